From an optimization exercise on the open Yosys and OpenROAD flow, aimed at small area, a short achievable clock period and few clock cycles; shortcuts taken in it are not production practice. RTL that was checked went through simulation tests only; none was proved equivalent to the original. Runs are listed by start time; runs that overlapped did not see each other's results, and the first one shown may already differ from the original design. Not every run is shown, and edits may drop behaviour that the tests do not exercise. Function not checked in runs 2, 14 and 16: the RTL went through the layout flow alone. Power and IR drop assume default switching activity.

==> design.v <==
module dct_top(data_in, clk, rst, dct_en, approx_en, data_out, dct_done);
parameter SIZE = 8, APPROX_BITS_ST1 = 6, APPROX_BITS_ST2 = 8, SIZE_MULT = SIZE+6, SIZE_OUT = SIZE+2, SIZE_FINAL = SIZE+4;
input [8*SIZE-1:0] data_in;
input clk, rst, dct_en;
input [1:0] approx_en;
output [64*(SIZE_FINAL-1)-1:0] data_out;
output dct_done;
	reg  [3:0] phase;      
	reg  [3:0] nrows;      
	reg  [2:0] row;        
	reg  [1:0] apx;
	wire       pulse = dct_en & ~nrows[3];
	always @(posedge clk) begin
		apx <= approx_en;
		if (rst) begin
			phase <= 4'd0;
			nrows <= 4'd0;
			row   <= 3'd0;
		end else begin
			if (pulse) begin
				phase <= 4'd1;
				row   <= nrows[2:0];
				nrows <= nrows + 4'd1;
			end else if (phase != 4'd0 && phase != 4'd8)
				phase <= phase + 4'd1;
			else
				phase <= 4'd0;
		end
	end
	reg [63:0] xa;
	reg        va;
	reg [2:0]  ta, ra;
	always @(posedge clk) begin
		xa <= data_in;
		va <= ~rst & (phase != 4'd0);
		ta <= phase[2:0] - 3'd1;
		ra <= row;
	end
	wire [9:0] y1;
	dctn_pass1 p1 (.x(xa), .j(ta), .apx(apx[0]), .y(y1));
	reg [9:0] yb;
	reg       vb;
	reg [2:0] tb, rb;
	reg       done_r;
	always @(posedge clk) begin
		yb <= y1;
		vb <= ~rst & va;
		tb <= ta;
		rb <= ra;
		done_r <= ~rst & va & (ta == 3'd7) & (ra == 3'd7);
	end
	assign dct_done = done_r;
	wire [8*18-1:0] add2;
	dctn_pass2 p2 (.y(yb), .r(rb), .apx(apx[1]), .addend(add2));
	genvar gi, gp;
	generate
		for (gi = 0; gi < 8; gi = gi + 1) begin : g_ring
			reg  [8*18-1:0] rg;
			wire [17:0] base = (rb == 3'd0) ? 18'd0 : rg[7*18 +: 18];
			wire [17:0] nxt  = base + add2[18*gi +: 18];
			always @(posedge clk) begin
				if (vb) rg <= {rg[0 +: 7*18], nxt};
			end
			for (gp = 0; gp < 8; gp = gp + 1) begin : g_out
				assign data_out[11*(8*gi+gp) +: 11] = rg[18*(7-gp) + 7 +: 11];
			end
		end
	endgenerate
endmodule
module dctn_coef(input [2:0] j, input [2:0] k, output reg [2:0] c, output reg s);
	always @* begin
		c = 3'd0; s = 1'b0;
		case (j)
			3'd0: begin c = 3'd0; s = 1'b0; end
			3'd1: begin case (k) 3'd0,3'd7: c = 3'd1; 3'd1,3'd6: c = 3'd3; 3'd2,3'd5: c = 3'd4; default: c = 3'd6; endcase
			            s = (k >= 3'd4); end
			3'd2: begin case (k) 3'd0,3'd3,3'd4,3'd7: c = 3'd2; default: c = 3'd5; endcase
			            s = (k >= 3'd2) & (k <= 3'd5); end
			3'd3: begin case (k) 3'd0,3'd7: c = 3'd3; 3'd1,3'd6: c = 3'd6; 3'd2,3'd5: c = 3'd1; default: c = 3'd4; endcase
			            s = (k == 3'd1) | (k == 3'd2) | (k == 3'd3) | (k == 3'd7); end
			3'd4: begin c = 3'd0; s = (k == 3'd1) | (k == 3'd2) | (k == 3'd5) | (k == 3'd6); end
			3'd5: begin case (k) 3'd0,3'd7: c = 3'd4; 3'd1,3'd6: c = 3'd1; 3'd2,3'd5: c = 3'd6; default: c = 3'd3; endcase
			            s = (k == 3'd1) | (k == 3'd4) | (k == 3'd5) | (k == 3'd7); end
			3'd6: begin case (k) 3'd0,3'd3,3'd4,3'd7: c = 3'd5; default: c = 3'd2; endcase
			            s = (k == 3'd1) | (k == 3'd3) | (k == 3'd4) | (k == 3'd6); end
			default: begin case (k) 3'd0,3'd7: c = 3'd6; 3'd1,3'd6: c = 3'd4; 3'd2,3'd5: c = 3'd3; default: c = 3'd1; endcase
			            s = k[0]; end
		endcase
	end
endmodule
module dctn_mult #(parameter W = 8, A = 6, OW = 20)(
	input  [W-1:0] x,
	input  [2:0]   c,
	input          apx,
	output signed [OW-1:0] m);
	wire signed [OW-1:0] X = {{(OW-W){x[W-1]}}, x};
	wire signed [OW-1:0] H = apx ? ~((1 << A) - 1) : {OW{1'b1}};   
	reg  signed [OW-1:0] a, b, e, f, ci;
	always @* begin
		a = 0; b = 0; e = 0; f = 0; ci = 0;
		case (c)
			3'd0: begin a = X & H; b = X <<< 2; e = (X <<< 3) & H; f = (X <<< 5) & H;
			            ci = apx ? ((x[A-1] + x[A-2] + x[A-3]) << A) : 0; end
			3'd1: begin a = X <<< 6; end
			3'd2: begin a = (X <<< 6) & H; b = ~(X <<< 2); ci = apx ? (((X <<< 6) >> (A-1)) & 1) << A : 1; end
			3'd3: begin a = (X <<< 6) & H; b = ~(X <<< 3); ci = apx ? (((X <<< 6) >> (A-1)) & 1) << A : 1; end
			3'd4: begin a = (X <<< 2) & H; b = X <<< 5; ci = apx ? (((X <<< 2) >> (A-1)) & 1) << A : 0; end
			3'd5: begin a = (X <<< 3) & H; b = X <<< 4; ci = apx ? (((X <<< 3) >> (A-1)) & 1) << A : 0; end
			default: begin a = (X <<< 2) & H; b = X <<< 3; ci = apx ? (((X <<< 2) >> (A-1)) & 1) << A : 0; end
		endcase
	end
	assign m = a + b + e + f + ci;
endmodule
module dctn_pass1(input [63:0] x, input [2:0] j, input apx, output [9:0] y);
	wire signed [18:0] t [0:7];
	genvar k;
	generate
		for (k = 0; k < 8; k = k + 1) begin : g_k
			wire [2:0] c; wire s;
			dctn_coef cf (.j(j), .k(k[2:0]), .c(c), .s(s));
			wire signed [18:0] m;
			dctn_mult #(.W(8), .A(6), .OW(19)) mu (.x(x[8*k +: 8]), .c(c), .apx(apx), .m(m));
			wire signed [18:0] op = s ? ~m : m;
			wire [5:0] L = op[5:0];
			wire [2:0] lk = (k == 0) ? (L[1] + L[2] + L[3] + L[4] + L[5]) :
			                (k == 3 || k == 4 || k == 6) ? {2'b0, L[5]} : 3'd0;
			assign t[k] = apx ? ((op & ~19'sd63) + ({16'd0, lk} << 6)) : (op + s);
		end
	endgenerate
	wire signed [18:0] sum = t[0] + t[1] + t[2] + t[3] + t[4] + t[5] + t[6] + t[7];
	assign y = sum[16:7];
endmodule
module dctn_pass2(input [9:0] y, input [2:0] r, input apx, output [8*18-1:0] addend);
	genvar i;
	generate
		for (i = 0; i < 8; i = i + 1) begin : g_i
			wire [2:0] c; wire s;
			dctn_coef cf (.j(i[2:0]), .k(r), .c(c), .s(s));
			wire signed [19:0] m;
			dctn_mult #(.W(10), .A(8), .OW(20)) mu (.x(y), .c(c), .apx(apx), .m(m));
			wire signed [19:0] op = s ? ~m : m;
			wire [7:0] L = op[7:0];
			wire [2:0] lk = (r == 3'd0) ? (L[3] + L[4] + L[5] + L[6] + L[7]) :
			                (r == 3'd3 || r == 3'd4 || r == 3'd6) ? {2'b0, L[7]} : 3'd0;
			wire b7 = (r == 3'd1) & L[7];
			wire signed [19:0] t = apx ? ((op & ~20'sd255) + ({17'd0, lk} << 8) + ({19'd0, b7} << 7)) : (op + s);
			assign addend[18*i +: 18] = t[17:0];
		end
	endgenerate
endmodule
==> run.sh <==
#!/bin/bash
# synth_recipe.tcl (not shown) runs the flow's synth.tcl, then flattens the netlist and writes it again
# the make line also repeats each setting of config.mk as NAME=value (left out here)
make -C /OpenROAD-flow-scripts/flow DESIGN_CONFIG=/design/flow/config.mk WORK_HOME=/design/flow/orfs CLKGATE_MAP_FILE= SYNTH_SCRIPT=/design/flow/synth_recipe.tcl finish
==> config.mk <==
export PLATFORM = sky130hd
export DESIGN_NAME = dct_top
export DESIGN_NICKNAME = dct_top
export VERILOG_FILES = /design/flow/design.v
export SDC_FILE = /design/flow/constraint.sdc
export NUM_CORES = 8
export LEC_CHECK = 0
export CAP_MARGIN = 20
export CORE_MARGIN = 2
export CORE_UTILIZATION = 45
export SLEW_MARGIN = 20
==> constraint.sdc <==
create_clock -name core_clock -period 15.0 [get_ports {clk}]
set_input_delay 3.0000 -clock core_clock [delete_from_list [all_inputs] [get_ports {clk}]]
set_output_delay 3.0000 -clock core_clock [all_outputs]
set_load 0.01 [all_outputs]
==> results of run 1 <==
stage by stage:
step,hold WS (ps),instances
6_report,352.9,10983
5_1_grt,362.9,10983
4_1_cts,356.8,10982
3_5_place_dp,344.9,10720
3_3_place_gp,343.9,10720
2_1_floorplan,330.1,8253
synthesized netlist by cell type, types with 81 or more instances:
cell,n
dfxtp_1,99
xnor2_1,578
o21ai_0,338
nor2_1,535
edfxtp_1,1152
nor3_1,106
nand2_1,592
clkbuf_1,237
a21oi_1,414
nor2b_1,217
ha_1,744
xor2_1,201
a21o_1,85
nand3_1,113
inv_1,526
buf_4,706
nand2b_1,81
fa_1,438
layout make-up:
cell class	instances	area, µm²
Fill cell	17405	96250
Tap cell	2624	3283
Clock inverter	86	1041
Inverter	538	2019
Sequential cell	1251	36600
Timing Repair Buffer	849	8378
Clock buffer	176	3722
Multi-Input combinational cell	5459	44100
worst register-to-register path, delay by kind of cell, from the launching register on:
kind	cells	cell delay, ps
adder cells (fa/ha/maj)	8	3650
XOR/XNOR	13	2650
AND/OR/NAND/NOR	7	2000
buffers and inverters	3	1380
AO/OA/AOI/OAI	4	800
flip-flops	1	570
per-layer routing:
layer	global-route usage [%]	share of wire, %
met5	0	0
met4	6.531	2.8
met3	3.948	6.2
met2	35.93	47
met1	29.56	44
state kept, by name (all words and copies together) (netlist names), 2 cells and up:
name,flops
apx,2
xa,64
row,3
ta,3
nrows,4
yb,10
rb,3
ra,3
phase,4
g_ring.rg,1152
final timing paths:
path | from | end | cells after the start
max reg2reg | ta[1]$_DFF_P_ | yb[9]$_DFF_P_ | 35
min | ra[2]$_DFF_P_ | rb[2]$_DFF_P_ | 0
max | ta[1]$_DFF_P_ | yb[9]$_DFF_P_ | 35
min reg2reg | ra[2]$_DFF_P_ | rb[2]$_DFF_P_ | 0
cells by family after synthesis:
kind of cell             count (synthesis)  synth area share [%]
AO/OA/AOI/OAI                         1389                 9.788
other                                    2              0.008464
XOR/XNOR                               785                 7.828
AND/OR/NAND/NOR                       1949                 10.50
buffers and inverters                 1543                 9.562
adder cells (fa/ha/maj)               1182                 20.37
multiplexers                            51                0.7220
flip-flops                            1251                 41.22
cells in the final DEF, fill, tap and decap left out, drive strengths merged, types with 107 or more instances in the layout:
cell type	instances
xnor2	580
edfxtp	1152
nor3	107
fa	438
inv	541
nor2b	217
o21ai	360
nor2	539
xor2	201
nand2	592
clkdlybuf4s50	773
ha	744
clkbuf	176
a21oi	415
nand3	113
==> impl_metrics.py, run 1 <==
metrics = {
    "run_status": {
        "outcome": "finished clean",
    },
    "critical_path": {
        "critical-path-slowest-cell": "dfxtp_4",
        "worstSetupStartpointType": "register",
        "cp.arrival_ps": 11840,
        "timing.critical_path.max_delay_family": "adder cells",
        "critPathCaptureType": "register",
        "largest_fanout_on_the_critical_path": 59,
        "timing.critical_path.slowest_cell_delay_ps": 570,
        "critical_path_buf_inv_count": 3,
        "worstPathRequired_ps": 15650,
        "critPathKind": "reg -> reg",
        "cpMostUsedCell": "xnor2_1",
        "rrSetupSlack_ps": 3800,
    },
    "sta": {
        "fin_crit_share_pct": 74.64,
        "finalHoldViolCount": 0,
        "finalSetupTns_ps": 0,
        "finalSetupViolations": 0,
        "fmax_ghz": 0.08932,
        "rsz_0062_raised_after_global_routing": "no",
        "postLayoutSetupSlackWorst_ps": 3804,
        "final-max-slew-violation-count": 0,
        "tightestPinTransition_ps": 1148,
        "finalClockSkew_ps": 65.18,
        "headroom_to_the_max_slew_limit_pct": 23.19,
        "timing.final.crit_period_ps": 11200,
    },
    "logic_synthesis": {
        "synthesis.area_per_instance_um2": 10.88,
        "fraction_of_registers_with_async_set_or_reset_after_synthesis_pct": 0,
        "yosysWarnings": 5,
        "postSynth.topFlopCell": "edfxtp_1",
        "netlist.area_leader.share_pct": 38.99,
        "synth.cell_area_mm2": 0.08873,
        "synth_cell_type_count": 103,
        "synth_edf_count": 1152,
        "yosys.area.top_type": "edfxtp_1",
        "synth_cells": 8152,
        "synth_seq_area_share_pct": 41.22,
        "synth.area.top_cells": "edfxtp_1 39%, ha_1 10%, fa_1 9.9%",
        "postSynthRegisterBits": 1251,
    },
    "final_layout": {
        "fin_nets": 9492,
        "area.growth.synth_to_final_pct": 11.74,
        "num_antenna_cells": 0,
        "fin_area_mm2": 0.09914,
        "final_core_utilization_pct": 50.74,
        "layout_cells_sized_above_1_pct": 4.522,
    },
    "floorplan": {
        "die_x_um": 448.0,
        "die_height_um": 448.0,
        "fp.coreArea_mm2": 0.1954,
        "initial_cell_density_of_the_core_pct": 45.41,
        "number_of_core_rows": 162,
        "num_io_pins": 774,
        "floorplan.die_area_mm2": 0.2007,
    },
    "cts": {
        "cts_repair_resize_count": 0,
        "ctsRootBufferMaster": "clkbuf_16",
        "cts.reportedPaths.clkPinSlew_ps": 60,
        "clockBufferDepth": 3,
        "clock_sinks": 1251,
        "cts_made_buffers": 142,
        "tritoncts": "done",
        "post-cts-setup-buffer-count": 0,
        "cts.htree.levels": 4,
        "clk_latency_ps": 820,
        "cts_hold_bufs": 0,
    },
    "global_routing": {
        "grt_pass1_vias": 57237,
        "global_route_wire_length_before_repair_mm": 340.8,
        "antenna_violations_before_repair": 1,
        "grtUsageTotal_pct": 21.90,
        "grt_overflow_total": 0,
        "grt_start_max_net_pins": 201,
    },
    "placed_design": {
        "routabilityCongestion": 0.8898,
        "postPlaceCellArea_mm2": 0.09435,
        "port-buffer-count": 773,
        "hpwlAfterDp_mm": 170.4,
        "post-place-ws_ps": 3853,
    },
    "routing": {
        "detail-route-antenna-nets": 0,
        "drt-pass1-iter-count": 6,
        "route.detailed.drc": 0,
        "drt_iter0_markers": 4348,
        "totalWireLength_mm": 226.1,
        "vias_per_cell": 5.326,
        "route.vias.total": 58492,
        "avgRoutedWirePerCell_um": 20.59,
    },
    "job": {
        "drv_cap": 0,
    },
    "worst_hold_path": {
        "min-delay-path-class": "reg -> reg",
    },
}
Testbench counts, summed over its fixed seeds: cycles 6,532.
Power of run 1 is left out: the tool's default activity adds up to more than one toggle a clock period on the data nets, which glitch-free logic cannot reach.
## Run 2: large edit since run 1, in outline
design.v: 150 -> 2698 lines; modules unchanged: 0
  dct_top: edited, 69 -> 102 lines
  dctn_sign1: new, 14 lines
  dctn_pass1: edited, 19 -> 1170 lines, not shown
  dctn_pass2: edited, 18 -> 1257 lines, shown in part
  dctn_bk17: new, 75 lines
  dctn_bk18: new, 80 lines
  removed: dctn_coef, dctn_mult
==> module dct_top as of run 2 <==
module dct_top(data_in, clk, rst, dct_en, approx_en, data_out, dct_done);
parameter SIZE = 8, APPROX_BITS_ST1 = 6, APPROX_BITS_ST2 = 8, SIZE_MULT = SIZE+6, SIZE_OUT = SIZE+2, SIZE_FINAL = SIZE+4;
input [8*SIZE-1:0] data_in;
input clk, rst, dct_en;
input [1:0] approx_en;
output [64*(SIZE_FINAL-1)-1:0] data_out;
output dct_done;
	reg        en_r;
	reg  [2:0] cnt;        
	reg  [3:0] nrows;      
	reg  [2:0] row;        
	reg  [1:0] ap_r;
	always @(posedge clk) begin
		en_r <= dct_en & ~rst & ~nrows[3];
		ap_r <= approx_en;
		if (rst) begin
			cnt   <= 3'd0;
			nrows <= 4'd0;
			row   <= 3'd0;
		end else if (en_r) begin
			cnt   <= 3'd7;
			row   <= nrows[2:0];
			nrows <= nrows + 4'd1;
		end else if (cnt != 3'd0)
			cnt <= cnt - 3'd1;
	end
	wire       dv   = en_r | (cnt != 3'd0);             
	wire [2:0] t    = en_r ? 3'd0 : 3'd0 - cnt;          
	wire [2:0] rcur = en_r ? nrows[2:0] : row;
	reg [2:0] ph;
	reg       running, fin;
	reg [63:0] xa;
	reg        va;
	reg [2:0]  ta, ra;
	wire [7:0] sg;
	dctn_sign1 sg1 (.j(ph + 3'd3), .s(sg));
	always @(posedge clk) begin
		xa  <= data_in ^ {{8{sg[7]}}, {8{sg[6]}}, {8{sg[5]}}, {8{sg[4]}}, {8{sg[3]}}, {8{sg[2]}}, {8{sg[1]}}, {8{sg[0]}}};
		va  <= ~rst & dv;
		ta  <= t;
		ra  <= rcur;
	end
	wire [9:0] y1;
	dctn_pass1 p1 (.clk(clk), .x(xa), .s1n(16'd1 << {ap_r[0], ph + 3'd3}), .y(y1));
	reg        v1;
	reg [2:0]  t1, r1;
	always @(posedge clk) begin
		v1 <= ~rst & va;
		t1 <= ta;
		r1 <= ra;
	end
	reg [9:0]  yb;
	reg        vb;
	reg [2:0]  tb, rb;
	reg        done_r;
	wire last_c = vb & (tb == 3'd7) & (rb == 3'd7);    
	always @(posedge clk) begin
		yb  <= y1;
		vb  <= ~rst & v1;
		tb  <= t1;
		rb  <= r1;
		if (rst) begin
			ph      <= 3'd3;
			running <= 1'b1;
			fin     <= 1'b0;
			done_r  <= 1'b0;
		end else begin
			ph      <= ph + 3'd1;
			running <= running & ~done_r;
			fin     <= fin | last_c;
			done_r  <= running & ~done_r & (ph == 3'd6) & (fin | last_c);
		end
	end
	assign dct_done = done_r;
	wire [8*18-1:0] tail, nxa, nxb;
	wire [15:0] s2n = v1 ? (16'd1 << {ap_r[1], r1}) : 16'd0;
	dctn_pass2 p2 (.clk(clk), .y(yb), .s2n(s2n), .tail(tail), .nxa(nxa), .nxb(nxb));
	genvar gi, gp;
	generate
		for (gi = 0; gi < 8; gi = gi + 1) begin : g_ring
			reg [17:0]     ca, cb;      
			reg [7*11-1:0] hi;          
			reg [7*7-1:0]  lo;          
			wire [17:0] e0;
			dctn_bk18 ad (.a(ca), .b(cb), .s(e0));
			assign tail[18*gi +: 18] = {hi[6*11 +: 11], lo[6*7 +: 7]};
			always @(posedge clk) begin
				ca[6:0] <= nxa[18*gi +: 7];
				cb      <= nxb[18*gi +: 18];
				lo      <= {lo[0 +: 6*7], e0[6:0]};
				if (running) begin
					ca[17:7] <= nxa[18*gi + 7 +: 11];
					hi       <= {hi[0 +: 6*11], e0[17:7]};
				end
			end
			assign data_out[11*(8*gi+7) +: 11] = ca[17:7];
			for (gp = 0; gp < 7; gp = gp + 1) begin : g_out
				assign data_out[11*(8*gi+gp) +: 11] = hi[11*(6-gp) +: 11];
			end
		end
	endgenerate
endmodule
==> module dctn_sign1 as of run 2 <==
module dctn_sign1(input [2:0] j, output reg [7:0] s);
	always @* begin
		case (j)
			3'd0: s = 8'b00000000;
			3'd1: s = 8'b11110000;
			3'd2: s = 8'b00111100;
			3'd3: s = 8'b10001110;
			3'd4: s = 8'b01100110;
			3'd5: s = 8'b10110010;
			3'd6: s = 8'b01011010;
			3'd7: s = 8'b10101010;
		endcase
	end
endmodule
==> module dctn_pass2, changes in run 2, first 80 of 1275 lines <==
@@ -1,18 +1,1257 @@
-module dctn_pass2(input [9:0] y, input [2:0] r, input apx, output [8*18-1:0] addend);
-	genvar i;
-	generate
-		for (i = 0; i < 8; i = i + 1) begin : g_i
-			wire [2:0] c; wire s;
-			dctn_coef cf (.j(i[2:0]), .k(r), .c(c), .s(s));
-			wire signed [19:0] m;
-			dctn_mult #(.W(10), .A(8), .OW(20)) mu (.x(y), .c(c), .apx(apx), .m(m));
-			wire signed [19:0] op = s ? ~m : m;
-			wire [7:0] L = op[7:0];
-			wire [2:0] lk = (r == 3'd0) ? (L[3] + L[4] + L[5] + L[6] + L[7]) :
-			                (r == 3'd3 || r == 3'd4 || r == 3'd6) ? {2'b0, L[7]} : 3'd0;
-			wire b7 = (r == 3'd1) & L[7];
-			wire signed [19:0] t = apx ? ((op & ~20'sd255) + ({17'd0, lk} << 8) + ({19'd0, b7} << 7)) : (op + s);
-			assign addend[18*i +: 18] = t[17:0];
-		end
-	endgenerate
+module dctn_pass2(input clk, input [9:0] y, input [15:0] s2n, input [8*18-1:0] tail, output [8*18-1:0] nxa, output [8*18-1:0] nxb);
+	reg nf;
+	always @(posedge clk) nf <= ~s2n[0] & ~s2n[8];
+	reg p2_s0;
+	reg p2_s1;
+	reg p2_s2;
+	reg p2_s3;
+	reg p2_s4;
+	reg p2_s5;
+	reg p2_s6;
+	reg p2_s7;
+	reg p2_s8;
+	reg p2_s9;
+	reg p2_s10;
+	reg p2_s11;
+	reg p2_s12;
+	reg p2_s13;
+	reg p2_s14;
+	reg p2_s15;
+	reg p2_s16;
+	reg p2_s17;
+	reg p2_s18;
+	reg p2_s19;
+	reg p2_s20;
+	reg p2_s21;
+	reg p2_s22;
+	reg p2_s23;
+	reg p2_s24;
+	reg p2_s25;
+	reg p2_s26;
+	reg p2_s27;
+	reg p2_s28;
+	reg p2_s29;
+	reg p2_s30;
+	reg p2_s31;
+	reg p2_s32;
+	reg p2_s33;
+	reg p2_s34;
+	reg p2_s35;
+	reg p2_s36;
+	reg p2_s37;
+	reg p2_s38;
+	reg p2_s39;
+	reg p2_s40;
+	reg p2_s41;
+	reg p2_s42;
+	reg p2_s43;
+	reg p2_s44;
+	reg p2_s45;
+	reg p2_s46;
+	reg p2_s47;
+	reg p2_s48;
+	reg p2_s49;
+	reg p2_s50;
+	reg p2_s51;
+	reg p2_s52;
+	reg p2_s53;
+	reg p2_s54;
+	reg p2_s55;
+	reg p2_s56;
+	reg p2_s57;
+	reg p2_s58;
==> module dctn_bk17 as of run 2 <==
module dctn_bk17(input [16:0] a, input [16:0] b, output [16:0] s);
	wire [16:0] p = a ^ b;
	wire [16:0] g = a & b;
	wire w0 = g[1] | (p[1] & g[0]);
	wire w1 = p[1] & p[0];
	wire w2 = g[3] | (p[3] & g[2]);
	wire w3 = p[3] & p[2];
	wire w4 = g[5] | (p[5] & g[4]);
	wire w5 = p[5] & p[4];
	wire w6 = g[7] | (p[7] & g[6]);
	wire w7 = p[7] & p[6];
	wire w8 = g[9] | (p[9] & g[8]);
	wire w9 = p[9] & p[8];
	wire w10 = g[11] | (p[11] & g[10]);
	wire w11 = p[11] & p[10];
	wire w12 = g[13] | (p[13] & g[12]);
	wire w13 = p[13] & p[12];
	wire w14 = g[15] | (p[15] & g[14]);
	wire w15 = p[15] & p[14];
	wire w16 = w2 | (w3 & w0);
	wire w17 = w3 & w1;
	wire w18 = w6 | (w7 & w4);
	wire w19 = w7 & w5;
	wire w20 = w10 | (w11 & w8);
	wire w21 = w11 & w9;
	wire w22 = w14 | (w15 & w12);
	wire w23 = w15 & w13;
	wire w24 = w18 | (w19 & w16);
	wire w25 = w19 & w17;
	wire w26 = w22 | (w23 & w20);
	wire w27 = w23 & w21;
	wire w28 = w26 | (w27 & w24);
	wire w29 = w27 & w25;
	wire w30 = w20 | (w21 & w24);
	wire w31 = w21 & w25;
	wire w32 = w4 | (w5 & w16);
	wire w33 = w5 & w17;
	wire w34 = w8 | (w9 & w24);
	wire w35 = w9 & w25;
	wire w36 = w12 | (w13 & w30);
	wire w37 = w13 & w31;
	wire w38 = g[2] | (p[2] & w0);
	wire w39 = p[2] & w1;
	wire w40 = g[4] | (p[4] & w16);
	wire w41 = p[4] & w17;
	wire w42 = g[6] | (p[6] & w32);
	wire w43 = p[6] & w33;
	wire w44 = g[8] | (p[8] & w24);
	wire w45 = p[8] & w25;
	wire w46 = g[10] | (p[10] & w34);
	wire w47 = p[10] & w35;
	wire w48 = g[12] | (p[12] & w30);
	wire w49 = p[12] & w31;
	wire w50 = g[14] | (p[14] & w36);
	wire w51 = p[14] & w37;
	wire w52 = g[16] | (p[16] & w28);
	wire w53 = p[16] & w29;
	assign s[0] = p[0];
	assign s[1] = p[1] ^ g[0];
	assign s[2] = p[2] ^ w0;
	assign s[3] = p[3] ^ w38;
	assign s[4] = p[4] ^ w16;
	assign s[5] = p[5] ^ w40;
	assign s[6] = p[6] ^ w32;
	assign s[7] = p[7] ^ w42;
	assign s[8] = p[8] ^ w24;
	assign s[9] = p[9] ^ w44;
	assign s[10] = p[10] ^ w34;
	assign s[11] = p[11] ^ w46;
	assign s[12] = p[12] ^ w30;
	assign s[13] = p[13] ^ w48;
	assign s[14] = p[14] ^ w36;
	assign s[15] = p[15] ^ w50;
	assign s[16] = p[16] ^ w28;
endmodule
==> module dctn_bk18 as of run 2 <==
module dctn_bk18(input [17:0] a, input [17:0] b, output [17:0] s);
	wire [17:0] p = a ^ b;
	wire [17:0] g = a & b;
	wire w0 = g[1] | (p[1] & g[0]);
	wire w1 = p[1] & p[0];
	wire w2 = g[3] | (p[3] & g[2]);
	wire w3 = p[3] & p[2];
	wire w4 = g[5] | (p[5] & g[4]);
	wire w5 = p[5] & p[4];
	wire w6 = g[7] | (p[7] & g[6]);
	wire w7 = p[7] & p[6];
	wire w8 = g[9] | (p[9] & g[8]);
	wire w9 = p[9] & p[8];
	wire w10 = g[11] | (p[11] & g[10]);
	wire w11 = p[11] & p[10];
	wire w12 = g[13] | (p[13] & g[12]);
	wire w13 = p[13] & p[12];
	wire w14 = g[15] | (p[15] & g[14]);
	wire w15 = p[15] & p[14];
	wire w16 = g[17] | (p[17] & g[16]);
	wire w17 = p[17] & p[16];
	wire w18 = w2 | (w3 & w0);
	wire w19 = w3 & w1;
	wire w20 = w6 | (w7 & w4);
	wire w21 = w7 & w5;
	wire w22 = w10 | (w11 & w8);
	wire w23 = w11 & w9;
	wire w24 = w14 | (w15 & w12);
	wire w25 = w15 & w13;
	wire w26 = w20 | (w21 & w18);
	wire w27 = w21 & w19;
	wire w28 = w24 | (w25 & w22);
	wire w29 = w25 & w23;
	wire w30 = w28 | (w29 & w26);
	wire w31 = w29 & w27;
	wire w32 = w22 | (w23 & w26);
	wire w33 = w23 & w27;
	wire w34 = w4 | (w5 & w18);
	wire w35 = w5 & w19;
	wire w36 = w8 | (w9 & w26);
	wire w37 = w9 & w27;
	wire w38 = w12 | (w13 & w32);
	wire w39 = w13 & w33;
	wire w40 = w16 | (w17 & w30);
	wire w41 = w17 & w31;
	wire w42 = g[2] | (p[2] & w0);
	wire w43 = p[2] & w1;
	wire w44 = g[4] | (p[4] & w18);
	wire w45 = p[4] & w19;
	wire w46 = g[6] | (p[6] & w34);
	wire w47 = p[6] & w35;
	wire w48 = g[8] | (p[8] & w26);
	wire w49 = p[8] & w27;
	wire w50 = g[10] | (p[10] & w36);
	wire w51 = p[10] & w37;
	wire w52 = g[12] | (p[12] & w32);
	wire w53 = p[12] & w33;
	wire w54 = g[14] | (p[14] & w38);
	wire w55 = p[14] & w39;
	wire w56 = g[16] | (p[16] & w30);
	wire w57 = p[16] & w31;
	assign s[0] = p[0];
	assign s[1] = p[1] ^ g[0];
	assign s[2] = p[2] ^ w0;
	assign s[3] = p[3] ^ w42;
	assign s[4] = p[4] ^ w18;
	assign s[5] = p[5] ^ w44;
	assign s[6] = p[6] ^ w34;
	assign s[7] = p[7] ^ w46;
	assign s[8] = p[8] ^ w26;
	assign s[9] = p[9] ^ w48;
	assign s[10] = p[10] ^ w36;
	assign s[11] = p[11] ^ w50;
	assign s[12] = p[12] ^ w32;
	assign s[13] = p[13] ^ w52;
	assign s[14] = p[14] ^ w38;
	assign s[15] = p[15] ^ w54;
	assign s[16] = p[16] ^ w30;
	assign s[17] = p[17] ^ w56;
endmodule
removed: run.sh
==> flow/run.sh (new file) <==
#!/bin/bash
# The standard layout (standard.sh), except that the port buffers
# are buf_2 cells instead of the delay buffers buffer_ports picks itself.
export BUFFER_PORTS_ARGS="-buffer_cell sky130_fd_sc_hd__buf_2"
bash standard.sh > standard.log 2>&1
==> standard.sh (new file) <==
#!/bin/bash
# synth_recipe.tcl (not shown) runs the flow's synth.tcl, then flattens the netlist and writes it again
# the make line also repeats each setting of config.mk as NAME=value (left out here)
make -C /OpenROAD-flow-scripts/flow DESIGN_CONFIG=/design/flow/config.mk WORK_HOME=/design/flow/orfs CLKGATE_MAP_FILE= SYNTH_SCRIPT=/design/flow/synth_recipe.tcl "${@:-finish}"
--- a/config.mk
+++ b/config.mk
@@ -5,7 +5,10 @@
 export SDC_FILE = /design/flow/constraint.sdc
 export NUM_CORES = 8
 export LEC_CHECK = 0
+export ABC_CLOCK_PERIOD_IN_PS = 4500
 export CAP_MARGIN = 20
 export CORE_MARGIN = 2
-export CORE_UTILIZATION = 45
+export CORE_UTILIZATION = 60
+export CTS_CLUSTER_DIAMETER = 60
+export CTS_CLUSTER_SIZE = 30
 export SLEW_MARGIN = 20
==> run 2 against run 1 <==
Net effect:
- still clean on timing, DRC and antenna
- fmax increased to 2.5 times the previous value
- critical path depth decreased by 34
- design area decreased by 25%
- hold slack got worse by 57 ps
- die area decreased by 44%
- cell count decreased by 37%
- first-iteration DRC count decreased by 25%
- global-route usage increased by 8.3 points
- clock skew decreased by 23 ps
- clock-buffer cell count decreased by 55
- highest routed layer unchanged
==> impl_metrics.py, run 2 <==
metrics = {
    "run_status": {
        "outcome": "finished clean",
    },
    "routing": {
        "totalWireLength_mm": 171.5,
        "drt_iter0_markers": 3259,
        "detail-route-antenna-nets": 0,
        "avgRoutedWirePerCell_um": 24.75,
        "vias_per_cell": 5.462,
        "route.detailed.drc": 0,
        "drt-pass1-iter-count": 9,
        "route.vias.total": 37837,
    },
    "sta": {
        "finalSetupTns_ps": 0,
        "headroom_to_the_max_slew_limit_pct": 17.73,
        "fin_crit_share_pct": 29.56,
        "postLayoutSetupSlackWorst_ps": 10570,
        "final-max-slew-violation-count": 0,
        "fmax_ghz": 0.2256,
        "finalHoldViolCount": 0,
        "finalSetupViolations": 0,
        "timing.final.crit_period_ps": 4433,
        "tightestPinTransition_ps": 1234,
        "finalHoldWorstSlack_ps": 295.8,
        "finalClockSkew_ps": 41.88,
        "rsz_0062_raised_after_global_routing": "no",
    },
    "logic_synthesis": {
        "synth.area.top_cells": "edfxtp_1 32%, dfxtp_1 28%, fa_1 15%",
        "yosysWarnings": 4,
        "synth_cells": 4773,
        "synth_seq_area_share_pct": 59.50,
        "most_frequent_cell_after_synthesis": "dfxtp_1",
        "netlist_top_cells_count": "908 x dfxtp_1, 704 x edfxtp_1, 557 x inv_1",
        "fraction_of_registers_with_async_set_or_reset_after_synthesis_pct": 0,
        "yosys.area.top_type": "edfxtp_1",
        "netlist.area_leader.share_pct": 31.99,
        "synthesis.area_per_instance_um2": 13.85,
        "postSynth.topFlopCell": "dfxtp_1",
        "postSynthRegisterBits": 1612,
        "synth.cell_area_mm2": 0.06608,
        "synth_edf_count": 704,
        "synth_cell_type_count": 76,
    },
    "critical_path": {
        "critPathKind": "reg -> out",
        "timing.rr.start": "p1.p1_r8$_DFF_P_",
        "timing.critical_path.max_delay_family": "flip-flops",
        "critPathCapture": "data_out[478]",
        "crit_path_depth": 1,
        "worstSetupStartpoint": "g_ring[5].hi[38]$_DFFE_PP_",
        "worstSetupStartpointType": "register",
        "cp.arrival_ps": 1430,
        "critical_path_buf_inv_count": 1,
        "r2r_cells": 13,
        "rrSetupSlack_ps": 10680,
        "critical-path-slowest-cell": "edfxtp_1",
        "worstPathRequired_ps": 12000,
        "crit_chain": "buf_2",
        "critPathCaptureType": "primary output",
        "timing.critical_path.slowest_cell_delay_ps": 500,
        "largest_fanout_on_the_critical_path": 2,
        "r2r_end": "yb[7]$_DFF_P_",
    },
    "power_and_ir_drop": {
        "max-vdd-ir-drop_mv": 0.1760,
        "share_seq_of_total_power_pct": 44.0,
        "power.combinational.fraction_pct": 37.9,
        "power.density_cell_area_mw_per_mm2": 238.9,
        "power.internal_w": 0.01103,
        "switching_share_pct": 38.11,
        "power.clock.fraction_pct": 18.1,
        "power_switching_w": 0.006791,
        "leakage_dissipation_nw": 34.69,
    },
    "final_layout": {
        "final_cell_mix": "897 x dfxtp_1, 773 x buf_2, 704 x edfxtp_1",
        "area.growth.synth_to_final_pct": 12.85,
        "num_antenna_cells": 0,
        "registers_with_the_highest_flip_flop_counts": "g_ring.hi: 616 flops, g_ring.lo: 308 flops",
        "fin_nets": 6191,
        "largest_reg_flops": 616,
        "final_core_utilization_pct": 68.42,
        "layout_cells_sized_above_1_pct": 20.41,
        "fin_area_mm2": 0.07458,
        "registers.top_by_ff_count": "g_ring.hi",
        "mostFrequentLayoutCell": "dfxtp_1",
    },
    "placed_design": {
        "routabilityCongestion": 1.000,
        "postPlaceCellArea_mm2": 0.07067,
        "hpwlAfterDp_mm": 131.4,
        "port-buffer-count": 773,
        "post-place-ws_ps": 10770,
    },
    "floorplan": {
        "num_io_pins": 774,
        "floorplan.die_area_mm2": 0.1128,
        "initial_cell_density_of_the_core_pct": 60.63,
        "die_x_um": 335.9,
        "fp.coreArea_mm2": 0.1090,
        "number_of_core_rows": 121,
        "die_height_um": 335.9,
    },
    "global_routing": {
        "global_route_wire_length_before_repair_mm": 250.0,
        "grt_overflow_total": 0,
        "grtUsageTotal_pct": 30.24,
        "grt_pass1_vias": 38799,
        "grt_start_max_net_pins": 200,
        "antenna_violations_before_repair": 3,
    },
    "cts": {
        "cts_repair_resize_count": 0,
        "clock_sinks": 1612,
        "cts.htree.levels": 3,
        "cts.reportedPaths.clkPinSlew_ps": 90,
        "cts_hold_bufs": 0,
        "cts_made_buffers": 107,
        "clk_latency_ps": 750,
        "tritoncts": "done",
        "post-cts-setup-buffer-count": 0,
        "ctsRootBufferMaster": "clkbuf_16",
        "clockBufferDepth": 3,
    },
    "worst_hold_path": {
        "min-delay-path-class": "reg -> reg",
    },
    "job": {
        "drv_cap": 0,
    },
}
==> run 2: kinds of logic after synthesis <==
group                      Yosys count  share of synthesized area (%)
DFF                               1612                          59.50
adders and majority gates          703                          18.84
muxes                              205                          3.243
AOI/OAI and AO/OA                  487                          5.315
xor gates and xnor gates           150                          2.028
buffers and inverters              831                          5.279
and+or+nand+nor                    785                          5.797
==> run 2: final cells by class <==
type | instances | area, µm²
sequential | 1612 | 39340
fill | 7939 | 34430
multi-input combinational | 2330 | 23290
timing repair buffer | 809 | 4177
clock buffer | 121 | 2849
inverter | 559 | 2098
tap | 1414 | 1769
clock inverter | 82 | 1061
==> run 2: metal layers <==
metal | wire length (µm) | global-route usage (%)
met5 | 0 | 0
met4 | 8363 | 13.31
met3 | 10490 | 5.006
met2 | 85440 | 51.59
met1 | 67170 | 38.23
==> run 2: worst min-delay path by stage <==
stage | start | end | slack (ps) | cells past startpoint
after global routing | g_ring[7].lo[23]$_DFF_P_ | g_ring[7].lo[30]$_DFF_P_ | 310 | 0
after floorplan | g_ring[0].lo[3]$_DFF_P_ | g_ring[0].lo[10]$_DFF_P_ | 310 | 0
after detailed placement | g_ring[0].lo[41]$_DFF_P_ | g_ring[0].lo[48]$_DFF_P_ | 310 | 0
after global placement | g_ring[4].lo[25]$_DFF_P_ | g_ring[4].lo[32]$_DFF_P_ | 310 | 0
final | g_ring[3].lo[27]$_DFF_P_ | g_ring[3].lo[34]$_DFF_P_ | 300 | 0
after CTS | g_ring[3].lo[27]$_DFF_P_ | g_ring[3].lo[34]$_DFF_P_ | 300 | 0
==> run 2: power groups by stage <==
| stage | combinational (W) | sequential (W) | clock [W] |
|---|---|---|---|
| floorplan | 0.00396 | 0.00784 | 0 |
| global placement | 0.00662 | 0.00786 | 0 |
| detailed placement | 0.00682 | 0.00791 | 0 |
| CTS | 0.00686 | 0.00783 | 0.00329 |
| global route | 0.00757 | 0.00800 | 0.00344 |
| finish | 0.00675 | 0.00783 | 0.00323 |
==> run 2: per-stage QoR <==
stage | power [W] | std cells
after floorplan | 0.01180 | 4773
after global placement | 0.01448 | 6724
after detailed placement | 0.01473 | 6724
after CTS | 0.01798 | 6927
after global routing | 0.01901 | 6927
final | 0.01782 | 6927
==> run 3: changes to the inputs <==
--- a/design.v
+++ b/design.v
@@ -81,6 +81,8 @@
 			reg [17:0]     ca, cb;      
 			reg [7*11-1:0] hi;          
 			reg [7*7-1:0]  lo;          
+			reg            run;         
+			always @(posedge clk) run <= rst | (run & ~done_r);
 			wire [17:0] e0;
 			dctn_bk18 ad (.a(ca), .b(cb), .s(e0));
 			assign tail[18*gi +: 18] = {hi[6*11 +: 11], lo[6*7 +: 7]};
@@ -88,7 +90,7 @@
 				ca[6:0] <= nxa[18*gi +: 7];
 				cb      <= nxb[18*gi +: 18];
 				lo      <= {lo[0 +: 6*7], e0[6:0]};
-				if (running) begin
+				if (run) begin
 					ca[17:7] <= nxa[18*gi + 7 +: 11];
 					hi       <= {hi[0 +: 6*11], e0[17:7]};
 				end
==> flow/run.sh (replaced) <==
#!/bin/bash
# The standard layout (standard.sh), except that the port buffers
# are buf_1 cells instead of the delay buffers buffer_ports picks itself.
export BUFFER_PORTS_ARGS="-buffer_cell sky130_fd_sc_hd__buf_1"
bash standard.sh > standard.log 2>&1
==> run 3 against run 2 <==
Net effect:
- still clean
- sequential share of layout area grew 0.59 points
- die area grew 0.47%
- critical path depth unchanged
- via count increased by 0.76%
- wire length decreased by 0.82%
- clock-buffer cell count stayed put
- hold slack got worse by 7.7 ps
- worst setup slack worse by 78 ps
- area after synthesis rose by 0.47%
- first-iteration DRC count up 7.7%
- critical path type unchanged
- critical endpoint is now data_out[542]
- largest power group unchanged
==> impl_metrics.py, run 3 <==
metrics = {
    "routing": {
        "totalWireLength_mm": 170.1,
        "detail-route-antenna-nets": 0,
        "route.vias.total": 38123,
        "drt_iter0_markers": 3511,
        "route.detailed.drc": 0,
        "vias_per_cell": 5.435,
        "avgRoutedWirePerCell_um": 24.25,
        "drt-pass1-iter-count": 8,
    },
    "sta": {
        "rsz_0062_raised_after_global_routing": "no",
        "headroom_to_the_max_slew_limit_pct": 29.73,
        "finalSetupViolations": 0,
        "timing.final.crit_period_ps": 4511,
        "finalHoldViolCount": 0,
        "tightestPinTransition_ps": 1053,
        "postLayoutSetupSlackWorst_ps": 10490,
        "finalClockSkew_ps": 49.56,
        "fin_crit_share_pct": 30.07,
        "finalSetupTns_ps": 0,
        "fmax_ghz": 0.2217,
        "final-max-slew-violation-count": 0,
    },
    "global_routing": {
        "grtUsageTotal_pct": 29.81,
        "grt_pass1_vias": 38181,
        "antenna_violations_before_repair": 5,
        "grt_start_max_net_pins": 89,
        "grt_overflow_total": 0,
        "global_route_wire_length_before_repair_mm": 247.8,
    },
    "cts": {
        "clock_sinks": 1620,
        "post-cts-setup-buffer-count": 0,
        "ctsRootBufferMaster": "clkbuf_16",
        "cts.reportedPaths.clkPinSlew_ps": 80,
        "clockBufferDepth": 3,
        "cts_made_buffers": 111,
        "cts_repair_resize_count": 0,
        "clk_latency_ps": 750,
        "tritoncts": "done",
        "cts.htree.levels": 3,
        "cts_hold_bufs": 0,
    },
    "critical_path": {
        "r2r_end": "yb[7]$_DFF_P_",
        "worstSetupStartpointType": "register",
        "timing.rr.start": "p1.p1_r8$_DFF_P_",
        "worstPathRequired_ps": 12000,
        "critPathCaptureType": "primary output",
        "r2r_cells": 13,
        "critPathKind": "reg -> out",
        "critical_path_buf_inv_count": 1,
        "critical-path-slowest-cell": "edfxtp_1",
        "cp.arrival_ps": 1510,
        "timing.critical_path.slowest_cell_delay_ps": 570,
        "crit_chain": "buf_1",
        "timing.critical_path.max_delay_family": "flip-flops",
        "largest_fanout_on_the_critical_path": 2,
        "rrSetupSlack_ps": 10650,
    },
    "logic_synthesis": {
        "synth_cell_type_count": 77,
        "fraction_of_registers_with_async_set_or_reset_after_synthesis_pct": 0,
        "most_frequent_cell_after_synthesis": "dfxtp_1",
        "postSynthRegisterBits": 1620,
        "netlist_top_cells_count": "916 x dfxtp_1, 704 x edfxtp_1, 548 x inv_1",
        "synth_cells": 4782,
        "netlist.area_leader.share_pct": 31.84,
        "synth.cell_area_mm2": 0.06640,
        "yosys.area.top_type": "edfxtp_1",
        "synthesis.area_per_instance_um2": 13.88,
        "synth_seq_area_share_pct": 59.46,
        "synth_edf_count": 704,
        "postSynth.topFlopCell": "dfxtp_1",
        "synth.area.top_cells": "edfxtp_1 32%, dfxtp_1 28%, fa_1 15%",
        "yosysWarnings": 4,
    },
    "final_layout": {
        "registers_with_the_highest_flip_flop_counts": "g_ring.hi: 616 flops, g_ring.lo: 308 flops",
        "fin_area_mm2": 0.07411,
        "largest_reg_flops": 616,
        "fin_nets": 6197,
        "final_cell_mix": "896 x dfxtp_1, 772 x buf_1, 704 x edfxtp_1",
        "n_fill_cell": 8106,
        "mostFrequentLayoutCell": "dfxtp_1",
        "layout_cells_sized_above_1_pct": 6.951,
        "final_core_utilization_pct": 67.24,
        "registers.top_by_ff_count": "g_ring.hi",
        "final_cell_count_no_fill": 7014,
        "area.growth.synth_to_final_pct": 11.62,
    },
    "floorplan": {
        "num_io_pins": 774,
        "die_height_um": 336.7,
        "die_x_um": 336.7,
        "number_of_core_rows": 122,
        "floorplan.die_area_mm2": 0.1133,
        "initial_cell_density_of_the_core_pct": 60.24,
        "fp.coreArea_mm2": 0.1102,
    },
    "placed_design": {
        "hpwlAfterDp_mm": 127.8,
        "port-buffer-count": 773,
        "postPlaceCellArea_mm2": 0.07001,
        "placed_cells_incl_taps": 6800,
        "routabilityCongestion": 1.009,
        "post-place-ws_ps": 10620,
    },
    "power_and_ir_drop": {
        "leakage_dissipation_nw": 32.47,
        "power.density_cell_area_mw_per_mm2": 237.9,
        "max-vdd-ir-drop_mv": 0.2019,
    },
    "run_status": {
        "outcome": "finished clean",
    },
    "worst_hold_path": {
        "timing.hold.worst_path_depth": 0,
        "hold_start": "g_ring[2].lo[10]$_DFF_P_",
        "min-delay-path-class": "reg -> reg",
        "holdPathEnd": "g_ring[2].lo[17]$_DFF_P_",
    },
    "job": {
        "drv_cap": 0,
    },
}
-- run 3: cells by family (layout without fill, tap and decap cells) --
logic type	Yosys count	count (layout)	share of synthesized area, %
AOI/OAI and AO/OA	491	491	5.410
xor gates and xnor gates	148	148	1.986
adders and majority gates	703	703	18.75
buffers and inverters	825	1567	5.271
DFF	1620	1620	59.46
muxes	205	205	3.228
other	0	2	0
and+or+nand+nor	790	790	5.893
-- run 3: layer usage --
| metal | track usage, % | vias to the layer above | share of wire [%] |
|---|---|---|---|
| met1 | 41.38 | 18891 | 42 |
| met3 | 7.994 | 384 | 8.9 |
| li1 | - | 17140 | - |
| met2 | 46.01 | 1702 | 45 |
| met4 | 9.688 | 6 | 3.6 |
| met5 | 0 | - | 0.026 |
-- run 3: report_power, final --
part,internal (W),total (W),switching (W),leakage (nW)
Combinational,0.00250,0.00642,0.00392,15.2
Sequential,0.00672,0.00789,0.00117,15.2
Clock,0.00158,0.00331,0.00173,1.99
-- run 3: layout make-up --
cell class	instances	area [µm²]	area share, %
repair buffers	804	3143	4.241
flip-flops and latches	1620	39530	53.33
diodes	2	5.005	0.006753
multi-input cells	2337	23420	31.60
well taps	1488	1862	2.512
clock buffers	121	2963	3.998
inverters	551	2068	2.791
clock inverters	91	1125	1.518
-- run 3: metrics by stage --
step	total power (W)	hold slack, ps
2_1_floorplan	0.01183	309.6
3_3_place_gp	0.01415	309.8
3_5_place_dp	0.01442	312.1
4_1_cts	0.01778	281.0
5_1_grt	0.01890	290.8
6_report	0.01763	288.2
-- run 3: worst max path at each step --
stage	start	endpoint	slack, ps	cells after the start
6_report	g_ring[6].hi[58]$_DFFE_PP_	data_out[542]	10490	1
3_5_place_dp	p1.p1_r8$_DFF_P_	yb[7]$_DFF_P_	10620	13
5_1_grt	p1.p1_r8$_DFF_P_	yb[7]$_DFF_P_	10380	13
4_1_cts	g_ring[4].hi[69]$_DFFE_PP_	data_out[355]	10460	1
3_3_place_gp	p1.p1_r8$_DFF_P_	yb[7]$_DFF_P_	10850	13
2_1_floorplan	p1.p1_r8$_DFF_P_	yb[4]$_DFF_P_	11290	13
Testbench counts for the RTL of run 3, summed over its fixed seeds: cycles 6,724.
==> run 4: changes to the inputs <==
==> flow/run.sh (replaced) <==
#!/bin/bash
# The standard layout (standard.sh) with two changes:
#  - the port buffers are buf_2 cells instead of the delay buffers that
#    buffer_ports picks itself;
#  - after the standard synthesis, flow/fixinv.py removes inverters between
#    full adders by choosing each full adder's polarity (a full adder is
#    self-dual); registers and all other cells stay as synthesized.
set -euo pipefail
export BUFFER_PORTS_ARGS="-buffer_cell sky130_fd_sc_hd__buf_2"
NET=$PWD/orfs/results/sky130hd/dct_top/base/1_2_yosys.v
bash standard.sh "$NET" > synth.log 2>&1
python3 flow/fixinv.py "$NET" "$NET.fixed" > fixinv.log 2>&1
cp "$NET" "$NET.orig"
mv "$NET.fixed" "$NET"
bash standard.sh > standard.log 2>&1
==> flow/fixinv.py (new file) <==
#!/usr/bin/env python3
"""Polarity optimisation of a sky130 gate netlist written by Yosys.

A full adder is self-dual: fa(~a, ~b, ~c) = (~sum, ~cout). The adder
extraction of the synthesis leaves inverters between many full adders; this
script chooses, for each full adder, whether it computes its function on
complemented inputs and outputs, so that as few nets as possible need an
inverter, then rebuilds the inverters. Registers and all other cells are left
as they are.

Usage: fixinv.py IN.v OUT.v
"""
import re
import sys
import random
from collections import defaultdict

OUTPINS = {'X', 'Y', 'Q', 'Q_N', 'SUM', 'COUT', 'HI', 'LO'}
INV_RE = re.compile(r'^sky130_fd_sc_hd__(inv|clkinv)_\d+$')
FA_RE = re.compile(r'^sky130_fd_sc_hd__fa_\d+$')


def parse(text):
    m = re.search(r'^module\s+(\w+)\s*\((.*?)\);', text, re.S | re.M)
    start = m.start()
    body_start = m.end()
    end = text.rindex('endmodule')
    body = text[body_start:end]
    cell_re = re.compile(r'^\s*(sky130_fd_sc_hd__\w+)\s+(\S+)\s*\((.*?)\);\s*$', re.S | re.M)
    cells = []
    for cm in cell_re.finditer(body):
        typ, name, pins = cm.group(1), cm.group(2), cm.group(3)
        conns = []
        for pm in re.finditer(r'\.(\w+)\(\s*((?:\\\S+\s)|[^()]*?)\s*\)', pins):
            conns.append([pm.group(1), pm.group(2).strip()])
        cells.append([typ, name, conns])
    decl = cell_re.sub('', body)
    ports = set()
    for line in decl.split('\n'):
        mm = re.match(r'\s*(input|output)\s+(\[(\d+):(\d+)\]\s+)?(\S+);', line)
        if mm:
            nm = mm.group(5)
            if mm.group(2):
                hi, lo = int(mm.group(3)), int(mm.group(4))
                for b in range(min(hi, lo), max(hi, lo) + 1):
                    ports.add(('%s' % mm.group(1), '%s[%d]' % (nm, b)))
            else:
                ports.add((mm.group(1), nm))
    return text[:body_start], decl, cells, text[end:], ports


def main():
    text = open(sys.argv[1]).read()
    head, decl, cells, tail, ports = parse(text)
    inports = {n for d, n in ports if d == 'input'}
    outports = {n for d, n in ports if d == 'output'}

    driver = {}            # net -> (cell index, pin)
    sinks = defaultdict(list)  # net -> [(cell index, pin index)]
    for ci, (typ, name, conns) in enumerate(cells):
        for pi, (pin, net) in enumerate(conns):
            if pin in OUTPINS:
                driver[net] = (ci, pin)
            else:
                sinks[net].append((ci, pi))
    isinv = [bool(INV_RE.match(c[0])) for c in cells]
    isfa = [bool(FA_RE.match(c[0])) for c in cells]
    # inverters and adders that drive ports stay as they are
    for ci, (typ, name, conns) in enumerate(cells):
        for pin, net in conns:
            if pin in OUTPINS and net in outports:
                isinv[ci] = False
                isfa[ci] = False

    def inv_io(ci):
        d = dict(cells[ci][2])
        return d['A'], d['Y']

    roots = [n for n in set(list(driver) + list(inports)) if not (n in driver and isinv[driver[n][0]])]
    groups = {}
    removable = set()
    for r in roots:
        sl = []
        stack = [(r, 0)]
        seen = set()
        while stack:
            n, q = stack.pop()
            if n in seen:
                continue
            seen.add(n)
            for ci, pi in sinks.get(n, []):
                if isinv[ci]:
                    removable.add(ci)
                    a, y = inv_io(ci)
                    stack.append((y, q ^ 1))
                else:
                    sl.append((ci, pi, q))
        groups[r] = sl

    flip = [0] * len(cells)

    def drv_flip(r):
        if r in driver and isfa[driver[r][0]]:
            return flip[driver[r][0]]
        return 0

    def need_of(r):
        fd = drv_flip(r)
        return [(ci, pi) for ci, pi, q in groups[r] if q ^ fd ^ (flip[ci] if isfa[ci] else 0)]

    def cost_root(r):
        fd = drv_flip(r)
        for ci, pi, q in groups[r]:
            if q ^ fd ^ (flip[ci] if isfa[ci] else 0):
                return 1
        return 0

    touch = defaultdict(set)
    for r, sl in groups.items():
        if r in driver and isfa[driver[r][0]]:
            touch[driver[r][0]].add(r)
        for ci, pi, q in sl:
            if isfa[ci]:
                touch[ci].add(r)
    total = sum(cost_root(r) for r in groups)
    before = total
    fas = [ci for ci in range(len(cells)) if isfa[ci]]
    improved = True
    rounds = 0
    while improved and rounds < 50:
        improved = False
        rounds += 1
        random.shuffle(fas)
        for ci in fas:
            rs = touch[ci]
            c0 = sum(cost_root(r) for r in rs)
            flip[ci] ^= 1
            c1 = sum(cost_root(r) for r in rs)
            if c1 < c0:
                total += c1 - c0
                improved = True
            else:
                flip[ci] ^= 1
    # annealing
    import math
    T = 2.0
    for it in range(200000):
        ci = random.choice(fas)
        rs = touch[ci]
        c0 = sum(cost_root(r) for r in rs)
        flip[ci] ^= 1
        c1 = sum(cost_root(r) for r in rs)
        d = c1 - c0
        if d <= 0 or random.random() < math.exp(-d / T):
            total += d
        else:
            flip[ci] ^= 1
        T = max(0.05, 2.0 * (1 - it / 180000))
    sys.stderr.write('inverters: %d (removable %d) -> %d nets inverted, %d adders flipped\n'
                     % (sum(1 for c in cells if INV_RE.match(c[0])), len(removable), total, sum(flip)))
    if len(sys.argv) < 3:
        return
    keepcells = [ci for ci in range(len(cells)) if not (ci in removable)]

    extra = []
    ninv = 0
    needs = {r: set(need_of(r)) for r in groups}
    # the outputs of flipped adders carry the complement: give them new names
    rename = {}
    for ci in range(len(cells)):
        if isfa[ci] and flip[ci]:
            for pc in cells[ci][2]:
                if pc[0] in OUTPINS:
                    old = pc[1]
                    new = 'fixinv_c%d' % len(rename)
                    rename[old] = new
                    pc[1] = new
    extra_c = list(rename.values())
    for r0 in groups:
        need = needs[r0]
        r = rename.get(r0, r0)
        for ci, pi, q in groups[r0]:
            if (ci, pi) not in need:
                cells[ci][2][pi][1] = r
        if need:
            nn = 'fixinv_n%d' % ninv
            k = len(need)
            size = 1 if k <= 4 else (2 if k <= 8 else 4)
            cells.append(['sky130_fd_sc_hd__inv_%d' % size, 'fixinv_i%d' % ninv, [['A', r], ['Y', nn]]])
            keepcells.append(len(cells) - 1)
            extra.append(nn)
            ninv += 1
            for ci, pi in need:
                cells[ci][2][pi][1] = nn
    out = [head.rstrip('\n'), decl.rstrip()]
    for w in extra + extra_c:
        out.append('  wire %s;' % w)
    for ci in keepcells:
        typ, name, conns = cells[ci]
        pins = ',\n'.join('    .%s(%s%s)' % (p, n, ' ' if n.startswith('\\') else '') for p, n in conns)
        out.append('  %s %s (\n%s\n  );' % (typ, name, pins))
    out.append(tail)
    open(sys.argv[2], 'w').write('\n'.join(out))
    sys.stderr.write('inverters now %d\n' % sum(1 for ci in keepcells if INV_RE.match(cells[ci][0])))


if __name__ == '__main__':
    random.seed(1)
    main()
--- a/config.mk
+++ b/config.mk
@@ -5,6 +5,7 @@
 export SDC_FILE = /design/flow/constraint.sdc
 export NUM_CORES = 8
 export LEC_CHECK = 0
+export ABC_AREA = 1
 export ABC_CLOCK_PERIOD_IN_PS = 4500
 export CAP_MARGIN = 20
 export CORE_MARGIN = 2
==> run 4 against run 3 <==
Net effect:
- still clean
- sequential share of layout area up 0.55 points
- critical path depth unchanged
- clock-buffer cell count down 9
- utilization up 1.4 points
- die area down 2.7%
- wire length up 5.7%
- hold slack better by 25 ps
- cell count up 2.0%
- synthesized cell count up 3.9%
- clock power about the same
- area after synthesis down 2.7%
- largest power group unchanged
- highest routed layer unchanged
==> impl_metrics.py, run 4 <==
metrics = {
    "final_layout": {
        "layout_cells_sized_above_1_pct": 19.60,
        "fin_nets": 6429,
        "final_cell_count_no_fill": 7153,
        "area.growth.synth_to_final_pct": 13.53,
        "final_cell_mix": "898 x dfxtp_1, 774 x buf_2, 763 x nand2_1",
        "mostFrequentLayoutCell": "dfxtp_1",
        "registers.top_by_ff_count": "g_ring.hi",
        "n_fill_cell": 7724,
        "largest_reg_flops": 616,
        "registers_with_the_highest_flip_flop_counts": "g_ring.hi: 616 flops, g_ring.lo: 308 flops",
    },
    "critical_path": {
        "timing.critical_path.slowest_cell_delay_ps": 580,
        "cp.arrival_ps": 1530,
        "worstPathRequired_ps": 12000,
        "critPathKind": "reg -> out",
        "worstSetupStartpointType": "register",
        "critPathCaptureType": "primary output",
        "critical-path-slowest-cell": "edfxtp_1",
        "largest_fanout_on_the_critical_path": 2,
        "crit_chain": "buf_2",
        "timing.critical_path.max_delay_family": "flip-flops",
        "critical_path_buf_inv_count": 1,
    },
    "routing": {
        "drt-pass1-iter-count": 5,
        "vias_per_cell": 5.512,
        "avgRoutedWirePerCell_um": 25.13,
        "route.vias.total": 39430,
        "totalWireLength_mm": 179.7,
        "detail-route-antenna-nets": 0,
        "route.detailed.drc": 0,
        "drt_iter0_markers": 3835,
    },
    "sta": {
        "fin_crit_share_pct": 30.20,
        "final-max-slew-violation-count": 0,
        "tightestPinTransition_ps": 1033,
        "headroom_to_the_max_slew_limit_pct": 31.10,
        "timing.final.crit_period_ps": 4530,
        "fmax_ghz": 0.2208,
        "finalSetupTns_ps": 0,
        "finalSetupViolations": 0,
        "finalClockSkew_ps": 49.49,
        "rsz_0062_raised_after_global_routing": "no",
        "finalHoldViolCount": 0,
    },
    "cts": {
        "tritoncts": "done",
        "cts_repair_resize_count": 0,
        "clockBufferDepth": 3,
        "clk_latency_ps": 740,
        "ctsRootBufferMaster": "clkbuf_16",
        "cts.reportedPaths.clkPinSlew_ps": 100,
        "clock_sinks": 1620,
        "post-cts-setup-buffer-count": 0,
        "cts.htree.levels": 3,
        "cts_hold_bufs": 0,
        "cts_made_buffers": 105,
    },
    "floorplan": {
        "fp.coreArea_mm2": 0.1069,
        "initial_cell_density_of_the_core_pct": 60.43,
        "die_x_um": 332.1,
        "number_of_core_rows": 120,
        "floorplan.die_area_mm2": 0.1103,
        "die_height_um": 332.1,
        "num_io_pins": 774,
    },
    "global_routing": {
        "grt_pass1_vias": 39554,
        "antenna_violations_before_repair": 2,
        "grtUsageTotal_pct": 32.60,
        "grt_start_max_net_pins": 88,
        "global_route_wire_length_before_repair_mm": 263.4,
        "grt_overflow_total": 0,
    },
    "power_and_ir_drop": {
        "max-vdd-ir-drop_mv": 0.2139,
        "power.density_cell_area_mw_per_mm2": 250.8,
        "report.power.total_w": 0.01839,
        "leakage_dissipation_nw": 34.50,
    },
    "worst_hold_path": {
        "min-delay-path-class": "reg -> reg",
    },
    "placed_design": {
        "hpwlAfterDp_mm": 139.0,
        "routabilityCongestion": 1.027,
        "port-buffer-count": 773,
        "placed_cells_incl_taps": 6952,
    },
    "logic_synthesis": {
        "synthesis.area_per_instance_um2": 13.01,
        "synth.cell_area_mm2": 0.06460,
        "yosysWarnings": 4,
        "synth_cells": 4967,
    },
    "job": {
        "drv_cap": 0,
    },
    "run_status": {
        "outcome": "finished clean",
    },
}
## run 4: where the power goes
group	leakage (nW)	internal [W]	total (W)	switching, W
registers	15.2	0.00685	0.00803	0.00118
logic	17.4	0.00283	0.00707	0.00424
clock network	1.93	0.00158	0.00330	0.00172
## run 4: final timing paths
check | start | end | slack (ps) | depth (start not counted)
max reg2reg | p1.p1_s27$_DFF_P_ | p1.p1_r47$_DFF_P_ | 10910 | 10
min | g_ring[2].lo[19]$_DFF_P_ | g_ring[2].lo[26]$_DFF_P_ | 310 | 0
max | g_ring[7].ca[7]$_DFFE_PP_ | data_out[693] | 10470 | 1
min reg2reg | g_ring[2].lo[19]$_DFF_P_ | g_ring[2].lo[26]$_DFF_P_ | 310 | 0
## run 4: layer usage
layer	part of all wire, %	vias to the layer above	global-route usage, %
li1	-	17655	-
met1	42	19540	46.54
met2	46	1910	50.97
met3	8.9	323	6.329
met4	3.3	2	10.38
met5	0.0067	-	0
## run 4: area by class of cell
type                    count  area [µm²]  share of cell area (%)
inverters                 608        2302                   3.139
diodes                      1       2.502                0.003412
well taps                1403        1755                   2.393
clock inverters            87        1277                   1.742
multi-input cells        2523       21670                   29.55
clock buffers             112        2739                   3.734
flip-flops and latches   1620       39520                   53.89
repair buffers            799        4073                   5.553
## run 4: stage by stage
stage          hold WS [ps]  setup slack [ps]  cell area [µm²]  util [%]
2_1_floorplan         309.6             11430            64600         -
3_3_place_gp          309.7             10440            69300     64.83
3_5_place_dp          312.1             10940            69320     64.84
4_1_cts               302.5             10450            73330     68.60
5_1_grt               316.9             10440            73340     68.61
6_report              313.6             10470            73350     68.61
==> run 5: changes to the inputs <==
--- a/config.mk
+++ b/config.mk
@@ -10,6 +10,6 @@
 export CAP_MARGIN = 20
 export CORE_MARGIN = 2
 export CORE_UTILIZATION = 60
-export CTS_CLUSTER_DIAMETER = 60
+export CTS_CLUSTER_DIAMETER = 80
 export CTS_CLUSTER_SIZE = 30
 export SLEW_MARGIN = 20
==> run 5 against run 4 <==
Net effect:
- still clean
- critical path type unchanged
- clock power is about 30% lower
- hold slack gained 11 ps
- highest routed layer unchanged
- sequential cell count did not move
- global-route usage increased by 0.34 points
- clock-buffer cell count shrank 12
- synthesized cell count stayed put
==> impl_metrics.py, run 5 <==
metrics = {
    "routing": {
        "drt-pass1-iter-count": 6,
        "drt_iter0_markers": 3946,
        "route.detailed.drc": 0,
        "detail-route-antenna-nets": 0,
        "totalWireLength_mm": 181.7,
        "vias_per_cell": 5.556,
        "avgRoutedWirePerCell_um": 25.67,
        "route.vias.total": 39333,
    },
    "placed_design": {
        "hpwlAfterDp_mm": 141.9,
        "routabilityCongestion": 1.024,
        "port-buffer-count": 773,
        "placed_cells_incl_taps": 6955,
        "postPlaceCellArea_mm2": 0.06933,
    },
    "floorplan": {
        "initial_cell_density_of_the_core_pct": 60.43,
        "floorplan.die_area_mm2": 0.1103,
        "number_of_core_rows": 120,
        "num_io_pins": 774,
        "die_x_um": 332.1,
        "fp.coreArea_mm2": 0.1069,
        "die_height_um": 332.1,
    },
    "critical_path": {
        "worstSetupStartpointType": "register",
        "crit_chain": "buf_2",
        "r2r_end": "p1.p1_r35$_DFF_P_",
        "critPathCaptureType": "primary output",
        "rrSetupSlack_ps": 10860,
        "worstPathRequired_ps": 12000,
        "timing.critical_path.max_delay_family": "flip-flops",
        "critical-path-slowest-cell": "edfxtp_1",
        "cp.arrival_ps": 1420,
        "critical_path_buf_inv_count": 1,
        "timing.rr.start": "p1.p1_s2$_DFF_P_",
        "largest_fanout_on_the_critical_path": 2,
        "timing.critical_path.slowest_cell_delay_ps": 540,
        "critPathKind": "reg -> out",
        "r2r_cells": 7,
    },
    "sta": {
        "headroom_to_the_max_slew_limit_pct": 26.76,
        "finalHoldViolCount": 0,
        "finalClockSkew_ps": 33.82,
        "rsz_0062_raised_after_global_routing": "no",
        "fmax_ghz": 0.2262,
        "tightestPinTransition_ps": 1087,
        "finalSetupViolations": 0,
        "final-max-slew-violation-count": 0,
        "finalSetupTns_ps": 0,
        "timing.final.crit_period_ps": 4420,
        "fin_crit_share_pct": 29.47,
    },
    "global_routing": {
        "grtUsageTotal_pct": 32.94,
        "antenna_violations_before_repair": 3,
        "grt_start_max_net_pins": 90,
        "global_route_wire_length_before_repair_mm": 265.7,
        "grt_pass1_vias": 39702,
        "grt_overflow_total": 0,
    },
    "final_layout": {
        "fin_area_mm2": 0.07152,
        "final_cell_count_no_fill": 7079,
        "mostFrequentLayoutCell": "dfxtp_1",
        "registers_with_the_highest_flip_flop_counts": "g_ring.hi: 616 flops, g_ring.lo: 308 flops",
        "fin_nets": 6395,
        "n_fill_cell": 7927,
        "largest_reg_flops": 616,
        "area.growth.synth_to_final_pct": 10.71,
        "registers.top_by_ff_count": "g_ring.hi",
        "sequential_cell_area_mm2": 0.03952,
        "layout_cells_sized_above_1_pct": 18.06,
        "final_core_utilization_pct": 66.90,
        "final_cell_mix": "899 x dfxtp_1, 773 x buf_2, 763 x nand2_1",
        "multiInputGateArea_mm2": 0.02167,
    },
    "cts": {
        "cts_repair_resize_count": 0,
        "clk_latency_ps": 690,
        "tritoncts": "done",
        "cts_made_buffers": 69,
        "cts.reportedPaths.clkPinSlew_ps": 110,
        "post-cts-setup-buffer-count": 0,
        "cts.htree.levels": 3,
        "cts_hold_bufs": 0,
        "clockBufferDepth": 3,
        "clock_sinks": 1620,
        "ctsRootBufferMaster": "clkbuf_16",
    },
    "worst_hold_path": {
        "min-delay-path-class": "reg -> reg",
        "timing.hold.worst_path_depth": 0,
        "hold_start": "g_ring[5].lo[12]$_DFF_P_",
        "holdPathEnd": "g_ring[5].lo[19]$_DFF_P_",
    },
    "power_and_ir_drop": {
        "max-vdd-ir-drop_mv": 0.1823,
        "leakage_dissipation_nw": 33.63,
        "power.density_cell_area_mw_per_mm2": 243.8,
    },
    "logic_synthesis": {
        "synth.cell_area_mm2": 0.06460,
        "yosysWarnings": 4,
        "synthesis.area_per_instance_um2": 13.01,
        "synth_cells": 4967,
    },
    "run_status": {
        "outcome": "finished clean",
    },
    "job": {
        "drv_cap": 0,
    },
}
==> run 5: stage by stage <==
stage / total power, W / setup slack [ps] / hold WS, ps
2_1_floorplan: 0.01214 / 11430 / 309.6
3_3_place_gp: 0.01487 / 11020 / 309.5
3_5_place_dp: 0.01521 / 10950 / 312.1
4_1_cts: 0.01755 / 10550 / 324.8
5_1_grt: 0.01865 / 10560 / 334.3
6_report: 0.01744 / 10580 / 325.0
==> run 5: power by group <==
part	leakage [nW]	switching, W	total (W)	internal (W)
registers	15.2	0.00116	0.00800	0.00684
clock network	1.05	0.00137	0.00231	0.000931
logic	17.4	0.00428	0.00713	0.00284
total	33.6	0.00682	0.0174	0.0106
==> run 5: routing by layer <==
metal,global-route usage (%),wire (µm)
met1,47.44,77610
met2,50.78,82150
met3,6.265,15450
met4,11.27,6503
met5,0,12
==> run 5: worst max-delay path by stage <==
stage | end | start | cells past startpoint
2_1_floorplan | data_out[166] | g_ring[1].ca[8]$_DFFE_PP_ | 1
5_1_grt | data_out[698] | g_ring[7].ca[12]$_DFFE_PP_ | 1
3_3_place_gp | p1.p1_r35$_DFF_P_ | p1.p1_s2$_DFF_P_ | 7
4_1_cts | data_out[693] | g_ring[7].ca[7]$_DFFE_PP_ | 1
3_5_place_dp | p1.p1_r35$_DFF_P_ | p1.p1_s2$_DFF_P_ | 7
6_report | data_out[693] | g_ring[7].ca[7]$_DFFE_PP_ | 1
==> run 5: cell type report <==
cell class	count	area share (%)
clock inverter	22	0.4146
antenna	2	0.006998
timing repair buffer	801	5.708
sequential	1620	55.26
tap	1403	2.454
clock buffer	100	2.635
multi-input combinational	2523	30.30
inverter	608	3.219
==> run 6: changes to the inputs <==
--- a/config.mk
+++ b/config.mk
@@ -10,6 +10,6 @@
 export CAP_MARGIN = 20
 export CORE_MARGIN = 2
 export CORE_UTILIZATION = 60
-export CTS_CLUSTER_DIAMETER = 80
+export CTS_CLUSTER_DIAMETER = 70
 export CTS_CLUSTER_SIZE = 30
 export SLEW_MARGIN = 20
==> run 6 against run 5 <==
Net effect:
- still clean on timing, DRC and antenna
- utilization is 0.85 points higher
- critical path type unchanged
- first-iteration DRC count is 3.9% lower
- clock-buffer cell count is 1 higher
==> impl_metrics.py, run 6 <==
metrics = {
    "critical_path": {
        "critical_path_buf_inv_count": 1,
        "timing.critical_path.slowest_cell_delay_ps": 510,
        "critPathCaptureType": "primary output",
        "crit_path_depth": 1,
        "worstSetupStartpointType": "register",
        "timing.critical_path.max_delay_family": "flip-flops",
        "cp.arrival_ps": 1400,
        "r2r_cells": 9,
        "critical-path-slowest-cell": "edfxtp_1",
        "crit_chain": "buf_2",
        "critPathKind": "reg -> out",
        "largest_fanout_on_the_critical_path": 2,
        "worstPathRequired_ps": 12000,
    },
    "sta": {
        "finalSetupViolations": 0,
        "timing.final.crit_period_ps": 4399,
        "tightestPinTransition_ps": 1026,
        "finalSetupTns_ps": 0,
        "fmax_ghz": 0.2273,
        "headroom_to_the_max_slew_limit_pct": 30.88,
        "final-max-slew-violation-count": 0,
        "finalClockSkew_ps": 33.77,
        "finalHoldViolCount": 0,
        "finalHoldWorstSlack_ps": 314.5,
        "fin_crit_share_pct": 29.33,
        "rsz_0062_raised_after_global_routing": "no",
    },
    "routing": {
        "drt-pass1-iter-count": 6,
        "detail-route-antenna-nets": 0,
        "vias_per_cell": 5.538,
        "totalWireLength_mm": 177.8,
        "route.vias.total": 39362,
        "drt_iter0_markers": 3791,
        "route.detailed.drc": 0,
        "avgRoutedWirePerCell_um": 25.01,
    },
    "cts": {
        "clock_sinks": 1620,
        "cts_made_buffers": 83,
        "ctsRootBufferMaster": "clkbuf_16",
        "cts.htree.levels": 3,
        "cts_repair_resize_count": 0,
        "post-cts-setup-buffer-count": 0,
        "cts.reportedPaths.clkPinSlew_ps": 100,
        "clockBufferDepth": 3,
        "clk_latency_ps": 710,
        "cts_hold_bufs": 0,
        "tritoncts": "done",
    },
    "final_layout": {
        "registers_with_the_highest_flip_flop_counts": "g_ring.hi: 616 flops, g_ring.lo: 308 flops",
        "area.growth.synth_to_final_pct": 12.11,
        "final_cell_count_no_fill": 7107,
        "largest_reg_flops": 616,
        "layout_cells_sized_above_1_pct": 18.78,
        "registers.top_by_ff_count": "g_ring.hi",
        "multiInputGateArea_mm2": 0.02167,
        "sequential_cell_area_mm2": 0.03952,
        "final_cell_mix": "899 x dfxtp_1, 773 x buf_2, 763 x nand2_1",
        "fin_area_mm2": 0.07243,
        "n_fill_cell": 7883,
        "mostFrequentLayoutCell": "dfxtp_1",
        "fin_nets": 6406,
    },
    "floorplan": {
        "die_height_um": 332.1,
        "die_x_um": 332.1,
        "fp.coreArea_mm2": 0.1069,
        "number_of_core_rows": 120,
        "floorplan.die_area_mm2": 0.1103,
        "initial_cell_density_of_the_core_pct": 60.43,
        "num_io_pins": 774,
    },
    "placed_design": {
        "port-buffer-count": 773,
        "postPlaceCellArea_mm2": 0.06931,
        "hpwlAfterDp_mm": 137.8,
        "placed_cells_incl_taps": 6952,
        "routabilityCongestion": 1.023,
    },
    "global_routing": {
        "grt_overflow_total": 0,
        "antenna_violations_before_repair": 5,
        "grt_start_max_net_pins": 89,
        "global_route_wire_length_before_repair_mm": 260.7,
        "grt_pass1_vias": 39460,
        "grtUsageTotal_pct": 32.12,
    },
    "power_and_ir_drop": {
        "power.density_cell_area_mw_per_mm2": 246.7,
        "max-vdd-ir-drop_mv": 0.2084,
        "report.power.total_w": 0.01787,
        "leakage_dissipation_nw": 34.06,
    },
    "job": {
        "drv_cap": 0,
    },
    "logic_synthesis": {
        "yosysWarnings": 4,
        "synth_cells": 4967,
        "synth.cell_area_mm2": 0.06460,
        "synthesis.area_per_instance_um2": 13.01,
    },
    "run_status": {
        "outcome": "finished clean",
    },
    "worst_hold_path": {
        "timing.hold.worst_path_depth": 0,
        "min-delay-path-class": "reg -> reg",
    },
}
run 6: report_power, final:
part	switching, W	leakage [nW]	internal, W
Sequential	0.00119	15.2	0.00685
Clock	0.00157	1.50	0.00125
Combinational	0.00420	17.4	0.00282
Total	0.00696	34.1	0.0109
run 6: through the flow:
stage          setup slack (ps)  utilization, %
6_report                  10600           67.75
3_5_place_dp              10720           64.83
2_1_floorplan             11430               -
3_3_place_gp              10740           64.83
4_1_cts                   10560           67.74
5_1_grt                   10560           67.75
run 6: per-layer routing:
metal	up-vias	part of all wire, %	global-route usage [%]
met5	-	0	0
met4	0	3.6	10.81
met3	353	8.6	6.253
met2	1975	46	49.94
met1	19455	42	45.85
li1	17579	-	-
run 6: layout make-up:
class | count | share of cell area [%]
well taps | 1403 | 2.424
clock inverters | 53 | 1.199
inverters | 608 | 3.179
diodes | 1 | 0.003455
clock buffers | 101 | 3.097
flip-flops and latches | 1620 | 54.57
multi-input cells | 2523 | 29.92
repair buffers | 798 | 5.606
run 6: worst paths after layout:
kind | from | to | slack, ps
max | g_ring[3].ca[7]$_DFFE_PP_ | data_out[341] | 10600
min | g_ring[6].lo[17]$_DFF_P_ | g_ring[6].lo[24]$_DFF_P_ | 310
max reg2reg | p1.p1_s27$_DFF_P_ | p1.p1_r47$_DFF_P_ | 10630
min reg2reg | g_ring[6].lo[17]$_DFF_P_ | g_ring[6].lo[24]$_DFF_P_ | 310
==> run 7: changes to the inputs <==
--- a/design.v
+++ b/design.v
@@ -1289,256 +1289,132 @@
 module dctn_pass2(input clk, input [9:0] y, input [15:0] s2n, input [8*18-1:0] tail, output [8*18-1:0] nxa, output [8*18-1:0] nxb);
 	reg nf;
 	always @(posedge clk) nf <= ~s2n[0] & ~s2n[8];
-	reg p2_s0;
-	reg p2_s1;
-	reg p2_s2;
-	reg p2_s3;
-	reg p2_s4;
-	reg p2_s5;
-	reg p2_s6;
-	reg p2_s7;
-	reg p2_s8;
-	reg p2_s9;
-	reg p2_s10;
-	reg p2_s11;
-	reg p2_s12;
-	reg p2_s13;
-	reg p2_s14;
-	reg p2_s15;
-	reg p2_s16;
-	reg p2_s17;
-	reg p2_s18;
-	reg p2_s19;
-	reg p2_s20;
-	reg p2_s21;
-	reg p2_s22;
-	reg p2_s23;
-	reg p2_s24;
-	reg p2_s25;
-	reg p2_s26;
-	reg p2_s27;
-	reg p2_s28;
-	reg p2_s29;
-	reg p2_s30;
-	reg p2_s31;
-	reg p2_s32;
-	reg p2_s33;
-	reg p2_s34;
-	reg p2_s35;
-	reg p2_s36;
-	reg p2_s37;
-	reg p2_s38;
-	reg p2_s39;
-	reg p2_s40;
-	reg p2_s41;
-	reg p2_s42;
-	reg p2_s43;
-	reg p2_s44;
-	reg p2_s45;
-	reg p2_s46;
-	reg p2_s47;
-	reg p2_s48;
-	reg p2_s49;
-	reg p2_s50;
-	reg p2_s51;
-	reg p2_s52;
-	reg p2_s53;
-	reg p2_s54;
-	reg p2_s55;
-	reg p2_s56;
-	reg p2_s57;
-	reg p2_s58;
-	reg p2_s59;
-	reg p2_s60;
-	reg p2_s61;
-	reg p2_s62;
-	reg p2_s63;
-	reg p2_s64;
-	reg p2_s65;
-	reg p2_s66;
-	reg p2_s67;
-	reg p2_s68;
-	reg p2_s69;
-	reg p2_s70;
-	reg p2_s71;
-	reg p2_s72;
-	reg p2_s73;
-	reg p2_s74;
-	reg p2_s75;
-	reg p2_s76;
-	reg p2_s77;
-	reg p2_s78;
-	reg p2_s79;
-	reg p2_s80;
-	reg p2_s81;
-	reg p2_s82;
-	reg p2_s83;
-	reg p2_s84;
-	reg p2_s85;
-	reg p2_s86;
-	reg p2_s87;
-	reg p2_s88;
-	reg p2_s89;
-	reg p2_s90;
-	reg p2_s91;
-	reg p2_s92;
-	reg p2_s93;
-	reg p2_s94;
-	reg p2_s95;
-	reg p2_s96;
-	reg p2_s97;
-	reg p2_s98;
-	reg p2_s99;
-	reg p2_s100;
-	reg p2_s101;
-	reg p2_s102;
-	reg p2_s103;
-	reg p2_s104;
-	reg p2_s105;
-	reg p2_s106;
-	reg p2_s107;
-	reg p2_s108;
-	reg p2_s109;
-	reg p2_s110;
-	reg p2_s111;
-	reg p2_s112;
-	reg p2_s113;
-	reg p2_s114;
-	reg p2_s115;
-	reg p2_s116;
-	reg p2_s117;
-	reg p2_s118;
-	reg p2_s119;
-	reg p2_s120;
-	reg p2_s121;
-	reg p2_s122;
-	reg p2_s123;
-	always @(posedge clk) begin
-		p2_s0 <= s2n[0] | s2n[1] | s2n[2] | s2n[3] | s2n[4] | s2n[5] | s2n[6] | s2n[7];
-		p2_s1 <= s2n[8];
-		p2_s2 <= s2n[0] | s2n[1] | s2n[2] | s2n[3] | s2n[4] | s2n[5] | s2n[6] | s2n[7] | s2n[9];
-		p2_s3 <= s2n[0] | s2n[1] | s2n[2] | s2n[3] | s2n[4] | s2n[5] | s2n[6] | s2n[7] | s2n[8] | s2n[9] | s2n[10] | s2n[11] | s2n[12] | s2n[13] | s2n[14] | s2n[15];
-		p2_s4 <= s2n[8] | s2n[9] | s2n[10] | s2n[11] | s2n[12] | s2n[13] | s2n[14] | s2n[15];
-		p2_s5 <= s2n[0] | s2n[1] | s2n[2] | s2n[3] | s2n[4] | s2n[5] | s2n[6] | s2n[7] | s2n[11] | s2n[12] | s2n[14];
-		p2_s6 <= s2n[0] | s2n[1] | s2n[2] | s2n[3] | s2n[4] | s2n[5] | s2n[6] | s2n[7] | s2n[9] | s2n[10] | s2n[11] | s2n[12] | s2n[13] | s2n[14] | s2n[15];
-		p2_s7 <= s2n[2] | s2n[3];
-		p2_s8 <= s2n[4] | s2n[5];
-		p2_s9 <= s2n[3] | s2n[6];
-		p2_s10 <= s2n[1] | s2n[4];
-		p2_s11 <= s2n[2];
-		p2_s12 <= s2n[5];
-		p2_s13 <= s2n[0] | s2n[1];
-		p2_s14 <= s2n[6] | s2n[7];
-		p2_s15 <= s2n[0] | s2n[1] | s2n[8];
-		p2_s16 <= s2n[14];
-		p2_s17 <= s2n[2] | s2n[3] | s2n[10];
-		p2_s18 <= s2n[4] | s2n[5] | s2n[13];
-		p2_s19 <= s2n[3] | s2n[6] | s2n[14];
-		p2_s20 <= s2n[1] | s2n[4] | s2n[9];
-		p2_s21 <= s2n[10];
-		p2_s22 <= s2n[13];
-		p2_s23 <= s2n[0] | s2n[1] | s2n[8] | s2n[9];
-		p2_s24 <= s2n[6] | s2n[7] | s2n[14] | s2n[15];
-		p2_s25 <= s2n[2] | s2n[3] | s2n[10] | s2n[11];
-		p2_s26 <= s2n[4] | s2n[5] | s2n[12] | s2n[13];
-		p2_s27 <= s2n[2] | s2n[10];
-		p2_s28 <= s2n[5] | s2n[13];
-		p2_s29 <= s2n[9];
-		p2_s30 <= s2n[11];
-		p2_s31 <= s2n[12];
-		p2_s32 <= s2n[3] | s2n[6] | s2n[11] | s2n[14];
-		p2_s33 <= s2n[1] | s2n[4] | s2n[9] | s2n[12];
-		p2_s34 <= s2n[2] | s2n[3] | s2n[4] | s2n[5] | s2n[10] | s2n[11] | s2n[12] | s2n[13];
-		p2_s35 <= s2n[1] | s2n[2] | s2n[5] | s2n[6] | s2n[9] | s2n[10] | s2n[13] | s2n[14];
-		p2_s36 <= s2n[1] | s2n[2] | s2n[3] | s2n[4] | s2n[5] | s2n[6] | s2n[9] | s2n[10] | s2n[11] | s2n[12] | s2n[13] | s2n[14];
-		p2_s37 <= s2n[1] | s2n[3] | s2n[4] | s2n[6] | s2n[9] | s2n[11] | s2n[12] | s2n[14];
-		p2_s38 <= s2n[0] | s2n[2] | s2n[3] | s2n[4] | s2n[5] | s2n[7] | s2n[8] | s2n[10] | s2n[11] | s2n[12] | s2n[13] | s2n[15];
-		p2_s39 <= s2n[3] | s2n[4];
-		p2_s40 <= s2n[0] | s2n[7];
-		p2_s41 <= s2n[1] | s2n[6];
-		p2_s42 <= s2n[2] | s2n[5];
-		p2_s43 <= s2n[0] | s2n[7] | s2n[15];
-		p2_s44 <= s2n[11] | s2n[12];
-		p2_s45 <= s2n[15];
-		p2_s46 <= s2n[1] | s2n[6] | s2n[9];
-		p2_s47 <= s2n[3] | s2n[4] | s2n[11] | s2n[12];
-		p2_s48 <= s2n[0] | s2n[7] | s2n[8];
-		p2_s49 <= s2n[1] | s2n[6] | s2n[9] | s2n[14];
-		p2_s50 <= s2n[2] | s2n[5] | s2n[10] | s2n[13];
-		p2_s51 <= s2n[0] | s2n[7] | s2n[8] | s2n[15];
-		p2_s52 <= s2n[2] | s2n[5] | s2n[8];
-		p2_s53 <= s2n[9] | s2n[14];
-		p2_s54 <= s2n[10] | s2n[13];
-		p2_s55 <= s2n[0] | s2n[3] | s2n[4] | s2n[7] | s2n[8] | s2n[11] | s2n[12] | s2n[15];
-		p2_s56 <= s2n[4] | s2n[6];
-		p2_s57 <= s2n[1] | s2n[3];
-		p2_s58 <= s2n[4];
-		p2_s59 <= s2n[3];
-		p2_s60 <= s2n[0] | s2n[5];
-		p2_s61 <= s2n[2] | s2n[7];
-		p2_s62 <= s2n[2] | s2n[7] | s2n[15];
-		p2_s63 <= s2n[8] | s2n[9];
-		p2_s64 <= s2n[4] | s2n[12];
-		p2_s65 <= s2n[3] | s2n[11];
-		p2_s66 <= s2n[6] | s2n[7] | s2n[12] | s2n[15];
-		p2_s67 <= s2n[0] | s2n[1] | s2n[8] | s2n[11];
-		p2_s68 <= s2n[4] | s2n[6] | s2n[12] | s2n[14];
-		p2_s69 <= s2n[1] | s2n[3] | s2n[9] | s2n[11];
-		p2_s70 <= s2n[0] | s2n[5] | s2n[13];
-		p2_s71 <= s2n[2] | s2n[7] | s2n[10] | s2n[15];
-		p2_s72 <= s2n[3] | s2n[8] | s2n[11];
-		p2_s73 <= s2n[0] | s2n[5] | s2n[8] | s2n[13];
-		p2_s74 <= s2n[0] | s2n[1] | s2n[3] | s2n[4] | s2n[6] | s2n[7] | s2n[8] | s2n[9] | s2n[11] | s2n[12] | s2n[14] | s2n[15];
-		p2_s75 <= s2n[0] | s2n[1] | s2n[6] | s2n[7] | s2n[8] | s2n[9] | s2n[14] | s2n[15];
-		p2_s76 <= s2n[0] | s2n[3] | s2n[4] | s2n[7];
-		p2_s77 <= s2n[1] | s2n[2] | s2n[5] | s2n[6];
-		p2_s78 <= s2n[1] | s2n[2] | s2n[5] | s2n[6] | s2n[9];
-		p2_s79 <= s2n[8] | s2n[11] | s2n[12] | s2n[15];
-		p2_s80 <= s2n[9] | s2n[10] | s2n[13] | s2n[14];
-		p2_s81 <= s2n[0] | s2n[3] | s2n[4] | s2n[7] | s2n[11] | s2n[12];
-		p2_s82 <= s2n[1] | s2n[2] | s2n[5] | s2n[6] | s2n[14];
-		p2_s83 <= s2n[0] | s2n[3] | s2n[4] | s2n[7] | s2n[11] | s2n[12] | s2n[15];
-		p2_s84 <= s2n[11] | s2n[12] | s2n[15];
-		p2_s85 <= s2n[0] | s2n[1] | s2n[2] | s2n[3] | s2n[4] | s2n[5] | s2n[6] | s2n[7] | s2n[9] | s2n[10] | s2n[13] | s2n[14];
-		p2_s86 <= s2n[0] | s2n[2];
-		p2_s87 <= s2n[5] | s2n[7];
-		p2_s88 <= s2n[2] | s2n[4];
-		p2_s89 <= s2n[3] | s2n[5];
-		p2_s90 <= s2n[0];
-		p2_s91 <= s2n[7];
-		p2_s92 <= s2n[5] | s2n[7] | s2n[15];
-		p2_s93 <= s2n[0] | s2n[8];
-		p2_s94 <= s2n[2] | s2n[4] | s2n[12];
-		p2_s95 <= s2n[3] | s2n[5] | s2n[11];
-		p2_s96 <= s2n[0] | s2n[2] | s2n[8] | s2n[10];
-		p2_s97 <= s2n[5] | s2n[7] | s2n[13] | s2n[15];
-		p2_s98 <= s2n[7] | s2n[15];
-		p2_s99 <= s2n[2] | s2n[4] | s2n[8] | s2n[12];
-		p2_s100 <= s2n[8] | s2n[11] | s2n[14];
-		p2_s101 <= s2n[2] | s2n[4] | s2n[10] | s2n[12];
-		p2_s102 <= s2n[3] | s2n[5] | s2n[11] | s2n[13];
-		p2_s103 <= s2n[0] | s2n[2] | s2n[5] | s2n[7] | s2n[8] | s2n[10] | s2n[13] | s2n[15];
-		p2_s104 <= s2n[0] | s2n[1] | s2n[2] | s2n[5] | s2n[6] | s2n[7] | s2n[8] | s2n[9] | s2n[10] | s2n[13] | s2n[14] | s2n[15];
-		p2_s105 <= s2n[1] | s2n[6] | s2n[14];
-		p2_s106 <= s2n[2] | s2n[5] | s2n[8] | s2n[10] | s2n[13];
-		p2_s107 <= s2n[8] | s2n[15];
-		p2_s108 <= s2n[0] | s2n[6];
-		p2_s109 <= s2n[1] | s2n[7];
-		p2_s110 <= s2n[6];
-		p2_s111 <= s2n[1];
-		p2_s112 <= s2n[2] | s2n[4] | s2n[10];
-		p2_s113 <= s2n[3] | s2n[5] | s2n[13];
-		p2_s114 <= s2n[6] | s2n[14];
-		p2_s115 <= s2n[1] | s2n[9];
-		p2_s116 <= s2n[0] | s2n[5] | s2n[8];
-		p2_s117 <= s2n[0] | s2n[6] | s2n[8] | s2n[14];
-		p2_s118 <= s2n[1] | s2n[7] | s2n[9] | s2n[15];
-		p2_s119 <= s2n[0] | s2n[5] | s2n[13] | s2n[14];
-		p2_s120 <= s2n[2] | s2n[7] | s2n[9] | s2n[10];
-		p2_s121 <= s2n[8] | s2n[12];
-		p2_s122 <= s2n[2] | s2n[4] | s2n[8] | s2n[10] | s2n[12];
-		p2_s123 <= s2n[6] | s2n[8] | s2n[14];
-	end
+	reg [15:0] p2_h;
+	always @(posedge clk) p2_h <= s2n;
+	wire p2_s0 = p2_h[0] | p2_h[1] | p2_h[2] | p2_h[3] | p2_h[4] | p2_h[5] | p2_h[6] | p2_h[7];
+	wire p2_s1 = p2_h[8];
+	wire p2_s2 = p2_h[0] | p2_h[1] | p2_h[2] | p2_h[3] | p2_h[4] | p2_h[5] | p2_h[6] | p2_h[7] | p2_h[9];
+	wire p2_s3 = p2_h[0] | p2_h[1] | p2_h[2] | p2_h[3] | p2_h[4] | p2_h[5] | p2_h[6] | p2_h[7] | p2_h[8] | p2_h[9] | p2_h[10] | p2_h[11] | p2_h[12] | p2_h[13] | p2_h[14] | p2_h[15];
+	wire p2_s4 = p2_h[8] | p2_h[9] | p2_h[10] | p2_h[11] | p2_h[12] | p2_h[13] | p2_h[14] | p2_h[15];
+	wire p2_s5 = p2_h[0] | p2_h[1] | p2_h[2] | p2_h[3] | p2_h[4] | p2_h[5] | p2_h[6] | p2_h[7] | p2_h[11] | p2_h[12] | p2_h[14];
+	wire p2_s6 = p2_h[0] | p2_h[1] | p2_h[2] | p2_h[3] | p2_h[4] | p2_h[5] | p2_h[6] | p2_h[7] | p2_h[9] | p2_h[10] | p2_h[11] | p2_h[12] | p2_h[13] | p2_h[14] | p2_h[15];
+	wire p2_s7 = p2_h[2] | p2_h[3];
+	wire p2_s8 = p2_h[4] | p2_h[5];
+	wire p2_s9 = p2_h[3] | p2_h[6];
+	wire p2_s10 = p2_h[1] | p2_h[4];
+	wire p2_s11 = p2_h[2];
+	wire p2_s12 = p2_h[5];
+	wire p2_s13 = p2_h[0] | p2_h[1];
+	wire p2_s14 = p2_h[6] | p2_h[7];
+	wire p2_s15 = p2_h[0] | p2_h[1] | p2_h[8];
+	wire p2_s16 = p2_h[14];
+	wire p2_s17 = p2_h[2] | p2_h[3] | p2_h[10];
+	wire p2_s18 = p2_h[4] | p2_h[5] | p2_h[13];
+	wire p2_s19 = p2_h[3] | p2_h[6] | p2_h[14];
+	wire p2_s20 = p2_h[1] | p2_h[4] | p2_h[9];
+	wire p2_s21 = p2_h[10];
+	wire p2_s22 = p2_h[13];
+	wire p2_s23 = p2_h[0] | p2_h[1] | p2_h[8] | p2_h[9];
+	wire p2_s24 = p2_h[6] | p2_h[7] | p2_h[14] | p2_h[15];
+	wire p2_s25 = p2_h[2] | p2_h[3] | p2_h[10] | p2_h[11];
+	wire p2_s26 = p2_h[4] | p2_h[5] | p2_h[12] | p2_h[13];
+	wire p2_s27 = p2_h[2] | p2_h[10];
+	wire p2_s28 = p2_h[5] | p2_h[13];
+	wire p2_s29 = p2_h[9];
+	wire p2_s30 = p2_h[11];
+	wire p2_s31 = p2_h[12];
+	wire p2_s32 = p2_h[3] | p2_h[6] | p2_h[11] | p2_h[14];
+	wire p2_s33 = p2_h[1] | p2_h[4] | p2_h[9] | p2_h[12];
+	wire p2_s34 = p2_h[2] | p2_h[3] | p2_h[4] | p2_h[5] | p2_h[10] | p2_h[11] | p2_h[12] | p2_h[13];
+	wire p2_s35 = p2_h[1] | p2_h[2] | p2_h[5] | p2_h[6] | p2_h[9] | p2_h[10] | p2_h[13] | p2_h[14];
+	wire p2_s36 = p2_h[1] | p2_h[2] | p2_h[3] | p2_h[4] | p2_h[5] | p2_h[6] | p2_h[9] | p2_h[10] | p2_h[11] | p2_h[12] | p2_h[13] | p2_h[14];
+	wire p2_s37 = p2_h[1] | p2_h[3] | p2_h[4] | p2_h[6] | p2_h[9] | p2_h[11] | p2_h[12] | p2_h[14];
+	wire p2_s38 = p2_h[0] | p2_h[2] | p2_h[3] | p2_h[4] | p2_h[5] | p2_h[7] | p2_h[8] | p2_h[10] | p2_h[11] | p2_h[12] | p2_h[13] | p2_h[15];
+	wire p2_s39 = p2_h[3] | p2_h[4];
+	wire p2_s40 = p2_h[0] | p2_h[7];
+	wire p2_s41 = p2_h[1] | p2_h[6];
+	wire p2_s42 = p2_h[2] | p2_h[5];
+	wire p2_s43 = p2_h[0] | p2_h[7] | p2_h[15];
+	wire p2_s44 = p2_h[11] | p2_h[12];
+	wire p2_s45 = p2_h[15];
+	wire p2_s46 = p2_h[1] | p2_h[6] | p2_h[9];
+	wire p2_s47 = p2_h[3] | p2_h[4] | p2_h[11] | p2_h[12];
+	wire p2_s48 = p2_h[0] | p2_h[7] | p2_h[8];
+	wire p2_s49 = p2_h[1] | p2_h[6] | p2_h[9] | p2_h[14];
+	wire p2_s50 = p2_h[2] | p2_h[5] | p2_h[10] | p2_h[13];
+	wire p2_s51 = p2_h[0] | p2_h[7] | p2_h[8] | p2_h[15];
+	wire p2_s52 = p2_h[2] | p2_h[5] | p2_h[8];
+	wire p2_s53 = p2_h[9] | p2_h[14];
+	wire p2_s54 = p2_h[10] | p2_h[13];
+	wire p2_s55 = p2_h[0] | p2_h[3] | p2_h[4] | p2_h[7] | p2_h[8] | p2_h[11] | p2_h[12] | p2_h[15];
+	wire p2_s56 = p2_h[4] | p2_h[6];
+	wire p2_s57 = p2_h[1] | p2_h[3];
+	wire p2_s58 = p2_h[4];
+	wire p2_s59 = p2_h[3];
+	wire p2_s60 = p2_h[0] | p2_h[5];
+	wire p2_s61 = p2_h[2] | p2_h[7];
+	wire p2_s62 = p2_h[2] | p2_h[7] | p2_h[15];
+	wire p2_s63 = p2_h[8] | p2_h[9];
+	wire p2_s64 = p2_h[4] | p2_h[12];
+	wire p2_s65 = p2_h[3] | p2_h[11];
+	wire p2_s66 = p2_h[6] | p2_h[7] | p2_h[12] | p2_h[15];
+	wire p2_s67 = p2_h[0] | p2_h[1] | p2_h[8] | p2_h[11];
+	wire p2_s68 = p2_h[4] | p2_h[6] | p2_h[12] | p2_h[14];
+	wire p2_s69 = p2_h[1] | p2_h[3] | p2_h[9] | p2_h[11];
+	wire p2_s70 = p2_h[0] | p2_h[5] | p2_h[13];
+	wire p2_s71 = p2_h[2] | p2_h[7] | p2_h[10] | p2_h[15];
+	wire p2_s72 = p2_h[3] | p2_h[8] | p2_h[11];
+	wire p2_s73 = p2_h[0] | p2_h[5] | p2_h[8] | p2_h[13];
+	wire p2_s74 = p2_h[0] | p2_h[1] | p2_h[3] | p2_h[4] | p2_h[6] | p2_h[7] | p2_h[8] | p2_h[9] | p2_h[11] | p2_h[12] | p2_h[14] | p2_h[15];
+	wire p2_s75 = p2_h[0] | p2_h[1] | p2_h[6] | p2_h[7] | p2_h[8] | p2_h[9] | p2_h[14] | p2_h[15];
+	wire p2_s76 = p2_h[0] | p2_h[3] | p2_h[4] | p2_h[7];
+	wire p2_s77 = p2_h[1] | p2_h[2] | p2_h[5] | p2_h[6];
+	wire p2_s78 = p2_h[1] | p2_h[2] | p2_h[5] | p2_h[6] | p2_h[9];
+	wire p2_s79 = p2_h[8] | p2_h[11] | p2_h[12] | p2_h[15];
+	wire p2_s80 = p2_h[9] | p2_h[10] | p2_h[13] | p2_h[14];
+	wire p2_s81 = p2_h[0] | p2_h[3] | p2_h[4] | p2_h[7] | p2_h[11] | p2_h[12];
+	wire p2_s82 = p2_h[1] | p2_h[2] | p2_h[5] | p2_h[6] | p2_h[14];
+	wire p2_s83 = p2_h[0] | p2_h[3] | p2_h[4] | p2_h[7] | p2_h[11] | p2_h[12] | p2_h[15];
+	wire p2_s84 = p2_h[11] | p2_h[12] | p2_h[15];
+	wire p2_s85 = p2_h[0] | p2_h[1] | p2_h[2] | p2_h[3] | p2_h[4] | p2_h[5] | p2_h[6] | p2_h[7] | p2_h[9] | p2_h[10] | p2_h[13] | p2_h[14];
+	wire p2_s86 = p2_h[0] | p2_h[2];
+	wire p2_s87 = p2_h[5] | p2_h[7];
+	wire p2_s88 = p2_h[2] | p2_h[4];
+	wire p2_s89 = p2_h[3] | p2_h[5];
+	wire p2_s90 = p2_h[0];
+	wire p2_s91 = p2_h[7];
+	wire p2_s92 = p2_h[5] | p2_h[7] | p2_h[15];
+	wire p2_s93 = p2_h[0] | p2_h[8];
+	wire p2_s94 = p2_h[2] | p2_h[4] | p2_h[12];
+	wire p2_s95 = p2_h[3] | p2_h[5] | p2_h[11];
+	wire p2_s96 = p2_h[0] | p2_h[2] | p2_h[8] | p2_h[10];
+	wire p2_s97 = p2_h[5] | p2_h[7] | p2_h[13] | p2_h[15];
+	wire p2_s98 = p2_h[7] | p2_h[15];
+	wire p2_s99 = p2_h[2] | p2_h[4] | p2_h[8] | p2_h[12];
+	wire p2_s100 = p2_h[8] | p2_h[11] | p2_h[14];
+	wire p2_s101 = p2_h[2] | p2_h[4] | p2_h[10] | p2_h[12];
+	wire p2_s102 = p2_h[3] | p2_h[5] | p2_h[11] | p2_h[13];
+	wire p2_s103 = p2_h[0] | p2_h[2] | p2_h[5] | p2_h[7] | p2_h[8] | p2_h[10] | p2_h[13] | p2_h[15];
+	wire p2_s104 = p2_h[0] | p2_h[1] | p2_h[2] | p2_h[5] | p2_h[6] | p2_h[7] | p2_h[8] | p2_h[9] | p2_h[10] | p2_h[13] | p2_h[14] | p2_h[15];
+	wire p2_s105 = p2_h[1] | p2_h[6] | p2_h[14];
+	wire p2_s106 = p2_h[2] | p2_h[5] | p2_h[8] | p2_h[10] | p2_h[13];
+	wire p2_s107 = p2_h[8] | p2_h[15];
+	wire p2_s108 = p2_h[0] | p2_h[6];
+	wire p2_s109 = p2_h[1] | p2_h[7];
+	wire p2_s110 = p2_h[6];
+	wire p2_s111 = p2_h[1];
+	wire p2_s112 = p2_h[2] | p2_h[4] | p2_h[10];
+	wire p2_s113 = p2_h[3] | p2_h[5] | p2_h[13];
+	wire p2_s114 = p2_h[6] | p2_h[14];
+	wire p2_s115 = p2_h[1] | p2_h[9];
+	wire p2_s116 = p2_h[0] | p2_h[5] | p2_h[8];
+	wire p2_s117 = p2_h[0] | p2_h[6] | p2_h[8] | p2_h[14];
+	wire p2_s118 = p2_h[1] | p2_h[7] | p2_h[9] | p2_h[15];
+	wire p2_s119 = p2_h[0] | p2_h[5] | p2_h[13] | p2_h[14];
+	wire p2_s120 = p2_h[2] | p2_h[7] | p2_h[9] | p2_h[10];
+	wire p2_s121 = p2_h[8] | p2_h[12];
+	wire p2_s122 = p2_h[2] | p2_h[4] | p2_h[8] | p2_h[10] | p2_h[12];
+	wire p2_s123 = p2_h[6] | p2_h[8] | p2_h[14];
 	wire q0_0 = (p2_s0 & y[0]);
 	wire q0_1 = (p2_s0 & y[1]);
 	wire q0_2 = (p2_s0 & y[2]);
--- a/config.mk
+++ b/config.mk
@@ -10,6 +10,6 @@
 export CAP_MARGIN = 20
 export CORE_MARGIN = 2
 export CORE_UTILIZATION = 60
-export CTS_CLUSTER_DIAMETER = 70
+export CTS_CLUSTER_DIAMETER = 80
 export CTS_CLUSTER_SIZE = 30
 export SLEW_MARGIN = 20
==> run 7 against run 6 <==
Net effect:
- global-route usage up 1.2 points
- clock skew down 3.1 ps
- first-iteration DRC count up 5.1%
- critical path type is now reg -> reg
==> impl_metrics.py, run 7 <==
metrics = {
    "run_status": {
        "outcome": "finished clean",
    },
    "final_layout": {
        "fin_nets": 6281,
        "registers_with_the_highest_flip_flop_counts": "g_ring.hi: 616 flops, g_ring.lo: 308 flops",
        "multiInputGateArea_mm2": 0.02164,
        "largest_reg_flops": 616,
        "fin_area_mm2": 0.06926,
        "num_antenna_cells": 0,
        "layout_cells_sized_above_1_pct": 18.11,
        "mostFrequentLayoutCell": "dfxtp_1",
        "n_fill_cell": 7558,
        "area.growth.synth_to_final_pct": 10.95,
        "final_cell_mix": "799 x dfxtp_1, 773 x buf_2, 744 x nand2_1",
        "registers.top_by_ff_count": "g_ring.hi",
        "sequential_cell_area_mm2": 0.03735,
    },
    "cts": {
        "clock_sinks": 1512,
        "cts.reportedPaths.clkPinSlew_ps": 110,
        "tritoncts": "done",
        "cts_hold_bufs": 0,
        "clockBufferDepth": 3,
        "post-cts-setup-buffer-count": 0,
        "ctsRootBufferMaster": "clkbuf_16",
        "clk_latency_ps": 690,
        "cts.htree.levels": 3,
        "cts_repair_resize_count": 0,
        "cts_made_buffers": 66,
    },
    "sta": {
        "finalHoldViolCount": 0,
        "finalSetupTns_ps": 0,
        "timing.final.crit_period_ps": 4617,
        "rsz_0062_raised_after_global_routing": "no",
        "tightestPinTransition_ps": 1170,
        "headroom_to_the_max_slew_limit_pct": 21.20,
        "fin_crit_share_pct": 30.78,
        "finalClockSkew_ps": 30.66,
        "finalSetupViolations": 0,
        "final-max-slew-violation-count": 0,
        "fmax_ghz": 0.2166,
    },
    "routing": {
        "route.detailed.drc": 0,
        "avgRoutedWirePerCell_um": 25.74,
        "drt-pass1-iter-count": 6,
        "totalWireLength_mm": 178.8,
        "route.vias.total": 38729,
        "detail-route-antenna-nets": 0,
        "drt_iter0_markers": 3985,
        "vias_per_cell": 5.577,
    },
    "floorplan": {
        "num_io_pins": 774,
        "floorplan.die_area_mm2": 0.1066,
        "number_of_core_rows": 118,
        "fp.coreArea_mm2": 0.1033,
        "initial_cell_density_of_the_core_pct": 60.40,
        "die_x_um": 326.6,
        "die_height_um": 326.6,
    },
    "placed_design": {
        "hpwlAfterDp_mm": 139.2,
        "routabilityCongestion": 1.039,
        "postPlaceCellArea_mm2": 0.06709,
        "port-buffer-count": 773,
    },
    "global_routing": {
        "global_route_wire_length_before_repair_mm": 259.6,
        "antenna_violations_before_repair": 1,
        "grt_pass1_vias": 38928,
        "grt_start_max_net_pins": 90,
        "grtUsageTotal_pct": 33.37,
        "grt_overflow_total": 0,
    },
    "critical_path": {
        "worstPathRequired_ps": 15430,
        "rrSetupSlack_ps": 10380,
        "critPathCaptureType": "register",
        "cp.arrival_ps": 5050,
        "largest_fanout_on_the_critical_path": 17,
        "critPathKind": "reg -> reg",
        "worstSetupStartpointType": "register",
    },
    "logic_synthesis": {
        "synth.cell_area_mm2": 0.06242,
        "yosysWarnings": 4,
        "synth_cells": 4862,
        "synthesis.area_per_instance_um2": 12.84,
    },
    "worst_hold_path": {
        "min-delay-path-class": "reg -> reg",
    },
    "job": {
        "drv_cap": 0,
    },
}
## run 7: cell types whose count changed in the layout (fill, tap and decap cells not counted), moves of 18 or more
cell | previous run | this run
clkbuf_1 | 12 | 32
clkbuf_16 | 87 | 69
dfxtp_1 | 899 | 799
inv_2 | 76 | 56
nand2_1 | 763 | 744
nor2_1 | 157 | 178
o21ai_0 | 250 | 219
o22ai_1 | 58 | 108
## run 7: final cells by class
type,instances,area share (%)
clock buffers,101,2.666
well taps,1380,2.493
clock inverters,19,0.4281
inverters,604,3.320
multi-input cells,2528,31.25
flip-flops and latches,1512,53.93
repair buffers,801,5.918
## run 7: critical path: stages (launching register included)
cell	delay [ps]
dfxtp_1	790
inv_1	490
nand3_1	420
nor2_1	250
o21ai_0	850
fa_1	590
fa_1	530
fa_1	430
## run 7: metrics by stage
| stage | setup slack (ps) | util (%) | std cells | hold WS (ps) |
|---|---|---|---|---|
| CTS | 10440 | 66.99 | 6944 | 321.8 |
| finish | 10380 | 67.02 | 6945 | 317.8 |
| global route | 10190 | 67.02 | 6945 | 321.5 |
| detailed placement | 10460 | 64.92 | 6824 | 312.1 |
| floorplan | 11400 | - | 4862 | 309.6 |
| global placement | 10630 | 64.92 | 6824 | 309.8 |
## run 7: worst paths after layout
kind	depth (start not counted)	startpoint	to
worst min-delay path	0	g_ring[1].lo[10]$_DFF_P_	g_ring[1].lo[17]$_DFF_P_
worst max-delay path	7	p2.p2_h[8]$_DFF_P_	g_ring[4].ca[11]$_DFFE_PP_
worst min register to register	0	g_ring[1].lo[10]$_DFF_P_	g_ring[1].lo[17]$_DFF_P_
worst max register to register	7	p2.p2_h[8]$_DFF_P_	g_ring[4].ca[11]$_DFFE_PP_
## run 7: routing by layer
layer | track usage, % | part of all wire [%]
met5 | 0 | 0
met2 | 54.38 | 48
met1 | 45.54 | 40
met4 | 12.67 | 4.0
met3 | 5.404 | 8.0
Testbench counts for the RTL of run 7, summed over its fixed seeds: cycles 6,724.
Power of run 7 is not shown: the default activity estimate is doubtful for this run.
==> run 8: changes to the inputs <==
--- a/flow/fixinv.py
+++ b/flow/fixinv.py
@@ -79,7 +79,9 @@
     roots = [n for n in set(list(driver) + list(inports)) if not (n in driver and isinv[driver[n][0]])]
     groups = {}
     removable = set()
+    invsize = {}
     for r in roots:
+        invsize[r] = 1
         sl = []
         stack = [(r, 0)]
         seen = set()
@@ -91,6 +93,7 @@
             for ci, pi in sinks.get(n, []):
                 if isinv[ci]:
                     removable.add(ci)
+                    invsize[r] = max(invsize[r], int(cells[ci][0].rsplit('_', 1)[1]))
                     a, y = inv_io(ci)
                     stack.append((y, q ^ 1))
                 else:
@@ -185,7 +188,10 @@
         if need:
             nn = 'fixinv_n%d' % ninv
             k = len(need)
-            size = 1 if k <= 4 else (2 if k <= 8 else 4)
+            size = 1 if k <= 3 else (2 if k <= 6 else (4 if k <= 12 else 8))
+            size = max(size, min(invsize[r0], 8))
+            if size not in (1, 2, 4, 6, 8):
+                size = 8
             cells.append(['sky130_fd_sc_hd__inv_%d' % size, 'fixinv_i%d' % ninv, [['A', r], ['Y', nn]]])
             keepcells.append(len(cells) - 1)
             extra.append(nn)
==> run 8 against run 7 <==
Net effect:
- fmax rose by 3.7%
- critical path depth rose by 2
- still clean on timing, DRC and antenna
- critical path type unchanged
- utilization barely moved
==> impl_metrics.py, run 8 <==
metrics = {
    "run_status": {
        "outcome": "finished clean",
    },
    "global_routing": {
        "grt_start_max_net_pins": 90,
        "grt_pass1_vias": 38496,
        "global_route_wire_length_before_repair_mm": 257.6,
        "antenna_violations_before_repair": 3,
        "grtUsageTotal_pct": 33.12,
        "grt_overflow_total": 0,
    },
    "logic_synthesis": {
        "yosysWarnings": 4,
        "synth.cell_area_mm2": 0.06247,
        "synthesis.area_per_instance_um2": 12.85,
        "synth_cells": 4862,
    },
    "final_layout": {
        "fin_area_mm2": 0.06930,
        "mostFrequentLayoutCell": "dfxtp_1",
        "fin_nets": 6278,
        "registers_with_the_highest_flip_flop_counts": "g_ring.hi: 616 flops, g_ring.lo: 308 flops",
        "layout_cells_sized_above_1_pct": 18.96,
        "final_core_utilization_pct": 67.06,
        "final_cell_mix": "799 x dfxtp_1, 773 x buf_2, 744 x nand2_1",
        "area.growth.synth_to_final_pct": 10.94,
        "largest_reg_flops": 616,
        "registers.top_by_ff_count": "g_ring.hi",
    },
    "worst_hold_path": {
        "min-delay-path-class": "reg -> reg",
    },
    "cts": {
        "cts_hold_bufs": 0,
        "clockBufferDepth": 3,
        "tritoncts": "done",
        "ctsRootBufferMaster": "clkbuf_16",
        "cts.htree.levels": 3,
        "cts.reportedPaths.clkPinSlew_ps": 100,
        "clock_sinks": 1512,
        "cts_made_buffers": 66,
        "clk_latency_ps": 690,
        "cts_repair_resize_count": 0,
        "post-cts-setup-buffer-count": 0,
    },
    "placed_design": {
        "routabilityCongestion": 1.041,
        "postPlaceCellArea_mm2": 0.06711,
        "hpwlAfterDp_mm": 138.8,
        "port-buffer-count": 773,
    },
    "critical_path": {
        "rrSetupSlack_ps": 10550,
        "critPathKind": "reg -> reg",
        "cpMostUsedCell": "fa_1",
        "critPathCaptureType": "register",
        "cp.arrival_ps": 4870,
        "crit_chain": "inv_2, nand3_1, nor2_1, nand2_2, nand2_1, fa_1, fa_1, inv_1, fa_1",
        "largest_fanout_on_the_critical_path": 27,
        "worstPathRequired_ps": 15410,
        "timing.critical_path.slowest_cell_delay_ps": 780,
        "worstSetupStartpointType": "register",
        "critical-path-slowest-cell": "dfxtp_1",
    },
    "sta": {
        "rsz_0062_raised_after_global_routing": "no",
        "finalHoldViolCount": 0,
        "finalSetupTns_ps": 0,
        "finalHoldWorstSlack_ps": 310.6,
        "finalClockSkew_ps": 48.85,
        "tightestPinTransition_ps": 1028,
        "finalSetupViolations": 0,
        "fmax_ghz": 0.2246,
        "timing.final.crit_period_ps": 4453,
        "headroom_to_the_max_slew_limit_pct": 31.23,
        "final-max-slew-violation-count": 0,
        "fin_crit_share_pct": 29.69,
    },
    "routing": {
        "totalWireLength_mm": 177.1,
        "vias_per_cell": 5.588,
        "drt_iter0_markers": 4062,
        "route.vias.total": 38784,
        "avgRoutedWirePerCell_um": 25.52,
        "drt-pass1-iter-count": 6,
        "route.detailed.drc": 0,
        "detail-route-antenna-nets": 0,
    },
    "floorplan": {
        "initial_cell_density_of_the_core_pct": 60.44,
        "die_x_um": 326.7,
        "number_of_core_rows": 118,
        "floorplan.die_area_mm2": 0.1067,
        "die_height_um": 326.7,
        "num_io_pins": 774,
        "fp.coreArea_mm2": 0.1033,
    },
    "job": {
        "drv_cap": 0,
    },
}
-- run 8: worst paths after layout --
kind	cells after the start	end	from
worst max-delay path	9	g_ring[0].ca[10]$_DFFE_PP_	p2.p2_h[8]$_DFF_P_
worst min register to register	0	g_ring[1].lo[16]$_DFF_P_	g_ring[1].lo[9]$_DFF_P_
worst min-delay path	0	g_ring[1].lo[16]$_DFF_P_	g_ring[1].lo[9]$_DFF_P_
worst max register to register	9	g_ring[0].ca[10]$_DFFE_PP_	p2.p2_h[8]$_DFF_P_
-- run 8: cell type report --
class	instances	area [µm²]
Antenna cell	3	7.507
Clock buffer	96	1828
Clock inverter	20	331.6
Fill cell	7638	34050
Inverter	604	2342
Multi-Input combinational cell	2528	21640
Sequential cell	1512	37350
Tap cell	1380	1727
Timing Repair Buffer	798	4076
-- run 8: critical path: cells and delay by family (launching register included) --
kind                       cells  cell delay, ps
adders and majority gates      3            1460
buffers and inverters          2             380
DFF                            1             780
and+or+nand+nor                4            1540
-- run 8: layer usage --
layer,share of wire [%],track usage [%]
met5,0.023,0
met4,4.1,12.30
met3,7.8,5.538
met2,47,53.37
met1,41,45.74
-- run 8: stage by stage --
step	std cells	setup slack (ps)
global route	6938	10410
finish	6941	10550
CTS	6937	10540
detailed placement	6821	10610
global placement	6821	10730
floorplan	4862	11400
Power of run 8 is not shown: the default activity estimate is doubtful for this run.
==> run 9: changes to the inputs <==
--- a/config.mk
+++ b/config.mk
@@ -5,7 +5,6 @@
 export SDC_FILE = /design/flow/constraint.sdc
 export NUM_CORES = 8
 export LEC_CHECK = 0
-export ABC_AREA = 1
 export ABC_CLOCK_PERIOD_IN_PS = 4500
 export CAP_MARGIN = 20
 export CORE_MARGIN = 2
==> run 9 against run 8 <==
Net effect:
- critical path depth decreased by 8
- largest cell class unchanged
- global-route usage down 2.0 points
- synthesized cell count down 5.9%
- via count down 4.2%
- fmax fell by 1.1%
- sequential share of layout area is essentially flat
- area after synthesis rose by 0.81%
- die area is 0.80% higher
- critical path type is now reg -> out
- first-iteration DRC count rose by 2.8%
==> impl_metrics.py, run 9 <==
metrics = {
    "run_status": {
        "outcome": "finished clean",
    },
    "final_layout": {
        "final_cell_mix": "789 x dfxtp_1, 773 x buf_2, 704 x edfxtp_1",
        "largest_reg_flops": 616,
        "final_core_utilization_pct": 66.81,
        "num_antenna_cells": 0,
        "fin_area_mm2": 0.06934,
        "n_fill_cell": 7632,
        "mostFrequentLayoutCell": "dfxtp_1",
        "fin_nets": 5906,
        "area.growth.synth_to_final_pct": 10.11,
        "registers_with_the_highest_flip_flop_counts": "g_ring.hi: 616 flops, g_ring.lo: 308 flops",
        "registers.top_by_ff_count": "g_ring.hi",
        "layout_cells_sized_above_1_pct": 19.49,
    },
    "critical_path": {
        "rrSetupSlack_ps": 10790,
        "critical-path-slowest-cell": "edfxtp_1",
        "crit_chain": "buf_2",
        "r2r_end": "p1.p1_r47$_DFF_P_",
        "timing.rr.start": "p1.p1_s27$_DFF_P_",
        "critical_path_buf_inv_count": 1,
        "critPathKind": "reg -> out",
        "critPathCaptureType": "primary output",
        "largest_fanout_on_the_critical_path": 2,
        "cp.arrival_ps": 1500,
        "timing.critical_path.slowest_cell_delay_ps": 560,
        "worstSetupStartpointType": "register",
        "r2r_cells": 9,
        "timing.critical_path.max_delay_family": "flip-flops",
        "worstPathRequired_ps": 12000,
    },
    "routing": {
        "vias_per_cell": 5.659,
        "drt-pass1-iter-count": 9,
        "drt_iter0_markers": 4174,
        "route.vias.total": 37167,
        "detail-route-antenna-nets": 0,
        "avgRoutedWirePerCell_um": 25.65,
        "highest-signal-layer": "met4",
        "route.detailed.drc": 0,
        "totalWireLength_mm": 168.5,
        "met3WireLength_mm": 14.74,
        "wirelength_met1_mm": 70.63,
        "wl_met2_mm": 77.70,
    },
    "floorplan": {
        "die_height_um": 328.0,
        "number_of_core_rows": 118,
        "floorplan.die_area_mm2": 0.1076,
        "die_x_um": 328.0,
        "fp.coreArea_mm2": 0.1038,
        "initial_cell_density_of_the_core_pct": 60.67,
        "num_io_pins": 774,
    },
    "sta": {
        "final-max-slew-violation-count": 0,
        "rsz_0062_raised_after_global_routing": "no",
        "postLayoutSetupSlackWorst_ps": 10500,
        "finalSetupTns_ps": 0,
        "fin_crit_share_pct": 30.03,
        "fmax_ghz": 0.2220,
        "finalSetupViolations": 0,
        "tightestPinTransition_ps": 1156,
        "timing.final.crit_period_ps": 4505,
        "headroom_to_the_max_slew_limit_pct": 22.23,
        "finalClockSkew_ps": 37.85,
        "finalHoldViolCount": 0,
    },
    "worst_hold_path": {
        "hold_start": "g_ring[7].lo[16]$_DFF_P_",
        "holdPathEnd": "g_ring[7].lo[23]$_DFF_P_",
        "min-delay-path-class": "reg -> reg",
        "timing.hold.worst_path_depth": 0,
    },
    "global_routing": {
        "antenna_violations_before_repair": 7,
        "grt_start_max_net_pins": 82,
        "grtUsageTotal_pct": 31.07,
        "global_route_wire_length_before_repair_mm": 245.3,
        "grt_overflow_total": 0,
        "grt_pass1_vias": 36968,
    },
    "logic_synthesis": {
        "synth_cells": 4574,
        "synth.cell_area_mm2": 0.06297,
        "synthesis.area_per_instance_um2": 13.77,
        "yosysWarnings": 4,
    },
    "cts": {
        "cts_repair_resize_count": 0,
        "cts.htree.levels": 2,
        "clockBufferDepth": 3,
        "clock_sinks": 1512,
        "ctsRootBufferMaster": "clkbuf_16",
        "tritoncts": "done",
        "cts.reportedPaths.clkPinSlew_ps": 110,
        "clk_latency_ps": 740,
        "post-cts-setup-buffer-count": 0,
        "cts_hold_bufs": 0,
        "cts_made_buffers": 61,
    },
    "placed_design": {
        "hpwlAfterDp_mm": 127.8,
        "port-buffer-count": 773,
        "postPlaceCellArea_mm2": 0.06734,
        "routabilityCongestion": 0.9865,
        "post-place-ws_ps": 10910,
    },
    "job": {
        "drv_cap": 0,
    },
}
run 9: cell types whose count changed in the layout (fill, tap and decap cells not counted), moves of 36 or more:
cell and delta:
nand2b_1 +36, nand2_1 -382, o22ai_1 -98, a22oi_1 +37, inv_1 -243, nand3_1 -47
o21ai_0 -72, inv_2 -70, nor2b_1 +41, and2_1 +145, mux2i_1 +52
run 9: metal layers:
layer,track usage [%],up-vias
met2,48.95,1845
met3,5.616,309
met4,9.234,0
met5,0,-
li1,-,16538
met1,44.58,18475
run 9: worst max path at each step:
stage	endpoint	cells after the start	start	slack [ps]
after global routing	data_out[332]	1	g_ring[3].hi[2]$_DFFE_PP_	10460
final	data_out[332]	1	g_ring[3].hi[2]$_DFFE_PP_	10500
after global placement	yb[8]$_DFF_P_	13	p1.p1_r20$_DFF_P_	10910
after floorplan	ph[1]$_SDFF_PP1_	3	rst	11250
after CTS	data_out[332]	1	g_ring[3].hi[2]$_DFFE_PP_	10460
after detailed placement	yb[6]$_DFF_P_	10	p1.p1_r20$_DFF_P_	10910
run 9: cell type report:
class,instances,area (µm²),area share [%]
flip-flops and latches,1512,37360,53.88
clock inverters,14,247.7,0.3573
repair buffers,803,4094,5.904
clock buffers,99,1755,2.532
multi-input cells,2490,23110,33.33
well taps,1380,1727,2.490
inverters,270,1041,1.501
run 9: metrics by stage:
stage,cells,hold WS (ps)
global placement,6455,309.8
global route,6568,322.9
finish,6568,312.3
detailed placement,6455,312.1
floorplan,4574,309.6
CTS,6568,325.1
Power of run 9 is not shown: the default activity estimate is doubtful for this run.
==> run 10: changes to the inputs <==
==> flow/run.sh (replaced) <==
#!/bin/bash
# The standard layout (standard.sh) with three changes:
#  - the port buffers are buf_2 cells instead of the delay buffers that
#    buffer_ports picks itself;
#  - after the standard synthesis, flow/fixinv.py removes inverters between
#    full adders by choosing each full adder's polarity (a full adder is
#    self-dual); registers and all other cells stay as synthesized;
#  - after global placement, flow/outbuf.tcl puts each output buffer next to
#    the register that drives it (detailed placement then legalizes).
set -euo pipefail
export BUFFER_PORTS_ARGS="-buffer_cell sky130_fd_sc_hd__buf_2"
R=$PWD/orfs/results/sky130hd/dct_top/base
NET=$R/1_2_yosys.v
bash standard.sh "$NET" > synth.log 2>&1
python3 flow/fixinv.py "$NET" "$NET.fixed" > fixinv.log 2>&1
cp "$NET" "$NET.orig"
mv "$NET.fixed" "$NET"
bash standard.sh "$R/3_3_place_gp.odb" > place.log 2>&1
ODB="$R/3_3_place_gp.odb" openroad -no_init -exit flow/outbuf.tcl > outbuf.log 2>&1
bash standard.sh > standard.log 2>&1
==> flow/outbuf.tcl (new file) <==
# Moves each output port's buffer onto the cell that drives it (after global
# placement; detailed placement legalizes), so that the register drives a
# short wire and the buffer drives the wire to the pin.
read_db $::env(ODB)
set block [ord::get_db_block]
set moved 0
foreach term [$block getBTerms] {
  if {[$term getIoType] ne "OUTPUT"} { continue }
  set net [$term getNet]
  if {$net eq "NULL"} { continue }
  set buf ""
  foreach it [$net getITerms] {
    if {[$it isOutputSignal]} { set buf [$it getInst] }
  }
  if {$buf eq ""} { continue }
  if {![string match "*buf*" [[$buf getMaster] getName]]} { continue }
  set inet ""
  foreach it [$buf getITerms] {
    if {[$it isInputSignal]} { set inet [$it getNet] }
  }
  if {$inet eq "" || $inet eq "NULL"} { continue }
  set drv ""
  foreach it [$inet getITerms] {
    if {[$it isOutputSignal]} { set drv [$it getInst] }
  }
  if {$drv eq ""} { continue }
  lassign [$drv getLocation] x y
  $buf setLocation $x $y
  incr moved
}
puts "moved $moved output buffers"
write_db $::env(ODB)
==> run 10 against run 9 <==
Net effect:
- utilization about the same
- critical endpoint is now data_out[339]
- die area unchanged
- hold slack improved by 7.8 ps
- clock-buffer cell count decreased by 2
- non-clock buffer count decreased by 2
- clock skew decreased by 16 ps
- sequential share of layout area about the same
- sequential cell count unchanged
- highest routed layer is now met5
- wire length increased by 4.3%
- still clean on timing, DRC and antenna
- critical path depth unchanged
- critical path type unchanged
- global-route usage increased by 1.3 points
- design area about the same
==> impl_metrics.py, run 10 <==
metrics = {
    "run_status": {
        "outcome": "finished clean",
    },
    "final_layout": {
        "layout_cells_sized_above_1_pct": 19.48,
        "num_antenna_cells": 0,
        "mostFrequentLayoutCell": "dfxtp_1",
        "registers.top_by_ff_count": "g_ring.hi",
        "registers_with_the_highest_flip_flop_counts": "g_ring.hi: 616 flops, g_ring.lo: 308 flops",
        "fin_area_mm2": 0.06930,
        "n_fill_cell": 7625,
        "final_cell_mix": "789 x dfxtp_1, 773 x buf_2, 704 x edfxtp_1",
        "final_core_utilization_pct": 66.76,
        "area.growth.synth_to_final_pct": 10.04,
        "largest_reg_flops": 616,
        "fin_nets": 5904,
    },
    "sta": {
        "tightestPinTransition_ps": 1139,
        "finalSetupViolations": 0,
        "rsz_0062_raised_after_global_routing": "no",
        "timing.final.crit_period_ps": 4483,
        "fin_crit_share_pct": 29.89,
        "finalSetupTns_ps": 0,
        "final-max-slew-violation-count": 0,
        "finalClockSkew_ps": 22.16,
        "headroom_to_the_max_slew_limit_pct": 23.70,
        "fmax_ghz": 0.2231,
        "finalHoldViolCount": 0,
        "postLayoutSetupSlackWorst_ps": 10520,
    },
    "job": {
        "drv_cap": 0,
    },
    "floorplan": {
        "floorplan.die_area_mm2": 0.1076,
        "die_height_um": 328.0,
        "fp.coreArea_mm2": 0.1038,
        "initial_cell_density_of_the_core_pct": 60.67,
        "num_io_pins": 774,
        "die_x_um": 328.0,
        "number_of_core_rows": 118,
    },
    "routing": {
        "drt_iter0_markers": 4206,
        "drt-pass1-iter-count": 8,
        "met3WireLength_mm": 16.98,
        "wl_met2_mm": 81.09,
        "route.detailed.drc": 0,
        "avgRoutedWirePerCell_um": 26.76,
        "route.vias.total": 37515,
        "detail-route-antenna-nets": 0,
        "highest-signal-layer": "met5",
        "wirelength_met1_mm": 71.75,
        "totalWireLength_mm": 175.7,
        "vias_per_cell": 5.714,
    },
    "critical_path": {
        "cp.arrival_ps": 1480,
        "critical-path-slowest-cell": "edfxtp_1",
        "largest_fanout_on_the_critical_path": 2,
        "critPathCaptureType": "primary output",
        "critical_path_buf_inv_count": 1,
        "r2r_end": "yb[8]$_DFF_P_",
        "timing.rr.start": "p1.p1_r20$_DFF_P_",
        "worstPathRequired_ps": 12000,
        "crit_chain": "buf_2",
        "critPathKind": "reg -> out",
        "timing.critical_path.max_delay_family": "flip-flops",
        "rrSetupSlack_ps": 10850,
        "timing.critical_path.slowest_cell_delay_ps": 520,
        "r2r_cells": 13,
        "worstSetupStartpointType": "register",
    },
    "global_routing": {
        "grtUsageTotal_pct": 32.41,
        "grt_start_max_net_pins": 79,
        "grt_pass1_vias": 37019,
        "grt_overflow_total": 0,
        "global_route_wire_length_before_repair_mm": 254.0,
        "antenna_violations_before_repair": 3,
    },
    "worst_hold_path": {
        "timing.hold.worst_path_depth": 0,
        "holdPathEnd": "g_ring[6].lo[19]$_DFF_P_",
        "min-delay-path-class": "reg -> reg",
        "hold_start": "g_ring[6].lo[12]$_DFF_P_",
    },
    "cts": {
        "clock_sinks": 1512,
        "cts.htree.levels": 2,
        "cts_repair_resize_count": 0,
        "clk_latency_ps": 720,
        "ctsRootBufferMaster": "clkbuf_16",
        "tritoncts": "done",
        "post-cts-setup-buffer-count": 0,
        "cts.reportedPaths.clkPinSlew_ps": 110,
        "cts_made_buffers": 61,
        "clockBufferDepth": 3,
        "cts_hold_bufs": 0,
    },
    "placed_design": {
        "port-buffer-count": 773,
        "postPlaceCellArea_mm2": 0.06732,
        "hpwlAfterDp_mm": 133.6,
        "routabilityCongestion": 0.9810,
        "post-place-ws_ps": 10870,
    },
    "logic_synthesis": {
        "synth.cell_area_mm2": 0.06297,
        "synth_cells": 4574,
        "synthesis.area_per_instance_um2": 13.77,
        "yosysWarnings": 4,
    },
}
[run 10: final cells by class]
cell class | instances | area, µm² | share of cell area [%]
clock inverter | 16 | 244.0 | 0.3521
multi-input combinational | 2490 | 23120 | 33.36
clock buffer | 97 | 1724 | 2.488
timing repair buffer | 801 | 4079 | 5.886
sequential | 1512 | 37360 | 53.92
tap | 1380 | 1727 | 2.492
inverter | 270 | 1041 | 1.502
[run 10: worst max path at each step]
stage                  endpoint                      start  slack [ps]  depth (start not counted)
2_1_floorplan  ph[1]$_SDFF_PP1_                        rst       11250                          3
3_3_place_gp      yb[8]$_DFF_P_          p1.p1_r20$_DFF_P_       10930                         13
3_5_place_dp      yb[6]$_DFF_P_          p1.p1_r20$_DFF_P_       10870                         10
4_1_cts           data_out[430]  g_ring[4].ca[8]$_DFFE_PP_       10470                          1
5_1_grt           data_out[430]  g_ring[4].ca[8]$_DFFE_PP_       10480                          1
6_report          data_out[339]  g_ring[3].hi[9]$_DFFE_PP_       10520                          1
[run 10: layer usage]
metal / up-vias / GRT usage, %
met2: 1912 / 51.24
met5: - / 0
met4: 2 / 9.882
li1: 16538 / -
met3: 305 / 7.017
met1: 18758 / 45.42
[run 10: through the flow]
| step | std cells | hold WS, ps |
|---|---|---|
| 2_1_floorplan | 4574 | 309.6 |
| 3_3_place_gp | 6453 | 309.7 |
| 3_5_place_dp | 6453 | 312.1 |
| 4_1_cts | 6566 | 315.0 |
| 5_1_grt | 6566 | 317.2 |
| 6_report | 6566 | 320.1 |
Power of run 10 is not shown: the default activity estimate is doubtful for this run.
==> run 11: changes to the inputs <==
==> flow/run.sh (replaced) <==
#!/bin/bash
# The standard layout (standard.sh) with three changes:
#  - the port buffers are buf_2 cells instead of the delay buffers that
#    buffer_ports picks itself;
#  - the output pins of each accumulator bit are grouped (flow/io.tcl);
#  - after the standard synthesis, flow/fixinv.py removes inverters between
#    full adders by choosing each full adder's polarity (a full adder is
#    self-dual); registers and all other cells stay as synthesized.
set -euo pipefail
export BUFFER_PORTS_ARGS="-buffer_cell sky130_fd_sc_hd__buf_2"
export IO_CONSTRAINTS=$PWD/flow/io.tcl
NET=$PWD/orfs/results/sky130hd/dct_top/base/1_2_yosys.v
bash standard.sh "$NET" > synth.log 2>&1
python3 flow/fixinv.py "$NET" "$NET.fixed" > fixinv.log 2>&1
cp "$NET" "$NET.orig"
mv "$NET.fixed" "$NET"
bash standard.sh > standard.log 2>&1
==> flow/io.tcl (new file) <==
# Output pins of one accumulator bit (ring i, bit b) for columns 7..0 sit
# next to each other, in ring order, so that the ring registers that shift
# into each other and drive these outputs can be placed together.
set_io_pin_constraint -group -order -pin_names {data_out[77] data_out[66] data_out[55] data_out[44] data_out[33] data_out[22] data_out[11] data_out[0]}
set_io_pin_constraint -group -order -pin_names {data_out[78] data_out[67] data_out[56] data_out[45] data_out[34] data_out[23] data_out[12] data_out[1]}
set_io_pin_constraint -group -order -pin_names {data_out[79] data_out[68] data_out[57] data_out[46] data_out[35] data_out[24] data_out[13] data_out[2]}
set_io_pin_constraint -group -order -pin_names {data_out[80] data_out[69] data_out[58] data_out[47] data_out[36] data_out[25] data_out[14] data_out[3]}
set_io_pin_constraint -group -order -pin_names {data_out[81] data_out[70] data_out[59] data_out[48] data_out[37] data_out[26] data_out[15] data_out[4]}
set_io_pin_constraint -group -order -pin_names {data_out[82] data_out[71] data_out[60] data_out[49] data_out[38] data_out[27] data_out[16] data_out[5]}
set_io_pin_constraint -group -order -pin_names {data_out[83] data_out[72] data_out[61] data_out[50] data_out[39] data_out[28] data_out[17] data_out[6]}
set_io_pin_constraint -group -order -pin_names {data_out[84] data_out[73] data_out[62] data_out[51] data_out[40] data_out[29] data_out[18] data_out[7]}
set_io_pin_constraint -group -order -pin_names {data_out[85] data_out[74] data_out[63] data_out[52] data_out[41] data_out[30] data_out[19] data_out[8]}
set_io_pin_constraint -group -order -pin_names {data_out[86] data_out[75] data_out[64] data_out[53] data_out[42] data_out[31] data_out[20] data_out[9]}
set_io_pin_constraint -group -order -pin_names {data_out[87] data_out[76] data_out[65] data_out[54] data_out[43] data_out[32] data_out[21] data_out[10]}
set_io_pin_constraint -group -order -pin_names {data_out[165] data_out[154] data_out[143] data_out[132] data_out[121] data_out[110] data_out[99] data_out[88]}
set_io_pin_constraint -group -order -pin_names {data_out[166] data_out[155] data_out[144] data_out[133] data_out[122] data_out[111] data_out[100] data_out[89]}
set_io_pin_constraint -group -order -pin_names {data_out[167] data_out[156] data_out[145] data_out[134] data_out[123] data_out[112] data_out[101] data_out[90]}
set_io_pin_constraint -group -order -pin_names {data_out[168] data_out[157] data_out[146] data_out[135] data_out[124] data_out[113] data_out[102] data_out[91]}
set_io_pin_constraint -group -order -pin_names {data_out[169] data_out[158] data_out[147] data_out[136] data_out[125] data_out[114] data_out[103] data_out[92]}
set_io_pin_constraint -group -order -pin_names {data_out[170] data_out[159] data_out[148] data_out[137] data_out[126] data_out[115] data_out[104] data_out[93]}
set_io_pin_constraint -group -order -pin_names {data_out[171] data_out[160] data_out[149] data_out[138] data_out[127] data_out[116] data_out[105] data_out[94]}
set_io_pin_constraint -group -order -pin_names {data_out[172] data_out[161] data_out[150] data_out[139] data_out[128] data_out[117] data_out[106] data_out[95]}
set_io_pin_constraint -group -order -pin_names {data_out[173] data_out[162] data_out[151] data_out[140] data_out[129] data_out[118] data_out[107] data_out[96]}
set_io_pin_constraint -group -order -pin_names {data_out[174] data_out[163] data_out[152] data_out[141] data_out[130] data_out[119] data_out[108] data_out[97]}
set_io_pin_constraint -group -order -pin_names {data_out[175] data_out[164] data_out[153] data_out[142] data_out[131] data_out[120] data_out[109] data_out[98]}
set_io_pin_constraint -group -order -pin_names {data_out[253] data_out[242] data_out[231] data_out[220] data_out[209] data_out[198] data_out[187] data_out[176]}
set_io_pin_constraint -group -order -pin_names {data_out[254] data_out[243] data_out[232] data_out[221] data_out[210] data_out[199] data_out[188] data_out[177]}
set_io_pin_constraint -group -order -pin_names {data_out[255] data_out[244] data_out[233] data_out[222] data_out[211] data_out[200] data_out[189] data_out[178]}
set_io_pin_constraint -group -order -pin_names {data_out[256] data_out[245] data_out[234] data_out[223] data_out[212] data_out[201] data_out[190] data_out[179]}
set_io_pin_constraint -group -order -pin_names {data_out[257] data_out[246] data_out[235] data_out[224] data_out[213] data_out[202] data_out[191] data_out[180]}
set_io_pin_constraint -group -order -pin_names {data_out[258] data_out[247] data_out[236] data_out[225] data_out[214] data_out[203] data_out[192] data_out[181]}
set_io_pin_constraint -group -order -pin_names {data_out[259] data_out[248] data_out[237] data_out[226] data_out[215] data_out[204] data_out[193] data_out[182]}
set_io_pin_constraint -group -order -pin_names {data_out[260] data_out[249] data_out[238] data_out[227] data_out[216] data_out[205] data_out[194] data_out[183]}
set_io_pin_constraint -group -order -pin_names {data_out[261] data_out[250] data_out[239] data_out[228] data_out[217] data_out[206] data_out[195] data_out[184]}
set_io_pin_constraint -group -order -pin_names {data_out[262] data_out[251] data_out[240] data_out[229] data_out[218] data_out[207] data_out[196] data_out[185]}
set_io_pin_constraint -group -order -pin_names {data_out[263] data_out[252] data_out[241] data_out[230] data_out[219] data_out[208] data_out[197] data_out[186]}
set_io_pin_constraint -group -order -pin_names {data_out[341] data_out[330] data_out[319] data_out[308] data_out[297] data_out[286] data_out[275] data_out[264]}
set_io_pin_constraint -group -order -pin_names {data_out[342] data_out[331] data_out[320] data_out[309] data_out[298] data_out[287] data_out[276] data_out[265]}
set_io_pin_constraint -group -order -pin_names {data_out[343] data_out[332] data_out[321] data_out[310] data_out[299] data_out[288] data_out[277] data_out[266]}
set_io_pin_constraint -group -order -pin_names {data_out[344] data_out[333] data_out[322] data_out[311] data_out[300] data_out[289] data_out[278] data_out[267]}
set_io_pin_constraint -group -order -pin_names {data_out[345] data_out[334] data_out[323] data_out[312] data_out[301] data_out[290] data_out[279] data_out[268]}
set_io_pin_constraint -group -order -pin_names {data_out[346] data_out[335] data_out[324] data_out[313] data_out[302] data_out[291] data_out[280] data_out[269]}
set_io_pin_constraint -group -order -pin_names {data_out[347] data_out[336] data_out[325] data_out[314] data_out[303] data_out[292] data_out[281] data_out[270]}
set_io_pin_constraint -group -order -pin_names {data_out[348] data_out[337] data_out[326] data_out[315] data_out[304] data_out[293] data_out[282] data_out[271]}
set_io_pin_constraint -group -order -pin_names {data_out[349] data_out[338] data_out[327] data_out[316] data_out[305] data_out[294] data_out[283] data_out[272]}
set_io_pin_constraint -group -order -pin_names {data_out[350] data_out[339] data_out[328] data_out[317] data_out[306] data_out[295] data_out[284] data_out[273]}
set_io_pin_constraint -group -order -pin_names {data_out[351] data_out[340] data_out[329] data_out[318] data_out[307] data_out[296] data_out[285] data_out[274]}
set_io_pin_constraint -group -order -pin_names {data_out[429] data_out[418] data_out[407] data_out[396] data_out[385] data_out[374] data_out[363] data_out[352]}
set_io_pin_constraint -group -order -pin_names {data_out[430] data_out[419] data_out[408] data_out[397] data_out[386] data_out[375] data_out[364] data_out[353]}
set_io_pin_constraint -group -order -pin_names {data_out[431] data_out[420] data_out[409] data_out[398] data_out[387] data_out[376] data_out[365] data_out[354]}
set_io_pin_constraint -group -order -pin_names {data_out[432] data_out[421] data_out[410] data_out[399] data_out[388] data_out[377] data_out[366] data_out[355]}
set_io_pin_constraint -group -order -pin_names {data_out[433] data_out[422] data_out[411] data_out[400] data_out[389] data_out[378] data_out[367] data_out[356]}
set_io_pin_constraint -group -order -pin_names {data_out[434] data_out[423] data_out[412] data_out[401] data_out[390] data_out[379] data_out[368] data_out[357]}
set_io_pin_constraint -group -order -pin_names {data_out[435] data_out[424] data_out[413] data_out[402] data_out[391] data_out[380] data_out[369] data_out[358]}
set_io_pin_constraint -group -order -pin_names {data_out[436] data_out[425] data_out[414] data_out[403] data_out[392] data_out[381] data_out[370] data_out[359]}
set_io_pin_constraint -group -order -pin_names {data_out[437] data_out[426] data_out[415] data_out[404] data_out[393] data_out[382] data_out[371] data_out[360]}
set_io_pin_constraint -group -order -pin_names {data_out[438] data_out[427] data_out[416] data_out[405] data_out[394] data_out[383] data_out[372] data_out[361]}
set_io_pin_constraint -group -order -pin_names {data_out[439] data_out[428] data_out[417] data_out[406] data_out[395] data_out[384] data_out[373] data_out[362]}
set_io_pin_constraint -group -order -pin_names {data_out[517] data_out[506] data_out[495] data_out[484] data_out[473] data_out[462] data_out[451] data_out[440]}
set_io_pin_constraint -group -order -pin_names {data_out[518] data_out[507] data_out[496] data_out[485] data_out[474] data_out[463] data_out[452] data_out[441]}
set_io_pin_constraint -group -order -pin_names {data_out[519] data_out[508] data_out[497] data_out[486] data_out[475] data_out[464] data_out[453] data_out[442]}
set_io_pin_constraint -group -order -pin_names {data_out[520] data_out[509] data_out[498] data_out[487] data_out[476] data_out[465] data_out[454] data_out[443]}
set_io_pin_constraint -group -order -pin_names {data_out[521] data_out[510] data_out[499] data_out[488] data_out[477] data_out[466] data_out[455] data_out[444]}
set_io_pin_constraint -group -order -pin_names {data_out[522] data_out[511] data_out[500] data_out[489] data_out[478] data_out[467] data_out[456] data_out[445]}
set_io_pin_constraint -group -order -pin_names {data_out[523] data_out[512] data_out[501] data_out[490] data_out[479] data_out[468] data_out[457] data_out[446]}
set_io_pin_constraint -group -order -pin_names {data_out[524] data_out[513] data_out[502] data_out[491] data_out[480] data_out[469] data_out[458] data_out[447]}
set_io_pin_constraint -group -order -pin_names {data_out[525] data_out[514] data_out[503] data_out[492] data_out[481] data_out[470] data_out[459] data_out[448]}
set_io_pin_constraint -group -order -pin_names {data_out[526] data_out[515] data_out[504] data_out[493] data_out[482] data_out[471] data_out[460] data_out[449]}
set_io_pin_constraint -group -order -pin_names {data_out[527] data_out[516] data_out[505] data_out[494] data_out[483] data_out[472] data_out[461] data_out[450]}
set_io_pin_constraint -group -order -pin_names {data_out[605] data_out[594] data_out[583] data_out[572] data_out[561] data_out[550] data_out[539] data_out[528]}
set_io_pin_constraint -group -order -pin_names {data_out[606] data_out[595] data_out[584] data_out[573] data_out[562] data_out[551] data_out[540] data_out[529]}
set_io_pin_constraint -group -order -pin_names {data_out[607] data_out[596] data_out[585] data_out[574] data_out[563] data_out[552] data_out[541] data_out[530]}
set_io_pin_constraint -group -order -pin_names {data_out[608] data_out[597] data_out[586] data_out[575] data_out[564] data_out[553] data_out[542] data_out[531]}
set_io_pin_constraint -group -order -pin_names {data_out[609] data_out[598] data_out[587] data_out[576] data_out[565] data_out[554] data_out[543] data_out[532]}
set_io_pin_constraint -group -order -pin_names {data_out[610] data_out[599] data_out[588] data_out[577] data_out[566] data_out[555] data_out[544] data_out[533]}
set_io_pin_constraint -group -order -pin_names {data_out[611] data_out[600] data_out[589] data_out[578] data_out[567] data_out[556] data_out[545] data_out[534]}
set_io_pin_constraint -group -order -pin_names {data_out[612] data_out[601] data_out[590] data_out[579] data_out[568] data_out[557] data_out[546] data_out[535]}
set_io_pin_constraint -group -order -pin_names {data_out[613] data_out[602] data_out[591] data_out[580] data_out[569] data_out[558] data_out[547] data_out[536]}
set_io_pin_constraint -group -order -pin_names {data_out[614] data_out[603] data_out[592] data_out[581] data_out[570] data_out[559] data_out[548] data_out[537]}
set_io_pin_constraint -group -order -pin_names {data_out[615] data_out[604] data_out[593] data_out[582] data_out[571] data_out[560] data_out[549] data_out[538]}
set_io_pin_constraint -group -order -pin_names {data_out[693] data_out[682] data_out[671] data_out[660] data_out[649] data_out[638] data_out[627] data_out[616]}
set_io_pin_constraint -group -order -pin_names {data_out[694] data_out[683] data_out[672] data_out[661] data_out[650] data_out[639] data_out[628] data_out[617]}
set_io_pin_constraint -group -order -pin_names {data_out[695] data_out[684] data_out[673] data_out[662] data_out[651] data_out[640] data_out[629] data_out[618]}
set_io_pin_constraint -group -order -pin_names {data_out[696] data_out[685] data_out[674] data_out[663] data_out[652] data_out[641] data_out[630] data_out[619]}
set_io_pin_constraint -group -order -pin_names {data_out[697] data_out[686] data_out[675] data_out[664] data_out[653] data_out[642] data_out[631] data_out[620]}
set_io_pin_constraint -group -order -pin_names {data_out[698] data_out[687] data_out[676] data_out[665] data_out[654] data_out[643] data_out[632] data_out[621]}
set_io_pin_constraint -group -order -pin_names {data_out[699] data_out[688] data_out[677] data_out[666] data_out[655] data_out[644] data_out[633] data_out[622]}
set_io_pin_constraint -group -order -pin_names {data_out[700] data_out[689] data_out[678] data_out[667] data_out[656] data_out[645] data_out[634] data_out[623]}
set_io_pin_constraint -group -order -pin_names {data_out[701] data_out[690] data_out[679] data_out[668] data_out[657] data_out[646] data_out[635] data_out[624]}
set_io_pin_constraint -group -order -pin_names {data_out[702] data_out[691] data_out[680] data_out[669] data_out[658] data_out[647] data_out[636] data_out[625]}
set_io_pin_constraint -group -order -pin_names {data_out[703] data_out[692] data_out[681] data_out[670] data_out[659] data_out[648] data_out[637] data_out[626]}
removed: flow/outbuf.tcl
==> run 11 against run 10 <==
Net effect:
- still clean on timing, DRC and antenna
- first-iteration DRC count fell by 1.7%
- cell count did not move
- via count fell by 0.91%
- die area did not move
- critical path type unchanged
==> impl_metrics.py, run 11 <==
metrics = {
    "logic_synthesis": {
        "synth_cells": 4574,
        "synth.cell_area_mm2": 0.06297,
        "synthesis.area_per_instance_um2": 13.77,
        "yosysWarnings": 4,
    },
    "critical_path": {
        "cp.arrival_ps": 1490,
        "critical_path_buf_inv_count": 1,
        "timing.critical_path.max_delay_family": "flip-flops",
        "crit_chain": "buf_2",
        "worstPathRequired_ps": 12000,
        "worstSetupStartpointType": "register",
        "rrSetupSlack_ps": 10860,
        "r2r_end": "p1.p1_r47$_DFF_P_",
        "r2r_cells": 9,
        "critPathCaptureType": "primary output",
        "critPathKind": "reg -> out",
        "critical-path-slowest-cell": "edfxtp_1",
        "largest_fanout_on_the_critical_path": 3,
        "timing.critical_path.slowest_cell_delay_ps": 480,
        "timing.rr.start": "p1.p1_s27$_DFF_P_",
    },
    "final_layout": {
        "fin_nets": 5905,
        "registers.top_by_ff_count": "g_ring.hi",
        "largest_reg_flops": 616,
        "registers_with_the_highest_flip_flop_counts": "g_ring.hi: 616 flops, g_ring.lo: 308 flops",
        "area.growth.synth_to_final_pct": 10.09,
        "mostFrequentLayoutCell": "dfxtp_1",
        "layout_cells_sized_above_1_pct": 19.52,
        "final_cell_mix": "789 x dfxtp_1, 773 x buf_2, 704 x edfxtp_1",
    },
    "global_routing": {
        "antenna_violations_before_repair": 3,
        "grt_pass1_vias": 37017,
        "grtUsageTotal_pct": 30.36,
        "grt_overflow_total": 0,
        "grt_start_max_net_pins": 90,
        "global_route_wire_length_before_repair_mm": 242.0,
    },
    "cts": {
        "clk_latency_ps": 730,
        "tritoncts": "done",
        "post-cts-setup-buffer-count": 0,
        "ctsRootBufferMaster": "clkbuf_16",
        "clock_sinks": 1512,
        "cts.htree.levels": 2,
        "cts.reportedPaths.clkPinSlew_ps": 110,
        "clockBufferDepth": 3,
        "cts_made_buffers": 61,
        "cts_repair_resize_count": 0,
        "cts_hold_bufs": 0,
    },
    "sta": {
        "finalSetupViolations": 0,
        "tightestPinTransition_ps": 1059,
        "final-max-slew-violation-count": 0,
        "rsz_0062_raised_after_global_routing": "no",
        "finalHoldViolCount": 0,
        "finalSetupTns_ps": 0,
        "finalClockSkew_ps": 38.80,
        "fin_crit_share_pct": 29.91,
        "headroom_to_the_max_slew_limit_pct": 29.37,
        "fmax_ghz": 0.2229,
        "timing.final.crit_period_ps": 4486,
    },
    "routing": {
        "route.detailed.drc": 0,
        "drt-pass1-iter-count": 10,
        "drt_iter0_markers": 4136,
        "avgRoutedWirePerCell_um": 25.17,
        "totalWireLength_mm": 165.3,
        "vias_per_cell": 5.661,
        "detail-route-antenna-nets": 0,
        "route.vias.total": 37172,
    },
    "worst_hold_path": {
        "holdPathEnd": "g_ring[4].lo[47]$_DFF_P_",
        "timing.hold.worst_path_depth": 0,
        "hold_start": "g_ring[4].lo[40]$_DFF_P_",
        "min-delay-path-class": "reg -> reg",
    },
    "floorplan": {
        "die_x_um": 328.0,
        "die_height_um": 328.0,
        "initial_cell_density_of_the_core_pct": 60.67,
        "fp.coreArea_mm2": 0.1038,
        "num_io_pins": 774,
        "number_of_core_rows": 118,
        "floorplan.die_area_mm2": 0.1076,
    },
    "job": {
        "drv_cap": 0,
    },
    "placed_design": {
        "routabilityCongestion": 1.011,
        "port-buffer-count": 773,
        "hpwlAfterDp_mm": 124.7,
    },
    "run_status": {
        "outcome": "finished clean",
    },
}
run 11: stage by stage:
stage	utilization [%]	area, µm²	instances	hold WS [ps]	setup WS [ps]
finish	66.79	69330	6566	322.9	10510
floorplan	-	62970	4574	309.6	11250
global route	66.79	69330	6565	334.2	10480
detailed placement	64.86	67320	6453	312.1	10890
CTS	66.76	69290	6564	329.2	10470
global placement	64.86	67320	6453	309.8	10890
run 11: worst max path at each step:
stage	slack, ps	cells after the start	startpoint	to
floorplan	11250	3	rst	ph[1]$_SDFF_PP1_
global placement	10890	13	p1.p1_r26$_DFF_P_	yb[8]$_DFF_P_
detailed placement	10890	13	p1.p1_r20$_DFF_P_	yb[8]$_DFF_P_
CTS	10470	1	g_ring[4].ca[10]$_DFFE_PP_	data_out[432]
global route	10480	1	g_ring[4].ca[10]$_DFFE_PP_	data_out[432]
finish	10510	1	g_ring[4].ca[10]$_DFFE_PP_	data_out[432]
run 11: per-layer routing:
layer | up-vias | GRT usage (%) | share of wire, %
met2 | 1822 | 46.94 | 45
met3 | 303 | 6.981 | 9.5
met4 | 2 | 7.958 | 3.2
met1 | 18513 | 43.77 | 42
met5 | - | 0 | 0.0079
li1 | 16532 | - | -
run 11: area by class of cell:
class	instances	area, µm²
flip-flops and latches	1512	37360
diodes	1	2.502
multi-input cells	2490	23110
fillers	7691	34460
inverters	270	1041
well taps	1380	1727
clock buffers	94	1724
clock inverters	17	247.7
repair buffers	802	4110
Power of run 11 is not shown: the default activity estimate is doubtful for this run.
==> run 12: changes to the inputs <==
==> flow/run.sh (replaced) <==
#!/bin/bash
# The standard layout (standard.sh) with two changes:
#  - the port buffers are buf_2 cells instead of the delay buffers that
#    buffer_ports picks itself;
#  - after the standard synthesis, flow/fixinv.py removes inverters between
#    full adders by choosing each full adder's polarity (a full adder is
#    self-dual); registers and all other cells stay as synthesized.
set -euo pipefail
export BUFFER_PORTS_ARGS="-buffer_cell sky130_fd_sc_hd__buf_2"
NET=$PWD/orfs/results/sky130hd/dct_top/base/1_2_yosys.v
bash standard.sh "$NET" > synth.log 2>&1
python3 flow/fixinv.py "$NET" "$NET.fixed" > fixinv.log 2>&1
cp "$NET" "$NET.orig"
mv "$NET.fixed" "$NET"
bash standard.sh > standard.log 2>&1
--- a/config.mk
+++ b/config.mk
@@ -8,7 +8,7 @@
 export ABC_CLOCK_PERIOD_IN_PS = 4500
 export CAP_MARGIN = 20
 export CORE_MARGIN = 2
-export CORE_UTILIZATION = 60
+export CORE_UTILIZATION = 70
 export CTS_CLUSTER_DIAMETER = 80
 export CTS_CLUSTER_SIZE = 30
 export SLEW_MARGIN = 20
removed: flow/io.tcl
==> run 12 against run 11 <==
Net effect:
- cell count is 3.2% lower
- global-route usage increased by 6.8 points
- clock skew is 2.8 ps lower
- sequential share of layout area up 0.33 points
- worst setup slack better by 43 ps
- register-to-register slack worse by 90 ps
- critical path depth did not move
- largest cell class unchanged
- highest routed layer is now met4
==> impl_metrics.py, run 12 <==
metrics = {
    "logic_synthesis": {
        "synthesis.area_per_instance_um2": 13.77,
        "yosysWarnings": 4,
        "synth_cells": 4574,
        "synth.cell_area_mm2": 0.06297,
    },
    "sta": {
        "timing.final.crit_period_ps": 4443,
        "finalSetupViolations": 0,
        "final-max-slew-violation-count": 0,
        "headroom_to_the_max_slew_limit_pct": 27.81,
        "finalClockSkew_ps": 35.98,
        "finalSetupTns_ps": 0,
        "tightestPinTransition_ps": 1083,
        "fmax_ghz": 0.2251,
        "rsz_0062_raised_after_global_routing": "no",
        "finalHoldViolCount": 0,
        "fin_crit_share_pct": 29.62,
    },
    "floorplan": {
        "fp.coreArea_mm2": 0.08960,
        "floorplan.die_area_mm2": 0.09237,
        "die_x_um": 303.9,
        "die_height_um": 303.9,
        "initial_cell_density_of_the_core_pct": 70.28,
        "num_io_pins": 774,
        "number_of_core_rows": 110,
    },
    "critical_path": {
        "worstSetupStartpoint": "g_ring[3].hi[0]$_DFFE_PP_",
        "worstSetupStartpointType": "register",
        "timing.rr.start": "p2.p2_h[12]$_SDFF_PN0_",
        "largest_fanout_on_the_critical_path": 2,
        "timing.critical_path.slowest_cell_delay_ps": 530,
        "critical-path-slowest-cell": "edfxtp_1",
        "critPathCaptureType": "primary output",
        "worstPathRequired_ps": 12000,
        "crit_chain": "buf_2",
        "critical_path_buf_inv_count": 1,
        "timing.critical_path.max_delay_family": "flip-flops",
        "cp.arrival_ps": 1440,
        "critPathKind": "reg -> out",
    },
    "global_routing": {
        "grt_overflow_total": 0,
        "grt_start_max_net_pins": 90,
        "grt_pass1_vias": 38553,
        "grtUsageTotal_pct": 37.19,
        "antenna_violations_before_repair": 6,
        "global_route_wire_length_before_repair_mm": 252.6,
    },
    "routing": {
        "avgRoutedWirePerCell_um": 27.23,
        "drt-pass1-iter-count": 9,
        "route.vias.total": 38526,
        "totalWireLength_mm": 173.1,
        "route.detailed.drc": 0,
        "drt_iter0_markers": 5014,
        "vias_per_cell": 6.061,
        "detail-route-antenna-nets": 0,
    },
    "final_layout": {
        "fin_nets": 5898,
        "sequential_cell_area_mm2": 0.03736,
        "final_cell_mix": "789 x dfxtp_1, 773 x buf_2, 704 x edfxtp_1",
        "multiInputGateArea_mm2": 0.02311,
        "mostFrequentLayoutCell": "dfxtp_1",
        "largest_reg_flops": 616,
        "registers.top_by_ff_count": "g_ring.hi",
        "area.growth.synth_to_final_pct": 9.428,
        "n_fill_cell": 5393,
        "layout_cells_sized_above_1_pct": 19.27,
        "registers_with_the_highest_flip_flop_counts": "g_ring.hi: 616 flops, g_ring.lo: 308 flops",
        "final_core_utilization_pct": 76.91,
        "final_cell_count_no_fill": 6356,
    },
    "cts": {
        "cts_repair_resize_count": 0,
        "clockBufferDepth": 3,
        "post-cts-setup-buffer-count": 0,
        "clk_latency_ps": 720,
        "tritoncts": "done",
        "cts.reportedPaths.clkPinSlew_ps": 110,
        "clock_sinks": 1512,
        "cts.htree.levels": 2,
        "ctsRootBufferMaster": "clkbuf_16",
        "cts_made_buffers": 59,
        "cts_hold_bufs": 0,
    },
    "run_status": {
        "outcome": "finished clean",
    },
    "job": {
        "drv_cap": 0,
    },
    "placed_design": {
        "hpwlAfterDp_mm": 130.1,
        "placed_cells_incl_taps": 6244,
        "port-buffer-count": 773,
        "routabilityCongestion": 1.006,
    },
    "worst_hold_path": {
        "hold_start": "g_ring[7].lo[37]$_DFF_P_",
        "min-delay-path-class": "reg -> reg",
    },
}
run 12: metrics by stage:
step | hold slack (ps) | area, µm² | setup slack [ps]
finish | 311.4 | 68910 | 10560
global route | 322.7 | 68910 | 10520
CTS | 307.1 | 68870 | 10520
detailed placement | 312.1 | 67030 | 10840
global placement | 309.5 | 67030 | 10800
floorplan | 309.6 | 62970 | 11250
run 12: worst paths after layout:
check | to | cells past startpoint | slack [ps]
worst min register to register | g_ring[7].lo[44]$_DFF_P_ | 0 | 310
worst max register to register | g_ring[4].ca[9]$_DFFE_PP_ | 8 | 10770
worst max-delay path | data_out[330] | 1 | 10560
worst min-delay path | g_ring[7].lo[44]$_DFF_P_ | 0 | 310
run 12: per-layer routing:
layer / track usage [%] / vias up / wire (µm)
li1: - / 16512 / -
met5: 0 / - / 0
met1: 50.21 / 19148 / 66110
met2: 59.05 / 2397 / 80690
met4: 15.71 / 0 / 8436
met3: 8.364 / 469 / 17840
run 12: cell type report:
cell class	count	area share, %
Antenna cell	2	0.007263
Clock inverter	11	0.2597
Tap cell	1176	2.135
Multi-Input combinational cell	2490	33.54
Sequential cell	1512	54.22
Timing Repair Buffer	797	5.910
Inverter	270	1.511
Clock buffer	98	2.415
Power of run 12 is not shown: the default activity estimate is doubtful for this run.
==> run 13: changes to the inputs <==
--- a/config.mk
+++ b/config.mk
@@ -8,7 +8,7 @@
 export ABC_CLOCK_PERIOD_IN_PS = 4500
 export CAP_MARGIN = 20
 export CORE_MARGIN = 2
-export CORE_UTILIZATION = 70
+export CORE_UTILIZATION = 75
 export CTS_CLUSTER_DIAMETER = 80
 export CTS_CLUSTER_SIZE = 30
 export SLEW_MARGIN = 20
==> run 13 against run 12 <==
Net effect:
- fmax decreased by 0.42%
- synthesized cell count unchanged
- worst setup slack got worse by 19 ps
- clock-buffer cell count decreased by 1
- critical path type unchanged
- design area about the same
- still clean on timing, DRC and antenna
- highest routed layer is now met5
- critical path depth unchanged
- sequential share of layout area about the same
- register-to-register slack about the same
- global-route usage increased by 6.5 points
==> impl_metrics.py, run 13 <==
metrics = {
    "cts": {
        "post-cts-setup-buffer-count": 0,
        "clockBufferDepth": 3,
        "ctsRootBufferMaster": "clkbuf_16",
        "cts_hold_bufs": 0,
        "cts.reportedPaths.clkPinSlew_ps": 110,
        "cts.htree.levels": 2,
        "tritoncts": "done",
        "clock_sinks": 1512,
        "cts_repair_resize_count": 0,
        "cts_made_buffers": 60,
        "clk_latency_ps": 690,
    },
    "routing": {
        "met3WireLength_mm": 23.45,
        "drt-pass1-iter-count": 10,
        "drt_iter0_markers": 6119,
        "avgRoutedWirePerCell_um": 30.34,
        "route.vias.total": 40737,
        "totalWireLength_mm": 190.1,
        "highest-signal-layer": "met5",
        "wl_met2_mm": 88.91,
        "wirelength_met1_mm": 64.90,
        "vias_per_cell": 6.501,
        "detail-route-antenna-nets": 0,
        "route.detailed.drc": 0,
    },
    "global_routing": {
        "grt_start_max_net_pins": 90,
        "grt_pass1_vias": 40925,
        "grt_overflow_total": 0,
        "antenna_violations_before_repair": 3,
        "global_route_wire_length_before_repair_mm": 273.7,
        "grtUsageTotal_pct": 43.70,
    },
    "placed_design": {
        "routabilityCongestion": 1.041,
        "hpwlAfterDp_mm": 136.2,
        "placed_cells_incl_taps": 6153,
        "port-buffer-count": 773,
        "post-place-ws_ps": 10780,
    },
    "final_layout": {
        "layout_cells_sized_above_1_pct": 19.39,
        "area.growth.synth_to_final_pct": 9.388,
        "mostFrequentLayoutCell": "dfxtp_1",
        "final_cell_mix": "789 x dfxtp_1, 773 x buf_2, 704 x edfxtp_1",
        "n_fill_cell": 4043,
        "fin_nets": 5905,
        "registers_with_the_highest_flip_flop_counts": "g_ring.hi: 616 flops, g_ring.lo: 308 flops",
        "registers.top_by_ff_count": "g_ring.hi",
        "largest_reg_flops": 616,
        "final_cell_count_no_fill": 6266,
    },
    "critical_path": {
        "largest_fanout_on_the_critical_path": 3,
        "worstPathRequired_ps": 12000,
        "critical_path_buf_inv_count": 1,
        "critPathCaptureType": "primary output",
        "r2r_cells": 13,
        "worstSetupStartpoint": "g_ring[1].ca[10]$_DFFE_PP_",
        "critPathCapture": "data_out[168]",
        "r2r_end": "yb[8]$_DFF_P_",
        "crit_chain": "buf_2",
        "cp.arrival_ps": 1460,
        "critical-path-slowest-cell": "edfxtp_1",
        "rrSetupSlack_ps": 10780,
        "timing.critical_path.max_delay_family": "flip-flops",
        "crit_path_depth": 1,
        "timing.rr.start": "p1.p1_r20$_DFF_P_",
        "critPathKind": "reg -> out",
        "timing.critical_path.slowest_cell_delay_ps": 540,
        "worstSetupStartpointType": "register",
    },
    "sta": {
        "fmax_ghz": 0.2241,
        "finalSetupViolations": 0,
        "finalHoldViolCount": 0,
        "finalSetupTns_ps": 0,
        "headroom_to_the_max_slew_limit_pct": 25.10,
        "rsz_0062_raised_after_global_routing": "no",
        "tightestPinTransition_ps": 1123,
        "postLayoutSetupSlackWorst_ps": 10540,
        "fin_crit_share_pct": 29.75,
        "final-max-slew-violation-count": 0,
        "finalClockSkew_ps": 32.39,
        "timing.final.crit_period_ps": 4462,
    },
    "logic_synthesis": {
        "yosysWarnings": 4,
        "synthesis.area_per_instance_um2": 13.77,
        "synth.cell_area_mm2": 0.06297,
        "synth_cells": 4574,
    },
    "floorplan": {
        "num_io_pins": 774,
        "initial_cell_density_of_the_core_pct": 75.49,
        "floorplan.die_area_mm2": 0.08629,
        "number_of_core_rows": 106,
        "die_height_um": 293.8,
        "die_x_um": 293.8,
        "fp.coreArea_mm2": 0.08342,
    },
    "run_status": {
        "outcome": "finished clean",
    },
    "worst_hold_path": {
        "min-delay-path-class": "reg -> reg",
    },
    "job": {
        "drv_cap": 0,
    },
}
## run 13: cell count changes in the layout (fill, tap and decap cells not counted), moves of 2 or more
| cell | change |
|---|---|
| buf_4 | +5 |
| clkbuf_16 | +2 |
| clkbuf_8 | -2 |
| inv_6 | -2 |
## run 13: through the flow
stage	cell area, µm²	hold WS [ps]	utilization, %
final	68880	326.2	82.57
after global placement	66950	309.7	80.25
after floorplan	62970	309.6	-
after CTS	68830	324.7	82.50
after global routing	68880	323.0	82.57
after detailed placement	66950	312.1	80.25
## run 13: how the worst min path moves through the flow
stage                             startpoint                       end  slack [ps]  cells past startpoint
floorplan            g_ring[0].lo[3]$_DFF_P_  g_ring[0].lo[10]$_DFF_P_         310                      0
finish              g_ring[1].lo[31]$_DFF_P_  g_ring[1].lo[38]$_DFF_P_         330                      0
global route        g_ring[6].lo[40]$_DFF_P_  g_ring[6].lo[47]$_DFF_P_         320                      0
global placement     g_ring[2].lo[5]$_DFF_P_  g_ring[2].lo[12]$_DFF_P_         310                      0
detailed placement   g_ring[7].lo[6]$_DFF_P_  g_ring[7].lo[13]$_DFF_P_         310                      0
CTS                 g_ring[6].lo[40]$_DFF_P_  g_ring[6].lo[47]$_DFF_P_         320                      0
## run 13: area by class of cell
cell class,count,area [µm²],share of cell area (%)
multi-input cells,2490,23110,33.55
inverters,270,1041,1.511
repair buffers,803,4130,5.996
well taps,1080,1351,1.962
flip-flops and latches,1512,37360,54.24
diodes,2,5.005,0.007266
clock inverters,12,197.7,0.2870
clock buffers,97,1683,2.443
## run 13: layer usage
metal / up-vias / global-route usage (%)
li1: 16533 / -
met1: 20041 / 55.51
met2: 3399 / 70.25
met3: 762 / 11.11
met4: 2 / 22.75
met5: - / 0
Power of run 13 is not shown: the default activity estimate is doubtful for this run.
==> run 14: changes to the inputs <==
--- a/design.v
+++ b/design.v
@@ -125,206 +125,107 @@
 	wire [7:0] x5 = x[47:40];
 	wire [7:0] x6 = x[55:48];
 	wire [7:0] x7 = x[63:56];
-	reg p1_s0;
-	reg p1_s1;
-	reg p1_s2;
-	reg p1_s3;
-	reg p1_s4;
-	reg p1_s5;
-	reg p1_s6;
-	reg p1_s7;
-	reg p1_s8;
-	reg p1_s9;
-	reg p1_s10;
-	reg p1_s11;
-	reg p1_s12;
-	reg p1_s13;
-	reg p1_s14;
-	reg p1_s15;
-	reg p1_s16;
-	reg p1_s17;
-	reg p1_s18;
-	reg p1_s19;
-	reg p1_s20;
-	reg p1_s21;
-	reg p1_s22;
-	reg p1_s23;
-	reg p1_s24;
-	reg p1_s25;
-	reg p1_s26;
-	reg p1_s27;
-	reg p1_s28;
-	reg p1_s29;
-	reg p1_s30;
-	reg p1_s31;
-	reg p1_s32;
-	reg p1_s33;
-	reg p1_s34;
-	reg p1_s35;
-	reg p1_s36;
-	reg p1_s37;
-	reg p1_s38;
-	reg p1_s39;
-	reg p1_s40;
-	reg p1_s41;
-	reg p1_s42;
-	reg p1_s43;
-	reg p1_s44;
-	reg p1_s45;
-	reg p1_s46;
-	reg p1_s47;
-	reg p1_s48;
-	reg p1_s49;
-	reg p1_s50;
-	reg p1_s51;
-	reg p1_s52;
-	reg p1_s53;
-	reg p1_s54;
-	reg p1_s55;
-	reg p1_s56;
-	reg p1_s57;
-	reg p1_s58;
-	reg p1_s59;
-	reg p1_s60;
-	reg p1_s61;
-	reg p1_s62;
-	reg p1_s63;
-	reg p1_s64;
-	reg p1_s65;
-	reg p1_s66;
-	reg p1_s67;
-	reg p1_s68;
-	reg p1_s69;
-	reg p1_s70;
-	reg p1_s71;
-	reg p1_s72;
-	reg p1_s73;
-	reg p1_s74;
-	reg p1_s75;
-	reg p1_s76;
-	reg p1_s77;
-	reg p1_s78;
-	reg p1_s79;
-	reg p1_s80;
-	reg p1_s81;
-	reg p1_s82;
-	reg p1_s83;
-	reg p1_s84;
-	reg p1_s85;
-	reg p1_s86;
-	reg p1_s87;
-	reg p1_s88;
-	reg p1_s89;
-	reg p1_s90;
-	reg p1_s91;
-	reg p1_s92;
-	reg p1_s93;
-	reg p1_s94;
-	reg p1_s95;
-	reg p1_s96;
-	reg p1_s97;
-	reg p1_s98;
-	always @(posedge clk) begin
-		p1_s0 <= s1n[0] | s1n[4];
-		p1_s1 <= s1n[0] | s1n[4] | s1n[5] | s1n[7];
-		p1_s2 <= s1n[2];
-		p1_s3 <= s1n[0] | s1n[3] | s1n[4] | s1n[7];
-		p1_s4 <= s1n[6];
-		p1_s5 <= s1n[0] | s1n[1] | s1n[4] | s1n[5];
-		p1_s6 <= s1n[0] | s1n[1] | s1n[3] | s1n[4];
-		p1_s7 <= s1n[4];
-		p1_s8 <= s1n[1] | s1n[2] | s1n[3] | s1n[5] | s1n[6] | s1n[7];
-		p1_s9 <= s1n[0] | s1n[4] | s1n[6] | s1n[7];
-		p1_s10 <= s1n[3];
-		p1_s11 <= s1n[0] | s1n[2] | s1n[3] | s1n[4];
-		p1_s12 <= s1n[1];
-		p1_s13 <= s1n[0] | s1n[2] | s1n[4] | s1n[5];
-		p1_s14 <= s1n[7];
-		p1_s15 <= s1n[0] | s1n[1] | s1n[4] | s1n[6];
-		p1_s16 <= s1n[5];
-		p1_s17 <= s1n[8] | s1n[12];
-		p1_s18 <= s1n[0] | s1n[4] | s1n[8] | s1n[12];
-		p1_s19 <= s1n[1] | s1n[2] | s1n[3] | s1n[4] | s1n[5] | s1n[6] | s1n[7];
-		p1_s20 <= s1n[0] | s1n[4] | s1n[5];
-		p1_s21 <= s1n[0] | s1n[4] | s1n[7];
-		p1_s22 <= s1n[0] | s1n[1] | s1n[4];
-		p1_s23 <= s1n[0] | s1n[3] | s1n[4];
-		p1_s24 <= s1n[1] | s1n[5] | s1n[6] | s1n[9] | s1n[13] | s1n[14];
-		p1_s25 <= s1n[15];
-		p1_s26 <= s1n[0] | s1n[4] | s1n[5] | s1n[7] | s1n[13] | s1n[15];
-		p1_s27 <= s1n[2] | s1n[10];
-		p1_s28 <= s1n[0] | s1n[4] | s1n[6] | s1n[7] | s1n[8] | s1n[12] | s1n[13] | s1n[14];
-		p1_s29 <= s1n[3] | s1n[10] | s1n[11];
-		p1_s30 <= s1n[9];
-		p1_s31 <= s1n[1] | s1n[2] | s1n[3] | s1n[8] | s1n[9] | s1n[12] | s1n[14] | s1n[15];
-		p1_s32 <= s1n[0] | s1n[4] | s1n[5] | s1n[13];
-		p1_s33 <= s1n[10] | s1n[11];
-		p1_s34 <= s1n[6] | s1n[9];
-		p1_s35 <= s1n[13];
-		p1_s36 <= s1n[6] | s1n[8] | s1n[12] | s1n[15];
-		p1_s37 <= s1n[0] | s1n[3] | s1n[4] | s1n[7] | s1n[11];
-		p1_s38 <= s1n[14];
-		p1_s39 <= s1n[0] | s1n[2] | s1n[3] | s1n[4] | s1n[10] | s1n[15];
-		p1_s40 <= s1n[1] | s1n[9];
-		p1_s41 <= s1n[0] | s1n[4] | s1n[7] | s1n[8] | s1n[12] | s1n[15];
-		p1_s42 <= s1n[2] | s1n[11];
-		p1_s43 <= s1n[0] | s1n[1] | s1n[4] | s1n[5] | s1n[9] | s1n[13];
-		p1_s44 <= s1n[6] | s1n[14];
-		p1_s45 <= s1n[0] | s1n[2] | s1n[4] | s1n[5] | s1n[9] | s1n[10];
-		p1_s46 <= s1n[7] | s1n[15];
-		p1_s47 <= s1n[0] | s1n[1] | s1n[4] | s1n[8] | s1n[9] | s1n[12];
-		p1_s48 <= s1n[1] | s1n[2] | s1n[3] | s1n[9] | s1n[10] | s1n[11];
-		p1_s49 <= s1n[0] | s1n[1] | s1n[3] | s1n[4] | s1n[9] | s1n[11];
-		p1_s50 <= s1n[0] | s1n[1] | s1n[4] | s1n[6] | s1n[8] | s1n[11] | s1n[12] | s1n[14];
-		p1_s51 <= s1n[9] | s1n[13];
-		p1_s52 <= s1n[0] | s1n[3] | s1n[4] | s1n[8] | s1n[11] | s1n[12] | s1n[14];
-		p1_s53 <= s1n[3] | s1n[6] | s1n[7] | s1n[11] | s1n[14] | s1n[15];
-		p1_s54 <= s1n[5] | s1n[10] | s1n[13];
-		p1_s55 <= s1n[2] | s1n[5] | s1n[7] | s1n[10] | s1n[11] | s1n[13] | s1n[15];
-		p1_s56 <= s1n[0] | s1n[3] | s1n[4] | s1n[7] | s1n[11] | s1n[15];
-		p1_s57 <= s1n[0] | s1n[2] | s1n[3] | s1n[4] | s1n[8] | s1n[10] | s1n[12] | s1n[15];
-		p1_s58 <= s1n[1] | s1n[9] | s1n[14];
-		p1_s59 <= s1n[0] | s1n[4] | s1n[7] | s1n[8] | s1n[10] | s1n[12] | s1n[15];
-		p1_s60 <= s1n[14] | s1n[15];
-		p1_s61 <= s1n[0] | s1n[4] | s1n[6] | s1n[7] | s1n[13] | s1n[14];
-		p1_s62 <= s1n[3] | s1n[11];
-		p1_s63 <= s1n[0] | s1n[4] | s1n[5] | s1n[8] | s1n[12] | s1n[13];
-		p1_s64 <= s1n[6] | s1n[14] | s1n[15];
-		p1_s65 <= s1n[5] | s1n[13];
-		p1_s66 <= s1n[0] | s1n[4] | s1n[5] | s1n[7] | s1n[8] | s1n[12] | s1n[13] | s1n[15];
-		p1_s67 <= s1n[1] | s1n[6] | s1n[9] | s1n[14];
-		p1_s68 <= s1n[0] | s1n[4] | s1n[6] | s1n[7] | s1n[14] | s1n[15];
-		p1_s69 <= s1n[0] | s1n[4] | s1n[5] | s1n[8] | s1n[12] | s1n[13] | s1n[14];
-		p1_s70 <= s1n[2] | s1n[3] | s1n[10] | s1n[11];
-		p1_s71 <= s1n[0] | s1n[3] | s1n[4] | s1n[7] | s1n[8] | s1n[11] | s1n[12] | s1n[15];
-		p1_s72 <= s1n[1] | s1n[2] | s1n[3] | s1n[8] | s1n[9] | s1n[10] | s1n[11] | s1n[12];
-		p1_s73 <= s1n[0] | s1n[1] | s1n[4] | s1n[5] | s1n[8] | s1n[9] | s1n[12] | s1n[13];
-		p1_s74 <= s1n[2] | s1n[8] | s1n[10] | s1n[11] | s1n[12];
-		p1_s75 <= s1n[0] | s1n[1] | s1n[4] | s1n[8] | s1n[9] | s1n[10] | s1n[12];
-		p1_s76 <= s1n[5] | s1n[6] | s1n[13] | s1n[14];
-		p1_s77 <= s1n[1] | s1n[2] | s1n[3] | s1n[5] | s1n[6] | s1n[7] | s1n[14] | s1n[15];
-		p1_s78 <= s1n[0] | s1n[1] | s1n[3] | s1n[4] | s1n[8] | s1n[9] | s1n[11] | s1n[12];
-		p1_s79 <= s1n[2] | s1n[8] | s1n[10] | s1n[12] | s1n[13];
-		p1_s80 <= s1n[0] | s1n[1] | s1n[4] | s1n[6] | s1n[9] | s1n[14];
-		p1_s81 <= s1n[2] | s1n[5] | s1n[7] | s1n[10] | s1n[13] | s1n[15];
-		p1_s82 <= s1n[6] | s1n[8] | s1n[9] | s1n[12] | s1n[14];
-		p1_s83 <= s1n[0] | s1n[2] | s1n[4] | s1n[5] | s1n[10] | s1n[13];
-		p1_s84 <= s1n[6] | s1n[8] | s1n[12] | s1n[14] | s1n[15];
-		p1_s85 <= s1n[0] | s1n[4] | s1n[6] | s1n[7] | s1n[8] | s1n[12] | s1n[14] | s1n[15];
-		p1_s86 <= s1n[2] | s1n[7] | s1n[10] | s1n[15];
-		p1_s87 <= s1n[2] | s1n[5] | s1n[10] | s1n[13];
-		p1_s88 <= s1n[0] | s1n[2] | s1n[3] | s1n[4] | s1n[8] | s1n[10] | s1n[11] | s1n[12];
-		p1_s89 <= s1n[0] | s1n[2] | s1n[4] | s1n[5] | s1n[8] | s1n[10] | s1n[12] | s1n[13];
-		p1_s90 <= s1n[0] | s1n[1] | s1n[4] | s1n[6] | s1n[8] | s1n[9] | s1n[12] | s1n[14];
-		p1_s91 <= s1n[0] | s1n[3] | s1n[4] | s1n[8] | s1n[11] | s1n[12];
-		p1_s92 <= s1n[6] | s1n[8] | s1n[12] | s1n[14];
-		p1_s93 <= s1n[2] | s1n[8] | s1n[10] | s1n[12];
-		p1_s94 <= s1n[3] | s1n[9] | s1n[11];
-		p1_s95 <= s1n[0] | s1n[2] | s1n[4] | s1n[8] | s1n[10] | s1n[12];
-		p1_s96 <= s1n[1] | s1n[2] | s1n[10];
-		p1_s97 <= s1n[6] | s1n[7] | s1n[14] | s1n[15];
-		p1_s98 <= s1n[3] | s1n[6] | s1n[11] | s1n[14];
-	end
+	reg [15:0] p1_h;
+	always @(posedge clk) p1_h <= s1n;
+	wire p1_s0 = p1_h[0] | p1_h[4];
+	wire p1_s1 = p1_h[0] | p1_h[4] | p1_h[5] | p1_h[7];
+	wire p1_s2 = p1_h[2];
+	wire p1_s3 = p1_h[0] | p1_h[3] | p1_h[4] | p1_h[7];
+	wire p1_s4 = p1_h[6];
+	wire p1_s5 = p1_h[0] | p1_h[1] | p1_h[4] | p1_h[5];
+	wire p1_s6 = p1_h[0] | p1_h[1] | p1_h[3] | p1_h[4];
+	wire p1_s7 = p1_h[4];
+	wire p1_s8 = p1_h[1] | p1_h[2] | p1_h[3] | p1_h[5] | p1_h[6] | p1_h[7];
+	wire p1_s9 = p1_h[0] | p1_h[4] | p1_h[6] | p1_h[7];
+	wire p1_s10 = p1_h[3];
+	wire p1_s11 = p1_h[0] | p1_h[2] | p1_h[3] | p1_h[4];
+	wire p1_s12 = p1_h[1];
+	wire p1_s13 = p1_h[0] | p1_h[2] | p1_h[4] | p1_h[5];
+	wire p1_s14 = p1_h[7];
+	wire p1_s15 = p1_h[0] | p1_h[1] | p1_h[4] | p1_h[6];
+	wire p1_s16 = p1_h[5];
+	wire p1_s17 = p1_h[8] | p1_h[12];
+	wire p1_s18 = p1_h[0] | p1_h[4] | p1_h[8] | p1_h[12];
+	wire p1_s19 = p1_h[1] | p1_h[2] | p1_h[3] | p1_h[4] | p1_h[5] | p1_h[6] | p1_h[7];
+	wire p1_s20 = p1_h[0] | p1_h[4] | p1_h[5];
+	wire p1_s21 = p1_h[0] | p1_h[4] | p1_h[7];
+	wire p1_s22 = p1_h[0] | p1_h[1] | p1_h[4];
+	wire p1_s23 = p1_h[0] | p1_h[3] | p1_h[4];
+	wire p1_s24 = p1_h[1] | p1_h[5] | p1_h[6] | p1_h[9] | p1_h[13] | p1_h[14];
+	wire p1_s25 = p1_h[15];
+	wire p1_s26 = p1_h[0] | p1_h[4] | p1_h[5] | p1_h[7] | p1_h[13] | p1_h[15];
+	wire p1_s27 = p1_h[2] | p1_h[10];
+	wire p1_s28 = p1_h[0] | p1_h[4] | p1_h[6] | p1_h[7] | p1_h[8] | p1_h[12] | p1_h[13] | p1_h[14];
+	wire p1_s29 = p1_h[3] | p1_h[10] | p1_h[11];
+	wire p1_s30 = p1_h[9];
+	wire p1_s31 = p1_h[1] | p1_h[2] | p1_h[3] | p1_h[8] | p1_h[9] | p1_h[12] | p1_h[14] | p1_h[15];
+	wire p1_s32 = p1_h[0] | p1_h[4] | p1_h[5] | p1_h[13];
+	wire p1_s33 = p1_h[10] | p1_h[11];
+	wire p1_s34 = p1_h[6] | p1_h[9];
+	wire p1_s35 = p1_h[13];
+	wire p1_s36 = p1_h[6] | p1_h[8] | p1_h[12] | p1_h[15];
+	wire p1_s37 = p1_h[0] | p1_h[3] | p1_h[4] | p1_h[7] | p1_h[11];
+	wire p1_s38 = p1_h[14];
+	wire p1_s39 = p1_h[0] | p1_h[2] | p1_h[3] | p1_h[4] | p1_h[10] | p1_h[15];
+	wire p1_s40 = p1_h[1] | p1_h[9];
+	wire p1_s41 = p1_h[0] | p1_h[4] | p1_h[7] | p1_h[8] | p1_h[12] | p1_h[15];
+	wire p1_s42 = p1_h[2] | p1_h[11];
+	wire p1_s43 = p1_h[0] | p1_h[1] | p1_h[4] | p1_h[5] | p1_h[9] | p1_h[13];
+	wire p1_s44 = p1_h[6] | p1_h[14];
+	wire p1_s45 = p1_h[0] | p1_h[2] | p1_h[4] | p1_h[5] | p1_h[9] | p1_h[10];
+	wire p1_s46 = p1_h[7] | p1_h[15];
+	wire p1_s47 = p1_h[0] | p1_h[1] | p1_h[4] | p1_h[8] | p1_h[9] | p1_h[12];
+	wire p1_s48 = p1_h[1] | p1_h[2] | p1_h[3] | p1_h[9] | p1_h[10] | p1_h[11];
+	wire p1_s49 = p1_h[0] | p1_h[1] | p1_h[3] | p1_h[4] | p1_h[9] | p1_h[11];
+	wire p1_s50 = p1_h[0] | p1_h[1] | p1_h[4] | p1_h[6] | p1_h[8] | p1_h[11] | p1_h[12] | p1_h[14];
+	wire p1_s51 = p1_h[9] | p1_h[13];
+	wire p1_s52 = p1_h[0] | p1_h[3] | p1_h[4] | p1_h[8] | p1_h[11] | p1_h[12] | p1_h[14];
+	wire p1_s53 = p1_h[3] | p1_h[6] | p1_h[7] | p1_h[11] | p1_h[14] | p1_h[15];
+	wire p1_s54 = p1_h[5] | p1_h[10] | p1_h[13];
+	wire p1_s55 = p1_h[2] | p1_h[5] | p1_h[7] | p1_h[10] | p1_h[11] | p1_h[13] | p1_h[15];
+	wire p1_s56 = p1_h[0] | p1_h[3] | p1_h[4] | p1_h[7] | p1_h[11] | p1_h[15];
+	wire p1_s57 = p1_h[0] | p1_h[2] | p1_h[3] | p1_h[4] | p1_h[8] | p1_h[10] | p1_h[12] | p1_h[15];
+	wire p1_s58 = p1_h[1] | p1_h[9] | p1_h[14];
+	wire p1_s59 = p1_h[0] | p1_h[4] | p1_h[7] | p1_h[8] | p1_h[10] | p1_h[12] | p1_h[15];
+	wire p1_s60 = p1_h[14] | p1_h[15];
+	wire p1_s61 = p1_h[0] | p1_h[4] | p1_h[6] | p1_h[7] | p1_h[13] | p1_h[14];
+	wire p1_s62 = p1_h[3] | p1_h[11];
+	wire p1_s63 = p1_h[0] | p1_h[4] | p1_h[5] | p1_h[8] | p1_h[12] | p1_h[13];
+	wire p1_s64 = p1_h[6] | p1_h[14] | p1_h[15];
+	wire p1_s65 = p1_h[5] | p1_h[13];
+	wire p1_s66 = p1_h[0] | p1_h[4] | p1_h[5] | p1_h[7] | p1_h[8] | p1_h[12] | p1_h[13] | p1_h[15];
+	wire p1_s67 = p1_h[1] | p1_h[6] | p1_h[9] | p1_h[14];
+	wire p1_s68 = p1_h[0] | p1_h[4] | p1_h[6] | p1_h[7] | p1_h[14] | p1_h[15];
+	wire p1_s69 = p1_h[0] | p1_h[4] | p1_h[5] | p1_h[8] | p1_h[12] | p1_h[13] | p1_h[14];
+	wire p1_s70 = p1_h[2] | p1_h[3] | p1_h[10] | p1_h[11];
+	wire p1_s71 = p1_h[0] | p1_h[3] | p1_h[4] | p1_h[7] | p1_h[8] | p1_h[11] | p1_h[12] | p1_h[15];
+	wire p1_s72 = p1_h[1] | p1_h[2] | p1_h[3] | p1_h[8] | p1_h[9] | p1_h[10] | p1_h[11] | p1_h[12];
+	wire p1_s73 = p1_h[0] | p1_h[1] | p1_h[4] | p1_h[5] | p1_h[8] | p1_h[9] | p1_h[12] | p1_h[13];
+	wire p1_s74 = p1_h[2] | p1_h[8] | p1_h[10] | p1_h[11] | p1_h[12];
+	wire p1_s75 = p1_h[0] | p1_h[1] | p1_h[4] | p1_h[8] | p1_h[9] | p1_h[10] | p1_h[12];
+	wire p1_s76 = p1_h[5] | p1_h[6] | p1_h[13] | p1_h[14];
+	wire p1_s77 = p1_h[1] | p1_h[2] | p1_h[3] | p1_h[5] | p1_h[6] | p1_h[7] | p1_h[14] | p1_h[15];
+	wire p1_s78 = p1_h[0] | p1_h[1] | p1_h[3] | p1_h[4] | p1_h[8] | p1_h[9] | p1_h[11] | p1_h[12];
+	wire p1_s79 = p1_h[2] | p1_h[8] | p1_h[10] | p1_h[12] | p1_h[13];
+	wire p1_s80 = p1_h[0] | p1_h[1] | p1_h[4] | p1_h[6] | p1_h[9] | p1_h[14];
+	wire p1_s81 = p1_h[2] | p1_h[5] | p1_h[7] | p1_h[10] | p1_h[13] | p1_h[15];
+	wire p1_s82 = p1_h[6] | p1_h[8] | p1_h[9] | p1_h[12] | p1_h[14];
+	wire p1_s83 = p1_h[0] | p1_h[2] | p1_h[4] | p1_h[5] | p1_h[10] | p1_h[13];
+	wire p1_s84 = p1_h[6] | p1_h[8] | p1_h[12] | p1_h[14] | p1_h[15];
+	wire p1_s85 = p1_h[0] | p1_h[4] | p1_h[6] | p1_h[7] | p1_h[8] | p1_h[12] | p1_h[14] | p1_h[15];
+	wire p1_s86 = p1_h[2] | p1_h[7] | p1_h[10] | p1_h[15];
+	wire p1_s87 = p1_h[2] | p1_h[5] | p1_h[10] | p1_h[13];
+	wire p1_s88 = p1_h[0] | p1_h[2] | p1_h[3] | p1_h[4] | p1_h[8] | p1_h[10] | p1_h[11] | p1_h[12];
+	wire p1_s89 = p1_h[0] | p1_h[2] | p1_h[4] | p1_h[5] | p1_h[8] | p1_h[10] | p1_h[12] | p1_h[13];
+	wire p1_s90 = p1_h[0] | p1_h[1] | p1_h[4] | p1_h[6] | p1_h[8] | p1_h[9] | p1_h[12] | p1_h[14];
+	wire p1_s91 = p1_h[0] | p1_h[3] | p1_h[4] | p1_h[8] | p1_h[11] | p1_h[12];
+	wire p1_s92 = p1_h[6] | p1_h[8] | p1_h[12] | p1_h[14];
+	wire p1_s93 = p1_h[2] | p1_h[8] | p1_h[10] | p1_h[12];
+	wire p1_s94 = p1_h[3] | p1_h[9] | p1_h[11];
+	wire p1_s95 = p1_h[0] | p1_h[2] | p1_h[4] | p1_h[8] | p1_h[10] | p1_h[12];
+	wire p1_s96 = p1_h[1] | p1_h[2] | p1_h[10];
+	wire p1_s97 = p1_h[6] | p1_h[7] | p1_h[14] | p1_h[15];
+	wire p1_s98 = p1_h[3] | p1_h[6] | p1_h[11] | p1_h[14];
 	reg p1_r0;
 	reg p1_r1;
 	reg p1_r2;
@@ -413,6 +314,42 @@
 	reg p1_r85;
 	reg p1_r86;
 	reg p1_r87;
+	reg p1_r88;
+	reg p1_r89;
+	reg p1_r90;
+	reg p1_r91;
+	reg p1_r92;
+	reg p1_r93;
+	reg p1_r94;
+	reg p1_r95;
+	reg p1_r96;
+	reg p1_r97;
+	reg p1_r98;
+	reg p1_r99;
+	reg p1_r100;
+	reg p1_r101;
+	reg p1_r102;
+	reg p1_r103;
+	reg p1_r104;
+	reg p1_r105;
+	reg p1_r106;
+	reg p1_r107;
+	reg p1_r108;
+	reg p1_r109;
+	reg p1_r110;
+	reg p1_r111;
+	reg p1_r112;
+	reg p1_r113;
+	reg p1_r114;
+	reg p1_r115;
+	reg p1_r116;
+	reg p1_r117;
+	reg p1_r118;
+	reg p1_r119;
+	reg p1_r120;
+	reg p1_r121;
+	reg p1_r122;
+	reg p1_r123;
 	wire p1_0 = (p1_s0 & x0[0]);
 	wire p1_1 = (p1_s0 & x1[0]);
 	wire p1_2 = (p1_s0 & x2[0]);
@@ -996,140 +933,140 @@
 	wire p1_580 = (p1_257 & p1_258) | (p1_257 & p1_259) | (p1_258 & p1_259);
 	wire p1_581 = p1_260 ^ p1_261 ^ p1_262;
 	wire p1_582 = (p1_260 & p1_261) | (p1_260 & p1_262) | (p1_261 & p1_262);
-	wire p1_583 = p1_0 ^ p1_1 ^ p1_2;
-	wire p1_584 = (p1_0 & p1_1) | (p1_0 & p1_2) | (p1_1 & p1_2);
-	wire p1_585 = p1_8 ^ p1_9 ^ p1_10;
-	wire p1_586 = (p1_8 & p1_9) | (p1_8 & p1_10) | (p1_9 & p1_10);
-	wire p1_587 = p1_11 ^ p1_12;
-	wire p1_588 = p1_11 & p1_12;
-	wire p1_589 = p1_503 ^ p1_505 ^ p1_26;
-	wire p1_590 = (p1_503 & p1_505) | (p1_503 & p1_26) | (p1_505 & p1_26);
-	wire p1_591 = p1_27 ^ p1_28 ^ p1_29;
-	wire p1_592 = (p1_27 & p1_28) | (p1_27 & p1_29) | (p1_28 & p1_29);
-	wire p1_593 = p1_30 ^ p1_31;
-	wire p1_594 = p1_30 & p1_31;
-	wire p1_595 = p1_504 ^ p1_506 ^ p1_507;
-	wire p1_596 = (p1_504 & p1_506) | (p1_504 & p1_507) | (p1_506 & p1_507);
-	wire p1_597 = p1_509 ^ p1_511 ^ p1_53;
-	wire p1_598 = (p1_509 & p1_511) | (p1_509 & p1_53) | (p1_511 & p1_53);
-	wire p1_599 = p1_54 ^ p1_55 ^ p1_56;
-	wire p1_600 = (p1_54 & p1_55) | (p1_54 & p1_56) | (p1_55 & p1_56);
-	wire p1_601 = p1_508 ^ p1_510 ^ p1_512;
-	wire p1_602 = (p1_508 & p1_510) | (p1_508 & p1_512) | (p1_510 & p1_512);
-	wire p1_603 = p1_513 ^ p1_515 ^ p1_517;
-	wire p1_604 = (p1_513 & p1_515) | (p1_513 & p1_517) | (p1_515 & p1_517);
-	wire p1_605 = p1_519 ^ p1_80 ^ p1_81;
-	wire p1_606 = (p1_519 & p1_80) | (p1_519 & p1_81) | (p1_80 & p1_81);
-	wire p1_607 = p1_514 ^ p1_516 ^ p1_518;
-	wire p1_608 = (p1_514 & p1_516) | (p1_514 & p1_518) | (p1_516 & p1_518);
-	wire p1_609 = p1_520 ^ p1_521 ^ p1_523;
-	wire p1_610 = (p1_520 & p1_521) | (p1_520 & p1_523) | (p1_521 & p1_523);
-	wire p1_611 = p1_525 ^ p1_527 ^ p1_114;
-	wire p1_612 = (p1_525 & p1_527) | (p1_525 & p1_114) | (p1_527 & p1_114);
-	wire p1_613 = p1_522 ^ p1_524 ^ p1_526;
-	wire p1_614 = (p1_522 & p1_524) | (p1_522 & p1_526) | (p1_524 & p1_526);
-	wire p1_615 = p1_528 ^ p1_529 ^ p1_531;
-	wire p1_616 = (p1_528 & p1_529) | (p1_528 & p1_531) | (p1_529 & p1_531);
-	wire p1_617 = p1_533 ^ p1_535 ^ p1_146;
-	wire p1_618 = (p1_533 & p1_535) | (p1_533 & p1_146) | (p1_535 & p1_146);
-	wire p1_619 = p1_530 ^ p1_532 ^ p1_534;
-	wire p1_620 = (p1_530 & p1_532) | (p1_530 & p1_534) | (p1_532 & p1_534);
-	wire p1_621 = p1_536 ^ p1_537 ^ p1_539;
-	wire p1_622 = (p1_536 & p1_537) | (p1_536 & p1_539) | (p1_537 & p1_539);
-	wire p1_623 = p1_541 ^ p1_543 ^ p1_179;
-	wire p1_624 = (p1_541 & p1_543) | (p1_541 & p1_179) | (p1_543 & p1_179);
-	wire p1_625 = p1_538 ^ p1_540 ^ p1_542;
-	wire p1_626 = (p1_538 & p1_540) | (p1_538 & p1_542) | (p1_540 & p1_542);
-	wire p1_627 = p1_544 ^ p1_545 ^ p1_547;
-	wire p1_628 = (p1_544 & p1_545) | (p1_544 & p1_547) | (p1_545 & p1_547);
-	wire p1_629 = p1_549 ^ p1_551 ^ p1_206;
-	wire p1_630 = (p1_549 & p1_551) | (p1_549 & p1_206) | (p1_551 & p1_206);
-	wire p1_631 = p1_546 ^ p1_548 ^ p1_550;
-	wire p1_632 = (p1_546 & p1_548) | (p1_546 & p1_550) | (p1_548 & p1_550);
-	wire p1_633 = p1_552 ^ p1_553 ^ p1_555;
-	wire p1_634 = (p1_552 & p1_553) | (p1_552 & p1_555) | (p1_553 & p1_555);
-	wire p1_635 = p1_557 ^ p1_559 ^ p1_230;
-	wire p1_636 = (p1_557 & p1_559) | (p1_557 & p1_230) | (p1_559 & p1_230);
-	wire p1_637 = p1_554 ^ p1_556 ^ p1_558;
-	wire p1_638 = (p1_554 & p1_556) | (p1_554 & p1_558) | (p1_556 & p1_558);
-	wire p1_639 = p1_560 ^ p1_561 ^ p1_563;
-	wire p1_640 = (p1_560 & p1_561) | (p1_560 & p1_563) | (p1_561 & p1_563);
-	wire p1_641 = p1_565 ^ p1_567 ^ p1_247;
-	wire p1_642 = (p1_565 & p1_567) | (p1_565 & p1_247) | (p1_567 & p1_247);
-	wire p1_643 = p1_562 ^ p1_564 ^ p1_566;
-	wire p1_644 = (p1_562 & p1_564) | (p1_562 & p1_566) | (p1_564 & p1_566);
-	wire p1_645 = p1_568 ^ p1_569 ^ p1_571;
-	wire p1_646 = (p1_568 & p1_569) | (p1_568 & p1_571) | (p1_569 & p1_571);
-	wire p1_647 = p1_573 ^ p1_575 ^ p1_256;
-	wire p1_648 = (p1_573 & p1_575) | (p1_573 & p1_256) | (p1_575 & p1_256);
-	wire p1_649 = p1_570 ^ p1_572 ^ p1_574;
-	wire p1_650 = (p1_570 & p1_572) | (p1_570 & p1_574) | (p1_572 & p1_574);
-	wire p1_651 = p1_576 ^ p1_577 ^ p1_579;
-	wire p1_652 = (p1_576 & p1_577) | (p1_576 & p1_579) | (p1_577 & p1_579);
-	wire p1_653 = p1_581 ^ p1_263 ^ p1_264;
-	wire p1_654 = (p1_581 & p1_263) | (p1_581 & p1_264) | (p1_263 & p1_264);
-	wire p1_655 = p1_578 ^ p1_580 ^ p1_582;
-	wire p1_656 = (p1_578 & p1_580) | (p1_578 & p1_582) | (p1_580 & p1_582);
-	wire p1_657 = p1_265 ^ p1_266 ^ p1_267;
-	wire p1_658 = (p1_265 & p1_266) | (p1_265 & p1_267) | (p1_266 & p1_267);
-	wire p1_659 = p1_r0 ^ p1_r1 ^ p1_r2;
-	wire p1_660 = (p1_r0 & p1_r1) | (p1_r0 & p1_r2) | (p1_r1 & p1_r2);
-	wire p1_661 = p1_r6 ^ p1_r7 ^ p1_r8;
-	wire p1_662 = (p1_r6 & p1_r7) | (p1_r6 & p1_r8) | (p1_r7 & p1_r8);
-	wire p1_663 = p1_r9 ^ p1_r10;
-	wire p1_664 = p1_r9 & p1_r10;
-	wire p1_665 = p1_r12 ^ p1_r13 ^ p1_r14;
-	wire p1_666 = (p1_r12 & p1_r13) | (p1_r12 & p1_r14) | (p1_r13 & p1_r14);
-	wire p1_667 = p1_r15 ^ p1_r16 ^ p1_r17;
-	wire p1_668 = (p1_r15 & p1_r16) | (p1_r15 & p1_r17) | (p1_r16 & p1_r17);
-	wire p1_669 = p1_r18 ^ p1_r19 ^ p1_r20;
-	wire p1_670 = (p1_r18 & p1_r19) | (p1_r18 & p1_r20) | (p1_r19 & p1_r20);
-	wire p1_671 = p1_r21 ^ p1_r22 ^ p1_r23;
-	wire p1_672 = (p1_r21 & p1_r22) | (p1_r21 & p1_r23) | (p1_r22 & p1_r23);
-	wire p1_673 = p1_r24 ^ p1_r25 ^ p1_r26;
-	wire p1_674 = (p1_r24 & p1_r25) | (p1_r24 & p1_r26) | (p1_r25 & p1_r26);
-	wire p1_675 = p1_r27 ^ p1_r28 ^ p1_r29;
-	wire p1_676 = (p1_r27 & p1_r28) | (p1_r27 & p1_r29) | (p1_r28 & p1_r29);
-	wire p1_677 = p1_r30 ^ p1_r31 ^ p1_r32;
-	wire p1_678 = (p1_r30 & p1_r31) | (p1_r30 & p1_r32) | (p1_r31 & p1_r32);
-	wire p1_679 = p1_r33 ^ p1_r34 ^ p1_r35;
-	wire p1_680 = (p1_r33 & p1_r34) | (p1_r33 & p1_r35) | (p1_r34 & p1_r35);
-	wire p1_681 = p1_r36 ^ p1_r37 ^ p1_r38;
-	wire p1_682 = (p1_r36 & p1_r37) | (p1_r36 & p1_r38) | (p1_r37 & p1_r38);
-	wire p1_683 = p1_r39 ^ p1_r40 ^ p1_r41;
-	wire p1_684 = (p1_r39 & p1_r40) | (p1_r39 & p1_r41) | (p1_r40 & p1_r41);
-	wire p1_685 = p1_r42 ^ p1_r43 ^ p1_r44;
-	wire p1_686 = (p1_r42 & p1_r43) | (p1_r42 & p1_r44) | (p1_r43 & p1_r44);
-	wire p1_687 = p1_r45 ^ p1_r46 ^ p1_r47;
-	wire p1_688 = (p1_r45 & p1_r46) | (p1_r45 & p1_r47) | (p1_r46 & p1_r47);
-	wire p1_689 = p1_r48 ^ p1_r49 ^ p1_r50;
-	wire p1_690 = (p1_r48 & p1_r49) | (p1_r48 & p1_r50) | (p1_r49 & p1_r50);
-	wire p1_691 = p1_r51 ^ p1_r52 ^ p1_r53;
-	wire p1_692 = (p1_r51 & p1_r52) | (p1_r51 & p1_r53) | (p1_r52 & p1_r53);
-	wire p1_693 = p1_r54 ^ p1_r55 ^ p1_r56;
-	wire p1_694 = (p1_r54 & p1_r55) | (p1_r54 & p1_r56) | (p1_r55 & p1_r56);
-	wire p1_695 = p1_r57 ^ p1_r58 ^ p1_r59;
-	wire p1_696 = (p1_r57 & p1_r58) | (p1_r57 & p1_r59) | (p1_r58 & p1_r59);
-	wire p1_697 = p1_r60 ^ p1_r61 ^ p1_r62;
-	wire p1_698 = (p1_r60 & p1_r61) | (p1_r60 & p1_r62) | (p1_r61 & p1_r62);
-	wire p1_699 = p1_r63 ^ p1_r64 ^ p1_r65;
-	wire p1_700 = (p1_r63 & p1_r64) | (p1_r63 & p1_r65) | (p1_r64 & p1_r65);
-	wire p1_701 = p1_r66 ^ p1_r67 ^ p1_r68;
-	wire p1_702 = (p1_r66 & p1_r67) | (p1_r66 & p1_r68) | (p1_r67 & p1_r68);
-	wire p1_703 = p1_r69 ^ p1_r70 ^ p1_r71;
-	wire p1_704 = (p1_r69 & p1_r70) | (p1_r69 & p1_r71) | (p1_r70 & p1_r71);
-	wire p1_705 = p1_r72 ^ p1_r73 ^ p1_r74;
-	wire p1_706 = (p1_r72 & p1_r73) | (p1_r72 & p1_r74) | (p1_r73 & p1_r74);
-	wire p1_707 = p1_r75 ^ p1_r76 ^ p1_r77;
-	wire p1_708 = (p1_r75 & p1_r76) | (p1_r75 & p1_r77) | (p1_r76 & p1_r77);
-	wire p1_709 = p1_r78 ^ p1_r79 ^ p1_r80;
-	wire p1_710 = (p1_r78 & p1_r79) | (p1_r78 & p1_r80) | (p1_r79 & p1_r80);
-	wire p1_711 = p1_r81 ^ p1_r82 ^ p1_r83;
-	wire p1_712 = (p1_r81 & p1_r82) | (p1_r81 & p1_r83) | (p1_r82 & p1_r83);
-	wire p1_713 = p1_r84 ^ p1_r85;
-	wire p1_714 = p1_r84 & p1_r85;
-	wire p1_715 = p1_659 ^ p1_r3;
-	wire p1_716 = p1_659 & p1_r3;
+	wire p1_583 = p1_r0 ^ p1_r1 ^ p1_r2;
+	wire p1_584 = (p1_r0 & p1_r1) | (p1_r0 & p1_r2) | (p1_r1 & p1_r2);
+	wire p1_585 = p1_r8 ^ p1_r9 ^ p1_r10;
+	wire p1_586 = (p1_r8 & p1_r9) | (p1_r8 & p1_r10) | (p1_r9 & p1_r10);
+	wire p1_587 = p1_r11 ^ p1_r12;
+	wire p1_588 = p1_r11 & p1_r12;
+	wire p1_589 = p1_r16 ^ p1_r17 ^ p1_r18;
+	wire p1_590 = (p1_r16 & p1_r17) | (p1_r16 & p1_r18) | (p1_r17 & p1_r18);
+	wire p1_591 = p1_r19 ^ p1_r20 ^ p1_r21;
+	wire p1_592 = (p1_r19 & p1_r20) | (p1_r19 & p1_r21) | (p1_r20 & p1_r21);
+	wire p1_593 = p1_r22 ^ p1_r23;
+	wire p1_594 = p1_r22 & p1_r23;
+	wire p1_595 = p1_r25 ^ p1_r26 ^ p1_r27;
+	wire p1_596 = (p1_r25 & p1_r26) | (p1_r25 & p1_r27) | (p1_r26 & p1_r27);
+	wire p1_597 = p1_r28 ^ p1_r29 ^ p1_r30;
+	wire p1_598 = (p1_r28 & p1_r29) | (p1_r28 & p1_r30) | (p1_r29 & p1_r30);
+	wire p1_599 = p1_r31 ^ p1_r32 ^ p1_r33;
+	wire p1_600 = (p1_r31 & p1_r32) | (p1_r31 & p1_r33) | (p1_r32 & p1_r33);
+	wire p1_601 = p1_r34 ^ p1_r35 ^ p1_r36;
+	wire p1_602 = (p1_r34 & p1_r35) | (p1_r34 & p1_r36) | (p1_r35 & p1_r36);
+	wire p1_603 = p1_r37 ^ p1_r38 ^ p1_r39;
+	wire p1_604 = (p1_r37 & p1_r38) | (p1_r37 & p1_r39) | (p1_r38 & p1_r39);
+	wire p1_605 = p1_r40 ^ p1_r41 ^ p1_r42;
+	wire p1_606 = (p1_r40 & p1_r41) | (p1_r40 & p1_r42) | (p1_r41 & p1_r42);
+	wire p1_607 = p1_r43 ^ p1_r44 ^ p1_r45;
+	wire p1_608 = (p1_r43 & p1_r44) | (p1_r43 & p1_r45) | (p1_r44 & p1_r45);
+	wire p1_609 = p1_r46 ^ p1_r47 ^ p1_r48;
+	wire p1_610 = (p1_r46 & p1_r47) | (p1_r46 & p1_r48) | (p1_r47 & p1_r48);
+	wire p1_611 = p1_r49 ^ p1_r50 ^ p1_r51;
+	wire p1_612 = (p1_r49 & p1_r50) | (p1_r49 & p1_r51) | (p1_r50 & p1_r51);
+	wire p1_613 = p1_r52 ^ p1_r53 ^ p1_r54;
+	wire p1_614 = (p1_r52 & p1_r53) | (p1_r52 & p1_r54) | (p1_r53 & p1_r54);
+	wire p1_615 = p1_r55 ^ p1_r56 ^ p1_r57;
+	wire p1_616 = (p1_r55 & p1_r56) | (p1_r55 & p1_r57) | (p1_r56 & p1_r57);
+	wire p1_617 = p1_r58 ^ p1_r59 ^ p1_r60;
+	wire p1_618 = (p1_r58 & p1_r59) | (p1_r58 & p1_r60) | (p1_r59 & p1_r60);
+	wire p1_619 = p1_r61 ^ p1_r62 ^ p1_r63;
+	wire p1_620 = (p1_r61 & p1_r62) | (p1_r61 & p1_r63) | (p1_r62 & p1_r63);
+	wire p1_621 = p1_r64 ^ p1_r65 ^ p1_r66;
+	wire p1_622 = (p1_r64 & p1_r65) | (p1_r64 & p1_r66) | (p1_r65 & p1_r66);
+	wire p1_623 = p1_r67 ^ p1_r68 ^ p1_r69;
+	wire p1_624 = (p1_r67 & p1_r68) | (p1_r67 & p1_r69) | (p1_r68 & p1_r69);
+	wire p1_625 = p1_r70 ^ p1_r71 ^ p1_r72;
+	wire p1_626 = (p1_r70 & p1_r71) | (p1_r70 & p1_r72) | (p1_r71 & p1_r72);
+	wire p1_627 = p1_r73 ^ p1_r74 ^ p1_r75;
+	wire p1_628 = (p1_r73 & p1_r74) | (p1_r73 & p1_r75) | (p1_r74 & p1_r75);
+	wire p1_629 = p1_r76 ^ p1_r77 ^ p1_r78;
+	wire p1_630 = (p1_r76 & p1_r77) | (p1_r76 & p1_r78) | (p1_r77 & p1_r78);
+	wire p1_631 = p1_r79 ^ p1_r80 ^ p1_r81;
+	wire p1_632 = (p1_r79 & p1_r80) | (p1_r79 & p1_r81) | (p1_r80 & p1_r81);
+	wire p1_633 = p1_r82 ^ p1_r83 ^ p1_r84;
+	wire p1_634 = (p1_r82 & p1_r83) | (p1_r82 & p1_r84) | (p1_r83 & p1_r84);
+	wire p1_635 = p1_r85 ^ p1_r86 ^ p1_r87;
+	wire p1_636 = (p1_r85 & p1_r86) | (p1_r85 & p1_r87) | (p1_r86 & p1_r87);
+	wire p1_637 = p1_r88 ^ p1_r89 ^ p1_r90;
+	wire p1_638 = (p1_r88 & p1_r89) | (p1_r88 & p1_r90) | (p1_r89 & p1_r90);
+	wire p1_639 = p1_r91 ^ p1_r92 ^ p1_r93;
+	wire p1_640 = (p1_r91 & p1_r92) | (p1_r91 & p1_r93) | (p1_r92 & p1_r93);
+	wire p1_641 = p1_r94 ^ p1_r95 ^ p1_r96;
+	wire p1_642 = (p1_r94 & p1_r95) | (p1_r94 & p1_r96) | (p1_r95 & p1_r96);
+	wire p1_643 = p1_r97 ^ p1_r98 ^ p1_r99;
+	wire p1_644 = (p1_r97 & p1_r98) | (p1_r97 & p1_r99) | (p1_r98 & p1_r99);
+	wire p1_645 = p1_r100 ^ p1_r101 ^ p1_r102;
+	wire p1_646 = (p1_r100 & p1_r101) | (p1_r100 & p1_r102) | (p1_r101 & p1_r102);
+	wire p1_647 = p1_r103 ^ p1_r104 ^ p1_r105;
+	wire p1_648 = (p1_r103 & p1_r104) | (p1_r103 & p1_r105) | (p1_r104 & p1_r105);
+	wire p1_649 = p1_r106 ^ p1_r107 ^ p1_r108;
+	wire p1_650 = (p1_r106 & p1_r107) | (p1_r106 & p1_r108) | (p1_r107 & p1_r108);
+	wire p1_651 = p1_r109 ^ p1_r110 ^ p1_r111;
+	wire p1_652 = (p1_r109 & p1_r110) | (p1_r109 & p1_r111) | (p1_r110 & p1_r111);
+	wire p1_653 = p1_r112 ^ p1_r113 ^ p1_r114;
+	wire p1_654 = (p1_r112 & p1_r113) | (p1_r112 & p1_r114) | (p1_r113 & p1_r114);
+	wire p1_655 = p1_r115 ^ p1_r116 ^ p1_r117;
+	wire p1_656 = (p1_r115 & p1_r116) | (p1_r115 & p1_r117) | (p1_r116 & p1_r117);
+	wire p1_657 = p1_r118 ^ p1_r119 ^ p1_r120;
+	wire p1_658 = (p1_r118 & p1_r119) | (p1_r118 & p1_r120) | (p1_r119 & p1_r120);
+	wire p1_659 = p1_583 ^ p1_r3 ^ p1_r4;
+	wire p1_660 = (p1_583 & p1_r3) | (p1_583 & p1_r4) | (p1_r3 & p1_r4);
+	wire p1_661 = p1_584 ^ p1_585 ^ p1_587;
+	wire p1_662 = (p1_584 & p1_585) | (p1_584 & p1_587) | (p1_585 & p1_587);
+	wire p1_663 = p1_r13 ^ p1_r14;
+	wire p1_664 = p1_r13 & p1_r14;
+	wire p1_665 = p1_586 ^ p1_588 ^ p1_589;
+	wire p1_666 = (p1_586 & p1_588) | (p1_586 & p1_589) | (p1_588 & p1_589);
+	wire p1_667 = p1_591 ^ p1_593 ^ p1_r24;
+	wire p1_668 = (p1_591 & p1_593) | (p1_591 & p1_r24) | (p1_593 & p1_r24);
+	wire p1_669 = p1_590 ^ p1_592 ^ p1_594;
+	wire p1_670 = (p1_590 & p1_592) | (p1_590 & p1_594) | (p1_592 & p1_594);
+	wire p1_671 = p1_595 ^ p1_597 ^ p1_599;
+	wire p1_672 = (p1_595 & p1_597) | (p1_595 & p1_599) | (p1_597 & p1_599);
+	wire p1_673 = p1_596 ^ p1_598 ^ p1_600;
+	wire p1_674 = (p1_596 & p1_598) | (p1_596 & p1_600) | (p1_598 & p1_600);
+	wire p1_675 = p1_601 ^ p1_603 ^ p1_605;
+	wire p1_676 = (p1_601 & p1_603) | (p1_601 & p1_605) | (p1_603 & p1_605);
+	wire p1_677 = p1_602 ^ p1_604 ^ p1_606;
+	wire p1_678 = (p1_602 & p1_604) | (p1_602 & p1_606) | (p1_604 & p1_606);
+	wire p1_679 = p1_607 ^ p1_609 ^ p1_611;
+	wire p1_680 = (p1_607 & p1_609) | (p1_607 & p1_611) | (p1_609 & p1_611);
+	wire p1_681 = p1_608 ^ p1_610 ^ p1_612;
+	wire p1_682 = (p1_608 & p1_610) | (p1_608 & p1_612) | (p1_610 & p1_612);
+	wire p1_683 = p1_613 ^ p1_615 ^ p1_617;
+	wire p1_684 = (p1_613 & p1_615) | (p1_613 & p1_617) | (p1_615 & p1_617);
+	wire p1_685 = p1_614 ^ p1_616 ^ p1_618;
+	wire p1_686 = (p1_614 & p1_616) | (p1_614 & p1_618) | (p1_616 & p1_618);
+	wire p1_687 = p1_619 ^ p1_621 ^ p1_623;
+	wire p1_688 = (p1_619 & p1_621) | (p1_619 & p1_623) | (p1_621 & p1_623);
+	wire p1_689 = p1_620 ^ p1_622 ^ p1_624;
+	wire p1_690 = (p1_620 & p1_622) | (p1_620 & p1_624) | (p1_622 & p1_624);
+	wire p1_691 = p1_625 ^ p1_627 ^ p1_629;
+	wire p1_692 = (p1_625 & p1_627) | (p1_625 & p1_629) | (p1_627 & p1_629);
+	wire p1_693 = p1_626 ^ p1_628 ^ p1_630;
+	wire p1_694 = (p1_626 & p1_628) | (p1_626 & p1_630) | (p1_628 & p1_630);
+	wire p1_695 = p1_631 ^ p1_633 ^ p1_635;
+	wire p1_696 = (p1_631 & p1_633) | (p1_631 & p1_635) | (p1_633 & p1_635);
+	wire p1_697 = p1_632 ^ p1_634 ^ p1_636;
+	wire p1_698 = (p1_632 & p1_634) | (p1_632 & p1_636) | (p1_634 & p1_636);
+	wire p1_699 = p1_637 ^ p1_639 ^ p1_641;
+	wire p1_700 = (p1_637 & p1_639) | (p1_637 & p1_641) | (p1_639 & p1_641);
+	wire p1_701 = p1_638 ^ p1_640 ^ p1_642;
+	wire p1_702 = (p1_638 & p1_640) | (p1_638 & p1_642) | (p1_640 & p1_642);
+	wire p1_703 = p1_643 ^ p1_645 ^ p1_647;
+	wire p1_704 = (p1_643 & p1_645) | (p1_643 & p1_647) | (p1_645 & p1_647);
+	wire p1_705 = p1_644 ^ p1_646 ^ p1_648;
+	wire p1_706 = (p1_644 & p1_646) | (p1_644 & p1_648) | (p1_646 & p1_648);
+	wire p1_707 = p1_649 ^ p1_651 ^ p1_653;
+	wire p1_708 = (p1_649 & p1_651) | (p1_649 & p1_653) | (p1_651 & p1_653);
+	wire p1_709 = p1_650 ^ p1_652 ^ p1_654;
+	wire p1_710 = (p1_650 & p1_652) | (p1_650 & p1_654) | (p1_652 & p1_654);
+	wire p1_711 = p1_655 ^ p1_657 ^ p1_r121;
+	wire p1_712 = (p1_655 & p1_657) | (p1_655 & p1_r121) | (p1_657 & p1_r121);
+	wire p1_713 = p1_656 ^ p1_658;
+	wire p1_714 = p1_656 & p1_658;
+	wire p1_715 = p1_659 ^ p1_r5;
+	wire p1_716 = p1_659 & p1_r5;
 	wire p1_717 = p1_660 ^ p1_661 ^ p1_663;
 	wire p1_718 = (p1_660 & p1_661) | (p1_660 & p1_663) | (p1_661 & p1_663);
 	wire p1_719 = p1_662 ^ p1_664 ^ p1_665;
@@ -1158,10 +1095,10 @@
 	wire p1_742 = (p1_706 & p1_708) | (p1_706 & p1_709) | (p1_708 & p1_709);
 	wire p1_743 = p1_710 ^ p1_712 ^ p1_713;
 	wire p1_744 = (p1_710 & p1_712) | (p1_710 & p1_713) | (p1_712 & p1_713);
-	wire p1_745 = p1_715 ^ p1_r4;
-	wire p1_746 = p1_715 & p1_r4;
-	wire p1_747 = p1_716 ^ p1_717 ^ p1_r11;
-	wire p1_748 = (p1_716 & p1_717) | (p1_716 & p1_r11) | (p1_717 & p1_r11);
+	wire p1_745 = p1_715 ^ p1_r6;
+	wire p1_746 = p1_715 & p1_r6;
+	wire p1_747 = p1_716 ^ p1_717 ^ p1_r15;
+	wire p1_748 = (p1_716 & p1_717) | (p1_716 & p1_r15) | (p1_717 & p1_r15);
 	wire p1_749 = p1_718 ^ p1_719 ^ p1_667;
 	wire p1_750 = (p1_718 & p1_719) | (p1_718 & p1_667) | (p1_719 & p1_667);
 	wire p1_751 = p1_720 ^ p1_721 ^ p1_671;
@@ -1186,102 +1123,138 @@
 	wire p1_770 = (p1_738 & p1_739) | (p1_738 & p1_707) | (p1_739 & p1_707);
 	wire p1_771 = p1_740 ^ p1_741 ^ p1_711;
 	wire p1_772 = (p1_740 & p1_741) | (p1_740 & p1_711) | (p1_741 & p1_711);
-	wire p1_773 = p1_742 ^ p1_743 ^ p1_r86;
-	wire p1_774 = (p1_742 & p1_743) | (p1_742 & p1_r86) | (p1_743 & p1_r86);
+	wire p1_773 = p1_742 ^ p1_743 ^ p1_r122;
+	wire p1_774 = (p1_742 & p1_743) | (p1_742 & p1_r122) | (p1_743 & p1_r122);
 	wire p1_775 = p1_744 ^ p1_714;
 	wire p1_776 = p1_744 & p1_714;
 	always @(posedge clk) begin
-		p1_r0 <= p1_583;
-		p1_r1 <= p1_3;
-		p1_r2 <= p1_4;
-		p1_r3 <= p1_5;
-		p1_r4 <= p1_6;
-		p1_r5 <= p1_7;
-		p1_r6 <= p1_584;
-		p1_r7 <= p1_585;
-		p1_r8 <= p1_587;
-		p1_r9 <= p1_13;
-		p1_r10 <= p1_14;
-		p1_r11 <= p1_15;
-		p1_r12 <= p1_586;
-		p1_r13 <= p1_588;
-		p1_r14 <= p1_589;
-		p1_r15 <= p1_591;
-		p1_r16 <= p1_593;
-		p1_r17 <= p1_32;
-		p1_r18 <= p1_590;
-		p1_r19 <= p1_592;
-		p1_r20 <= p1_594;
-		p1_r21 <= p1_595;
-		p1_r22 <= p1_597;
-		p1_r23 <= p1_599;
-		p1_r24 <= p1_596;
-		p1_r25 <= p1_598;
-		p1_r26 <= p1_600;
-		p1_r27 <= p1_601;
-		p1_r28 <= p1_603;
-		p1_r29 <= p1_605;
-		p1_r30 <= p1_602;
-		p1_r31 <= p1_604;
-		p1_r32 <= p1_606;
-		p1_r33 <= p1_607;
-		p1_r34 <= p1_609;
-		p1_r35 <= p1_611;
-		p1_r36 <= p1_608;
-		p1_r37 <= p1_610;
-		p1_r38 <= p1_612;
-		p1_r39 <= p1_613;
-		p1_r40 <= p1_615;
-		p1_r41 <= p1_617;
-		p1_r42 <= p1_614;
-		p1_r43 <= p1_616;
-		p1_r44 <= p1_618;
-		p1_r45 <= p1_619;
-		p1_r46 <= p1_621;
-		p1_r47 <= p1_623;
-		p1_r48 <= p1_620;
-		p1_r49 <= p1_622;
-		p1_r50 <= p1_624;
-		p1_r51 <= p1_625;
-		p1_r52 <= p1_627;
-		p1_r53 <= p1_629;
-		p1_r54 <= p1_626;
-		p1_r55 <= p1_628;
-		p1_r56 <= p1_630;
-		p1_r57 <= p1_631;
-		p1_r58 <= p1_633;
-		p1_r59 <= p1_635;
-		p1_r60 <= p1_632;
-		p1_r61 <= p1_634;
-		p1_r62 <= p1_636;
-		p1_r63 <= p1_637;
-		p1_r64 <= p1_639;
-		p1_r65 <= p1_641;
-		p1_r66 <= p1_638;
-		p1_r67 <= p1_640;
-		p1_r68 <= p1_642;
-		p1_r69 <= p1_643;
-		p1_r70 <= p1_645;
-		p1_r71 <= p1_647;
-		p1_r72 <= p1_644;
-		p1_r73 <= p1_646;
-		p1_r74 <= p1_648;
-		p1_r75 <= p1_649;
-		p1_r76 <= p1_651;
-		p1_r77 <= p1_653;
-		p1_r78 <= p1_650;
-		p1_r79 <= p1_652;
-		p1_r80 <= p1_654;
-		p1_r81 <= p1_655;
-		p1_r82 <= p1_657;
-		p1_r83 <= p1_268;
-		p1_r84 <= p1_656;
-		p1_r85 <= p1_658;
-		p1_r86 <= p1_269;
-		p1_r87 <= p1_270;
+		p1_r0 <= p1_0;
+		p1_r1 <= p1_1;
+		p1_r2 <= p1_2;
+		p1_r3 <= p1_3;
+		p1_r4 <= p1_4;
+		p1_r5 <= p1_5;
+		p1_r6 <= p1_6;
+		p1_r7 <= p1_7;
+		p1_r8 <= p1_8;
+		p1_r9 <= p1_9;
+		p1_r10 <= p1_10;
+		p1_r11 <= p1_11;
+		p1_r12 <= p1_12;
+		p1_r13 <= p1_13;
+		p1_r14 <= p1_14;
+		p1_r15 <= p1_15;
+		p1_r16 <= p1_503;
+		p1_r17 <= p1_505;
+		p1_r18 <= p1_26;
+		p1_r19 <= p1_27;
+		p1_r20 <= p1_28;
+		p1_r21 <= p1_29;
+		p1_r22 <= p1_30;
+		p1_r23 <= p1_31;
+		p1_r24 <= p1_32;
+		p1_r25 <= p1_504;
+		p1_r26 <= p1_506;
+		p1_r27 <= p1_507;
+		p1_r28 <= p1_509;
+		p1_r29 <= p1_511;
+		p1_r30 <= p1_53;
+		p1_r31 <= p1_54;
+		p1_r32 <= p1_55;
+		p1_r33 <= p1_56;
+		p1_r34 <= p1_508;
+		p1_r35 <= p1_510;
+		p1_r36 <= p1_512;
+		p1_r37 <= p1_513;
+		p1_r38 <= p1_515;
+		p1_r39 <= p1_517;
+		p1_r40 <= p1_519;
+		p1_r41 <= p1_80;
+		p1_r42 <= p1_81;
+		p1_r43 <= p1_514;
+		p1_r44 <= p1_516;
+		p1_r45 <= p1_518;
+		p1_r46 <= p1_520;
+		p1_r47 <= p1_521;
+		p1_r48 <= p1_523;
+		p1_r49 <= p1_525;
+		p1_r50 <= p1_527;
+		p1_r51 <= p1_114;
+		p1_r52 <= p1_522;
+		p1_r53 <= p1_524;
+		p1_r54 <= p1_526;
+		p1_r55 <= p1_528;
+		p1_r56 <= p1_529;
+		p1_r57 <= p1_531;
+		p1_r58 <= p1_533;
+		p1_r59 <= p1_535;
+		p1_r60 <= p1_146;
+		p1_r61 <= p1_530;
+		p1_r62 <= p1_532;
+		p1_r63 <= p1_534;
+		p1_r64 <= p1_536;
+		p1_r65 <= p1_537;
+		p1_r66 <= p1_539;
+		p1_r67 <= p1_541;
+		p1_r68 <= p1_543;
+		p1_r69 <= p1_179;
+		p1_r70 <= p1_538;
+		p1_r71 <= p1_540;
+		p1_r72 <= p1_542;
+		p1_r73 <= p1_544;
+		p1_r74 <= p1_545;
+		p1_r75 <= p1_547;
+		p1_r76 <= p1_549;
+		p1_r77 <= p1_551;
+		p1_r78 <= p1_206;
+		p1_r79 <= p1_546;
+		p1_r80 <= p1_548;
+		p1_r81 <= p1_550;
+		p1_r82 <= p1_552;
+		p1_r83 <= p1_553;
+		p1_r84 <= p1_555;
+		p1_r85 <= p1_557;
+		p1_r86 <= p1_559;
+		p1_r87 <= p1_230;
+		p1_r88 <= p1_554;
+		p1_r89 <= p1_556;
+		p1_r90 <= p1_558;
+		p1_r91 <= p1_560;
+		p1_r92 <= p1_561;
+		p1_r93 <= p1_563;
+		p1_r94 <= p1_565;
+		p1_r95 <= p1_567;
+		p1_r96 <= p1_247;
+		p1_r97 <= p1_562;
+		p1_r98 <= p1_564;
+		p1_r99 <= p1_566;
+		p1_r100 <= p1_568;
+		p1_r101 <= p1_569;
+		p1_r102 <= p1_571;
+		p1_r103 <= p1_573;
+		p1_r104 <= p1_575;
+		p1_r105 <= p1_256;
+		p1_r106 <= p1_570;
+		p1_r107 <= p1_572;
+		p1_r108 <= p1_574;
+		p1_r109 <= p1_576;
+		p1_r110 <= p1_577;
+		p1_r111 <= p1_579;
+		p1_r112 <= p1_581;
+		p1_r113 <= p1_263;
+		p1_r114 <= p1_264;
+		p1_r115 <= p1_578;
+		p1_r116 <= p1_580;
+		p1_r117 <= p1_582;
+		p1_r118 <= p1_265;
+		p1_r119 <= p1_266;
+		p1_r120 <= p1_267;
+		p1_r121 <= p1_268;
+		p1_r122 <= p1_269;
+		p1_r123 <= p1_270;
 	end
 	wire [16:0] sa = {p1_776, p1_774, p1_772, p1_770, p1_768, p1_766, p1_764, p1_762, p1_760, p1_758, p1_756, p1_754, p1_752, p1_750, p1_748, p1_746, p1_745};
-	wire [16:0] sb = {p1_r87, p1_775, p1_773, p1_771, p1_769, p1_767, p1_765, p1_763, p1_761, p1_759, p1_757, p1_755, p1_753, p1_751, p1_749, p1_747, p1_r5};
+	wire [16:0] sb = {p1_r123, p1_775, p1_773, p1_771, p1_769, p1_767, p1_765, p1_763, p1_761, p1_759, p1_757, p1_755, p1_753, p1_751, p1_749, p1_747, p1_r7};
 	wire [16:0] sum;
 	dctn_bk17 ad (.a(sa), .b(sb), .s(sum));
 	assign y = sum[16:7];
--- a/flow/run.sh
+++ b/flow/run.sh
@@ -4,7 +4,8 @@
 #    buffer_ports picks itself;
 #  - after the standard synthesis, flow/fixinv.py removes inverters between
 #    full adders by choosing each full adder's polarity (a full adder is
-#    self-dual); registers and all other cells stay as synthesized.
+#    self-dual), and drops the buffers that synthesis put between registers
+#    and the output ports they drive; registers stay as synthesized.
 set -euo pipefail
 export BUFFER_PORTS_ARGS="-buffer_cell sky130_fd_sc_hd__buf_2"
 NET=$PWD/orfs/results/sky130hd/dct_top/base/1_2_yosys.v
--- a/flow/fixinv.py
+++ b/flow/fixinv.py
@@ -54,6 +54,36 @@
     head, decl, cells, tail, ports = parse(text)
     inports = {n for d, n in ports if d == 'input'}
     outports = {n for d, n in ports if d == 'output'}
+
+    # buffers between a register and an output port (inserted for nets
+    # that are both an output and used inside) are removed: the register
+    # drives the port net directly and the inside loads move onto it
+    BUF_RE = re.compile(r'^sky130_fd_sc_hd__(clk)?buf_\d+$')
+    FF_RE = re.compile(r'^sky130_fd_sc_hd__e?dfxtp_\d+$')
+    drv0 = {}
+    for ci, (typ, name, conns) in enumerate(cells):
+        for pin, net in conns:
+            if pin in OUTPINS:
+                drv0[net] = ci
+    dropped = set()
+    renamed = {}
+    for ci, (typ, name, conns) in enumerate(cells):
+        if not BUF_RE.match(typ):
+            continue
+        d = dict(conns)
+        a, x = d.get('A'), d.get('X')
+        if x in outports and a in drv0 and FF_RE.match(cells[drv0[a]][0]) and a not in outports and a not in renamed:
+            dropped.add(ci)
+            renamed[a] = x
+    if renamed:
+        for ci, (typ, name, conns) in enumerate(cells):
+            if ci in dropped:
+                continue
+            for pc in conns:
+                if pc[1] in renamed:
+                    pc[1] = renamed[pc[1]]
+        cells = [c for ci, c in enumerate(cells) if ci not in dropped]
+    sys.stderr.write('register-to-port buffers removed: %d\n' % len(dropped))
 
     driver = {}            # net -> (cell index, pin)
     sinks = defaultdict(list)  # net -> [(cell index, pin index)]
--- a/config.mk
+++ b/config.mk
@@ -8,7 +8,7 @@
 export ABC_CLOCK_PERIOD_IN_PS = 4500
 export CAP_MARGIN = 20
 export CORE_MARGIN = 2
-export CORE_UTILIZATION = 75
+export CORE_UTILIZATION = 70
 export CTS_CLUSTER_DIAMETER = 80
 export CTS_CLUSTER_SIZE = 30
 export SLEW_MARGIN = 20
==> run 14 against run 13 <==
Net effect:
- non-clock buffer count is 6 higher
- highest routed layer unchanged
- area after synthesis shrank 2.7%
- largest cell class unchanged
- clock skew is 1.7 ps lower
- worst setup slack got worse by 81 ps
- first-iteration DRC count decreased by 16%
- still clean
- clock-buffer cell count fell by 2
==> impl_metrics.py, run 14 <==
metrics = {
    "sta": {
        "tightestPinTransition_ps": 1104,
        "timing.final.crit_period_ps": 4543,
        "final-max-slew-violation-count": 0,
        "fmax_ghz": 0.2201,
        "finalHoldViolCount": 0,
        "fin_crit_share_pct": 30.29,
        "headroom_to_the_max_slew_limit_pct": 26.31,
        "finalSetupViolations": 0,
        "rsz_0062_raised_after_global_routing": "no",
        "finalSetupTns_ps": 0,
        "finalClockSkew_ps": 30.66,
    },
    "critical_path": {
        "rrSetupSlack_ps": 10460,
        "timing.rr.start": "p2.p2_h[2]$_SDFF_PP0_",
        "cp.arrival_ps": 5000,
        "timing.critical_path.slowest_cell_delay_ps": 750,
        "r2r_cells": 9,
        "critPathCaptureType": "register",
        "largest_fanout_on_the_critical_path": 14,
        "worstSetupStartpoint": "p2.p2_h[2]$_SDFF_PP0_",
        "worstSetupStartpointType": "register",
        "critical-path-slowest-cell": "dfxtp_1",
        "cpMostUsedCell": "fa_1",
        "r2r_end": "g_ring[4].ca[9]$_DFFE_PP_",
        "critPathCapture": "g_ring[4].ca[9]$_DFFE_PP_",
        "critPathKind": "reg -> reg",
        "worstPathRequired_ps": 15460,
        "crit_chain": "or2_1, inv_2, nand3_2, inv_1, nand2_1, a21boi_1, fa_1, fa_1, fa_1",
    },
    "floorplan": {
        "num_io_pins": 774,
        "number_of_core_rows": 108,
        "initial_cell_density_of_the_core_pct": 70.65,
        "floorplan.die_area_mm2": 0.08994,
        "die_height_um": 299.9,
        "die_x_um": 299.9,
        "fp.coreArea_mm2": 0.08675,
    },
    "final_layout": {
        "registers.top_by_ff_count": "g_ring.hi",
        "layout_cells_sized_above_1_pct": 19.20,
        "registers_with_the_highest_flip_flop_counts": "g_ring.hi: 616 flops, g_ring.lo: 308 flops",
        "final_cell_mix": "773 x buf_2, 742 x dfxtp_1, 704 x edfxtp_1",
        "area.growth.synth_to_final_pct": 10.68,
        "multiInputGateArea_mm2": 0.02320,
        "largest_reg_flops": 616,
        "n_fill_cell": 4922,
        "final_core_utilization_pct": 78.20,
        "fin_nets": 5914,
        "mostFrequentLayoutCell": "buf_2",
        "sequential_cell_area_mm2": 0.03638,
    },
    "cts": {
        "cts_hold_bufs": 0,
        "tritoncts": "done",
        "cts_repair_resize_count": 0,
        "cts_made_buffers": 58,
        "cts.reportedPaths.clkPinSlew_ps": 110,
        "clk_latency_ps": 710,
        "post-cts-setup-buffer-count": 0,
        "clock_sinks": 1463,
        "ctsRootBufferMaster": "clkbuf_16",
        "cts.htree.levels": 2,
        "clockBufferDepth": 3,
    },
    "routing": {
        "route.detailed.drc": 0,
        "vias_per_cell": 6.225,
        "totalWireLength_mm": 183.3,
        "avgRoutedWirePerCell_um": 28.86,
        "drt-pass1-iter-count": 8,
        "detail-route-antenna-nets": 0,
        "drt_iter0_markers": 5157,
        "route.vias.total": 39526,
    },
    "placed_design": {
        "port-buffer-count": 773,
        "hpwlAfterDp_mm": 134.5,
        "routabilityCongestion": 1.029,
    },
    "run_status": {
        "outcome": "finished clean",
    },
    "logic_synthesis": {
        "yosysWarnings": 4,
        "synth_cells": 4499,
        "synth.cell_area_mm2": 0.06129,
        "synthesis.area_per_instance_um2": 13.62,
    },
    "global_routing": {
        "grt_overflow_total": 0,
        "grtUsageTotal_pct": 40.53,
        "grt_pass1_vias": 40154,
        "global_route_wire_length_before_repair_mm": 264.9,
        "grt_start_max_net_pins": 90,
        "antenna_violations_before_repair": 4,
    },
    "worst_hold_path": {
        "min-delay-path-class": "reg -> reg",
    },
    "job": {
        "drv_cap": 0,
    },
}
[run 14: worst min path at each step]
stage	startpoint	to	slack [ps]	depth (start not counted)
final	g_ring[1].lo[41]$_DFF_P_	g_ring[1].lo[48]$_DFF_P_	330	0
after detailed placement	g_ring[0].lo[22]$_DFF_P_	g_ring[0].lo[29]$_DFF_P_	310	0
after global routing	g_ring[6].lo[19]$_DFF_P_	g_ring[6].lo[26]$_DFF_P_	330	0
after floorplan	g_ring[0].lo[3]$_DFF_P_	g_ring[0].lo[10]$_DFF_P_	310	0
after global placement	g_ring[2].lo[40]$_DFF_P_	g_ring[2].lo[47]$_DFF_P_	310	0
after CTS	g_ring[1].lo[38]$_DFF_P_	g_ring[1].lo[45]$_DFF_P_	330	0
[run 14: worst max-delay path, delay by kind of cell (launching register included)]
family	cells	cell delay, ps
AND/OR/NAND/NOR	3	950
buffers and inverters	2	310
flip-flops	1	750
adder cells (fa/ha/maj)	3	1550
AO/OA/AOI/OAI	1	720
[run 14: final cells by class]
class | instances | area share [%]
Tap cell | 1155 | 2.130
Sequential cell | 1463 | 53.63
Timing Repair Buffer | 809 | 6.131
Antenna cell | 1 | 0.003689
Inverter | 219 | 1.230
Multi-Input combinational cell | 2594 | 34.20
Clock buffer | 95 | 2.390
Clock inverter | 14 | 0.2933
[run 14: per-layer routing]
metal,wire length (µm),track usage (%),up-vias
li1,-,-,16553
met1,63340,50.01,19487
met2,89330,67.52,2799
met3,17110,7.436,681
met4,13440,24.06,6
met5,46,0,-
[run 14: per-stage QoR]
stage | area (µm²) | hold slack [ps] | worst slack (ps) | instances
floorplan | 61290 | 309.6 | 11060 | 4499
global placement | 65980 | 309.9 | 10450 | 6238
global route | 67840 | 333.5 | 10360 | 6349
finish | 67840 | 328.7 | 10460 | 6350
detailed placement | 65990 | 312.1 | 10240 | 6239
CTS | 67810 | 326.0 | 10260 | 6348
Power of run 14 is not shown: the default activity estimate is doubtful for this run.
==> run 15: changes to the inputs <==
==> design.v: back to that of run 7 <==
==> run 15 against run 14 <==
Net effect:
- wire length decreased by 3.6%
- synthesized cell count decreased by 0.29%
- sequential cell count increased by 49
- utilization about the same
- cell count is essentially flat
- hold slack lost 46 ps
- critical path type is now reg -> out
- highest routed layer unchanged
- still clean
- critical path depth shrank 8
- non-clock buffer count fell by 11
- design area grew 1.7%
==> impl_metrics.py, run 15 <==
metrics = {
    "floorplan": {
        "number_of_core_rows": 109,
        "die_x_um": 302.4,
        "floorplan.die_area_mm2": 0.09142,
        "fp.coreArea_mm2": 0.08824,
        "initial_cell_density_of_the_core_pct": 70.62,
        "die_height_um": 302.4,
        "num_io_pins": 774,
    },
    "worst_hold_path": {
        "min-delay-path-class": "reg -> reg",
    },
    "critical_path": {
        "r2r_cells": 8,
        "critPathKind": "reg -> out",
        "worstSetupStartpointType": "register",
        "crit_path_depth": 1,
        "r2r_end": "p1.p1_r35$_DFF_P_",
        "timing.critical_path.max_delay_family": "flip-flops",
        "largest_fanout_on_the_critical_path": 2,
        "worstPathRequired_ps": 12000,
        "critical_path_buf_inv_count": 1,
        "worstSetupStartpoint": "g_ring[6].hi[70]$_DFFE_PP_",
        "rrSetupSlack_ps": 10810,
        "crit_chain": "buf_2",
        "critPathCaptureType": "primary output",
        "critical-path-slowest-cell": "edfxtp_1",
        "critPathCapture": "data_out[532]",
        "timing.rr.start": "p1.p1_s17$_DFF_P_",
        "timing.critical_path.slowest_cell_delay_ps": 530,
        "cp.arrival_ps": 1440,
    },
    "final_layout": {
        "area.growth.synth_to_final_pct": 10.77,
        "registers_with_the_highest_flip_flop_counts": "g_ring.hi: 616 flops, g_ring.lo: 308 flops",
        "largest_reg_flops": 616,
        "fin_nets": 5901,
        "registers.top_by_ff_count": "g_ring.hi",
        "layout_cells_sized_above_1_pct": 19.38,
        "mostFrequentLayoutCell": "dfxtp_1",
        "final_cell_mix": "789 x dfxtp_1, 773 x buf_2, 704 x edfxtp_1",
    },
    "sta": {
        "final-max-slew-violation-count": 0,
        "headroom_to_the_max_slew_limit_pct": 30.02,
        "rsz_0062_raised_after_global_routing": "no",
        "fmax_ghz": 0.2250,
        "fin_crit_share_pct": 29.63,
        "timing.final.crit_period_ps": 4445,
        "finalHoldViolCount": 0,
        "finalSetupViolations": 0,
        "finalClockSkew_ps": 62.88,
        "finalSetupTns_ps": 0,
        "tightestPinTransition_ps": 1050,
    },
    "routing": {
        "vias_per_cell": 6.124,
        "route.detailed.drc": 0,
        "totalWireLength_mm": 176.6,
        "route.vias.total": 38905,
        "detail-route-antenna-nets": 0,
        "avgRoutedWirePerCell_um": 27.80,
        "drt-pass1-iter-count": 11,
        "drt_iter0_markers": 5318,
    },
    "cts": {
        "clock_sinks": 1512,
        "cts.htree.levels": 2,
        "cts_hold_bufs": 0,
        "cts_repair_resize_count": 0,
        "cts_made_buffers": 61,
        "clockBufferDepth": 3,
        "cts.reportedPaths.clkPinSlew_ps": 110,
        "clk_latency_ps": 720,
        "ctsRootBufferMaster": "clkbuf_16",
        "tritoncts": "done",
        "post-cts-setup-buffer-count": 0,
    },
    "job": {
        "drv_cap": 0,
    },
    "logic_synthesis": {
        "yosysWarnings": 4,
        "synth.cell_area_mm2": 0.06231,
        "synth_cells": 4486,
        "synthesis.area_per_instance_um2": 13.89,
    },
    "run_status": {
        "outcome": "finished clean",
    },
    "global_routing": {
        "grtUsageTotal_pct": 38.36,
        "grt_start_max_net_pins": 90,
        "antenna_violations_before_repair": 6,
        "grt_pass1_vias": 39288,
        "global_route_wire_length_before_repair_mm": 255.9,
        "grt_overflow_total": 0,
    },
    "placed_design": {
        "hpwlAfterDp_mm": 132.1,
        "routabilityCongestion": 1.042,
        "port-buffer-count": 773,
    },
}
run 15: routing by layer:
layer,track usage (%),part of all wire [%],vias to the layer above
li1,-,-,16533
met1,50.80,37,19184
met2,60.76,46,2656
met3,9.646,11,530
met4,17.08,5.7,2
met5,0,0.0068,-
run 15: final cells by class:
cell class | instances | area (µm²)
diodes | 3 | 7.507
clock buffers | 100 | 1747
clock inverters | 15 | 222.7
fillers | 5105 | 19210
inverters | 270 | 1041
multi-input cells | 2490 | 23110
flip-flops and latches | 1512 | 37360
well taps | 1165 | 1458
repair buffers | 798 | 4073
run 15: worst min path at each step:
stage,startpoint,end,slack [ps],depth (start not counted)
final,g_ring[6].lo[12]$_DFF_P_,g_ring[6].lo[19]$_DFF_P_,280,0
after global routing,g_ring[6].lo[12]$_DFF_P_,g_ring[6].lo[19]$_DFF_P_,290,0
after CTS,g_ring[6].lo[12]$_DFF_P_,g_ring[6].lo[19]$_DFF_P_,300,0
after detailed placement,g_ring[1].lo[30]$_DFF_P_,g_ring[1].lo[37]$_DFF_P_,310,0
after global placement,g_ring[2].lo[23]$_DFF_P_,g_ring[2].lo[30]$_DFF_P_,310,0
after floorplan,g_ring[0].lo[3]$_DFF_P_,g_ring[0].lo[10]$_DFF_P_,310,0
run 15: metrics by stage:
step	hold WS, ps	setup WS [ps]	utilization, %	instance area [µm²]	instances
2_1_floorplan	309.6	11250	-	62310	4486
3_3_place_gp	309.6	10910	75.96	67020	6234
5_1_grt	292.8	10540	78.22	69020	6352
4_1_cts	298.8	10540	78.19	68990	6349
3_5_place_dp	312.1	10920	75.96	67020	6234
6_report	282.8	10560	78.22	69020	6353
Testbench counts for the RTL of run 15, summed over its fixed seeds: cycles 6,724.
Power of run 15 is not shown: the default activity estimate is doubtful for this run.
==> run 16: changes to the inputs <==
--- a/design.v
+++ b/design.v
@@ -125,206 +125,203 @@
 	wire [7:0] x5 = x[47:40];
 	wire [7:0] x6 = x[55:48];
 	wire [7:0] x7 = x[63:56];
-	reg p1_s0;
-	reg p1_s1;
-	reg p1_s2;
-	reg p1_s3;
-	reg p1_s4;
-	reg p1_s5;
-	reg p1_s6;
-	reg p1_s7;
-	reg p1_s8;
-	reg p1_s9;
-	reg p1_s10;
-	reg p1_s11;
-	reg p1_s12;
-	reg p1_s13;
-	reg p1_s14;
-	reg p1_s15;
-	reg p1_s16;
-	reg p1_s17;
-	reg p1_s18;
-	reg p1_s19;
-	reg p1_s20;
-	reg p1_s21;
-	reg p1_s22;
-	reg p1_s23;
-	reg p1_s24;
-	reg p1_s25;
-	reg p1_s26;
-	reg p1_s27;
-	reg p1_s28;
-	reg p1_s29;
-	reg p1_s30;
-	reg p1_s31;
-	reg p1_s32;
-	reg p1_s33;
-	reg p1_s34;
-	reg p1_s35;
-	reg p1_s36;
-	reg p1_s37;
-	reg p1_s38;
-	reg p1_s39;
-	reg p1_s40;
-	reg p1_s41;
-	reg p1_s42;
-	reg p1_s43;
-	reg p1_s44;
-	reg p1_s45;
-	reg p1_s46;
-	reg p1_s47;
-	reg p1_s48;
-	reg p1_s49;
-	reg p1_s50;
-	reg p1_s51;
-	reg p1_s52;
-	reg p1_s53;
-	reg p1_s54;
-	reg p1_s55;
-	reg p1_s56;
-	reg p1_s57;
-	reg p1_s58;
-	reg p1_s59;
-	reg p1_s60;
-	reg p1_s61;
-	reg p1_s62;
-	reg p1_s63;
-	reg p1_s64;
-	reg p1_s65;
-	reg p1_s66;
-	reg p1_s67;
-	reg p1_s68;
-	reg p1_s69;
-	reg p1_s70;
-	reg p1_s71;
-	reg p1_s72;
-	reg p1_s73;
-	reg p1_s74;
-	reg p1_s75;
-	reg p1_s76;
-	reg p1_s77;
-	reg p1_s78;
-	reg p1_s79;
-	reg p1_s80;
-	reg p1_s81;
-	reg p1_s82;
-	reg p1_s83;
-	reg p1_s84;
-	reg p1_s85;
-	reg p1_s86;
-	reg p1_s87;
-	reg p1_s88;
-	reg p1_s89;
-	reg p1_s90;
-	reg p1_s91;
-	reg p1_s92;
-	reg p1_s93;
-	reg p1_s94;
-	reg p1_s95;
-	reg p1_s96;
-	reg p1_s97;
-	reg p1_s98;
+	reg p1_ap;
+	reg p1_j0;
+	reg p1_j1;
+	reg p1_j2;
+	reg p1_j3;
+	reg p1_j4;
+	reg p1_j5;
+	reg p1_j6;
+	reg p1_j7;
+	reg p1_j8;
+	reg p1_j9;
+	reg p1_j10;
+	reg p1_j11;
+	reg p1_j12;
+	reg p1_j13;
+	reg p1_j14;
+	reg p1_j15;
+	reg p1_j16;
+	reg p1_j17;
+	reg p1_j18;
+	reg p1_j19;
+	reg p1_j20;
+	reg p1_j21;
+	reg p1_j22;
+	reg p1_j23;
+	reg p1_j24;
+	reg p1_j25;
+	reg p1_j26;
+	reg p1_j27;
+	reg p1_j28;
+	reg p1_j29;
+	reg p1_j30;
+	reg p1_j31;
+	reg p1_j32;
+	reg p1_j33;
+	reg p1_j34;
+	reg p1_j35;
+	reg p1_j36;
+	reg p1_j37;
+	reg p1_j38;
+	reg p1_j39;
+	reg p1_j40;
+	reg p1_j41;
+	reg p1_j42;
+	reg p1_j43;
+	reg p1_j44;
+	reg p1_j45;
+	reg p1_j46;
 	always @(posedge clk) begin
-		p1_s0 <= s1n[0] | s1n[4];
-		p1_s1 <= s1n[0] | s1n[4] | s1n[5] | s1n[7];
-		p1_s2 <= s1n[2];
-		p1_s3 <= s1n[0] | s1n[3] | s1n[4] | s1n[7];
-		p1_s4 <= s1n[6];
-		p1_s5 <= s1n[0] | s1n[1] | s1n[4] | s1n[5];
-		p1_s6 <= s1n[0] | s1n[1] | s1n[3] | s1n[4];
-		p1_s7 <= s1n[4];
-		p1_s8 <= s1n[1] | s1n[2] | s1n[3] | s1n[5] | s1n[6] | s1n[7];
-		p1_s9 <= s1n[0] | s1n[4] | s1n[6] | s1n[7];
-		p1_s10 <= s1n[3];
-		p1_s11 <= s1n[0] | s1n[2] | s1n[3] | s1n[4];
-		p1_s12 <= s1n[1];
-		p1_s13 <= s1n[0] | s1n[2] | s1n[4] | s1n[5];
-		p1_s14 <= s1n[7];
-		p1_s15 <= s1n[0] | s1n[1] | s1n[4] | s1n[6];
-		p1_s16 <= s1n[5];
-		p1_s17 <= s1n[8] | s1n[12];
-		p1_s18 <= s1n[0] | s1n[4] | s1n[8] | s1n[12];
-		p1_s19 <= s1n[1] | s1n[2] | s1n[3] | s1n[4] | s1n[5] | s1n[6] | s1n[7];
-		p1_s20 <= s1n[0] | s1n[4] | s1n[5];
-		p1_s21 <= s1n[0] | s1n[4] | s1n[7];
-		p1_s22 <= s1n[0] | s1n[1] | s1n[4];
-		p1_s23 <= s1n[0] | s1n[3] | s1n[4];
-		p1_s24 <= s1n[1] | s1n[5] | s1n[6] | s1n[9] | s1n[13] | s1n[14];
-		p1_s25 <= s1n[15];
-		p1_s26 <= s1n[0] | s1n[4] | s1n[5] | s1n[7] | s1n[13] | s1n[15];
-		p1_s27 <= s1n[2] | s1n[10];
-		p1_s28 <= s1n[0] | s1n[4] | s1n[6] | s1n[7] | s1n[8] | s1n[12] | s1n[13] | s1n[14];
-		p1_s29 <= s1n[3] | s1n[10] | s1n[11];
-		p1_s30 <= s1n[9];
-		p1_s31 <= s1n[1] | s1n[2] | s1n[3] | s1n[8] | s1n[9] | s1n[12] | s1n[14] | s1n[15];
-		p1_s32 <= s1n[0] | s1n[4] | s1n[5] | s1n[13];
-		p1_s33 <= s1n[10] | s1n[11];
-		p1_s34 <= s1n[6] | s1n[9];
-		p1_s35 <= s1n[13];
-		p1_s36 <= s1n[6] | s1n[8] | s1n[12] | s1n[15];
-		p1_s37 <= s1n[0] | s1n[3] | s1n[4] | s1n[7] | s1n[11];
-		p1_s38 <= s1n[14];
-		p1_s39 <= s1n[0] | s1n[2] | s1n[3] | s1n[4] | s1n[10] | s1n[15];
-		p1_s40 <= s1n[1] | s1n[9];
-		p1_s41 <= s1n[0] | s1n[4] | s1n[7] | s1n[8] | s1n[12] | s1n[15];
-		p1_s42 <= s1n[2] | s1n[11];
-		p1_s43 <= s1n[0] | s1n[1] | s1n[4] | s1n[5] | s1n[9] | s1n[13];
-		p1_s44 <= s1n[6] | s1n[14];
-		p1_s45 <= s1n[0] | s1n[2] | s1n[4] | s1n[5] | s1n[9] | s1n[10];
-		p1_s46 <= s1n[7] | s1n[15];
-		p1_s47 <= s1n[0] | s1n[1] | s1n[4] | s1n[8] | s1n[9] | s1n[12];
-		p1_s48 <= s1n[1] | s1n[2] | s1n[3] | s1n[9] | s1n[10] | s1n[11];
-		p1_s49 <= s1n[0] | s1n[1] | s1n[3] | s1n[4] | s1n[9] | s1n[11];
-		p1_s50 <= s1n[0] | s1n[1] | s1n[4] | s1n[6] | s1n[8] | s1n[11] | s1n[12] | s1n[14];
-		p1_s51 <= s1n[9] | s1n[13];
-		p1_s52 <= s1n[0] | s1n[3] | s1n[4] | s1n[8] | s1n[11] | s1n[12] | s1n[14];
-		p1_s53 <= s1n[3] | s1n[6] | s1n[7] | s1n[11] | s1n[14] | s1n[15];
-		p1_s54 <= s1n[5] | s1n[10] | s1n[13];
-		p1_s55 <= s1n[2] | s1n[5] | s1n[7] | s1n[10] | s1n[11] | s1n[13] | s1n[15];
-		p1_s56 <= s1n[0] | s1n[3] | s1n[4] | s1n[7] | s1n[11] | s1n[15];
-		p1_s57 <= s1n[0] | s1n[2] | s1n[3] | s1n[4] | s1n[8] | s1n[10] | s1n[12] | s1n[15];
-		p1_s58 <= s1n[1] | s1n[9] | s1n[14];
-		p1_s59 <= s1n[0] | s1n[4] | s1n[7] | s1n[8] | s1n[10] | s1n[12] | s1n[15];
-		p1_s60 <= s1n[14] | s1n[15];
-		p1_s61 <= s1n[0] | s1n[4] | s1n[6] | s1n[7] | s1n[13] | s1n[14];
-		p1_s62 <= s1n[3] | s1n[11];
-		p1_s63 <= s1n[0] | s1n[4] | s1n[5] | s1n[8] | s1n[12] | s1n[13];
-		p1_s64 <= s1n[6] | s1n[14] | s1n[15];
-		p1_s65 <= s1n[5] | s1n[13];
-		p1_s66 <= s1n[0] | s1n[4] | s1n[5] | s1n[7] | s1n[8] | s1n[12] | s1n[13] | s1n[15];
-		p1_s67 <= s1n[1] | s1n[6] | s1n[9] | s1n[14];
-		p1_s68 <= s1n[0] | s1n[4] | s1n[6] | s1n[7] | s1n[14] | s1n[15];
-		p1_s69 <= s1n[0] | s1n[4] | s1n[5] | s1n[8] | s1n[12] | s1n[13] | s1n[14];
-		p1_s70 <= s1n[2] | s1n[3] | s1n[10] | s1n[11];
-		p1_s71 <= s1n[0] | s1n[3] | s1n[4] | s1n[7] | s1n[8] | s1n[11] | s1n[12] | s1n[15];
-		p1_s72 <= s1n[1] | s1n[2] | s1n[3] | s1n[8] | s1n[9] | s1n[10] | s1n[11] | s1n[12];
-		p1_s73 <= s1n[0] | s1n[1] | s1n[4] | s1n[5] | s1n[8] | s1n[9] | s1n[12] | s1n[13];
-		p1_s74 <= s1n[2] | s1n[8] | s1n[10] | s1n[11] | s1n[12];
-		p1_s75 <= s1n[0] | s1n[1] | s1n[4] | s1n[8] | s1n[9] | s1n[10] | s1n[12];
-		p1_s76 <= s1n[5] | s1n[6] | s1n[13] | s1n[14];
-		p1_s77 <= s1n[1] | s1n[2] | s1n[3] | s1n[5] | s1n[6] | s1n[7] | s1n[14] | s1n[15];
-		p1_s78 <= s1n[0] | s1n[1] | s1n[3] | s1n[4] | s1n[8] | s1n[9] | s1n[11] | s1n[12];
-		p1_s79 <= s1n[2] | s1n[8] | s1n[10] | s1n[12] | s1n[13];
-		p1_s80 <= s1n[0] | s1n[1] | s1n[4] | s1n[6] | s1n[9] | s1n[14];
-		p1_s81 <= s1n[2] | s1n[5] | s1n[7] | s1n[10] | s1n[13] | s1n[15];
-		p1_s82 <= s1n[6] | s1n[8] | s1n[9] | s1n[12] | s1n[14];
-		p1_s83 <= s1n[0] | s1n[2] | s1n[4] | s1n[5] | s1n[10] | s1n[13];
-		p1_s84 <= s1n[6] | s1n[8] | s1n[12] | s1n[14] | s1n[15];
-		p1_s85 <= s1n[0] | s1n[4] | s1n[6] | s1n[7] | s1n[8] | s1n[12] | s1n[14] | s1n[15];
-		p1_s86 <= s1n[2] | s1n[7] | s1n[10] | s1n[15];
-		p1_s87 <= s1n[2] | s1n[5] | s1n[10] | s1n[13];
-		p1_s88 <= s1n[0] | s1n[2] | s1n[3] | s1n[4] | s1n[8] | s1n[10] | s1n[11] | s1n[12];
-		p1_s89 <= s1n[0] | s1n[2] | s1n[4] | s1n[5] | s1n[8] | s1n[10] | s1n[12] | s1n[13];
-		p1_s90 <= s1n[0] | s1n[1] | s1n[4] | s1n[6] | s1n[8] | s1n[9] | s1n[12] | s1n[14];
-		p1_s91 <= s1n[0] | s1n[3] | s1n[4] | s1n[8] | s1n[11] | s1n[12];
-		p1_s92 <= s1n[6] | s1n[8] | s1n[12] | s1n[14];
-		p1_s93 <= s1n[2] | s1n[8] | s1n[10] | s1n[12];
-		p1_s94 <= s1n[3] | s1n[9] | s1n[11];
-		p1_s95 <= s1n[0] | s1n[2] | s1n[4] | s1n[8] | s1n[10] | s1n[12];
-		p1_s96 <= s1n[1] | s1n[2] | s1n[10];
-		p1_s97 <= s1n[6] | s1n[7] | s1n[14] | s1n[15];
-		p1_s98 <= s1n[3] | s1n[6] | s1n[11] | s1n[14];
+		p1_ap <= s1n[8] | s1n[9] | s1n[10] | s1n[11] | s1n[12] | s1n[13] | s1n[14] | s1n[15];
+		p1_j0 <= s1n[0] | s1n[8] | s1n[4] | s1n[12];
+		p1_j1 <= s1n[0] | s1n[8] | s1n[4] | s1n[12] | s1n[5] | s1n[13] | s1n[7] | s1n[15];
+		p1_j2 <= s1n[2] | s1n[10];
+		p1_j3 <= s1n[0] | s1n[8] | s1n[3] | s1n[11] | s1n[4] | s1n[12] | s1n[7] | s1n[15];
+		p1_j4 <= s1n[6] | s1n[14];
+		p1_j5 <= s1n[0] | s1n[8] | s1n[1] | s1n[9] | s1n[4] | s1n[12] | s1n[5] | s1n[13];
+		p1_j6 <= s1n[0] | s1n[8] | s1n[1] | s1n[9] | s1n[3] | s1n[11] | s1n[4] | s1n[12];
+		p1_j7 <= s1n[4] | s1n[12];
+		p1_j8 <= s1n[1] | s1n[9] | s1n[2] | s1n[10] | s1n[3] | s1n[11] | s1n[5] | s1n[13] | s1n[6] | s1n[14] | s1n[7] | s1n[15];
+		p1_j9 <= s1n[0] | s1n[8] | s1n[4] | s1n[12] | s1n[6] | s1n[14] | s1n[7] | s1n[15];
+		p1_j10 <= s1n[3] | s1n[11];
+		p1_j11 <= s1n[0] | s1n[8] | s1n[2] | s1n[10] | s1n[3] | s1n[11] | s1n[4] | s1n[12];
+		p1_j12 <= s1n[1] | s1n[9];
+		p1_j13 <= s1n[0] | s1n[8] | s1n[2] | s1n[10] | s1n[4] | s1n[12] | s1n[5] | s1n[13];
+		p1_j14 <= s1n[7] | s1n[15];
+		p1_j15 <= s1n[0] | s1n[8] | s1n[1] | s1n[9] | s1n[4] | s1n[12] | s1n[6] | s1n[14];
+		p1_j16 <= s1n[5] | s1n[13];
+		p1_j17 <= s1n[1] | s1n[9] | s1n[2] | s1n[10] | s1n[3] | s1n[11] | s1n[4] | s1n[12] | s1n[5] | s1n[13] | s1n[6] | s1n[14] | s1n[7] | s1n[15];
+		p1_j18 <= s1n[0] | s1n[8] | s1n[4] | s1n[12] | s1n[5] | s1n[13];
+		p1_j19 <= s1n[0] | s1n[8] | s1n[4] | s1n[12] | s1n[7] | s1n[15];
+		p1_j20 <= s1n[0] | s1n[8] | s1n[1] | s1n[9] | s1n[4] | s1n[12];
+		p1_j21 <= s1n[0] | s1n[8] | s1n[3] | s1n[11] | s1n[4] | s1n[12];
+		p1_j22 <= s1n[1] | s1n[9] | s1n[5] | s1n[13] | s1n[6] | s1n[14];
+		p1_j23 <= s1n[5] | s1n[13] | s1n[7] | s1n[15];
+		p1_j24 <= s1n[0] | s1n[8] | s1n[4] | s1n[12] | s1n[5] | s1n[13] | s1n[6] | s1n[14];
+		p1_j25 <= s1n[2] | s1n[10] | s1n[3] | s1n[11];
+		p1_j26 <= s1n[1] | s1n[9] | s1n[2] | s1n[10] | s1n[3] | s1n[11];
+		p1_j27 <= s1n[0] | s1n[8] | s1n[1] | s1n[9] | s1n[4] | s1n[12] | s1n[6] | s1n[14] | s1n[7] | s1n[15];
+		p1_j28 <= s1n[2] | s1n[10] | s1n[7] | s1n[15];
+		p1_j29 <= s1n[1] | s1n[9] | s1n[5] | s1n[13];
+		p1_j30 <= s1n[1] | s1n[9] | s1n[2] | s1n[10];
+		p1_j31 <= s1n[1] | s1n[9] | s1n[3] | s1n[11];
+		p1_j32 <= s1n[0] | s1n[8] | s1n[3] | s1n[11] | s1n[4] | s1n[12] | s1n[6] | s1n[14];
+		p1_j33 <= s1n[3] | s1n[11] | s1n[6] | s1n[14] | s1n[7] | s1n[15];
+		p1_j34 <= s1n[2] | s1n[10] | s1n[5] | s1n[13];
+		p1_j35 <= s1n[2] | s1n[10] | s1n[5] | s1n[13] | s1n[7] | s1n[15];
+		p1_j36 <= s1n[2] | s1n[10] | s1n[3] | s1n[11] | s1n[5] | s1n[13] | s1n[7] | s1n[15];
+		p1_j37 <= s1n[3] | s1n[11] | s1n[7] | s1n[15];
+		p1_j38 <= s1n[0] | s1n[8] | s1n[2] | s1n[10] | s1n[4] | s1n[12] | s1n[7] | s1n[15];
+		p1_j39 <= s1n[1] | s1n[9] | s1n[6] | s1n[14];
+		p1_j40 <= s1n[6] | s1n[14] | s1n[7] | s1n[15];
+		p1_j41 <= s1n[5] | s1n[13] | s1n[6] | s1n[14];
+		p1_j42 <= s1n[0] | s1n[8] | s1n[1] | s1n[9] | s1n[2] | s1n[10] | s1n[3] | s1n[11] | s1n[4] | s1n[12];
+		p1_j43 <= s1n[0] | s1n[8] | s1n[1] | s1n[9] | s1n[2] | s1n[10] | s1n[4] | s1n[12];
+		p1_j44 <= s1n[0] | s1n[8] | s1n[4] | s1n[12] | s1n[6] | s1n[14];
+		p1_j45 <= s1n[0] | s1n[8] | s1n[2] | s1n[10] | s1n[4] | s1n[12];
+		p1_j46 <= s1n[3] | s1n[11] | s1n[6] | s1n[14];
 	end
+	wire p1_s0 = ~p1_ap & p1_j0;
+	wire p1_s1 = ~p1_ap & p1_j1;
+	wire p1_s2 = ~p1_ap & p1_j2;
+	wire p1_s3 = ~p1_ap & p1_j3;
+	wire p1_s4 = ~p1_ap & p1_j4;
+	wire p1_s5 = ~p1_ap & p1_j5;
+	wire p1_s6 = ~p1_ap & p1_j6;
+	wire p1_s7 = ~p1_ap & p1_j7;
+	wire p1_s8 = ~p1_ap & p1_j8;
+	wire p1_s9 = ~p1_ap & p1_j9;
+	wire p1_s10 = ~p1_ap & p1_j10;
+	wire p1_s11 = ~p1_ap & p1_j11;
+	wire p1_s12 = ~p1_ap & p1_j12;
+	wire p1_s13 = ~p1_ap & p1_j13;
+	wire p1_s14 = ~p1_ap & p1_j14;
+	wire p1_s15 = ~p1_ap & p1_j15;
+	wire p1_s16 = ~p1_ap & p1_j16;
+	wire p1_s17 = p1_ap & p1_j0;
+	wire p1_s18 = p1_j0;
+	wire p1_s19 = ~p1_ap & p1_j17;
+	wire p1_s20 = ~p1_ap & p1_j18;
+	wire p1_s21 = ~p1_ap & p1_j19;
+	wire p1_s22 = ~p1_ap & p1_j20;
+	wire p1_s23 = ~p1_ap & p1_j21;
+	wire p1_s24 = p1_j22;
+	wire p1_s25 = p1_ap & p1_j14;
+	wire p1_s26 = (~p1_ap & p1_j1) | (p1_ap & p1_j23);
+	wire p1_s27 = p1_j2;
+	wire p1_s28 = (~p1_ap & p1_j9) | (p1_ap & p1_j24);
+	wire p1_s29 = (~p1_ap & p1_j10) | (p1_ap & p1_j25);
+	wire p1_s30 = p1_ap & p1_j12;
+	wire p1_s31 = (~p1_ap & p1_j26) | (p1_ap & p1_j27);
+	wire p1_s32 = (~p1_ap & p1_j18) | (p1_ap & p1_j16);
+	wire p1_s33 = p1_ap & p1_j25;
+	wire p1_s34 = (~p1_ap & p1_j4) | (p1_ap & p1_j12);
+	wire p1_s35 = p1_ap & p1_j16;
+	wire p1_s36 = (~p1_ap & p1_j4) | (p1_ap & p1_j19);
+	wire p1_s37 = (~p1_ap & p1_j3) | (p1_ap & p1_j10);
+	wire p1_s38 = p1_ap & p1_j4;
+	wire p1_s39 = (~p1_ap & p1_j11) | (p1_ap & p1_j28);
+	wire p1_s40 = p1_j12;
+	wire p1_s41 = p1_j19;
+	wire p1_s42 = (~p1_ap & p1_j2) | (p1_ap & p1_j10);
+	wire p1_s43 = (~p1_ap & p1_j5) | (p1_ap & p1_j29);
+	wire p1_s44 = p1_j4;
+	wire p1_s45 = (~p1_ap & p1_j13) | (p1_ap & p1_j30);
+	wire p1_s46 = p1_j14;
+	wire p1_s47 = p1_j20;
+	wire p1_s48 = p1_j26;
+	wire p1_s49 = (~p1_ap & p1_j6) | (p1_ap & p1_j31);
+	wire p1_s50 = (~p1_ap & p1_j15) | (p1_ap & p1_j32);
+	wire p1_s51 = p1_ap & p1_j29;
+	wire p1_s52 = (~p1_ap & p1_j21) | (p1_ap & p1_j32);
+	wire p1_s53 = p1_j33;
+	wire p1_s54 = (~p1_ap & p1_j16) | (p1_ap & p1_j34);
+	wire p1_s55 = (~p1_ap & p1_j35) | (p1_ap & p1_j36);
+	wire p1_s56 = (~p1_ap & p1_j3) | (p1_ap & p1_j37);
+	wire p1_s57 = (~p1_ap & p1_j11) | (p1_ap & p1_j38);
+	wire p1_s58 = (~p1_ap & p1_j12) | (p1_ap & p1_j39);
+	wire p1_s59 = (~p1_ap & p1_j19) | (p1_ap & p1_j38);
+	wire p1_s60 = p1_ap & p1_j40;
+	wire p1_s61 = (~p1_ap & p1_j9) | (p1_ap & p1_j41);
+	wire p1_s62 = p1_j10;
+	wire p1_s63 = p1_j18;
+	wire p1_s64 = (~p1_ap & p1_j4) | (p1_ap & p1_j40);
+	wire p1_s65 = p1_j16;
+	wire p1_s66 = p1_j1;
+	wire p1_s67 = p1_j39;
+	wire p1_s68 = (~p1_ap & p1_j9) | (p1_ap & p1_j40);
+	wire p1_s69 = (~p1_ap & p1_j18) | (p1_ap & p1_j24);
+	wire p1_s70 = p1_j25;
+	wire p1_s71 = p1_j3;
+	wire p1_s72 = (~p1_ap & p1_j26) | (p1_ap & p1_j42);
+	wire p1_s73 = p1_j5;
+	wire p1_s74 = (~p1_ap & p1_j2) | (p1_ap & p1_j11);
+	wire p1_s75 = (~p1_ap & p1_j20) | (p1_ap & p1_j43);
+	wire p1_s76 = p1_j41;
+	wire p1_s77 = (~p1_ap & p1_j8) | (p1_ap & p1_j40);
+	wire p1_s78 = p1_j6;
+	wire p1_s79 = (~p1_ap & p1_j2) | (p1_ap & p1_j13);
+	wire p1_s80 = (~p1_ap & p1_j15) | (p1_ap & p1_j39);
+	wire p1_s81 = p1_j35;
+	wire p1_s82 = (~p1_ap & p1_j4) | (p1_ap & p1_j15);
+	wire p1_s83 = (~p1_ap & p1_j13) | (p1_ap & p1_j34);
+	wire p1_s84 = (~p1_ap & p1_j4) | (p1_ap & p1_j9);
+	wire p1_s85 = p1_j9;
+	wire p1_s86 = p1_j28;
+	wire p1_s87 = p1_j34;
+	wire p1_s88 = p1_j11;
+	wire p1_s89 = p1_j13;
+	wire p1_s90 = p1_j15;
+	wire p1_s91 = p1_j21;
+	wire p1_s92 = (~p1_ap & p1_j4) | (p1_ap & p1_j44);
+	wire p1_s93 = (~p1_ap & p1_j2) | (p1_ap & p1_j45);
+	wire p1_s94 = (~p1_ap & p1_j10) | (p1_ap & p1_j31);
+	wire p1_s95 = p1_j45;
+	wire p1_s96 = (~p1_ap & p1_j30) | (p1_ap & p1_j2);
+	wire p1_s97 = p1_j40;
+	wire p1_s98 = p1_j46;
 	reg p1_r0;
 	reg p1_r1;
 	reg p1_r2;
==> run 16 against run 15 <==
Net effect:
- hold slack gained 35 ps
- sequential share of layout area shrank 0.78 points
- area after synthesis shrank 1.4%
- wire length grew 0.26%
- synthesized cell count is essentially flat
- worst setup slack lost 560 ps
- die area shrank 1.4%
==> impl_metrics.py, run 16 <==
metrics = {
    "cts": {
        "clk_latency_ps": 730,
        "ctsRootBufferMaster": "clkbuf_16",
        "clockBufferDepth": 3,
        "tritoncts": "done",
        "post-cts-setup-buffer-count": 0,
        "clock_sinks": 1461,
        "cts.reportedPaths.clkPinSlew_ps": 120,
        "cts_hold_bufs": 0,
        "cts_made_buffers": 59,
        "cts.htree.levels": 2,
        "cts_repair_resize_count": 0,
    },
    "global_routing": {
        "gr-usage-met2_pct": 63.86,
        "globalRouteMet1Util_pct": 51.27,
        "busiest_layer": "met2",
        "grtUsageTotal_pct": 38.98,
        "global_route_wire_length_before_repair_mm": 256.3,
        "grt_start_max_net_pins": 92,
        "antenna_violations_before_repair": 1,
        "met3_usage_pct": 8.122,
        "grt_pass1_vias": 38932,
        "grt_overflow_total": 0,
    },
    "routing": {
        "drt_iter0_markers": 5632,
        "avgRoutedWirePerCell_um": 28.03,
        "vias_per_cell": 6.176,
        "route.detailed.drc": 0,
        "drt-pass1-iter-count": 8,
        "totalWireLength_mm": 177.1,
        "route.vias.total": 39018,
        "detail-route-antenna-nets": 0,
    },
    "floorplan": {
        "initial_cell_density_of_the_core_pct": 70.72,
        "num_io_pins": 774,
        "floorplan.die_area_mm2": 0.09017,
        "die_height_um": 300.3,
        "number_of_core_rows": 108,
        "die_x_um": 300.3,
        "fp.coreArea_mm2": 0.08689,
    },
    "logic_synthesis": {
        "synth_cells": 4489,
        "synth.cell_area_mm2": 0.06145,
        "yosysWarnings": 4,
        "synthesis.area_per_instance_um2": 13.69,
    },
    "critical_path": {
        "cp.arrival_ps": 5640,
        "worstSetupStartpointType": "register",
        "largest_fanout_on_the_critical_path": 91,
        "critPathCaptureType": "register",
        "r2r_end": "p1.p1_r41$_DFF_P_",
        "timing.critical_path.max_delay_family": "adder cells",
        "r2r_cells": 10,
        "critical_path_buf_inv_count": 1,
        "timing.critical_path.slowest_cell_delay_ps": 850,
        "crit_chain": "buf_4, mux2i_1, nand2_1, o21ai_0, nand2_1, fa_1, fa_1, fa_1, fa_1, fa_1",
        "cpMostUsedCell": "fa_1",
        "worstSetupStartpoint": "p1.p1_ap$_DFF_P_",
        "worstPathRequired_ps": 15640,
        "critical-path-slowest-cell": "buf_4",
        "critPathKind": "reg -> reg",
        "critPathCapture": "p1.p1_r41$_DFF_P_",
        "rrSetupSlack_ps": 9990,
        "crit_path_depth": 10,
        "timing.rr.start": "p1.p1_ap$_DFF_P_",
    },
    "final_layout": {
        "registers_with_the_highest_flip_flop_counts": "g_ring.hi: 616 flops, g_ring.lo: 308 flops",
        "registers.top_by_ff_count": "g_ring.hi",
        "largest_reg_flops": 616,
        "mostFrequentLayoutCell": "buf_2",
        "final_cell_mix": "773 x buf_2, 734 x dfxtp_1, 704 x edfxtp_1",
        "fin_area_mm2": 0.06814,
        "num_antenna_cells": 0,
        "fin_nets": 5889,
        "area.growth.synth_to_final_pct": 10.89,
        "layout_cells_sized_above_1_pct": 19.62,
    },
    "worst_hold_path": {
        "min-delay-path-class": "reg -> reg",
    },
    "sta": {
        "finalSetupViolations": 0,
        "final-max-slew-violation-count": 0,
        "timing.final.crit_period_ps": 5007,
        "fmax_ghz": 0.1997,
        "fin_crit_share_pct": 33.38,
        "headroom_to_the_max_slew_limit_pct": 20.95,
        "tightestPinTransition_ps": 1175,
        "finalClockSkew_ps": 50.82,
        "finalSetupTns_ps": 0,
        "finalHoldViolCount": 0,
        "rsz_0062_raised_after_global_routing": "no",
    },
    "placed_design": {
        "hpwlAfterDp_mm": 126.4,
        "postPlaceCellArea_mm2": 0.06616,
        "routabilityCongestion": 1.018,
        "port-buffer-count": 773,
    },
    "run_status": {
        "outcome": "finished clean",
    },
    "job": {
        "drv_cap": 0,
    },
}
run 16: how the worst min path moves through the flow:
stage | from | to | slack [ps] | cells past startpoint
2_1_floorplan | g_ring[0].lo[3]$_DFF_P_ | g_ring[0].lo[10]$_DFF_P_ | 310 | 0
3_3_place_gp | g_ring[7].lo[24]$_DFF_P_ | g_ring[7].lo[31]$_DFF_P_ | 310 | 0
3_5_place_dp | g_ring[6].lo[2]$_DFF_P_ | g_ring[6].lo[9]$_DFF_P_ | 310 | 0
4_1_cts | g_ring[5].lo[39]$_DFF_P_ | g_ring[5].lo[46]$_DFF_P_ | 320 | 0
5_1_grt | g_ring[6].lo[38]$_DFF_P_ | g_ring[6].lo[45]$_DFF_P_ | 320 | 0
6_report | g_ring[5].lo[10]$_DFF_P_ | g_ring[5].lo[17]$_DFF_P_ | 320 | 0
run 16: layout make-up:
cell class / instances / area, µm²
repair buffers: 808 / 4172
well taps: 1155 / 1445
fillers: 4946 / 18750
flip-flops and latches: 1461 / 36350
inverters: 252 / 983.4
clock inverters: 12 / 219.0
clock buffers: 93 / 1689
multi-input cells: 2537 / 23280
run 16: per-layer routing:
layer / up-vias / wire length (µm)
li1: 16451 / -
met1: 19497 / 64700
met2: 2556 / 85330
met3: 512 / 18060
met4: 2 / 8989
met5: - / 12
run 16: per-stage QoR:
| stage | hold WS (ps) | worst slack [ps] | util (%) | instances |
|---|---|---|---|---|
| 2_1_floorplan | 309.6 | 10940 | - | 4489 |
| 3_3_place_gp | 309.8 | 10210 | 76.13 | 6210 |
| 3_5_place_dp | 312.1 | 10130 | 76.14 | 6210 |
| 4_1_cts | 318.1 | 10120 | 78.34 | 6315 |
| 5_1_grt | 316.6 | 9882 | 78.42 | 6318 |
| 6_report | 317.8 | 9993 | 78.42 | 6318 |
Power of run 16 is not shown: the default activity estimate is doubtful for this run.

what the ideal ports hide:
No port has a modelled driver above. Below, the same layouts with a new extraction and two added sets of constraints. Step 1 assumes that a clkbuf_16 drives the clock port and a buf_2 every other input. Step 2 times the ports against the registers' clock, not the clock port: input delays grow and output delays shrink by t, the midpoint of the rising clock arrivals with the driver on. a / b / c = ideal / step 1 / step 2; a / b = the first two.
| run | t, ns | setup WS [ns] | clock arrival spread, ns | slew at the worst register clock pin (ns) |
|---|---|---|---|---|
| run 1 | 0.873 | 3.804 / 3.804 / 3.804 | 0.065 / 0.065 | 0.07 / 0.07 |
| run 2 | 0.805 | 10.567 / 10.491 / 10.681 | 0.048 / 0.048 | 0.11 / 0.11 |
| run 3 | 0.805 | 10.489 / 10.406 / 10.652 | 0.052 / 0.052 | 0.10 / 0.10 |
| run 4 | 0.791 | 10.470 / 10.392 / 10.905 | 0.054 / 0.054 | 0.11 / 0.11 |
| run 5 | 0.754 | 10.580 / 10.503 / 10.860 | 0.037 / 0.038 | 0.12 / 0.12 |
| run 6 | 0.772 | 10.601 / 10.522 / 10.628 | 0.041 / 0.041 | 0.11 / 0.11 |
| run 7 | 0.753 | 10.383 / 10.383 / 10.383 | 0.040 / 0.040 | 0.12 / 0.12 |
| run 8 | 0.748 | 10.547 / 10.539 / 10.547 | 0.058 / 0.058 | 0.11 / 0.11 |
| run 9 | 0.803 | 10.495 / 10.415 / 10.792 | 0.051 / 0.051 | 0.12 / 0.12 |
| run 10 | 0.792 | 10.517 / 10.441 / 10.854 | 0.026 / 0.026 | 0.12 / 0.12 |
| run 11 | 0.764 | 10.514 / 10.456 / 10.861 | 0.040 / 0.040 | 0.11 / 0.11 |
| run 12 | 0.758 | 10.557 / 10.498 / 10.767 | 0.041 / 0.042 | 0.12 / 0.12 |
| run 13 | 0.743 | 10.538 / 10.475 / 10.779 | 0.044 / 0.044 | 0.12 / 0.12 |
| run 14 | 0.770 | 10.457 / 10.438 / 10.457 | 0.033 / 0.033 | 0.12 / 0.12 |
| run 15 | 0.742 | 10.555 / 10.498 / 10.810 | 0.066 / 0.065 | 0.12 / 0.12 |
| run 16 | 0.780 | 9.993 / 9.993 / 9.993 | 0.051 / 0.051 | 0.12 / 0.12 |
After both steps setup and hold are still met in every run listed.
